What follows belongs to an exercise in optimizing a design on an open flow for small area; a production flow would make more cautious choices. In this exercise RTL edits were held to simulation tests only and were not proved equivalent to the original. The runs stand in the order in which they began. Some may have run side by side, so a run need not build on the results above it, and the first need not be the original design. The series may have gaps, and a smaller design here may also do less where the tests do not look. No driver is modelled on the clock port, so clocking that relies on it looks cheaper here than on a real chip.

`design/flow/config.mk`:
```
export PLATFORM = sky130hd
export DESIGN_NAME = adc16_top
export DESIGN_NICKNAME = adc16_top
export VERILOG_FILES = /design/flow/design.v
export SDC_FILE = /design/flow/constraint.sdc
export NUM_CORES = 4
export LEC_CHECK = 0
export CAP_MARGIN = 20
export CORE_MARGIN = 2
export CORE_UTILIZATION = 40
export SLEW_MARGIN = 20
```
`design/flow/constraint.sdc`:
```
create_clock -name core_clock -period 20.0 [get_ports {CLK}]
set_input_delay 4.0000 -clock core_clock [delete_from_list [all_inputs] [get_ports {CLK}]]
set_output_delay 4.0000 -clock core_clock [all_outputs]
set_load 0.01 [all_outputs]
```
`design/flow/design.v`:
```
module UART_RX #(parameter BAUDRATE = 115200, parameter FREQ = 50_000_000)(
    input                 CLK,
    input                 RESET_n,
    input                 RX,
    output reg    [7:0]   DATA_OUT,
    output reg            VALID
    );
    localparam T = FREQ / BAUDRATE;
    reg                   BUSY;  
	reg    [7:0]          DATA_OUT_reg; 
    reg    [3:0]          cnt_bit;  
    reg    [31:0]         cnt_clk;
    wire                  end_cnt_clk;
    wire                  end_cnt_bit;
    assign                end_cnt_clk = cnt_clk == T - 1;
    assign                end_cnt_bit = end_cnt_clk && cnt_bit == 10 - 1;
    always @(posedge CLK or negedge RESET_n) begin
        if(RESET_n == 0)
            BUSY <= 0; 
        else if(BUSY == 0 && RX == 0)
            BUSY <= 1;
        else if(cnt_bit == 0 && cnt_clk == T / 2 - 1 && RX == 1)
            BUSY <= 0;
        else if(end_cnt_bit)
            BUSY <= 0;
    end
    always @(posedge CLK or negedge RESET_n) begin
        if(RESET_n == 0)
            cnt_clk <= 0;
        else if(BUSY) begin
            if(end_cnt_clk)
                cnt_clk <= 0;
            else
                cnt_clk <= cnt_clk + 1'b1;
        end else
            cnt_clk <= 0;
    end
    always @(posedge CLK or negedge RESET_n) begin
        if(RESET_n == 0)
            cnt_bit <= 0;
        else if(end_cnt_clk) begin
            if(end_cnt_bit)
                cnt_bit <= 0;
            else
                cnt_bit <= cnt_bit + 1'b1;
        end
    end    
    always @(posedge CLK or negedge RESET_n) begin
        if(RESET_n == 0)
            DATA_OUT_reg <= 0;
        else if(cnt_clk == T / 2 - 1 && cnt_bit != 1 - 1 && cnt_bit != 10 - 1)
            DATA_OUT_reg[cnt_bit - 1] <= RX;
    end
    always @(posedge CLK or negedge RESET_n) begin
        if(RESET_n == 0)
            VALID <= 0;
        else if(end_cnt_bit) begin
            VALID <= 1;
        end else
            VALID <= 0;
    end
    always @(posedge CLK) begin
        if(end_cnt_bit)
            DATA_OUT <= DATA_OUT_reg;
    end
endmodule
module uart_tx #(parameter BAUDRATE = 115200, parameter FREQ = 50_000_000)(
input               clk,
input               reset_n,
input               wrreq,
input       [7:0]   wdata,
input               RX,
output reg          TX,
output reg          IDLE
);
localparam T = FREQ / BAUDRATE;
reg         [7:0]   DATA;
reg         [3:0]   cnt_bit;
reg         [31:0]  cnt_clk;
wire                end_cnt_clk;
wire                end_cnt_bit;
assign end_cnt_clk = cnt_clk == T - 1;
assign end_cnt_bit = end_cnt_clk && cnt_bit == 10 - 1;
always @(posedge clk or negedge reset_n) begin
    if(!reset_n)
        IDLE <= 1;
    else if(wrreq) begin
	     DATA <= wdata;
        IDLE <= 0;
    end else if(end_cnt_bit)
        IDLE <= 1;
end
always @(posedge clk or negedge reset_n) begin
    if(!reset_n)
        cnt_clk <= 0;
    else if(IDLE == 0) begin
        if(end_cnt_clk)
            cnt_clk <= 0;
        else
            cnt_clk <= cnt_clk + 1;
    end
end
always @(posedge clk or negedge reset_n) begin
    if(!reset_n)
        cnt_bit <= 0;
    else if(end_cnt_clk) begin
        if(end_cnt_bit)
            cnt_bit <= 0;
        else
            cnt_bit <= cnt_bit + 1;
    end
end
always @(posedge clk or negedge reset_n) begin
    if(!reset_n)
        TX <= 1;
    else if(IDLE == 0 && cnt_clk == 0) begin
        if(cnt_bit == 0)
            TX <= 0;
        else if(cnt_bit == 9)
            TX <= 1;
        else
            TX <= DATA[cnt_bit - 1];
    end
end
endmodule
module LTC2203(
    input   wire           CLK,
    input   wire           RESET_n,
    input   wire           CLKOUT_U10_n,
    input   wire           CLKOUT_U11_n,
    input   wire           CLKOUT_U12_n,
    input   wire           CLKOUT_U13_n,
    input   wire           CLKOUT_U14_n,
    input   wire           CLKOUT_U15_n,
    input   wire           CLKOUT_U16_n,
    input   wire           CLKOUT_U17_n,
    input   wire           CLKOUT_U18_n,
    input   wire           CLKOUT_U19_n,
    input   wire           CLKOUT_U20_n,
    input   wire           CLKOUT_U21_n,
    input   wire           CLKOUT_U22_n,
    input   wire           CLKOUT_U23_n,
    input   wire           CLKOUT_U24_n,
    input   wire           CLKOUT_U25_n,
    input   wire           CLKOUT_U10_p,
    input   wire           CLKOUT_U11_p,
    input   wire           CLKOUT_U12_p,
    input   wire           CLKOUT_U13_p,
    input   wire           CLKOUT_U14_p,
    input   wire           CLKOUT_U15_p,
    input   wire           CLKOUT_U16_p,
    input   wire           CLKOUT_U17_p,
    input   wire           CLKOUT_U18_p,
    input   wire           CLKOUT_U19_p,
    input   wire           CLKOUT_U20_p,
    input   wire           CLKOUT_U21_p,
    input   wire           CLKOUT_U22_p,
    input   wire           CLKOUT_U23_p,
    input   wire           CLKOUT_U24_p,
    input   wire           CLKOUT_U25_p,
    input   wire  [15:0]   DATA_IN_U10,
    input   wire  [15:0]   DATA_IN_U11,
    input   wire  [15:0]   DATA_IN_U12,
    input   wire  [15:0]   DATA_IN_U13,
    input   wire  [15:0]   DATA_IN_U14,
    input   wire  [15:0]   DATA_IN_U15,
    input   wire  [15:0]   DATA_IN_U16,
    input   wire  [15:0]   DATA_IN_U17,
    input   wire  [15:0]   DATA_IN_U18,
    input   wire  [15:0]   DATA_IN_U19,
    input   wire  [15:0]   DATA_IN_U20,
    input   wire  [15:0]   DATA_IN_U21,
    input   wire  [15:0]   DATA_IN_U22,
    input   wire  [15:0]   DATA_IN_U23,
    input   wire  [15:0]   DATA_IN_U24,
    input   wire  [15:0]   DATA_IN_U25,
    output  wire  [15:0]   DATA_OUT_U10,
    output  wire  [15:0]   DATA_OUT_U11,
    output  wire  [15:0]   DATA_OUT_U12,
    output  wire  [15:0]   DATA_OUT_U13,
    output  wire  [15:0]   DATA_OUT_U14,
    output  wire  [15:0]   DATA_OUT_U15,
    output  wire  [15:0]   DATA_OUT_U16,
    output  wire  [15:0]   DATA_OUT_U17,
    output  wire  [15:0]   DATA_OUT_U18,
    output  wire  [15:0]   DATA_OUT_U19,
    output  wire  [15:0]   DATA_OUT_U20,
    output  wire  [15:0]   DATA_OUT_U21,
    output  wire  [15:0]   DATA_OUT_U22,
    output  wire  [15:0]   DATA_OUT_U23,
    output  wire  [15:0]   DATA_OUT_U24,
    output  wire  [15:0]   DATA_OUT_U25
    );
    wire       [15:0]      CLKOUT_n_bus = {CLKOUT_U25_n, CLKOUT_U24_n, CLKOUT_U23_n, CLKOUT_U22_n, CLKOUT_U21_n, CLKOUT_U20_n, CLKOUT_U19_n, CLKOUT_U18_n, CLKOUT_U17_n, CLKOUT_U16_n, CLKOUT_U15_n, CLKOUT_U14_n, CLKOUT_U13_n, CLKOUT_U12_n, CLKOUT_U11_n, CLKOUT_U10_n};
    wire       [255:0]     DATA_IN_bus  = {DATA_IN_U25, DATA_IN_U24, DATA_IN_U23, DATA_IN_U22, DATA_IN_U21, DATA_IN_U20, DATA_IN_U19, DATA_IN_U18, DATA_IN_U17, DATA_IN_U16, DATA_IN_U15, DATA_IN_U14, DATA_IN_U13, DATA_IN_U12, DATA_IN_U11, DATA_IN_U10};
    reg        [15:0]      CLKOUT_n_d;
    reg        [255:0]     DATA_IN_reg;
    always @(posedge CLK or negedge RESET_n) begin
        if (!RESET_n)
            CLKOUT_n_d <= 16'hFFFF;
        else
            CLKOUT_n_d <= CLKOUT_n_bus;
    end
    genvar k;
    generate
        for (k = 0; k < 16; k = k + 1) begin : g_ch
            always @(posedge CLK) begin
                if (CLKOUT_n_bus[k] && !CLKOUT_n_d[k])
                    DATA_IN_reg[16*k +: 16] <= DATA_IN_bus[16*k +: 16];
            end
        end
    endgenerate
    assign                 DATA_OUT_U10 = DATA_IN_reg[15:0];
    assign                 DATA_OUT_U11 = DATA_IN_reg[31:16];
    assign                 DATA_OUT_U12 = DATA_IN_reg[47:32];
    assign                 DATA_OUT_U13 = DATA_IN_reg[63:48];
    assign                 DATA_OUT_U14 = DATA_IN_reg[79:64];
    assign                 DATA_OUT_U15 = DATA_IN_reg[95:80];
    assign                 DATA_OUT_U16 = DATA_IN_reg[111:96];
    assign                 DATA_OUT_U17 = DATA_IN_reg[127:112];
    assign                 DATA_OUT_U18 = DATA_IN_reg[143:128];
    assign                 DATA_OUT_U19 = DATA_IN_reg[159:144];
    assign                 DATA_OUT_U20 = DATA_IN_reg[175:160];
    assign                 DATA_OUT_U21 = DATA_IN_reg[191:176];
    assign                 DATA_OUT_U22 = DATA_IN_reg[207:192];
    assign                 DATA_OUT_U23 = DATA_IN_reg[223:208];
    assign                 DATA_OUT_U24 = DATA_IN_reg[239:224];
    assign                 DATA_OUT_U25 = DATA_IN_reg[255:240];
endmodule
module DATA_TRANS(
    input   wire               CLK_50M,
    input   wire               RESET_n,
    input   wire   [15:0]      DATA_IN_U10,
    input   wire   [15:0]      DATA_IN_U11,
    input   wire   [15:0]      DATA_IN_U12,
    input   wire   [15:0]      DATA_IN_U13,
    input   wire   [15:0]      DATA_IN_U14,
    input   wire   [15:0]      DATA_IN_U15,
    input   wire   [15:0]      DATA_IN_U16,
    input   wire   [15:0]      DATA_IN_U17,
    input   wire   [15:0]      DATA_IN_U18,
    input   wire   [15:0]      DATA_IN_U19,
    input   wire   [15:0]      DATA_IN_U20,
    input   wire   [15:0]      DATA_IN_U21,
    input   wire   [15:0]      DATA_IN_U22,
    input   wire   [15:0]      DATA_IN_U23,
    input   wire   [15:0]      DATA_IN_U24,
    input   wire   [15:0]      DATA_IN_U25,
    input   wire               RX,
    output  wire               TX
    );
    reg             [ 7:0]     CHANNEL;
    reg             [15:0]     DATA[15:0];   
    reg             [ 7:0]     DATA_RX;
    wire            [ 7:0]     DATA_RX_reg;
    reg             [ 7:0]     STATE;
    reg                        SEND_REQ;
    reg             [ 7:0]     SEND_DATA;
    wire                       VALID;
    wire                       IDLE;
    always @(posedge CLK_50M) begin
        if (!RESET_n) begin
            STATE <= 0;
            SEND_REQ <= 0;
        end else begin
            case (STATE)
                0: begin
                    CHANNEL <= 0;
                    STATE <= 1;
                    SEND_REQ <= 0;
                end
                1: begin
                            if(DATA_RX == 8'hFF) begin
                              DATA[0] <= DATA_IN_U10; 
                              DATA[1] <= DATA_IN_U11;
                              DATA[2] <= DATA_IN_U12;
                              DATA[3] <= DATA_IN_U13;
                              DATA[4] <= DATA_IN_U14;
                              DATA[5] <= DATA_IN_U15;
                              DATA[6] <= DATA_IN_U16;
                              DATA[7] <= DATA_IN_U17;
                              DATA[8] <= DATA_IN_U18;
                              DATA[9] <= DATA_IN_U19;
                              DATA[10] <= DATA_IN_U20;
                              DATA[11] <= DATA_IN_U21;
                              DATA[12] <= DATA_IN_U22;
                              DATA[13] <= DATA_IN_U23;
                              DATA[14] <= DATA_IN_U24;
                              DATA[15] <= DATA_IN_U25;
                              STATE <= 2;
                          end
                end
                2: begin
                    if (CHANNEL <= 15) begin
                        SEND_DATA <= DATA[CHANNEL][7:0];
                        STATE <= 3;
                    end else begin
                        if(DATA_RX == 8'h00)
                                    STATE <= 0;
                    end
                end
                3: begin
                    SEND_REQ <= 1;
                    STATE <= 4;
                end
                4: begin
                    SEND_REQ <= 0;
                    STATE <= 5;
                end
                5: begin
                    if (IDLE) begin
                        SEND_DATA <= DATA[CHANNEL][15:8];
                        STATE <= 6;
                    end
                end
                6: begin
                    SEND_REQ <= 1;
                    STATE <= 7;
                end
                7: begin
                    SEND_REQ <= 0;
                    STATE <= 8;
                end
                8: begin
                    if (IDLE) begin
                        CHANNEL <= CHANNEL+1;
                        STATE <= 2;
                    end
                end
                default: 
                    STATE <= 0;
            endcase
        end
    end
     always @(posedge CLK_50M) begin
            if (!RESET_n)
                DATA_RX[7:0] <= 8'h00;
            else if(VALID)
                DATA_RX[7:0] <= DATA_RX_reg[7:0];
     end
    UART_RX i2(
         .CLK        (CLK_50M),
        .RESET_n    (RESET_n),
        .RX         (RX),
        .DATA_OUT   (DATA_RX_reg),
        .VALID      (VALID)
    ); 
    uart_tx i1 (
        .clk        (CLK_50M),
        .reset_n    (RESET_n),
        .wrreq      (SEND_REQ),
        .wdata      (SEND_DATA),
        .RX         (1'b1),
        .TX         (TX),
        .IDLE       (IDLE)
    );
endmodule  
module adc16_top(
 	input                  CLK,
    input                  RESET_n,
	input                  RX1,
	output                 TX1,
    input   wire           CLKOUT_U10_n,
    input   wire           CLKOUT_U11_n,
    input   wire           CLKOUT_U12_n,
    input   wire           CLKOUT_U13_n,
    input   wire           CLKOUT_U14_n,
    input   wire           CLKOUT_U15_n,
    input   wire           CLKOUT_U16_n,
    input   wire           CLKOUT_U17_n,
    input   wire           CLKOUT_U18_n,
    input   wire           CLKOUT_U19_n,
    input   wire           CLKOUT_U20_n,
    input   wire           CLKOUT_U21_n,
    input   wire           CLKOUT_U22_n,
    input   wire           CLKOUT_U23_n,
    input   wire           CLKOUT_U24_n,
    input   wire           CLKOUT_U25_n,
    input   wire           CLKOUT_U10_p,
    input   wire           CLKOUT_U11_p,
    input   wire           CLKOUT_U12_p,
    input   wire           CLKOUT_U13_p,
    input   wire           CLKOUT_U14_p,
    input   wire           CLKOUT_U15_p,
    input   wire           CLKOUT_U16_p,
    input   wire           CLKOUT_U17_p,
    input   wire           CLKOUT_U18_p,
    input   wire           CLKOUT_U19_p,
    input   wire           CLKOUT_U20_p,
    input   wire           CLKOUT_U21_p,
    input   wire           CLKOUT_U22_p,
    input   wire           CLKOUT_U23_p,
    input   wire           CLKOUT_U24_p,
    input   wire           CLKOUT_U25_p,
    input   wire  [15:0]   DATA_IN_U10,
    input   wire  [15:0]   DATA_IN_U11,
    input   wire  [15:0]   DATA_IN_U12,
    input   wire  [15:0]   DATA_IN_U13,
    input   wire  [15:0]   DATA_IN_U14,
    input   wire  [15:0]   DATA_IN_U15,
    input   wire  [15:0]   DATA_IN_U16,
    input   wire  [15:0]   DATA_IN_U17,
    input   wire  [15:0]   DATA_IN_U18,
    input   wire  [15:0]   DATA_IN_U19,
    input   wire  [15:0]   DATA_IN_U20,
    input   wire  [15:0]   DATA_IN_U21,
    input   wire  [15:0]   DATA_IN_U22,
    input   wire  [15:0]   DATA_IN_U23,
    input   wire  [15:0]   DATA_IN_U24,
    input   wire  [15:0]   DATA_IN_U25
	);
    wire          [15:0]   DATA_OUT_U10;
    wire          [15:0]   DATA_OUT_U11;
    wire          [15:0]   DATA_OUT_U12;
    wire          [15:0]   DATA_OUT_U13;
    wire          [15:0]   DATA_OUT_U14;
    wire          [15:0]   DATA_OUT_U15;
    wire          [15:0]   DATA_OUT_U16;
    wire          [15:0]   DATA_OUT_U17;
    wire          [15:0]   DATA_OUT_U18;
    wire          [15:0]   DATA_OUT_U19;
    wire          [15:0]   DATA_OUT_U20;
    wire          [15:0]   DATA_OUT_U21;
    wire          [15:0]   DATA_OUT_U22;
    wire          [15:0]   DATA_OUT_U23;
    wire          [15:0]   DATA_OUT_U24;
    wire          [15:0]   DATA_OUT_U25;
    DATA_TRANS ins2(
        .CLK_50M        (CLK),
        .RESET_n        (RESET_n),
        .DATA_IN_U10    (DATA_OUT_U10),
        .DATA_IN_U11    (DATA_OUT_U11),
        .DATA_IN_U12    (DATA_OUT_U12),
        .DATA_IN_U13    (DATA_OUT_U13),
        .DATA_IN_U14    (DATA_OUT_U14),
        .DATA_IN_U15    (DATA_OUT_U15),
        .DATA_IN_U16    (DATA_OUT_U16),
        .DATA_IN_U17    (DATA_OUT_U17),
        .DATA_IN_U18    (DATA_OUT_U18),
        .DATA_IN_U19    (DATA_OUT_U19),
        .DATA_IN_U20    (DATA_OUT_U20),
        .DATA_IN_U21    (DATA_OUT_U21),
        .DATA_IN_U22    (DATA_OUT_U22),
        .DATA_IN_U23    (DATA_OUT_U23),
        .DATA_IN_U24    (DATA_OUT_U24),
        .DATA_IN_U25    (DATA_OUT_U25),
        .RX             (RX1),
        .TX             (TX1)
    );
    LTC2203 ins3(
        .CLK            (CLK),
        .RESET_n        (RESET_n),
        .CLKOUT_U10_n   (CLKOUT_U10_n),
        .CLKOUT_U11_n   (CLKOUT_U11_n),
        .CLKOUT_U12_n   (CLKOUT_U12_n),
        .CLKOUT_U13_n   (CLKOUT_U13_n),
        .CLKOUT_U14_n   (CLKOUT_U14_n),
        .CLKOUT_U15_n   (CLKOUT_U15_n),
        .CLKOUT_U16_n   (CLKOUT_U16_n),
        .CLKOUT_U17_n   (CLKOUT_U17_n),
        .CLKOUT_U18_n   (CLKOUT_U18_n),
        .CLKOUT_U19_n   (CLKOUT_U19_n),
        .CLKOUT_U20_n   (CLKOUT_U20_n),
        .CLKOUT_U21_n   (CLKOUT_U21_n),
        .CLKOUT_U22_n   (CLKOUT_U22_n),
        .CLKOUT_U23_n   (CLKOUT_U23_n),
        .CLKOUT_U24_n   (CLKOUT_U24_n),
        .CLKOUT_U25_n   (CLKOUT_U25_n),
        .CLKOUT_U10_p   (CLKOUT_U10_p),
        .CLKOUT_U11_p   (CLKOUT_U11_p),
        .CLKOUT_U12_p   (CLKOUT_U12_p),
        .CLKOUT_U13_p   (CLKOUT_U13_p),
        .CLKOUT_U14_p   (CLKOUT_U14_p),
        .CLKOUT_U15_p   (CLKOUT_U15_p),
        .CLKOUT_U16_p   (CLKOUT_U16_p),
        .CLKOUT_U17_p   (CLKOUT_U17_p),
        .CLKOUT_U18_p   (CLKOUT_U18_p),
        .CLKOUT_U19_p   (CLKOUT_U19_p),
        .CLKOUT_U20_p   (CLKOUT_U20_p),
        .CLKOUT_U21_p   (CLKOUT_U21_p),
        .CLKOUT_U22_p   (CLKOUT_U22_p),
        .CLKOUT_U23_p   (CLKOUT_U23_p),
        .CLKOUT_U24_p   (CLKOUT_U24_p),
        .CLKOUT_U25_p   (CLKOUT_U25_p),
        .DATA_IN_U10    (DATA_IN_U10),
        .DATA_IN_U11    (DATA_IN_U11),
        .DATA_IN_U12    (DATA_IN_U12),
        .DATA_IN_U13    (DATA_IN_U13),
        .DATA_IN_U14    (DATA_IN_U14),
        .DATA_IN_U15    (DATA_IN_U15),
        .DATA_IN_U16    (DATA_IN_U16),
        .DATA_IN_U17    (DATA_IN_U17),
        .DATA_IN_U18    (DATA_IN_U18),
        .DATA_IN_U19    (DATA_IN_U19),
        .DATA_IN_U20    (DATA_IN_U20),
        .DATA_IN_U21    (DATA_IN_U21),
        .DATA_IN_U22    (DATA_IN_U22),
        .DATA_IN_U23    (DATA_IN_U23),
        .DATA_IN_U24    (DATA_IN_U24),
        .DATA_IN_U25    (DATA_IN_U25),
        .DATA_OUT_U10   (DATA_OUT_U10),
        .DATA_OUT_U11   (DATA_OUT_U11),
        .DATA_OUT_U12   (DATA_OUT_U12),
        .DATA_OUT_U13   (DATA_OUT_U13),
        .DATA_OUT_U14   (DATA_OUT_U14),
        .DATA_OUT_U15   (DATA_OUT_U15),
        .DATA_OUT_U16   (DATA_OUT_U16),
        .DATA_OUT_U17   (DATA_OUT_U17),
        .DATA_OUT_U18   (DATA_OUT_U18),
        .DATA_OUT_U19   (DATA_OUT_U19),
        .DATA_OUT_U20   (DATA_OUT_U20),
        .DATA_OUT_U21   (DATA_OUT_U21),
        .DATA_OUT_U22   (DATA_OUT_U22),
        .DATA_OUT_U23   (DATA_OUT_U23),
        .DATA_OUT_U24   (DATA_OUT_U24),
        .DATA_OUT_U25   (DATA_OUT_U25)
    );
endmodule
```
`design/flow/run.sh`:
```
#!/bin/bash
# synth_recipe.tcl (not shown) runs the flow's synth.tcl, then flattens the netlist and writes it again
# the make line also repeats each setting of config.mk as NAME=value (left out here)
make -C /OpenROAD-flow-scripts/flow DESIGN_CONFIG=/design/flow/config.mk WORK_HOME=/design/flow/orfs CLKGATE_MAP_FILE= SYNTH_SCRIPT=/design/flow/synth_recipe.tcl finish
```
==> run notes, run 1 <==
* **outcome** complete, no violations
* **commonest cells in the netlist** sky130_fd_sc_hd__edfxtp_1 (544), sky130_fd_sc_hd__dfrtp_1 (82), sky130_fd_sc_hd__nor2_1 (74)
* **achievable frequency** 159 MHz
* **maximum clock path buffer count** 3
* **via count** 13820
* **number of gates given a new drive strength after cts** 0
* **worst path cell trace** buf_4, nand3_1, nor3_4, buf_12, buf_6
* **Post CTS Setup Buffer Count** 0
* **CTS root buf** sky130_fd_sc_hd__clkbuf_16
* **Post-CTS Hold Fix Bufs** 0
* **latest clock arrival within the worst-skew pair** 620 ps
* **Tmin final** 6290 ps
* **clock tree from TritonCTS** built
* **share of the synthesized area in the top cell type** 66.5%
* **Critical Path Source Type** input port
* **RSZ-0062 raised after global routing** no
* **Core Box Area** 60600 um^2
* **average via count per standard cell** 5.30
* **total wire length** 60500 um
* **count of state elements after synthesis** 657
* **Worst Setup End Kind** flop
* **reg-to-reg critical path startpoint** ins2.CHANNEL[2]
* **Slowest-stage cell, CP** sky130_fd_sc_hd__buf_6
* **cell row count** 90
* **x dimension of the die** 252 um
* **leading cell type by number of instances after synthesis** sky130_fd_sc_hd__edfxtp_1
* **number of global-route vias before repair** 14416
* **Starting Density** 40.6%
* **Die Span Y** 252 um
* **growth of design area from synthesis to finish** 24.5%
* **total gr overflow** 0
* **drt pass-1 iters** 7
* **leading area contributor after synthesis** sky130_fd_sc_hd__edfxtp_1
* **Synth Cell Area** 24600 um^2
* **HPWL after detailed placement** 40200 um
* **path type of the worst setup path** in -> reg
* **Fin. Hold Viols** 0
* **# Max-Cap Violations** 0
* **area of the die** 63400 um^2
* **share of the yosys chip area belonging to registers** 77.8%
* **final weighted congestion in routability-driven placement** 0.770
* **dominant register cell in the synthesized netlist** sky130_fd_sc_hd__edfxtp_1
* **DRC violations left** 0
* **dominant delay contributor by cell family on the critical path** buffers and inverters
* **count of yosys warnings during synthesis** 5
* **clock edge transition at the registers on the reported setup and hold paths** 60 ps
* **total buffers and inverters traversed by the critical path** 3
* **distinct cell type count of the synthesized netlist** 75
* **H-tree level count** 3
* **global-route wire length before repair** 89100 um
* **Worst EP arrival** 6510 ps
* **worst r2r path cells** 6
* **period utilization** 31.4%
* **cell count along the critical path** 5
* **Post-synth EDFFs** 544
* **reg-to-reg slack, setup** 16020 ps
* **number of cells produced by synthesis** 1458
* **capture instance of the worst register-to-register path** ins2.SEND_DATA[5]
* **maximum fanout count along the critical path** 167
* **IO buf count** 275
* **transition at the pin with the smallest max-transition slack** 1050 ps
* **Total Nets Final** 2083
* **Slew HR** 29.8%
* **# clock sinks** 657
* **share of post-route cells with drive strength above 1** 10.9%
* **final routed wire length divided by cell count** 23.2 um
* **class of the tightest hold or removal check** reg -> reg
* **Total GRT Usage** 19.2%
* **Post-Syn Nets** 1776
* **largest clock skew in the final design** 29.3 ps
* **Worst setup startpoint** RESET_n
* **destination of the critical timing path** ins2.DATA[15][8]
* **largest cells by area after synthesis** sky130_fd_sc_hd__edfxtp_1 (66%), sky130_fd_sc_hd__dfrtp_1 (8.4%), sky130_fd_sc_hd__dfstp_2 (1.9%)
* **largest stage delay on the critical path** 700 ps
* **initial antenna violation count** 6
* **drt first-iter violations** 1278
* **Slew Limit Fails** 0
* **Async SR Flop Fraction** 15.2%
* **Final Setup Violations** 0
* **antenna violation net count after detailed routing** 0
* **maximum number of pins on one net before global-route repair** 168
* **syn_area_per_cell** 16.9 um^2
* **sum of negative setup slack** 0 ps
* **required time of the worst setup path** 20230 ps
* **Inserted Clock Buffers** 71
* **IO Pins** 292
layer usage:
metal / GRT usage, % / part of all wire, % / routed length (um)
met2: 32.6 / 51 / 30700
met3: 3.04 / 5.6 / 3370
met4: 7.19 / 2.4 / 1480
met1: 24.9 / 41 / 24900
met5: 0 / 0 / 0
worst min path at each step:
stage	from	to	slack [ps]	depth (start not counted)
after floorplan	ins2.SEND_REQ	ins2.i1.IDLE	360	1
after global placement	ins2.SEND_DATA[3]	ins2.i1.DATA[3]	400	0
after detailed placement	ins2.SEND_REQ	ins2.i1.IDLE	390	1
after CTS	ins2.SEND_REQ	ins2.i1.IDLE	400	1
after global routing	ins3.DATA_IN_reg[24]	ins2.DATA[1][8]	410	0
final	ins2.SEND_REQ	ins2.i1.IDLE	400	1
layout by cell type (no fill, tap or decap), types with 7 or more instances in the layout:
| cell type | count |
|---|---|
| sky130_fd_sc_hd__a221oi_1 | 19 |
| sky130_fd_sc_hd__clkinv_1 | 9 |
| sky130_fd_sc_hd__nand3_1 | 45 |
| sky130_fd_sc_hd__nand4_1 | 30 |
| sky130_fd_sc_hd__dfstp_2 | 18 |
| sky130_fd_sc_hd__dfxtp_1 | 13 |
| sky130_fd_sc_hd__buf_4 | 21 |
| sky130_fd_sc_hd__nor2b_1 | 19 |
| sky130_fd_sc_hd__and4_1 | 7 |
| sky130_fd_sc_hd__nor4_1 | 25 |
| sky130_fd_sc_hd__a222oi_1 | 16 |
| sky130_fd_sc_hd__clkdlybuf4s50_1 | 274 |
| sky130_fd_sc_hd__a211oi_1 | 9 |
| sky130_fd_sc_hd__o21ai_0 | 27 |
| sky130_fd_sc_hd__inv_1 | 22 |
| sky130_fd_sc_hd__o31ai_1 | 8 |
| sky130_fd_sc_hd__dfrtp_1 | 82 |
| sky130_fd_sc_hd__mux2i_1 | 28 |
| sky130_fd_sc_hd__clkbuf_16 | 72 |
| sky130_fd_sc_hd__xnor2_1 | 29 |
| sky130_fd_sc_hd__nor3_1 | 15 |
| sky130_fd_sc_hd__nor2_1 | 74 |
| sky130_fd_sc_hd__xor2_1 | 39 |
| sky130_fd_sc_hd__and3_1 | 24 |
| sky130_fd_sc_hd__clkbuf_1 | 20 |
| sky130_fd_sc_hd__a31oi_1 | 7 |
| sky130_fd_sc_hd__clkinv_2 | 12 |
| sky130_fd_sc_hd__nor2b_2 | 11 |
| sky130_fd_sc_hd__mux2_2 | 15 |
| sky130_fd_sc_hd__edfxtp_1 | 544 |
| sky130_fd_sc_hd__a22o_1 | 10 |
| sky130_fd_sc_hd__ha_1 | 23 |
| sky130_fd_sc_hd__mux4_2 | 8 |
| sky130_fd_sc_hd__a22oi_1 | 32 |
| sky130_fd_sc_hd__diode_2 | 7 |
| sky130_fd_sc_hd__nand2_1 | 59 |
| sky130_fd_sc_hd__a21oi_1 | 28 |
through the flow:
stage / utilization (%) / hold WS [ps] / std cells / cell area, um^2 / setup slack [ps]
CTS: 50.5 / 398 / 2600 / 30600 / 13380
floorplan: - / 361 / 1458 / 24600 / 5420
detailed placement: 46.7 / 387 / 2474 / 28300 / 12730
finish: 50.5 / 400 / 2607 / 30600 / 13710
global route: 50.5 / 411 / 2606 / 30600 / 13460
global placement: 46.7 / 401 / 2474 / 28300 / 12820
cells by family after synthesis:
family          Yosys count  synth area share [%]
simple gates            359                  7.92
compound gates          204                  6.24
flops                   657                  77.8
xor+xnor                 69                  2.49
mux                      55                  2.74
buf+inv                  87                  1.40
fa+ha+maj                27                  1.38
final cells by class:
class / count / area (um^2)
antenna: 7 / 17.5
sequential: 657 / 19100
clock inverter: 34 / 377
multi-input combinational: 714 / 5200
tap: 782 / 978
clock buffer: 92 / 1880
inverter: 23 / 86.3
fill: 5001 / 30000
timing repair buffer: 298 / 2940
Power of run 1 is not shown: the default activity estimate is doubtful for this run.
==> inputs of run 2 (changes only) <==
--- a/design/flow/design.v
+++ b/design/flow/design.v
@@ -4,22 +4,23 @@
     input                 RX,
-    output reg    [7:0]   DATA_OUT,
-    output reg            VALID
+    output reg            RX_FF,
+    output reg            RX_00
     );
     localparam T = FREQ / BAUDRATE;
-    reg                   BUSY;  
-	reg    [7:0]          DATA_OUT_reg; 
-    reg    [3:0]          cnt_bit;  
-    reg    [31:0]         cnt_clk;
-    wire                  end_cnt_clk;
-    wire                  end_cnt_bit;
-    assign                end_cnt_clk = cnt_clk == T - 1;
-    assign                end_cnt_bit = end_cnt_clk && cnt_bit == 10 - 1;
+    reg                   BUSY;
+    reg    [3:0]          cnt_bit;
+    reg    [8:0]          cnt_clk;
+    reg                   ones;
+    reg                   zeros;
+    reg                   VALID;
+    wire                  end_cnt_clk = cnt_clk == T - 1;
+    wire                  end_cnt_bit = end_cnt_clk && cnt_bit == 10 - 1;
+    wire                  mid         = cnt_clk == T / 2 - 1;
     always @(posedge CLK or negedge RESET_n) begin
-        if(RESET_n == 0)
-            BUSY <= 0; 
-        else if(BUSY == 0 && RX == 0)
+        if (RESET_n == 0)
+            BUSY <= 0;
+        else if (BUSY == 0 && RX == 0)
             BUSY <= 1;
-        else if(cnt_bit == 0 && cnt_clk == T / 2 - 1 && RX == 1)
+        else if (cnt_bit == 0 && mid && RX == 1)
             BUSY <= 0;
-        else if(end_cnt_bit)
+        else if (end_cnt_bit)
             BUSY <= 0;
@@ -27,10 +28,7 @@
     always @(posedge CLK or negedge RESET_n) begin
-        if(RESET_n == 0)
+        if (RESET_n == 0)
             cnt_clk <= 0;
-        else if(BUSY) begin
-            if(end_cnt_clk)
-                cnt_clk <= 0;
-            else
-                cnt_clk <= cnt_clk + 1'b1;
-        end else
+        else if (BUSY && !end_cnt_clk)
+            cnt_clk <= cnt_clk + 1'b1;
+        else
             cnt_clk <= 0;
@@ -38,6 +36,6 @@
     always @(posedge CLK or negedge RESET_n) begin
-        if(RESET_n == 0)
+        if (RESET_n == 0)
             cnt_bit <= 0;
-        else if(end_cnt_clk) begin
-            if(end_cnt_bit)
+        else if (end_cnt_clk) begin
+            if (end_cnt_bit)
                 cnt_bit <= 0;
@@ -46,20 +44,23 @@
         end
-    end    
-    always @(posedge CLK or negedge RESET_n) begin
-        if(RESET_n == 0)
-            DATA_OUT_reg <= 0;
-        else if(cnt_clk == T / 2 - 1 && cnt_bit != 1 - 1 && cnt_bit != 10 - 1)
-            DATA_OUT_reg[cnt_bit - 1] <= RX;
+    end
+    always @(posedge CLK) begin
+        if (mid && cnt_bit != 0 && cnt_bit != 10 - 1) begin
+            ones  <= RX & (ones | cnt_bit == 1);
+            zeros <= !RX & (zeros | cnt_bit == 1);
+        end
     end
     always @(posedge CLK or negedge RESET_n) begin
-        if(RESET_n == 0)
-            VALID <= 0;
-        else if(end_cnt_bit) begin
-            VALID <= 1;
-        end else
+        if (RESET_n == 0)
             VALID <= 0;
+        else
+            VALID <= end_cnt_bit;
     end
     always @(posedge CLK) begin
-        if(end_cnt_bit)
-            DATA_OUT <= DATA_OUT_reg;
+        if (!RESET_n) begin
+            RX_FF <= 1'b0;
+            RX_00 <= 1'b1;
+        end else if (VALID) begin
+            RX_FF <= ones;
+            RX_00 <= zeros;
+        end
     end
@@ -69,55 +70,38 @@
 input               reset_n,
-input               wrreq,
-input       [7:0]   wdata,
-input               RX,
-output reg          TX,
-output reg          IDLE
+input               busy,
+input               wbit,
+output      [2:0]   widx,
+output              done,
+output reg          TX
 );
 localparam T = FREQ / BAUDRATE;
-reg         [7:0]   DATA;
 reg         [3:0]   cnt_bit;
-reg         [31:0]  cnt_clk;
-wire                end_cnt_clk;
-wire                end_cnt_bit;
-assign end_cnt_clk = cnt_clk == T - 1;
-assign end_cnt_bit = end_cnt_clk && cnt_bit == 10 - 1;
+reg         [8:0]   cnt_clk;
+wire                end_cnt_clk = cnt_clk == T - 1;
+assign widx = cnt_bit[2:0];
+assign done = busy && end_cnt_clk && cnt_bit == 8;
 always @(posedge clk or negedge reset_n) begin
-    if(!reset_n)
-        IDLE <= 1;
-    else if(wrreq) begin
-	     DATA <= wdata;
-        IDLE <= 0;
-    end else if(end_cnt_bit)
-        IDLE <= 1;
-end
-always @(posedge clk or negedge reset_n) begin
-    if(!reset_n)
+    if (!reset_n)
+        cnt_clk <= 0;
+    else if (busy && !end_cnt_clk)
+        cnt_clk <= cnt_clk + 1'b1;
+    else
         cnt_clk <= 0;
-    else if(IDLE == 0) begin
-        if(end_cnt_clk)
-            cnt_clk <= 0;
-        else
-            cnt_clk <= cnt_clk + 1;
-    end
 end
 always @(posedge clk or negedge reset_n) begin
-    if(!reset_n)
-        cnt_bit <= 0;
-    else if(end_cnt_clk) begin
-        if(end_cnt_bit)
-            cnt_bit <= 0;
-        else
-            cnt_bit <= cnt_bit + 1;
-    end
+    if (!reset_n)
+        cnt_bit <= 4'hF;
+    else if (busy && end_cnt_clk)
+        cnt_bit <= (cnt_bit == 8) ? 4'hF : cnt_bit + 1'b1;
 end
 always @(posedge clk or negedge reset_n) begin
-    if(!reset_n)
+    if (!reset_n)
         TX <= 1;
-    else if(IDLE == 0 && cnt_clk == 0) begin
-        if(cnt_bit == 0)
+    else if (busy && cnt_clk == 0) begin
+        if (cnt_bit == 4'hF)
             TX <= 0;
-        else if(cnt_bit == 9)
+        else if (cnt_bit == 8)
             TX <= 1;
         else
-            TX <= DATA[cnt_bit - 1];
+            TX <= wbit;
     end
@@ -251,82 +235,46 @@
     );
-    reg             [ 7:0]     CHANNEL;
-    reg             [15:0]     DATA[15:0];   
-    reg             [ 7:0]     DATA_RX;
-    wire            [ 7:0]     DATA_RX_reg;
-    reg             [ 7:0]     STATE;
-    reg                        SEND_REQ;
-    reg             [ 7:0]     SEND_DATA;
-    wire                       VALID;
-    wire                       IDLE;
+    localparam S_START = 3'd0,   
+               S_WAIT  = 3'd1,   
+               S_NEXT  = 3'd2,   
+               S_SET   = 3'd3,
+               S_REQ   = 3'd4,
+               S_BUSY  = 3'd5,   
+               S_POST  = 3'd6;   
+    wire            [255:0]    DATA_IN = {DATA_IN_U25, DATA_IN_U24, DATA_IN_U23, DATA_IN_U22, DATA_IN_U21, DATA_IN_U20, DATA_IN_U19, DATA_IN_U18, DATA_IN_U17, DATA_IN_U16, DATA_IN_U15, DATA_IN_U14, DATA_IN_U13, DATA_IN_U12, DATA_IN_U11, DATA_IN_U10};
+    reg             [255:0]    DATA;
+    reg             [ 2:0]     STATE;
+    reg             [ 5:0]     BYTE;       
+    wire                       RX_FF;
+    wire                       RX_00;
+    wire            [ 2:0]     widx;
+    wire                       done;
+    always @(posedge CLK_50M) begin
+        if (STATE == S_WAIT && RX_FF)
+            DATA <= DATA_IN;
+    end
     always @(posedge CLK_50M) begin
         if (!RESET_n) begin
-            STATE <= 0;
-            SEND_REQ <= 0;
+            STATE <= S_START;
         end else begin
             case (STATE)
-                0: begin
-                    CHANNEL <= 0;
-                    STATE <= 1;
-                    SEND_REQ <= 0;
-                end
-                1: begin
-                            if(DATA_RX == 8'hFF) begin
-                              DATA[0] <= DATA_IN_U10; 
-                              DATA[1] <= DATA_IN_U11;
-                              DATA[2] <= DATA_IN_U12;
-                              DATA[3] <= DATA_IN_U13;
-                              DATA[4] <= DATA_IN_U14;
-                              DATA[5] <= DATA_IN_U15;
-                              DATA[6] <= DATA_IN_U16;
-                              DATA[7] <= DATA_IN_U17;
-                              DATA[8] <= DATA_IN_U18;
-                              DATA[9] <= DATA_IN_U19;
-                              DATA[10] <= DATA_IN_U20;
-                              DATA[11] <= DATA_IN_U21;
-                              DATA[12] <= DATA_IN_U22;
-                              DATA[13] <= DATA_IN_U23;
-                              DATA[14] <= DATA_IN_U24;
-                              DATA[15] <= DATA_IN_U25;
-                              STATE <= 2;
-                          end
+                S_START: STATE <= S_WAIT;
+                S_WAIT: begin
+                    BYTE <= 0;
+                    if (RX_FF)
+                        STATE <= S_NEXT;
                 end
-                2: begin
-                    if (CHANNEL <= 15) begin
-                        SEND_DATA <= DATA[CHANNEL][7:0];
-                        STATE <= 3;
-                    end else begin
-                        if(DATA_RX == 8'h00)
-                                    STATE <= 0;
-                    end
+                S_NEXT: begin
+                    if (!BYTE[5])
+                        STATE <= S_SET;
+                    else if (RX_00)
+                        STATE <= S_START;
                 end
-                3: begin
-                    SEND_REQ <= 1;
-                    STATE <= 4;
+                S_SET:  STATE <= S_REQ;
+                S_REQ:  STATE <= S_BUSY;
+                S_BUSY: if (done) STATE <= S_POST;
+                S_POST: begin
+                    BYTE <= BYTE + 1'b1;
+                    STATE <= BYTE[0] ? S_NEXT : S_SET;
                 end
-                4: begin
-                    SEND_REQ <= 0;
-                    STATE <= 5;
-                end
-                5: begin
-                    if (IDLE) begin
-                        SEND_DATA <= DATA[CHANNEL][15:8];
-                        STATE <= 6;
-                    end
-                end
-                6: begin
-                    SEND_REQ <= 1;
-                    STATE <= 7;
-                end
-                7: begin
-                    SEND_REQ <= 0;
-                    STATE <= 8;
-                end
-                8: begin
-                    if (IDLE) begin
-                        CHANNEL <= CHANNEL+1;
-                        STATE <= 2;
-                    end
-                end
-                default: 
-                    STATE <= 0;
+                default: STATE <= S_START;
             endcase
@@ -334,15 +282,9 @@
     end
-     always @(posedge CLK_50M) begin
-            if (!RESET_n)
-                DATA_RX[7:0] <= 8'h00;
-            else if(VALID)
-                DATA_RX[7:0] <= DATA_RX_reg[7:0];
-     end
     UART_RX i2(
-         .CLK        (CLK_50M),
+        .CLK        (CLK_50M),
         .RESET_n    (RESET_n),
         .RX         (RX),
-        .DATA_OUT   (DATA_RX_reg),
-        .VALID      (VALID)
-    ); 
+        .RX_FF      (RX_FF),
+        .RX_00      (RX_00)
+    );
     uart_tx i1 (
@@ -350,9 +292,9 @@
         .reset_n    (RESET_n),
-        .wrreq      (SEND_REQ),
-        .wdata      (SEND_DATA),
-        .RX         (1'b1),
-        .TX         (TX),
-        .IDLE       (IDLE)
+        .busy       (STATE == S_BUSY),
+        .wbit       (DATA[{BYTE[4:0], widx}]),
+        .widx       (widx),
+        .done       (done),
+        .TX         (TX)
     );
-endmodule  
+endmodule
 module adc16_top(
==> run 2 against run 1 <==
Net effect: sequential share of layout area grew 3.0 points; die area down 18%; global-route usage shrank 3.9 points.
==> run notes, run 2 <==
* **outcome** complete, no violations
* **leading area contributor after synthesis** sky130_fd_sc_hd__edfxtp_1
* **CTS root buf** sky130_fd_sc_hd__clkbuf_16
* **largest cells by area after synthesis** sky130_fd_sc_hd__edfxtp_1 (78%), sky130_fd_sc_hd__mux4_2 (6.9%), sky130_fd_sc_hd__dfrtp_1 (3.0%)
* **leading cell type by number of instances after synthesis** sky130_fd_sc_hd__edfxtp_1
* **total gr overflow** 0, unchanged
* **Slew Limit Fails** 0, unchanged
* **Inserted Clock Buffers** 57, -20%
* **Starting Density** 40.3%, -0.24 points
* **H-tree level count** 2, -1
* **commonest cells in the netlist** sky130_fd_sc_hd__edfxtp_1 (520), sky130_fd_sc_hd__mux4_2 (62), sky130_fd_sc_hd__nor2_1 (49)
* **via count** 9410, -32%
* **multi-input logic area** 3100 um^2, -40%
* **# Max-Cap Violations** 0, unchanged
* **drt pass-1 iters** 5, -2
* **reg-to-reg slack, setup** 15920 ps, -100 ps
* **Critical Path Source Type** flop
* **number of cells produced by synthesis** 926, -36%
* **antenna violation net count after detailed routing** 0, unchanged
* **IO Pins** 292, unchanged
* **period utilization** 28.5%, -2.9 points
* **growth of design area from synthesis to finish** 27.9%
* **IO buf count** 275, unchanged
* **Worst Setup End Kind** primary output
* **Slew HR** 29.2%, -0.58 points
* **number of global-route vias before repair** 9937, -31%
* **distinct cell type count of the synthesized netlist** 58, -23%
* **Post-CTS Hold Fix Bufs** 0, unchanged
* **global-route wire length before repair** 59000 um, -34%
* **Post CTS Setup Buffer Count** 0, unchanged
* **Async SR Flop Fraction** 7.89%, -7.3 points
* **clock edge transition at the registers on the reported setup and hold paths** 60 ps, about the same
* **clock tree from TritonCTS** built
* **average via count per standard cell** 4.74, -11%
* **capture instance of the worst register-to-register path** ins2.i1.TX
* **Total Nets Final** 1564, -25%
* **Worst EP arrival** 1710 ps, -4800 ps
* **total buffers and inverters traversed by the critical path** 1, -2
* **dominant register cell in the synthesized netlist** sky130_fd_sc_hd__edfxtp_1
* **share of the yosys chip area belonging to registers** 83.7%, +5.9 points
* **FILL cells** 3970, -21%
* **initial antenna violation count** 8, +2
* **Core Box Area** 50000 um^2, -18%
* **dominant delay contributor by cell family on the critical path** flip-flops
* **required time of the worst setup path** 16000 ps, -4230 ps
* **DRC violations left** 0, unchanged
* **Synth Cell Area** 20100 um^2, -18%
* **drt first-iter violations** 608, -52%
* **syn_area_per_cell** 21.8 um^2, +29%
* **destination of the critical timing path** TX1
* **final weighted congestion in routability-driven placement** 0.766, -0.52%
* **Slowest-stage cell, CP** sky130_fd_sc_hd__dfstp_2
* **total wire length** 39200 um, -35%
* **final cell area excluding filler cells** 25800 um^2, -16%
* **cell area after placement** 23800 um^2, -16%
* **maximum number of pins on one net before global-route repair** 85, -49%
* **Tmin final** 5710 ps, -580 ps
* **commonest cells after routing, fill and taps aside** sky130_fd_sc_hd__edfxtp_1 (520), sky130_fd_sc_hd__clkdlybuf4s50_1 (274), sky130_fd_sc_hd__mux4_2 (62)
* **maximum clock path buffer count** 3, unchanged
* **cell count along the critical path** 1, -4
* **largest clock skew in the final design** 16.2 ps, -13.2 ps
* **sum of negative setup slack** 0 ps, unchanged
* **HPWL after detailed placement** 26200 um, -35%
* **most common cell after layout, fill and taps aside** sky130_fd_sc_hd__edfxtp_1
* **Fin. Hold Viols** 0, unchanged
* **transition at the pin with the smallest max-transition slack** 1060 ps, +8.65 ps
* **Worst Hold Margin** 412 ps, +11.2 ps
* **reg-to-reg critical path startpoint** ins2.i1.cnt_bit[0]
* **number of gates given a new drive strength after cts** 0, unchanged
* **# clock sinks** 570, -13%
* **worst path cell trace** clkdlybuf4s50_1
* **worst r2r path cells** 8, +2
* **class of the tightest hold or removal check** reg -> reg
* **count of yosys warnings during synthesis** 4, -1
* **Die Span Y** 228 um, -9.3%
* **path type of the worst setup path** reg -> out
* **x dimension of the die** 228 um, -9.3%
* **share of the synthesized area in the top cell type** 77.5%, +11 points
* **largest stage delay on the critical path** 570 ps, -130 ps
* **share of post-route cells with drive strength above 1** 15.9%, +5.0 points
* **area of the die** 52200 um^2, -18%
* **Post-Syn Nets** 1229, -31%
* **maximum fanout count along the critical path** 2, -99%
* **cell row count** 82, -8.9%
* **count of state elements after synthesis** 570, -13%
* **latest clock arrival within the worst-skew pair** 600 ps, -20 ps
* **Total GRT Usage** 15.3%, -3.9 points
* **Worst setup startpoint** ins2.i1.TX
* **Post-synth EDFFs** 520, -4.4%
* **Final Setup Violations** 0, unchanged
* **final routed wire length divided by cell count** 19.8 um, -15%
* **achievable frequency** 175 MHz, +10%
* **RSZ-0062 raised after global routing** no
* **fin util** 51.5%, +1.0 points
* **total area of sequential cells** 16900 um^2, -12%
[run 2: changes by cell type in the layout (fill, tap and decap cells not counted), sizes merged, moves of 18 or more]
cell	change
nand4	-27
a22oi	-29
nand2	-36
xnor2	-21
a21oi	-19
dfrtp	-58
nor4	-27
and3	-18
nor2	-25
xor2	-30
edfxtp	-24
mux4	+55
nand3	-32
[run 2: cell families (layout without fill, tap and decap cells)]
logic type | Yosys count | after routing | synth area share [%]
AOI/OAI and AO/OA | 57 | 57 | 1.89
xor gates and xnor gates | 18 | 18 | 0.783
adders and majority gates | 12 | 12 | 0.745
buffers and inverters | 37 | 420 | 0.938
DFF | 570 | 570 | 83.7
muxes | 88 | 88 | 8.33
other | 0 | 5 | 0
and+or+nand+nor | 144 | 144 | 3.58
[run 2: stage by stage]
step,cells,setup slack [ps]
after floorplan,926,1040
after global placement,1873,14190
after detailed placement,1873,14380
after CTS,1980,14240
after global routing,1986,14250
final,1986,14290
[run 2: cell type report]
type / count / area share, %
clock inverter: 22 / 1.07
multi-input combinational: 319 / 12.0
antenna: 5 / 0.0486
inverter: 14 / 0.204
tap: 672 / 3.26
sequential: 570 / 65.5
timing repair buffer: 299 / 11.4
clock buffer: 85 / 6.41
[run 2: per-layer routing]
layer  global-route usage, %  wire, um  up-vias
met4                    6.52      1240        4
met1                    19.0     16000     4694
met2                    25.8     19800      241
met5                       0        24        -
li1                        -         -     4393
met3                    3.56      2240       78
[run 2: worst min path at each step]
stage	slack (ps)	startpoint	cells past startpoint	to
2_1_floorplan	400	ins3.DATA_IN_reg[0]	0	ins2.DATA[0]
3_3_place_gp	400	ins3.DATA_IN_reg[66]	0	ins2.DATA[66]
3_5_place_dp	400	ins3.DATA_IN_reg[105]	0	ins2.DATA[105]
4_1_cts	410	ins3.DATA_IN_reg[199]	0	ins2.DATA[199]
5_1_grt	420	ins3.DATA_IN_reg[218]	0	ins2.DATA[218]
6_report	410	ins3.DATA_IN_reg[202]	0	ins2.DATA[202]
Power of run 2 is not shown: the default activity estimate is doubtful for this run.
==> inputs of run 3 (changes only) <==
==> design/flow/flow/run.sh (new file) <==
#!/bin/bash
set -euo pipefail
bash standard.sh "BUFFER_PORTS_ARGS=-buffer_cell sky130_fd_sc_hd__buf_1" finish > standard.log 2>&1
==> design/flow/standard.sh (new file) <==
#!/bin/bash
# synth_recipe.tcl (not shown) runs the flow's synth.tcl, then flattens the netlist and writes it again
# the make line also repeats each setting of config.mk as NAME=value (left out here)
make -C /OpenROAD-flow-scripts/flow DESIGN_CONFIG=/design/flow/config.mk WORK_HOME=/design/flow/orfs CLKGATE_MAP_FILE= SYNTH_SCRIPT=/design/flow/synth_recipe.tcl "${@:-finish}"
removed: design/flow/run.sh
==> run 3 against run 2 <==
Net effect: still clean on timing, DRC and antenna; first-iteration DRC count is 9.7% higher; design area is 7.0% lower; die area stayed put; utilization is 3.6 points lower; synthesized area stayed put; routed wire length is 1.9% lower; worst hold slack worse by 3.2 ps; critical path type unchanged; critical endpoint unchanged; largest cell class unchanged.
==> run notes, run 3 <==
* **outcome** complete, no violations
* **count of state elements after synthesis** 570, unchanged
* **Critical Path Source Type** flop
* **reg-to-reg slack, setup** 15950 ps, +30 ps
* **largest stage delay on the critical path** 540 ps, -30 ps
* **# Max-Cap Violations** 0, unchanged
* **final routed wire length divided by cell count** 19.4 um, -1.7%
* **drt first-iter violations** 667, +9.7%
* **required time of the worst setup path** 16000 ps, about the same
* **maximum clock path buffer count** 3, unchanged
* **HPWL after detailed placement** 25500 um, -2.7%
* **class of the tightest hold or removal check** reg -> reg
* **global-route wire length before repair** 58700 um, -0.51%
* **CTS root buf** sky130_fd_sc_hd__clkbuf_16
* **worst hold path cell count** 0, unchanged
* **maximum fanout count along the critical path** 2, unchanged
* **leading cell type by number of instances after synthesis** sky130_fd_sc_hd__edfxtp_1
* **share of post-route cells with drive strength above 1** 16.0%, +0.11 points
* **worst r2r path cells** 8, unchanged
* **transition at the pin with the smallest max-transition slack** 1020 ps, -43.0 ps
* **largest clock skew in the final design** 21.7 ps, +5.51 ps
* **initial antenna violation count** 5, -3
* **drt pass-1 iters** 4, -1
* **Post-Syn Nets** 1229, unchanged
* **period utilization** 26.7%, -1.8 points
* **total wire length** 38500 um, -1.9%
* **Worst Setup End Kind** primary output
* **largest cells by area after synthesis** sky130_fd_sc_hd__edfxtp_1 (78%), sky130_fd_sc_hd__mux4_2 (6.9%), sky130_fd_sc_hd__dfrtp_1 (3.0%)
* **share of the yosys chip area belonging to registers** 83.7%, unchanged
* **Starting Density** 40.3%, unchanged
* **Total GRT Usage** 15.1%, -0.20 points
* **commonest cells in the netlist** sky130_fd_sc_hd__edfxtp_1 (520), sky130_fd_sc_hd__mux4_2 (62), sky130_fd_sc_hd__nor2_1 (49)
* **clock edge transition at the registers on the reported setup and hold paths** 60 ps, about the same
* **Worst setup startpoint** ins2.i1.TX
* **cell count along the critical path** 1, unchanged
* **Inserted Clock Buffers** 57, unchanged
* **path type of the worst setup path** reg -> out
* **Core Box Area** 50000 um^2, unchanged
* **Slowest-stage cell, CP** sky130_fd_sc_hd__dfstp_2
* **Die Span Y** 228 um, unchanged
* **antenna violation net count after detailed routing** 0, unchanged
* **number of gates given a new drive strength after cts** 0, unchanged
* **x dimension of the die** 228 um, unchanged
* **Slew HR** 32.1%, +2.9 points
* **total gr overflow** 0, unchanged
* **maximum number of pins on one net before global-route repair** 85, unchanged
* **average via count per standard cell** 4.74, about the same
* **latest clock arrival within the worst-skew pair** 600 ps, about the same
* **Async SR Flop Fraction** 7.89%, unchanged
* **most common cell after layout, fill and taps aside** sky130_fd_sc_hd__edfxtp_1
* **Final Setup Violations** 0, unchanged
* **clock tree from TritonCTS** built
* **worst path cell trace** buf_1
* **number of cells produced by synthesis** 926, unchanged
* **Fin. Hold Viols** 0, unchanged
* **syn_area_per_cell** 21.8 um^2, unchanged
* **Worst EP arrival** 1340 ps, -370 ps
* **Post CTS Setup Buffer Count** 0, unchanged
* **growth of design area from synthesis to finish** 19.0%
* **total buffers and inverters traversed by the critical path** 1, unchanged
* **distinct cell type count of the synthesized netlist** 58, unchanged
* **area of the die** 52200 um^2, unchanged
* **via count** 9399, -0.12%
* **reg-to-reg critical path startpoint** ins2.i1.cnt_bit[0]
* **DRC violations left** 0, unchanged
* **Post-CTS Hold Fix Bufs** 0, unchanged
* **Post-synth EDFFs** 520, unchanged
* **H-tree level count** 2, unchanged
* **Synth Cell Area** 20100 um^2, unchanged
* **dominant delay contributor by cell family on the critical path** flip-flops
* **dominant register cell in the synthesized netlist** sky130_fd_sc_hd__edfxtp_1
* **sum of negative setup slack** 0 ps, unchanged
* **RSZ-0062 raised after global routing** no
* **commonest cells after routing, fill and taps aside** sky130_fd_sc_hd__edfxtp_1 (520), sky130_fd_sc_hd__buf_1 (274), sky130_fd_sc_hd__mux4_2 (62)
* **achievable frequency** 187 MHz, +6.9%
* **destination of the critical timing path** TX1
* **number of global-route vias before repair** 10023, +0.87%
* **Slew Limit Fails** 0, unchanged
* **cell row count** 82, unchanged
* **Total Nets Final** 1562, -0.13%
* **IO Pins** 292, unchanged
* **leading area contributor after synthesis** sky130_fd_sc_hd__edfxtp_1
* **share of the synthesized area in the top cell type** 77.5%, unchanged
* **IO buf count** 275, unchanged
* **count of yosys warnings during synthesis** 4, unchanged
* **Tmin final** 5340 ps, -369 ps
* **# clock sinks** 570, unchanged
* **capture instance of the worst register-to-register path** ins2.i1.TX
* **final weighted congestion in routability-driven placement** 0.764, -0.22%
[run 3: how the worst min path moves through the flow]
stage,from,to,slack [ps]
6_report,ins3.DATA_IN_reg[201],ins2.DATA[201],410
2_1_floorplan,ins3.DATA_IN_reg[0],ins2.DATA[0],400
4_1_cts,ins3.DATA_IN_reg[201],ins2.DATA[201],400
3_5_place_dp,ins3.DATA_IN_reg[103],ins2.DATA[103],400
3_3_place_gp,ins3.DATA_IN_reg[179],ins2.DATA[179],400
5_1_grt,ins3.DATA_IN_reg[201],ins2.DATA[201],400
[run 3: kinds of logic (layout without fill, tap and decap cells)]
family          after synthesis  count (layout)  synth area share [%]
mux                          88              88                  8.33
flops                       570             570                  83.7
fa+ha+maj                    12              12                 0.745
simple gates                144             144                  3.58
compound gates               57              57                  1.89
buf+inv                      37             417                 0.938
other cells                   0               5                     0
xor+xnor                     18              18                 0.783
[run 3: area by class of cell]
cell class                      instances  area (um^2)
Antenna cell                            5         12.5
Clock buffer                           70         1490
Clock inverter                         36          378
Fill cell                            4198        26000
Inverter                               14         52.6
Multi-Input combinational cell        319         3100
Sequential cell                       570        16900
Tap cell                              672          841
Timing Repair Buffer                  297         1220
[run 3: per-stage QoR]
step                cells  worst slack, ps  hold WS, ps  cell area, um^2  util, %
floorplan             926             1040          400            20100        -
global placement     1871            14540          400            22100     44.1
detailed placement   1871            14660          405            22100     44.2
CTS                  1977            14600          398            23900     47.9
global route         1983            14600          402            24000     48.0
finish               1983            14660          409            24000     48.0
[run 3: per-layer routing]
layer	up-vias	share of wire, %	track usage, %
met1	4732	41	18.8
met3	57	5.3	3.59
li1	4376	-	-
met4	0	2.5	4.84
met5	-	0	0
met2	234	51	26.0
Power of run 3 is not shown: the default activity estimate is doubtful for this run.
==> inputs of run 4 (changes only) <==
==> design/flow/run.sh (new file) <==
#!/bin/bash
# synth_recipe.tcl (not shown) runs the flow's synth.tcl, then flattens the netlist and writes it again
# the make line also repeats each setting of config.mk as NAME=value (left out here)
make -C /OpenROAD-flow-scripts/flow DESIGN_CONFIG=/design/flow/config.mk WORK_HOME=/design/flow/orfs CLKGATE_MAP_FILE= SYNTH_SCRIPT=/design/flow/synth_recipe.tcl finish
--- a/design/flow/config.mk
+++ b/design/flow/config.mk
@@ -10,2 +10,3 @@
 export CORE_UTILIZATION = 40
+export CTS_BUF_LIST = sky130_fd_sc_hd__clkbuf_4 sky130_fd_sc_hd__clkbuf_8
 export SLEW_MARGIN = 20
removed: design/flow/flow/run.sh
removed: design/flow/standard.sh
==> run 4 against run 3 <==
Net effect: clock skew rose by 8.2 ps; non-clock buffer count rose by 2; register-to-register slack barely moved; largest cell class unchanged; synthesized cell count did not move; worst setup slack got worse by 440 ps; count of clock-buffer cells in the layout rose by 66.
==> run notes, run 4 <==
* **count of yosys warnings during synthesis** 4, unchanged
* **Die Span Y** 228 um, unchanged
* **Critical Path Source Type** flop
* **global-route wire length before repair** 60400 um, +2.9%
* **path type of the worst setup path** reg -> out
* **latest clock arrival within the worst-skew pair** 670 ps, +70 ps
* **commonest cells in the netlist** sky130_fd_sc_hd__edfxtp_1 (520), sky130_fd_sc_hd__mux4_2 (62), sky130_fd_sc_hd__nor2_1 (49)
* **reg-to-reg critical path startpoint** ins2.i1.cnt_bit[0]
* **number of global-route vias before repair** 10346, +3.2%
* **Total GRT Usage** 15.7%, +0.60 points
* **syn_area_per_cell** 21.8 um^2, unchanged
* **total gr overflow** 0, unchanged
* **Starting Density** 40.3%, unchanged
* **final routed wire length divided by cell count** 19.5 um, +0.33%
* **met2 Track Usage GR** 26.4%, +0.40 points
* **total buffers and inverters traversed by the critical path** 1, unchanged
* **clock tree from TritonCTS** built
* **number of gates given a new drive strength after cts** 0, unchanged
* **Synth Cell Area** 20100 um^2, unchanged
* **dominant register cell in the synthesized netlist** sky130_fd_sc_hd__edfxtp_1
* **period utilization** 28.9%, +2.2 points
* **Worst setup startpoint** ins2.i1.TX
* **capture instance of the worst register-to-register path** ins2.i1.TX
* **total wire length** 39900 um, +3.7%
* **area of the die** 52200 um^2, unchanged
* **sum of negative setup slack** 0 ps, unchanged
* **Slew Limit Fails** 0, unchanged
* **initial antenna violation count** 9, +4
* **commonest cells after routing, fill and taps aside** sky130_fd_sc_hd__edfxtp_1 (520), sky130_fd_sc_hd__clkdlybuf4s50_1 (274), sky130_fd_sc_hd__clkbuf_8 (100)
* **RSZ-0062 raised after global routing** no
* **maximum clock path buffer count** 3, unchanged
* **Core Box Area** 50000 um^2, unchanged
* **worst r2r path cells** 8, unchanged
* **largest clock skew in the final design** 29.9 ps, +8.18 ps
* **largest stage delay on the critical path** 570 ps, +30 ps
* **average via count per standard cell** 4.69, -1.1%
* **destination of the critical timing path** TX1
* **distinct cell type count of the synthesized netlist** 58, unchanged
* **cell count along the critical path** 1, unchanged
* **achievable frequency** 173 MHz, -7.7%
* **non-filler instance count after layout** 2049, +3.3%
* **via count** 9602, +2.2%
* **Worst EP arrival** 1780 ps, +440 ps
* **drt first-iter violations** 617, -7.5%
* **outcome** complete, no violations
* **fin util** 51.5%, +3.6 points
* **leading cell type by number of instances after synthesis** sky130_fd_sc_hd__edfxtp_1
* **transition at the pin with the smallest max-transition slack** 1050 ps, +34.0 ps
* **dominant delay contributor by cell family on the critical path** flip-flops
* **Worst Setup End Kind** primary output
* **final weighted congestion in routability-driven placement** 0.766, +0.22%
* **global-route layer with the greatest usage** met2
* **maximum number of pins on one net before global-route repair** 85, unchanged
* **reg-to-reg slack, setup** 15940 ps, about the same
* **antenna violation net count after detailed routing** 0, unchanged
* **CTS root buf** sky130_fd_sc_hd__clkbuf_8
* **worst path cell trace** clkdlybuf4s50_1
* **Global Route met1 Usage** 18.9%, +0.037 points
* **x dimension of the die** 228 um, unchanged
* **count of state elements after synthesis** 570, unchanged
* **Post-synth EDFFs** 520, unchanged
* **Slew HR** 29.9%, -2.3 points
* **most common cell after layout, fill and taps aside** sky130_fd_sc_hd__edfxtp_1
* **Fin. Hold Viols** 0, unchanged
* **Post-Syn Nets** 1229, unchanged
* **IO Pins** 292, unchanged
* **Tmin final** 5780 ps, +442 ps
* **class of the tightest hold or removal check** reg -> reg
* **# clock sinks** 570, unchanged
* **share of the yosys chip area belonging to registers** 83.7%, unchanged
* **maximum fanout count along the critical path** 2, unchanged
* **required time of the worst setup path** 16000 ps, about the same
* **share of post-route cells with drive strength above 1** 20.0%, +4.0 points
* **Post CTS Setup Buffer Count** 0, unchanged
* **Final Setup Violations** 0, unchanged
* **Inserted Clock Buffers** 94, +65%
* **leading area contributor after synthesis** sky130_fd_sc_hd__edfxtp_1
* **drt pass-1 iters** 5, +1
* **growth of design area from synthesis to finish** 27.9%
* **Async SR Flop Fraction** 7.89%, unchanged
* **# Max-Cap Violations** 0, unchanged
* **DRC violations left** 0, unchanged
* **cell row count** 82, unchanged
* **Total Nets Final** 1601, +2.5%
* **clock edge transition at the registers on the reported setup and hold paths** 60 ps, about the same
* **largest cells by area after synthesis** sky130_fd_sc_hd__edfxtp_1 (78%), sky130_fd_sc_hd__mux4_2 (6.9%), sky130_fd_sc_hd__dfrtp_1 (3.0%)
* **Post-CTS Hold Fix Bufs** 0, unchanged
* **IO buf count** 275, unchanged
* **share of the synthesized area in the top cell type** 77.5%, unchanged
* **met3 Use GR** 4.90%, +1.3 points
* **HPWL after detailed placement** 26200 um, +2.7%
* **H-tree level count** 3, +1
* **Slowest-stage cell, CP** sky130_fd_sc_hd__dfstp_2
* **dpl cells** 1873, +0.11%
* **number of cells produced by synthesis** 926, unchanged
* **Worst Hold Margin** 408 ps, -0.612 ps
[run 4: cell counts after synthesis]
No cell type changed its count.
[run 4: worst min-delay path by stage]
| stage | start | endpoint | slack (ps) | cells past startpoint |
|---|---|---|---|---|
| after detailed placement | ins3.DATA_IN_reg[105] | ins2.DATA[105] | 400 | 0 |
| after global routing | ins3.DATA_IN_reg[42] | ins2.DATA[42] | 420 | 0 |
| after floorplan | ins3.DATA_IN_reg[0] | ins2.DATA[0] | 400 | 0 |
| final | ins3.DATA_IN_reg[199] | ins2.DATA[199] | 410 | 0 |
| after CTS | ins3.DATA_IN_reg[5] | ins2.DATA[5] | 410 | 0 |
| after global placement | ins3.DATA_IN_reg[66] | ins2.DATA[66] | 400 | 0 |
[run 4: through the flow]
step                worst slack [ps]  instance area, um^2
floorplan                       1040                20100
global placement               14190                23800
detailed placement             14380                23800
CTS                            14150                25700
global route                   14150                25800
finish                         14220                25800
[run 4: cells by family (layout without fill, tap and decap cells)]
group / after synthesis / in the layout / synth area share (%)
fa+ha+maj: 12 / 12 / 0.745
compound gates: 57 / 57 / 1.89
other cells: 0 / 5 / 0
simple gates: 144 / 144 / 3.58
flops: 570 / 570 / 83.7
buf+inv: 37 / 483 / 0.938
xor+xnor: 18 / 18 / 0.783
mux: 88 / 88 / 8.33
[run 4: routing by layer]
metal,routed length [um],part of all wire (%)
met5,38,0.095
met2,20100,50
met1,16200,41
met3,2350,5.9
met4,1190,3.0
[run 4: area by class of cell]
| type | count | area [um^2] |
|---|---|---|
| fillers | 4027 | 24200 |
| multi-input cells | 319 | 3100 |
| flip-flops and latches | 570 | 16900 |
| inverters | 14 | 52.6 |
| well taps | 672 | 841 |
| repair buffers | 299 | 2950 |
| clock inverters | 34 | 283 |
| diodes | 5 | 12.5 |
| clock buffers | 136 | 1650 |
Power of run 4 is not shown: the default activity estimate is doubtful for this run.
==> inputs of run 5 (changes only) <==
==> design/flow/flow/run.sh (new file) <==
#!/bin/bash
set -euo pipefail
bash standard.sh \
  "BUFFER_PORTS_ARGS=-buffer_cell sky130_fd_sc_hd__buf_1" \
  "CTS_ARGS=-sink_clustering_enable -repair_clock_nets -sink_clustering_size 30 -sink_clustering_max_diameter 200 -dont_use_dummy_load" \
  finish > standard.log 2>&1
==> design/flow/standard.sh (new file) <==
#!/bin/bash
# synth_recipe.tcl (not shown) runs the flow's synth.tcl, then flattens the netlist and writes it again
# the make line also repeats each setting of config.mk as NAME=value (left out here)
make -C /OpenROAD-flow-scripts/flow DESIGN_CONFIG=/design/flow/config.mk WORK_HOME=/design/flow/orfs CLKGATE_MAP_FILE= SYNTH_SCRIPT=/design/flow/synth_recipe.tcl "${@:-finish}"
--- a/design/flow/config.mk
+++ b/design/flow/config.mk
@@ -10,3 +10,2 @@
 export CORE_UTILIZATION = 40
-export CTS_BUF_LIST = sky130_fd_sc_hd__clkbuf_4 sky130_fd_sc_hd__clkbuf_8
 export SLEW_MARGIN = 20
removed: design/flow/run.sh
==> run 5 against run 4 <==
Net effect: flip-flop and latch count is the same; non-clock buffer count fell by 3; sequential share of layout area rose by 9.1 points; design area shrank 12%; critical endpoint unchanged.
==> run notes, run 5 <==
* **maximum fanout count along the critical path** 2, unchanged
* **average via count per standard cell** 4.78, +2.0%
* **maximum clock path buffer count** 3, unchanged
* **Worst EP arrival** 1340 ps, -440 ps
* **Post CTS Setup Buffer Count** 0, unchanged
* **RSZ-0062 raised after global routing** no
* **share of the synthesized area in the top cell type** 77.5%, unchanged
* **clock edge transition at the registers on the reported setup and hold paths** 110 ps, +50 ps
* **Slew Limit Fails** 0, unchanged
* **initial antenna violation count** 6, -3
* **worst r2r path cells** 8, unchanged
* **sum of negative setup slack** 0 ps, unchanged
* **cell count along the critical path** 1, unchanged
* **commonest cells after routing, fill and taps aside** sky130_fd_sc_hd__edfxtp_1 (520), sky130_fd_sc_hd__buf_1 (274), sky130_fd_sc_hd__mux4_2 (62)
* **count of state elements after synthesis** 570, unchanged
* **total wire length** 37700 um, -5.6%
* **drt pass-1 iters** 5, unchanged
* **Die Span Y** 228 um, unchanged
* **required time of the worst setup path** 16000 ps, about the same
* **Post-Syn Nets** 1229, unchanged
* **share of post-route cells with drive strength above 1** 11.4%, -8.7 points
* **most common cell after layout, fill and taps aside** sky130_fd_sc_hd__edfxtp_1
* **distinct cell type count of the synthesized netlist** 58, unchanged
* **period utilization** 26.7%, -2.2 points
* **capture instance of the worst register-to-register path** ins2.i1.TX
* **number of cells produced by synthesis** 926, unchanged
* **final routed wire length divided by cell count** 19.8 um, +1.8%
* **Final Setup Violations** 0, unchanged
* **drt first-iter violations** 704, +14%
* **Fin. Hold Viols** 0, unchanged
* **# Max-Cap Violations** 0, unchanged
* **non-filler instance count after layout** 1899, -7.3%
* **x dimension of the die** 228 um, unchanged
* **clock tree from TritonCTS** built
* **class of the tightest hold or removal check** reg -> reg
* **CTS root buf** sky130_fd_sc_hd__clkbuf_16
* **antenna violation net count after detailed routing** 0, unchanged
* **latest clock arrival within the worst-skew pair** 570 ps, -100 ps
* **Total GRT Usage** 14.5%, -1.2 points
* **dpl cells** 1871, -0.11%
* **via count** 9076, -5.5%
* **IO Pins** 292, unchanged
* **Post-synth EDFFs** 520, unchanged
* **Total Nets Final** 1526, -4.7%
* **Slew HR** 29.2%, -0.62 points
* **number of global-route vias before repair** 9589, -7.3%
* **IO buf count** 275, unchanged
* **dominant register cell in the synthesized netlist** sky130_fd_sc_hd__edfxtp_1
* **share of the yosys chip area belonging to registers** 83.7%, unchanged
* **largest clock skew in the final design** 17.5 ps, -12.3 ps
* **dominant delay contributor by cell family on the critical path** flip-flops
* **reg-to-reg slack, setup** 15960 ps, +20 ps
* **Post-CTS Hold Fix Bufs** 0, unchanged
* **DRC violations left** 0, unchanged
* **path type of the worst setup path** reg -> out
* **count of yosys warnings during synthesis** 4, unchanged
* **commonest cells in the netlist** sky130_fd_sc_hd__edfxtp_1 (520), sky130_fd_sc_hd__mux4_2 (62), sky130_fd_sc_hd__nor2_1 (49)
* **Worst Setup End Kind** primary output
* **Inserted Clock Buffers** 22, -77%
* **growth of design area from synthesis to finish** 12.3%
* **destination of the critical timing path** TX1
* **HPWL after detailed placement** 25500 um, -2.7%
* **Async SR Flop Fraction** 7.89%, unchanged
* **worst path cell trace** buf_1
* **final weighted congestion in routability-driven placement** 0.764, -0.22%
* **largest cells by area after synthesis** sky130_fd_sc_hd__edfxtp_1 (78%), sky130_fd_sc_hd__mux4_2 (6.9%), sky130_fd_sc_hd__dfrtp_1 (3.0%)
* **leading cell type by number of instances after synthesis** sky130_fd_sc_hd__edfxtp_1
* **Tmin final** 5340 ps, -435 ps
* **area of the die** 52200 um^2, unchanged
* **syn_area_per_cell** 21.8 um^2, unchanged
* **global-route wire length before repair** 56700 um, -6.1%
* **reg-to-reg critical path startpoint** ins2.i1.cnt_bit[0]
* **total gr overflow** 0, unchanged
* **FILL cells** 4287, +6.5%
* **achievable frequency** 187 MHz, +8.1%
* **cell row count** 82, unchanged
* **Worst setup startpoint** ins2.i1.TX
* **maximum number of pins on one net before global-route repair** 85, unchanged
* **Synth Cell Area** 20100 um^2, unchanged
* **Starting Density** 40.3%, unchanged
* **Slowest-stage cell, CP** sky130_fd_sc_hd__dfstp_2
* **# clock sinks** 570, unchanged
* **number of gates given a new drive strength after cts** 0, unchanged
* **H-tree level count** 1, -2
* **leading area contributor after synthesis** sky130_fd_sc_hd__edfxtp_1
* **transition at the pin with the smallest max-transition slack** 1060 ps, +9.28 ps
* **total buffers and inverters traversed by the critical path** 1, unchanged
* **fin util** 45.3%, -6.3 points
* **Core Box Area** 50000 um^2, unchanged
* **largest stage delay on the critical path** 560 ps, about the same
* **outcome** complete, no violations
* **Critical Path Source Type** flop
==> run 5: cell counts after synthesis <==
No cell type changed its count.
==> run 5: how the worst min path moves through the flow <==
stage / startpoint / endpoint / cells past startpoint
after global routing: ins3.DATA_IN_reg[237] / ins2.DATA[237] / 0
after floorplan: ins3.DATA_IN_reg[0] / ins2.DATA[0] / 0
after global placement: ins3.DATA_IN_reg[179] / ins2.DATA[179] / 0
after CTS: ins3.DATA_IN_reg[157] / ins2.DATA[157] / 0
final: ins3.DATA_IN_reg[157] / ins2.DATA[157] / 0
after detailed placement: ins3.DATA_IN_reg[103] / ins2.DATA[103] / 0
==> run 5: cell type report <==
cell class	count	area, um^2	area share (%)
Antenna cell	6	15.0	0.0664
Clock buffer	22	551	2.43
Inverter	14	52.6	0.232
Multi-Input combinational cell	319	3100	13.7
Sequential cell	570	16900	74.6
Tap cell	672	841	3.72
Timing Repair Buffer	296	1190	5.26
==> run 5: per-layer routing <==
layer	vias to the layer above	global-route usage (%)	routed length [um]
li1	4241	-	-
met1	4622	18.6	15900
met2	182	25.6	19300
met3	31	2.66	1590
met4	0	3.43	802
met5	-	0	0
==> run 5: cells by family after synthesis <==
logic type                 synth area share [%]
AOI/OAI and AO/OA                          1.89
xor gates and xnor gates                  0.783
adders and majority gates                 0.745
buffers and inverters                     0.938
DFF                                        83.7
muxes                                      8.33
and+or+nand+nor                            3.58
==> run 5: per-stage QoR <==
stage               worst slack, ps  hold slack [ps]  instance area, um^2
CTS                           14600              421                22600
global placement              14540              400                22100
finish                        14660              416                22600
floorplan                      1040              400                20100
detailed placement            14660              405                22100
global route                  14580              426                22600
Power of run 5 is not shown: the default activity estimate is doubtful for this run.
==> inputs of run 6 (changes only) <==
--- a/design/flow/design.v
+++ b/design/flow/design.v
@@ -1,2 +1,2 @@
-module UART_RX #(parameter BAUDRATE = 115200, parameter FREQ = 50_000_000)(
+module UART_RX (
     input                 CLK,
@@ -7,3 +7,4 @@
     );
-    localparam T = FREQ / BAUDRATE;
+    localparam [8:0] L_MID = 9'h026;   
+    localparam [8:0] L_END = 9'h0b6;   
     reg                   BUSY;
@@ -14,7 +15,7 @@
     reg                   VALID;
-    wire                  end_cnt_clk = cnt_clk == T - 1;
+    wire                  end_cnt_clk = cnt_clk == L_END;
     wire                  end_cnt_bit = end_cnt_clk && cnt_bit == 10 - 1;
-    wire                  mid         = cnt_clk == T / 2 - 1;
-    always @(posedge CLK or negedge RESET_n) begin
-        if (RESET_n == 0)
+    wire                  mid         = cnt_clk == L_MID;
+    always @(posedge CLK) begin
+        if (!RESET_n)
             BUSY <= 0;
@@ -27,7 +28,5 @@
     end
-    always @(posedge CLK or negedge RESET_n) begin
-        if (RESET_n == 0)
-            cnt_clk <= 0;
-        else if (BUSY && !end_cnt_clk)
-            cnt_clk <= cnt_clk + 1'b1;
+    always @(posedge CLK) begin
+        if (RESET_n && BUSY && !end_cnt_clk)
+            cnt_clk <= {cnt_clk[7:0], ~(cnt_clk[8] ^ cnt_clk[4])};
         else
@@ -35,4 +34,4 @@
     end
-    always @(posedge CLK or negedge RESET_n) begin
-        if (RESET_n == 0)
+    always @(posedge CLK) begin
+        if (!RESET_n)
             cnt_bit <= 0;
@@ -51,7 +50,4 @@
     end
-    always @(posedge CLK or negedge RESET_n) begin
-        if (RESET_n == 0)
-            VALID <= 0;
-        else
-            VALID <= end_cnt_bit;
+    always @(posedge CLK) begin
+        VALID <= RESET_n && end_cnt_bit;
     end
@@ -67,3 +63,3 @@
 endmodule
-module uart_tx #(parameter BAUDRATE = 115200, parameter FREQ = 50_000_000)(
+module uart_tx (
 input               clk,
@@ -76,13 +72,11 @@
 );
-localparam T = FREQ / BAUDRATE;
+localparam [8:0] L_END = 9'h0b6;   
 reg         [3:0]   cnt_bit;
 reg         [8:0]   cnt_clk;
-wire                end_cnt_clk = cnt_clk == T - 1;
-assign widx = cnt_bit[2:0];
-assign done = busy && end_cnt_clk && cnt_bit == 8;
-always @(posedge clk or negedge reset_n) begin
-    if (!reset_n)
-        cnt_clk <= 0;
-    else if (busy && !end_cnt_clk)
-        cnt_clk <= cnt_clk + 1'b1;
+wire                end_cnt_clk = cnt_clk == L_END;
+assign widx = ~cnt_bit[2:0];
+assign done = busy && end_cnt_clk && cnt_bit == 7;
+always @(posedge clk) begin
+    if (reset_n && busy && !end_cnt_clk)
+        cnt_clk <= {cnt_clk[7:0], ~(cnt_clk[8] ^ cnt_clk[4])};
     else
@@ -90,7 +84,7 @@
 end
-always @(posedge clk or negedge reset_n) begin
-    if (!reset_n)
-        cnt_bit <= 4'hF;
+always @(posedge clk) begin
+    if (!reset_n || done)
+        cnt_bit <= 0;
     else if (busy && end_cnt_clk)
-        cnt_bit <= (cnt_bit == 8) ? 4'hF : cnt_bit + 1'b1;
+        cnt_bit <= cnt_bit - 1'b1;
 end
@@ -100,5 +94,5 @@
     else if (busy && cnt_clk == 0) begin
-        if (cnt_bit == 4'hF)
+        if (cnt_bit == 0)
             TX <= 0;
-        else if (cnt_bit == 8)
+        else if (cnt_bit == 7)
             TX <= 1;
==> run 6 against run 5 <==
Net effect: still clean on timing, DRC and antenna; count of clock-buffer cells in the layout unchanged; maximum frequency increased by 0.31%; final cell count decreased by 1.4%; critical path depth unchanged; largest cell class unchanged.
==> run notes, run 6 <==
* **final cell area excluding filler cells** 22400 um^2, -1.2%
* **largest cells by area after synthesis** sky130_fd_sc_hd__edfxtp_1 (78%), sky130_fd_sc_hd__mux4_2 (5.2%), sky130_fd_sc_hd__dfxtp_1 (3.3%)
* **maximum number of pins on one net before global-route repair** 85, unchanged
* **final weighted congestion in routability-driven placement** 0.741, -3.1%
* **commonest cells after routing, fill and taps aside** sky130_fd_sc_hd__edfxtp_1 (520), sky130_fd_sc_hd__buf_1 (274), sky130_fd_sc_hd__mux4_2 (46)
* **Die Span Y** 227 um, -0.48%
* **Core Box Area** 49100 um^2, -1.8%
* **Inserted Clock Buffers** 22, unchanged
* **dominant register cell in the synthesized netlist** sky130_fd_sc_hd__edfxtp_1
* **antenna violation net count after detailed routing** 0, unchanged
* **Critical Path Source Type** flop
* **commonest cells in the netlist** sky130_fd_sc_hd__edfxtp_1 (520), sky130_fd_sc_hd__mux4_2 (46), sky130_fd_sc_hd__dfxtp_1 (33)
* **cell row count** 81, -1.2%
* **via count** 8925, -1.7%
* **Starting Density** 40.7%, +0.35 points
* **Worst EP arrival** 1330 ps, about the same
* **Worst setup startpoint** ins2.i1.TX
* **count of yosys warnings during synthesis** 4, unchanged
* **number of cells produced by synthesis** 914, -1.3%
* **outcome** complete, no violations
* **cell area after placement** 21800 um^2, -1.2%
* **Fin. Hold Viols** 0, unchanged
* **total buffers and inverters traversed by the critical path** 1, unchanged
* **initial antenna violation count** 1, -5
* **Worst Setup End Kind** primary output
* **required time of the worst setup path** 16000 ps, about the same
* **final routed wire length divided by cell count** 19.7 um, -0.74%
* **maximum fanout count along the critical path** 2, unchanged
* **Final Setup Violations** 0, unchanged
* **share of the yosys chip area belonging to registers** 83.8%, +0.097 points
* **Slew Limit Fails** 0, unchanged
* **latest clock arrival within the worst-skew pair** 560 ps, about the same
* **total wire length** 36900 um, -2.2%
* **CTS root buf** sky130_fd_sc_hd__clkbuf_16
* **# clock sinks** 570, unchanged
* **HPWL after detailed placement** 25200 um, -1.2%
* **Total Nets Final** 1506, -1.3%
* **period utilization** 26.6%, -0.081 points
* **average via count per standard cell** 4.77, -0.25%
* **total gr overflow** 0, unchanged
* **share of post-route cells with drive strength above 1** 10.0%, -1.4 points
* **DRC violations left** 0, unchanged
* **Hold Path Origin** ins3.DATA_IN_reg[56]
* **transition at the pin with the smallest max-transition slack** 963 ps, -99.0 ps
* **count of state elements after synthesis** 570, unchanged
* **worst path cell trace** buf_1
* **drt first-iter violations** 703, -0.14%
* **Post-Syn Nets** 1211, -1.5%
* **number of global-route vias before repair** 9305, -3.0%
* **leading cell type by number of instances after synthesis** sky130_fd_sc_hd__edfxtp_1
* **area of the die** 51700 um^2, -0.96%
* **Slowest-stage cell, CP** sky130_fd_sc_hd__dfstp_2
* **syn_area_per_cell** 21.8 um^2, +0.32%
* **leading area contributor after synthesis** sky130_fd_sc_hd__edfxtp_1
* **class of the tightest hold or removal check** reg -> reg
* **global-route wire length before repair** 54400 um, -4.0%
* **drt pass-1 iters** 4, -1
* **# Max-Cap Violations** 0, unchanged
* **maximum clock path buffer count** 3, unchanged
* **clock tree from TritonCTS** built
* **dominant delay contributor by cell family on the critical path** flip-flops
* **Slew HR** 35.8%, +6.6 points
* **path type of the worst setup path** reg -> out
* **Total GRT Usage** 14.2%, -0.23 points
* **distinct cell type count of the synthesized netlist** 56, -3.4%
* **achievable frequency** 188 MHz, +0.31%
* **Post-synth EDFFs** 520, unchanged
* **Synth Cell Area** 19900 um^2, -0.98%
* **IO buf count** 275, unchanged
* **H-tree level count** 1, unchanged
* **Async SR Flop Fraction** 2.98%, -4.9 points
* **RSZ-0062 raised after global routing** no
* **FILL cells** 4229, -1.4%
* **sum of negative setup slack** 0 ps, unchanged
* **x dimension of the die** 227 um, -0.48%
* **fin util** 45.6%, +0.31 points
* **clock edge transition at the registers on the reported setup and hold paths** 120 ps, about the same
* **growth of design area from synthesis to finish** 12.1%
* **Post-CTS Hold Fix Bufs** 0, unchanged
* **number of gates given a new drive strength after cts** 0, unchanged
* **share of the synthesized area in the top cell type** 78.3%, +0.76 points
* **most common cell after layout, fill and taps aside** sky130_fd_sc_hd__edfxtp_1
* **largest clock skew in the final design** 11.3 ps, -6.25 ps
* **Post CTS Setup Buffer Count** 0, unchanged
* **Tmin final** 5330 ps, -16.3 ps
* **IO Pins** 292, unchanged
* **reg-to-reg critical path startpoint** ins2.i1.cnt_bit[0]
* **largest stage delay on the critical path** 550 ps, about the same
==> run 6: changes by cell type after synthesis, moves of 7 or more <==
cell,before,now
sky130_fd_sc_hd__nor2_1,49,29
sky130_fd_sc_hd__and2_1,5,23
sky130_fd_sc_hd__mux4_2,62,46
sky130_fd_sc_hd__mux2i_1,21,32
sky130_fd_sc_hd__a21oi_1,9,19
sky130_fd_sc_hd__nor2b_1,21,31
sky130_fd_sc_hd__dfrtp_1,24,0
sky130_fd_sc_hd__mux4_1,1,10
sky130_fd_sc_hd__dfxtp_1,5,33
sky130_fd_sc_hd__nor3_1,4,11
==> run 6: final timing paths <==
check,end,slack [ps],cells past startpoint
min in group asynchronous,ins3.CLKOUT_n_d[8],3880,2
max in group asynchronous,ins3.CLKOUT_n_d[12],16060,2
setup / recovery,TX1,14670,1
setup reg to reg,ins2.i1.TX,16640,8
hold / removal,ins2.DATA[56],420,0
hold reg to reg,ins2.DATA[56],420,0
==> run 6: layer usage <==
layer  global-route usage [%]  part of all wire (%)
met1                     19.7                    43
met2                     23.7                    49
met3                     2.25                   5.2
met4                     3.61                   2.0
met5                        0                     0
==> run 6: layout make-up <==
class | count | area, um^2 | area share (%)
inverters | 7 | 26.3 | 0.117
flip-flops and latches | 570 | 16700 | 74.8
diodes | 1 | 2.50 | 0.0112
well taps | 664 | 831 | 3.71
clock buffers | 22 | 551 | 2.46
repair buffers | 299 | 1230 | 5.52
multi-input cells | 309 | 2990 | 13.4
==> run 6: stage by stage <==
stage	hold slack, ps	cells	setup slack (ps)
CTS	420	1870	14620
floorplan	400	914	12880
global route	432	1872	14590
global placement	401	1848	14630
finish	422	1872	14670
detailed placement	405	1848	14630
==> run 6: kinds of logic after synthesis <==
logic type,synth area share [%]
mux,8.23
buf+inv,1.20
simple gates,3.91
compound gates,2.15
flops,83.8
xor+xnor,0.307
fa+ha+maj,0.376
Power of run 6 is not shown: the default activity estimate is doubtful for this run.
==> inputs of run 7 (changes only) <==
--- a/design/flow/config.mk
+++ b/design/flow/config.mk
@@ -7,5 +7,5 @@
 export LEC_CHECK = 0
-export CAP_MARGIN = 20
+export CAP_MARGIN = 0
 export CORE_MARGIN = 2
 export CORE_UTILIZATION = 40
-export SLEW_MARGIN = 20
+export SLEW_MARGIN = 0
==> run 7 against run 6 <==
Net effect: critical path depth unchanged; via count barely moved; synthesized cell count is the same; utilization shrank 0.056 points; final cell count hardly changed; die area unchanged; register-to-register slack got worse by 20 ps; non-clock buffer count is 1 lower; critical endpoint unchanged.
==> run notes, run 7 <==
* **outcome** complete, no violations
* **final weighted congestion in routability-driven placement** 0.741, unchanged
* **cell count along the critical path** 1, unchanged
* **dominant delay contributor by cell family on the critical path** flip-flops
* **latest clock arrival within the worst-skew pair** 560 ps, about the same
* **non-filler instance count after layout** 1871, -0.053%
* **fin util** 45.5%, -0.056 points
* **number of cells produced by synthesis** 914, unchanged
* **IO Pins** 292, unchanged
* **Core Box Area** 49100 um^2, unchanged
* **Post CTS Setup Buffer Count** 0, unchanged
* **Synth Cell Area** 19900 um^2, unchanged
* **dominant register cell in the synthesized netlist** sky130_fd_sc_hd__edfxtp_1
* **Slew HR** 27.1%, -8.7 points
* **worst hold path cell count** 0, unchanged
* **IO buf count** 275, unchanged
* **Critical Path Source Type** flop
* **growth of design area from synthesis to finish** 12.0%
* **count of yosys warnings during synthesis** 4, unchanged
* **largest clock skew in the final design** 14.7 ps, +3.46 ps
* **cell row count** 81, unchanged
* **average via count per standard cell** 4.77, about the same
* **total area of sequential cells** 16700 um^2, unchanged
* **RSZ-0062 raised after global routing** no
* **Slowest-stage cell, CP** sky130_fd_sc_hd__dfstp_2
* **path type of the worst setup path** reg -> out
* **Tmin final** 5330 ps, +3.60 ps
* **Worst EP arrival** 1330 ps, about the same
* **Die Span Y** 227 um, unchanged
* **Post-CTS Hold Fix Bufs** 0, unchanged
* **class of the tightest hold or removal check** reg -> reg
* **Slew Limit Fails** 0, unchanged
* **# clock sinks** 570, unchanged
* **final routed wire length divided by cell count** 19.7 um, about the same
* **largest stage delay on the critical path** 550 ps, about the same
* **share of the synthesized area in the top cell type** 78.3%, unchanged
* **count of state elements after synthesis** 570, unchanged
* **global-route wire length before repair** 54400 um, unchanged
* **x dimension of the die** 227 um, unchanged
* **largest cells by area after synthesis** sky130_fd_sc_hd__edfxtp_1 (78%), sky130_fd_sc_hd__mux4_2 (5.2%), sky130_fd_sc_hd__dfxtp_1 (3.3%)
* **# Max-Cap Violations** 0, unchanged
* **commonest cells in the netlist** sky130_fd_sc_hd__edfxtp_1 (520), sky130_fd_sc_hd__mux4_2 (46), sky130_fd_sc_hd__dfxtp_1 (33)
* **area of the die** 51700 um^2, unchanged
* **H-tree level count** 1, unchanged
* **most common cell after layout, fill and taps aside** sky130_fd_sc_hd__edfxtp_1
* **number of global-route vias before repair** 9305, unchanged
* **drt pass-1 iters** 4, unchanged
* **Worst Setup End Kind** primary output
* **Post-Syn Nets** 1211, unchanged
* **initial antenna violation count** 1, unchanged
* **Total GRT Usage** 14.2%, unchanged
* **required time of the worst setup path** 16000 ps, about the same
* **syn_area_per_cell** 21.8 um^2, unchanged
* **multi-input logic area** 2990 um^2, unchanged
* **Final Setup Violations** 0, unchanged
* **leading cell type by number of instances after synthesis** sky130_fd_sc_hd__edfxtp_1
* **Starting Density** 40.7%, unchanged
* **maximum clock path buffer count** 3, unchanged
* **commonest cells after routing, fill and taps aside** sky130_fd_sc_hd__edfxtp_1 (520), sky130_fd_sc_hd__buf_1 (274), sky130_fd_sc_hd__mux4_2 (46)
* **antenna violation net count after detailed routing** 0, unchanged
* **transition at the pin with the smallest max-transition slack** 1090 ps, +131 ps
* **share of post-route cells with drive strength above 1** 9.95%, -0.075 points
* **achievable frequency** 188 MHz, about the same
* **via count** 8919, -0.067%
* **Total Nets Final** 1505, -0.066%
* **Fin. Hold Viols** 0, unchanged
* **worst r2r path cells** 8, unchanged
* **Async SR Flop Fraction** 2.98%, unchanged
* **distinct cell type count of the synthesized netlist** 56, unchanged
* **Post-synth EDFFs** 520, unchanged
* **HPWL after detailed placement** 25200 um, unchanged
* **Inserted Clock Buffers** 22, unchanged
* **drt first-iter violations** 691, -1.7%
* **share of the yosys chip area belonging to registers** 83.8%, unchanged
* **leading area contributor after synthesis** sky130_fd_sc_hd__edfxtp_1
* **FILL cells** 4232, +0.071%
* **DRC violations left** 0, unchanged
* **total buffers and inverters traversed by the critical path** 1, unchanged
* **dpl cells** 1848, unchanged
* **number of gates given a new drive strength after cts** 0, unchanged
* **total wire length** 36900 um, about the same
* **total gr overflow** 0, unchanged
* **maximum fanout count along the critical path** 2, unchanged
* **maximum number of pins on one net before global-route repair** 85, unchanged
* **sum of negative setup slack** 0 ps, unchanged
* **worst path cell trace** buf_1
* **period utilization** 26.7%, about the same
* **CTS root buf** sky130_fd_sc_hd__clkbuf_16
* **clock edge transition at the registers on the reported setup and hold paths** 120 ps, about the same
* **clock tree from TritonCTS** built
## run 7: cell counts after synthesis
No cell type changed its count.
## run 7: final cells by class
class | instances | area share [%]
antenna | 1 | 0.0112
clock buffer | 22 | 2.46
tap | 664 | 3.72
sequential | 570 | 74.9
multi-input combinational | 309 | 13.4
timing repair buffer | 298 | 5.40
inverter | 7 | 0.118
## run 7: kinds of logic after synthesis
kind of cell / count (synthesis) / synth area share (%)
xor+xnor: 7 / 0.307
compound gates: 62 / 2.15
mux: 90 / 8.23
simple gates: 144 / 3.91
flops: 570 / 83.8
fa+ha+maj: 6 / 0.376
buf+inv: 35 / 1.20
## run 7: path summary, 6_finish.rpt
check                                      from                  end  slack (ps)
setup reg to reg             ins2.i1.cnt_bit[0]           ins2.i1.TX       16620
min in group asynchronous               RESET_n   ins3.CLKOUT_n_d[8]        3870
setup / recovery                     ins2.i1.TX                  TX1       14670
hold reg to reg            ins3.DATA_IN_reg[56]        ins2.DATA[56]         420
max in group asynchronous               RESET_n  ins3.CLKOUT_n_d[13]       16070
hold / removal             ins3.DATA_IN_reg[56]        ins2.DATA[56]         420
## run 7: stage by stage
stage          hold slack, ps  worst slack [ps]  area (um^2)
2_1_floorplan             400             12880        19900
6_report                  421             14670        22300
3_5_place_dp              405             14630        21800
3_3_place_gp              401             14630        21800
4_1_cts                   420             14620        22300
5_1_grt                   432             14590        22300
## run 7: layer usage
metal | global-route usage [%] | share of wire, % | vias up
li1 | - | - | 4206
met1 | 19.7 | 43 | 4463
met2 | 23.7 | 49 | 212
met3 | 2.25 | 5.3 | 38
met4 | 3.61 | 2.0 | 0
met5 | 0 | 0 | -
Power of run 7 is not shown: the default activity estimate is doubtful for this run.
==> inputs of run 8 (changes only) <==
--- a/design/flow/config.mk
+++ b/design/flow/config.mk
@@ -10,2 +10,3 @@
 export CORE_UTILIZATION = 40
+export GPL_TIMING_DRIVEN = 0
 export SLEW_MARGIN = 0
==> run 8 against run 7 <==
Net effect: worst hold slack worse by 27 ps; sequential share of layout area down 0.67 points; non-clock buffer count up 10; via count up 1.4%; register-to-register slack worse by 260 ps; synthesized cell count unchanged; utilization up 0.39 points; first-iteration DRC count down 2.3%; routed wire length up 6.4%; critical path depth unchanged; critical path type unchanged; largest cell class unchanged; highest routed layer is now met5.
==> run notes, run 8 <==
* **multi-input logic area** 3020 um^2, +0.92%
* **Starting Density** 40.7%, unchanged
* **H-tree level count** 1, unchanged
* **Die Span Y** 227 um, unchanged
* **path type of the worst setup path** reg -> out
* **initial antenna violation count** 3, +2
* **uppermost layer routed** met5
* **post-synthesis mux area share** 8.23%, unchanged
* **Post-synth EDFFs** 520, unchanged
* **met2 layer wire length in the routed design** 19500 um, +7.0%
* **share of the synthesized area in the top cell type** 78.3%, unchanged
* **average via count per standard cell** 4.81, +0.82%
* **syn_area_per_cell** 21.8 um^2, unchanged
* **Synth Area in Compound Gates** 2.15%, unchanged
* **cell row count** 81, unchanged
* **area share of xor/xnor cells in the synthesized design** 0.307%, unchanged
* **antenna violation net count after detailed routing** 0, unchanged
* **Critical Path Source Type** flop
* **transition at the pin with the smallest max-transition slack** 1340 ps, +242 ps
* **Post-Syn Nets** 1211, unchanged
* **final routed wire length divided by cell count** 20.9 um, +5.9%
* **drt pass-1 iters** 5, +1
* **final weighted congestion in routability-driven placement** 0.746, +0.70%
* **growth of design area from synthesis to finish** 12.9%
* **most common cell after layout, fill and taps aside** sky130_fd_sc_hd__edfxtp_1
* **global-route wire length before repair** 57500 um, +5.6%
* **leading cell type by number of instances after synthesis** sky130_fd_sc_hd__edfxtp_1
* **Worst EP arrival** 1410 ps, +80 ps
* **number of gates given a new drive strength after cts** 0, unchanged
* **dominant delay contributor by cell family on the critical path** flip-flops
* **Slowest-stage cell, CP** sky130_fd_sc_hd__dfstp_2
* **main combinational cell family by area after synthesis** multiplexers
* **via count** 9040, +1.4%
* **simple-gate area share of the yosys netlist** 3.91%, unchanged
* **total gr overflow** 0, unchanged
* **Post-CTS Hold Fix Bufs** 0, unchanged
* **commonest cells in the netlist** sky130_fd_sc_hd__edfxtp_1 (520), sky130_fd_sc_hd__mux4_2 (46), sky130_fd_sc_hd__dfxtp_1 (33)
* **Worst Setup End Kind** primary output
* **area of the die** 51700 um^2, unchanged
* **total area of sequential cells** 16700 um^2, about the same
* **FILL cells** 4206, -0.61%
* **Async SR Flop Fraction** 2.98%, unchanged
* **maximum fanout count along the critical path** 2, unchanged
* **total wire length** 39200 um, +6.4%
* **clock tree from TritonCTS** built
* **leading area contributor after synthesis** sky130_fd_sc_hd__edfxtp_1
* **synthesized-area fraction occupied by adder cells** 0.376%, unchanged
* **final cell area excluding filler cells** 22500 um^2, +0.85%
* **commonest cells after routing, fill and taps aside** sky130_fd_sc_hd__edfxtp_1 (520), sky130_fd_sc_hd__buf_1 (276), sky130_fd_sc_hd__mux4_2 (46)
* **CTS root buf** sky130_fd_sc_hd__clkbuf_16
* **Slew Limit Fails** 0, unchanged
* **maximum number of pins on one net before global-route repair** 67, -21%
* **Slew HR** 10.8%, -16 points
* **x dimension of the die** 227 um, unchanged
* **period utilization** 27.0%, +0.38 points
* **Total GRT Usage** 15.2%, +1.0 points
* **Total Nets Final** 1515, +0.66%
* **DRT met1 WL** 17100 um, +7.1%
* **latest clock arrival within the worst-skew pair** 600 ps, +40 ps
* **drt first-iter violations** 675, -2.3%
* **distinct cell type count of the synthesized netlist** 56, unchanged
* **largest clock skew in the final design** 70.3 ps, +55.6 ps
* **Final Setup Violations** 0, unchanged
* **number of global-route vias before repair** 9517, +2.3%
* **share of the yosys chip area belonging to registers** 83.8%, unchanged
* **count of yosys warnings during synthesis** 4, unchanged
* **RSZ-0062 raised after global routing** no
* **clock edge transition at the registers on the reported setup and hold paths** 120 ps, about the same
* **count of state elements after synthesis** 570, unchanged
* **outcome** complete, no violations
* **largest stage delay on the critical path** 550 ps, about the same
* **# clock sinks** 570, unchanged
* **share of post-route cells with drive strength above 1** 10.7%, +0.74 points
* **fin util** 45.9%, +0.39 points
* **Post CTS Setup Buffer Count** 0, unchanged
* **DRC violations left** 0, unchanged
* **Inserted Clock Buffers** 22, unchanged
* **largest cells by area after synthesis** sky130_fd_sc_hd__edfxtp_1 (78%), sky130_fd_sc_hd__mux4_2 (5.2%), sky130_fd_sc_hd__dfxtp_1 (3.3%)
* **number of cells produced by synthesis** 914, unchanged
* **required time of the worst setup path** 16000 ps, about the same
* **dominant register cell in the synthesized netlist** sky130_fd_sc_hd__edfxtp_1
* **sum of negative setup slack** 0 ps, unchanged
* **worst path cell trace** buf_1
* **maximum clock path buffer count** 3, unchanged
* **Fin. Hold Viols** 0, unchanged
* **total buffers and inverters traversed by the critical path** 1, unchanged
* **# Max-Cap Violations** 0, unchanged
* **cell area after placement** 21900 um^2, +0.76%
* **Core Box Area** 49100 um^2, unchanged
* **Synth Cell Area** 19900 um^2, unchanged
* **HPWL after detailed placement** 27900 um, +11%
* **class of the tightest hold or removal check** reg -> reg
* **IO buf count** 275, unchanged
* **total met3 wirelength after detailed routing** 2040 um, +3.6%
* **IO Pins** 292, unchanged
* **Tmin final** 5410 ps, +75.1 ps
* **achievable frequency** 185 MHz, -1.4%
[run 8: changes by cell type in the layout (fill, tap and decap cells not counted), moves of 5 or more]
cell,delta
sky130_fd_sc_hd__buf_4,-20
sky130_fd_sc_hd__buf_2,+10
sky130_fd_sc_hd__nor2b_1,-11
sky130_fd_sc_hd__buf_6,+5
sky130_fd_sc_hd__nor2b_2,+11
sky130_fd_sc_hd__clkbuf_1,+6
[run 8: per-stage QoR]
| step | hold slack (ps) | worst slack, ps | instances |
|---|---|---|---|
| floorplan | 400 | 12880 | 914 |
| global placement | 400 | 10330 | 1853 |
| detailed placement | 405 | 14240 | 1858 |
| CTS | 389 | 14550 | 1880 |
| global route | 406 | 14510 | 1881 |
| finish | 394 | 14590 | 1881 |
[run 8: area by class of cell]
type                    count  area share [%]
flip-flops and latches    570            74.2
multi-input cells         309            13.4
repair buffers            280            5.17
well taps                 664            3.69
clock buffers              22            2.44
plain buffers              28           0.950
inverters                   7           0.117
diodes                      1          0.0111
[run 8: cells by family after synthesis]
logic type,Yosys count
AO/OA/AOI/OAI,62
XOR/XNOR,7
adder cells (fa/ha/maj),6
buffers and inverters,35
flip-flops,570
multiplexers,90
AND/OR/NAND/NOR,144
[run 8: final timing paths]
path / cells past startpoint / start / slack, ps / endpoint
worst min-delay path: 0 / ins3.DATA_IN_reg[74] / 390 / ins2.DATA[74]
worst min register to register: 0 / ins3.DATA_IN_reg[74] / 390 / ins2.DATA[74]
worst max-delay path: 1 / ins2.i1.TX / 14590 / TX1
worst max register to register: 9 / ins2.i1.cnt_bit[1] / 16360 / ins2.i1.TX
min in group asynchronous: 1 / RESET_n / 3650 / ins3.CLKOUT_n_d[8]
max in group asynchronous: 2 / RESET_n / 16100 / ins3.CLKOUT_n_d[14]
[run 8: layer usage]
| layer | vias up | GRT usage (%) |
|---|---|---|
| met5 | - | 0 |
| met4 | 4 | 3.48 |
| met3 | 41 | 2.80 |
| met2 | 209 | 25.7 |
| met1 | 4562 | 20.7 |
| li1 | 4224 | - |
Power of run 8 is not shown: the default activity estimate is doubtful for this run.
==> inputs of run 9 (changes only) <==
--- a/design/flow/flow/run.sh
+++ b/design/flow/flow/run.sh
@@ -1,4 +1,12 @@
 #!/bin/bash
+# The standard layout (standard.sh) with three changes:
+#  - synthesis maps the combinational logic with an area-oriented ABC script;
+#  - port buffers are sky130_fd_sc_hd__buf_1 instead of the default cell;
+#  - clock-tree sinks are clustered into groups of up to 30, without dummy loads.
 set -euo pipefail
+W=$PWD
+export CUSTOM_ABC_SCRIPT=$W/flow/abc_area.script
+export FLOW_SYNTH_TCL=$W/synth_recipe.tcl
 bash standard.sh \
+  "SYNTH_SCRIPT=$W/flow/synth.tcl" \
   "BUFFER_PORTS_ARGS=-buffer_cell sky130_fd_sc_hd__buf_1" \
==> design/flow/flow/abc_area.script (new file) <==
strash
&get -n
&st
&syn2
&dch
&put
amap -m
==> design/flow/flow/synth.tcl (new file) <==
# The standard synthesis (synth_recipe.tcl), with Yosys's abc pass given
# an area-oriented ABC script (abc_area.script beside this file) in place of
# ORFS's speed script. Only the combinational mapping changes: the flip-flops
# are mapped by dfflibmap before abc runs, exactly as in the standard flow.
proc abc {args} {
  set i [lsearch -exact $args -script]
  if {$i >= 0} { lset args [expr {$i + 1}] $::env(CUSTOM_ABC_SCRIPT) }
  yosys abc {*}$args
}
source $::env(FLOW_SYNTH_TCL)
--- a/design/flow/config.mk
+++ b/design/flow/config.mk
@@ -10,3 +10,2 @@
 export CORE_UTILIZATION = 40
-export GPL_TIMING_DRIVEN = 0
 export SLEW_MARGIN = 0
==> run 9 against run 8 <==
Net effect: critical path depth is 3 higher; sequential share of layout area up 2.1 points; worst setup slack worse by 68 ps; die area fell by 3.0%; first-iteration DRC count rose by 3.3%; largest cell class unchanged; global-route usage up 0.62 points; flip-flop and latch count unchanged.
==> run notes, run 9 <==
* **share of the yosys chip area belonging to registers** 86.5%, +2.6 points
* **distinct cell type count of the synthesized netlist** 30, -46%
* **worst hold path cell count** 2, +2
* **Critical Path Source Type** input port
* **# clock sinks** 570, unchanged
* **largest cells by area after synthesis** sky130_fd_sc_hd__edfxtp_1 (81%), sky130_fd_sc_hd__o221ai_1 (5.8%), sky130_fd_sc_hd__dfxtp_1 (3.4%)
* **setup slack after placement** 13870 ps, -375 ps
* **H-tree level count** 1, unchanged
* **reg-to-reg slack, setup** 16360 ps, about the same
* **number of gates given a new drive strength after cts** 0, unchanged
* **Fin. Hold Viols** 0, unchanged
* **worst path cell trace** clkbuf_2, buf_4, clkinv_1, a21oi_1
* **worst r2r path cells** 12, +3
* **initial antenna violation count** 4, +1
* **outcome** complete, no violations
* **Worst Setup Slack, final** 14530 ps, -67.5 ps
* **Slew HR** 15.2%, +4.4 points
* **leading area contributor after synthesis** sky130_fd_sc_hd__edfxtp_1
* **Post CTS Setup Buffer Count** 0, unchanged
* **most common cell after layout, fill and taps aside** sky130_fd_sc_hd__edfxtp_1
* **Async SR Flop Fraction** 2.98%, unchanged
* **global-route wire length before repair** 59700 um, +3.9%
* **Global Route met1 Usage** 21.1%, +0.46 points
* **growth of design area from synthesis to finish** 13.3%
* **Slowest-stage cell, CP** sky130_fd_sc_hd__a21oi_1
* **average via count per standard cell** 5.28, +9.9%
* **DRC violations left** 0, unchanged
* **Post-synth EDFFs** 520, unchanged
* **cell row count** 80, -1.2%
* **sum of negative setup slack** 0 ps, unchanged
* **Die Span Y** 224 um, -1.5%
* **Worst EP arrival** 5690 ps, +4280 ps
* **maximum number of pins on one net before global-route repair** 81, +21%
* **met3 Use GR** 3.24%, +0.44 points
* **transition at the pin with the smallest max-transition slack** 1270 ps, -66.2 ps
* **leading cell type by number of instances after synthesis** sky130_fd_sc_hd__edfxtp_1
* **IO buf count** 275, unchanged
* **global-route layer with the greatest usage** met2
* **Slew Limit Fails** 0, unchanged
* **RSZ-0062 raised after global routing** no
* **Core Box Area** 47700 um^2, -2.7%
* **final routed wire length divided by cell count** 21.3 um, +2.1%
* **Total Nets Final** 1592, +5.1%
* **via count** 10085, +12%
* **total buffers and inverters traversed by the critical path** 3, +2
* **number of global-route vias before repair** 10212, +7.3%
* **final weighted congestion in routability-driven placement** 0.779, +4.4%
* **dominant register cell in the synthesized netlist** sky130_fd_sc_hd__edfxtp_1
* **met2 Track Usage GR** 26.8%, +1.1 points
* **count of state elements after synthesis** 570, unchanged
* **drt first-iter violations** 697, +3.3%
* **required time of the worst setup path** 20210 ps, +4210 ps
* **largest stage delay on the critical path** 610 ps, +60 ps
* **FILL cells** 4055, -3.6%
* **count of yosys warnings during synthesis** 4, unchanged
* **clock edge transition at the registers on the reported setup and hold paths** 120 ps, about the same
* **# Max-Cap Violations** 0, unchanged
* **area of the die** 50100 um^2, -3.0%
* **maximum fanout count along the critical path** 22, +20
* **Inserted Clock Buffers** 22, unchanged
* **commonest cells in the netlist** sky130_fd_sc_hd__edfxtp_1 (520), sky130_fd_sc_hd__o221ai_1 (129), sky130_fd_sc_hd__nand3_1 (56)
* **syn_area_per_cell** 20.0 um^2, -8.5%
* **total wire length** 40700 um, +3.7%
* **maximum clock path buffer count** 3, unchanged
* **dominant delay contributor by cell family on the critical path** buffers and inverters
* **class of the tightest hold or removal check** reg -> reg
* **cell count along the critical path** 4, +3
* **IO Pins** 292, unchanged
* **share of the synthesized area in the top cell type** 80.7%, +2.5 points
* **Starting Density** 40.5%, -0.16 points
* **Synth Cell Area** 19300 um^2, -3.0%
* **clock tree from TritonCTS** built
* **drt pass-1 iters** 4, -1
* **Total GRT Usage** 15.9%, +0.62 points
* **path type of the worst setup path** in -> reg
* **achievable frequency** 183 MHz, -1.2%
* **antenna violation net count after detailed routing** 0, unchanged
* **total gr overflow** 0, unchanged
* **Final Setup Violations** 0, unchanged
* **Post-Syn Nets** 1266, +4.5%
* **largest clock skew in the final design** 16.4 ps, -53.9 ps
* **Worst Setup End Kind** flop
* **latest clock arrival within the worst-skew pair** 560 ps, -40 ps
* **share of post-route cells with drive strength above 1** 5.72%, -5.0 points
* **period utilization** 27.4%, +0.34 points
* **HPWL after detailed placement** 26200 um, -6.3%
* **Post-CTS Hold Fix Bufs** 0, unchanged
* **CTS root buf** sky130_fd_sc_hd__clkbuf_16
* **x dimension of the die** 224 um, -1.5%
* **Tmin final** 5470 ps, +67.5 ps
* **commonest cells after routing, fill and taps aside** sky130_fd_sc_hd__edfxtp_1 (520), sky130_fd_sc_hd__buf_1 (274), sky130_fd_sc_hd__o221ai_1 (129)
* **number of cells produced by synthesis** 969, +6.0%
run 9: cell count changes in the layout (fill, tap and decap cells not counted), moves of 24 or more:
cell	before	now
sky130_fd_sc_hd__clkinv_1	0	34
sky130_fd_sc_hd__nand3_1	9	56
sky130_fd_sc_hd__mux4_2	46	0
sky130_fd_sc_hd__mux2i_1	32	0
sky130_fd_sc_hd__buf_4	3	27
sky130_fd_sc_hd__o221ai_1	0	129
run 9: area by class of cell:
type                            instances  area (um^2)  share of cell area [%]
Sequential cell                       570        16700                    76.3
Timing Repair Buffer                  302         1240                    5.64
Inverter                               38          145                   0.662
Antenna cell                            2         5.00                  0.0228
Multi-Input combinational cell        361         2480                    11.3
Tap cell                              615          769                    3.51
Clock buffer                           22          551                    2.51
run 9: worst paths after layout:
kind,from,end
max in group asynchronous,RESET_n,ins3.CLKOUT_n_d[14]
hold reg to reg,ins2.i2.cnt_clk[5],ins2.i2.cnt_clk[6]
min in group asynchronous,RESET_n,ins3.CLKOUT_n_d[12]
setup / recovery,RESET_n,ins2.BYTE[4]
setup reg to reg,ins2.i1.cnt_bit[1],ins2.i1.TX
hold / removal,ins2.i2.cnt_clk[5],ins2.i2.cnt_clk[6]
run 9: logic make-up (layout without fill, tap and decap cells):
family                     Yosys count  after routing  share of synthesized area, %
DFF                                570            570                          86.5
AOI/OAI and AO/OA                  204            204                          8.62
and+or+nand+nor                    151            151                          3.80
buffers and inverters               38            362                         0.737
adders and majority gates            6              6                         0.388
other                                0              2                             0
run 9: per-layer routing:
metal | routed length, um | part of all wire (%)
met4 | 794 | 2.0
met2 | 19900 | 49
met3 | 2420 | 5.9
met1 | 17500 | 43
met5 | 25 | 0.061
run 9: worst register-to-register path, cell delays in order, from the launching register on:
cell	delay, ps
sky130_fd_sc_hd__dfxtp_4	460
sky130_fd_sc_hd__inv_4	490
sky130_fd_sc_hd__buf_4	910
sky130_fd_sc_hd__o221ai_1	250
sky130_fd_sc_hd__a31oi_1	210
sky130_fd_sc_hd__a32oi_1	150
sky130_fd_sc_hd__o22ai_1	430
sky130_fd_sc_hd__o22ai_1	130
sky130_fd_sc_hd__o22ai_1	130
sky130_fd_sc_hd__o22a_1	180
sky130_fd_sc_hd__o22ai_1	90
sky130_fd_sc_hd__nor2_1	100
sky130_fd_sc_hd__a21o_1	90
run 9: per-stage QoR:
step                      area [um^2]  utilization, %  hold slack [ps]  std cells
after floorplan                 19300               -              400        969
after global placement          21400            44.7              401       1886
after detailed placement        21400            44.7              405       1886
after CTS                       21900            45.9              417       1908
after global routing            21900            45.9              427       1910
final                           21900            45.9              415       1910
Power of run 9 is not shown: the default activity estimate is doubtful for this run.
==> inputs of run 10 (changes only) <==
--- a/design/flow/flow/run.sh
+++ b/design/flow/flow/run.sh
@@ -12,3 +12,3 @@
   "BUFFER_PORTS_ARGS=-buffer_cell sky130_fd_sc_hd__buf_1" \
-  "CTS_ARGS=-sink_clustering_enable -repair_clock_nets -sink_clustering_size 30 -sink_clustering_max_diameter 200 -dont_use_dummy_load" \
+  "CTS_ARGS=-sink_clustering_enable -repair_clock_nets -sink_clustering_size 40 -sink_clustering_max_diameter 60 -dont_use_dummy_load" \
   finish > standard.log 2>&1
==> run 10 against run 9 <==
Net effect: still clean on timing, DRC and antenna; utilization increased by 0.79 points; final cell count is 0.79% higher; global-route usage rose by 0.32 points; synthesized cell count did not move; via count increased by 1.1%; count of clock-buffer cells in the layout rose by 15; clock skew increased by 35 ps; critical path type unchanged; critical endpoint unchanged; largest cell class unchanged; highest routed layer unchanged.
==> run notes, run 10 <==
* **outcome** complete, no violations
* **area of the die** 50100 um^2, unchanged
* **Critical Path Source Type** input port
* **via count** 10199, +1.1%
* **fin util** 46.7%, +0.79 points
* **class of the tightest hold or removal check** reg -> reg
* **Total Nets Final** 1607, +0.94%
* **count of state elements after synthesis** 570, unchanged
* **share of the synthesized area in the top cell type** 80.7%, unchanged
* **initial antenna violation count** 4, unchanged
* **# clock sinks** 570, unchanged
* **maximum number of pins on one net before global-route repair** 81, unchanged
* **average via count per standard cell** 5.30, +0.34%
* **growth of design area from synthesis to finish** 15.3%
* **endpoint of the worst hold-timing path** ins2.DATA[123]
* **commonest cells after routing, fill and taps aside** sky130_fd_sc_hd__edfxtp_1 (520), sky130_fd_sc_hd__buf_1 (274), sky130_fd_sc_hd__o221ai_1 (129)
* **dominant register cell in the synthesized netlist** sky130_fd_sc_hd__edfxtp_1
* **reg-to-reg slack, setup** 16350 ps, about the same
* **Post-Syn Nets** 1266, unchanged
* **required time of the worst setup path** 20150 ps, -60 ps
* **IO buf count** 275, unchanged
* **Post CTS Setup Buffer Count** 0, unchanged
* **distinct cell type count of the synthesized netlist** 30, unchanged
* **Fin. Hold Viols** 0, unchanged
* **global-route wire length before repair** 60200 um, +0.92%
* **final routed wire length divided by cell count** 21.3 um, +0.19%
* **number of global-route vias before repair** 10333, +1.2%
* **Async SR Flop Fraction** 2.98%, unchanged
* **setup slack after placement** 13870 ps, unchanged
* **Slew HR** 14.6%, -0.57 points
* **share of post-route cells with drive strength above 1** 6.80%, +1.1 points
* **achievable frequency** 181 MHz, -0.64%
* **capture instance of the worst register-to-register path** ins2.i1.TX
* **dpl cells** 1886, unchanged
* **clock edge transition at the registers on the reported setup and hold paths** 80 ps, -40 ps
* **Post-synth EDFFs** 520, unchanged
* **Die Span Y** 224 um, unchanged
* **RSZ-0062 raised after global routing** no
* **HPWL after detailed placement** 26200 um, unchanged
* **Final Setup Violations** 0, unchanged
* **Total GRT Usage** 16.2%, +0.32 points
* **path type of the worst setup path** in -> reg
* **latest clock arrival within the worst-skew pair** 570 ps, about the same
* **total met3 wirelength after detailed routing** 2360 um, -2.4%
* **cell row count** 80, unchanged
* **Starting Density** 40.5%, unchanged
* **Inserted Clock Buffers** 37, +68%
* **reg-to-reg critical path startpoint** ins2.i1.cnt_bit[1]
* **antenna violation net count after detailed routing** 0, unchanged
* **leading cell type by number of instances after synthesis** sky130_fd_sc_hd__edfxtp_1
* **maximum fanout count along the critical path** 22, unchanged
* **drt first-iter violations** 585, -16%
* **commonest cells in the netlist** sky130_fd_sc_hd__edfxtp_1 (520), sky130_fd_sc_hd__o221ai_1 (129), sky130_fd_sc_hd__nand3_1 (56)
* **largest cells by area after synthesis** sky130_fd_sc_hd__edfxtp_1 (81%), sky130_fd_sc_hd__o221ai_1 (5.8%), sky130_fd_sc_hd__dfxtp_1 (3.4%)
* **drt pass-1 iters** 5, +1
* **final weighted congestion in routability-driven placement** 0.779, unchanged
* **Synth Cell Area** 19300 um^2, unchanged
* **DRT met1 WL** 17600 um, +0.30%
* **FILL cells** 4006, -1.2%
* **share of the yosys chip area belonging to registers** 86.5%, unchanged
* **Worst Setup End Kind** flop
* **Tmin final** 5510 ps, +35.4 ps
* **Slew Limit Fails** 0, unchanged
* **number of gates given a new drive strength after cts** 0, unchanged
* **Post-CTS Hold Fix Bufs** 0, unchanged
* **clock tree from TritonCTS** built
* **# Max-Cap Violations** 0, unchanged
* **met2 layer wire length in the routed design** 20200 um, +1.1%
* **worst hold path cell count** 0, -2
* **H-tree level count** 2, +1
* **number of cells produced by synthesis** 969, unchanged
* **maximum clock path buffer count** 3, unchanged
* **period utilization** 27.5%, +0.18 points
* **DRC violations left** 0, unchanged
* **Core Box Area** 47700 um^2, unchanged
* **non-filler instance count after layout** 1925, +0.79%
* **worst r2r path cells** 12, unchanged
* **total wire length** 41100 um, +0.98%
* **leading area contributor after synthesis** sky130_fd_sc_hd__edfxtp_1
* **uppermost layer routed** met5
* **syn_area_per_cell** 20.0 um^2, unchanged
* **Worst Setup Slack, final** 14490 ps, -35.4 ps
* **total gr overflow** 0, unchanged
* **x dimension of the die** 224 um, unchanged
* **Worst EP arrival** 5660 ps, -30 ps
* **Hold Path Origin** ins3.DATA_IN_reg[123]
* **count of yosys warnings during synthesis** 4, unchanged
* **sum of negative setup slack** 0 ps, unchanged
* **largest clock skew in the final design** 51.1 ps, +34.6 ps
* **IO Pins** 292, unchanged
* **most common cell after layout, fill and taps aside** sky130_fd_sc_hd__edfxtp_1
* **transition at the pin with the smallest max-transition slack** 1280 ps, +8.58 ps
* **CTS root buf** sky130_fd_sc_hd__clkbuf_16
-- run 10: cell counts after synthesis --
Identical to the previous run, type by type.
-- run 10: cell type report --
| class | count | area [um^2] | area share [%] |
|---|---|---|---|
| well taps | 615 | 769 | 3.45 |
| repair buffers | 302 | 1240 | 5.54 |
| inverters | 38 | 145 | 0.651 |
| diodes | 2 | 5.00 | 0.0224 |
| flip-flops and latches | 570 | 16700 | 75.0 |
| multi-input cells | 361 | 2480 | 11.1 |
| clock buffers | 37 | 926 | 4.15 |
-- run 10: worst max-delay path, cell delays in order --
cell and delay, ps:
sky130_fd_sc_hd__clkbuf_2 80, sky130_fd_sc_hd__buf_4 460, sky130_fd_sc_hd__clkinv_1 500, sky130_fd_sc_hd__a21oi_1 610
-- run 10: kinds of logic after synthesis --
logic type / synth area share [%]
adders and majority gates: 0.388
and+or+nand+nor: 3.80
buffers and inverters: 0.737
AOI/OAI and AO/OA: 8.62
DFF: 86.5
-- run 10: worst max path at each step --
stage,slack (ps),cells past startpoint,from,endpoint
final,14490,4,RESET_n,ins2.BYTE[4]
after global placement,13930,4,RESET_n,ins2.BYTE[1]
after CTS,14440,4,RESET_n,ins2.BYTE[2]
after detailed placement,13870,4,RESET_n,ins2.BYTE[2]
after global routing,14270,4,RESET_n,ins2.BYTE[2]
after floorplan,7350,3,ins2.STATE[2],ins2.DATA[0]
-- run 10: per-layer routing --
layer | vias up | global-route usage [%]
met3 | 62 | 3.62
met1 | 5131 | 21.3
li1 | 4739 | -
met4 | 4 | 5.29
met5 | - | 0
met2 | 263 | 26.8
-- run 10: through the flow --
step / area, um^2 / hold slack, ps
6_report: 22300 / 400
5_1_grt: 22300 / 401
4_1_cts: 22300 / 404
3_5_place_dp: 21400 / 405
3_3_place_gp: 21400 / 401
2_1_floorplan: 19300 / 400
Power of run 10 is not shown: the default activity estimate is doubtful for this run.
==> inputs of run 11 (changes only) <==
--- a/design/flow/flow/run.sh
+++ b/design/flow/flow/run.sh
@@ -12,3 +12,3 @@
   "BUFFER_PORTS_ARGS=-buffer_cell sky130_fd_sc_hd__buf_1" \
-  "CTS_ARGS=-sink_clustering_enable -repair_clock_nets -sink_clustering_size 40 -sink_clustering_max_diameter 60 -dont_use_dummy_load" \
+  "CTS_ARGS=-sink_clustering_enable -repair_clock_nets -sink_clustering_size 30 -sink_clustering_max_diameter 200 -dont_use_dummy_load" \
   finish > standard.log 2>&1
--- a/design/flow/config.mk
+++ b/design/flow/config.mk
@@ -9,3 +9,4 @@
 export CORE_MARGIN = 2
-export CORE_UTILIZATION = 40
+export CORE_UTILIZATION = 65
+export PLACE_DENSITY = 0.75
 export SLEW_MARGIN = 0
==> run 11 against run 10 <==
Net effect: still clean; worst setup slack gained 110 ps; die area shrank 38%; clock skew shrank 18 ps; worst hold slack lost 2.7 ps; utilization grew 27 points; critical endpoint unchanged; largest cell class unchanged.
==> run notes, run 11 <==
* **maximum number of pins on one net before global-route repair** 76, -6.2%
* **cell row count** 63, -21%
* **Core Box Area** 29500 um^2, -38%
* **final routed wire length divided by cell count** 22.2 um, +3.8%
* **antenna violation net count after detailed routing** 0, unchanged
* **growth of design area from synthesis to finish** 11.7%
* **maximum clock path buffer count** 3, unchanged
* **Total Nets Final** 1587, -1.2%
* **most common cell after layout, fill and taps aside** sky130_fd_sc_hd__edfxtp_1
* **Final Setup Violations** 0, unchanged
* **Worst Hold Margin** 398 ps, -2.70 ps
* **period utilization** 27.0%, -0.55 points
* **drt pass-1 iters** 7, +2
* **Worst Setup End Kind** flop
* **largest cells by area after synthesis** sky130_fd_sc_hd__edfxtp_1 (81%), sky130_fd_sc_hd__o221ai_1 (5.8%), sky130_fd_sc_hd__dfxtp_1 (3.4%)
* **Post-CTS Hold Fix Bufs** 0, unchanged
* **largest clock skew in the final design** 32.8 ps, -18.3 ps
* **Total GRT Usage** 23.9%, +7.7 points
* **total wire length** 37300 um, -9.2%
* **Post-synth EDFFs** 520, unchanged
* **maximum fanout count along the critical path** 22, unchanged
* **Worst EP arrival** 5590 ps, -70 ps
* **IO buf count** 275, unchanged
* **Slew Limit Fails** 0, unchanged
* **RSZ-0062 raised after global routing** no
* **Slew HR** 15.8%, +1.2 points
* **number of global-route vias before repair** 10170, -1.6%
* **commonest cells in the netlist** sky130_fd_sc_hd__edfxtp_1 (520), sky130_fd_sc_hd__o221ai_1 (129), sky130_fd_sc_hd__nand3_1 (56)
* **achievable frequency** 185 MHz, +2.0%
* **number of gates given a new drive strength after cts** 0, unchanged
* **outcome** complete, no violations
* **Tmin final** 5400 ps, -110 ps
* **area of the die** 31200 um^2, -38%
* **# clock sinks** 570, unchanged
* **Post-Syn Nets** 1266, unchanged
* **class of the tightest hold or removal check** reg -> reg
* **via count** 10279, +0.78%
* **share of post-route cells with drive strength above 1** 5.36%, -1.4 points
* **global-route wire length before repair** 55800 um, -7.4%
* **commonest cells after routing, fill and taps aside** sky130_fd_sc_hd__edfxtp_1 (520), sky130_fd_sc_hd__buf_1 (274), sky130_fd_sc_hd__o221ai_1 (129)
* **CTS root buf** sky130_fd_sc_hd__clkbuf_16
* **clock tree from TritonCTS** built
* **number of cells produced by synthesis** 969, unchanged
* **Post CTS Setup Buffer Count** 0, unchanged
* **sum of negative setup slack** 0 ps, unchanged
* **Async SR Flop Fraction** 2.98%, unchanged
* **dominant register cell in the synthesized netlist** sky130_fd_sc_hd__edfxtp_1
* **clock edge transition at the registers on the reported setup and hold paths** 110 ps, +30 ps
* **path type of the worst setup path** in -> reg
* **share of the yosys chip area belonging to registers** 86.5%, unchanged
* **count of yosys warnings during synthesis** 4, unchanged
* **drt first-iter violations** 1092, +87%
* **leading area contributor after synthesis** sky130_fd_sc_hd__edfxtp_1
* **leading cell type by number of instances after synthesis** sky130_fd_sc_hd__edfxtp_1
* **initial antenna violation count** 8, +4
* **HPWL after detailed placement** 23100 um, -12%
* **Critical Path Source Type** input port
* **total gr overflow** 0, unchanged
* **Starting Density** 65.6%, +25 points
* **H-tree level count** 1, -1
* **syn_area_per_cell** 20.0 um^2, unchanged
* **# Max-Cap Violations** 0, unchanged
* **count of state elements after synthesis** 570, unchanged
* **distinct cell type count of the synthesized netlist** 30, unchanged
* **FILL cells** 1770, -56%
* **Synth Cell Area** 19300 um^2, unchanged
* **final weighted congestion in routability-driven placement** 0.851, +9.3%
* **IO Pins** 292, unchanged
* **latest clock arrival within the worst-skew pair** 560 ps, about the same
* **transition at the pin with the smallest max-transition slack** 1260 ps, -17.5 ps
* **Die Span Y** 176 um, -21%
* **Fin. Hold Viols** 0, unchanged
* **x dimension of the die** 176 um, -21%
* **average via count per standard cell** 6.10, +15%
* **DRC violations left** 0, unchanged
* **Inserted Clock Buffers** 22, -41%
* **required time of the worst setup path** 20190 ps, +40 ps
* **share of the synthesized area in the top cell type** 80.7%, unchanged
[run 11: changes by cell type in the layout (fill, tap and decap cells not counted)]
cell / previous run / this run
sky130_fd_sc_hd__buf_4: 27 / 22
sky130_fd_sc_hd__clkbuf_16: 37 / 22
sky130_fd_sc_hd__dfxtp_2: 0 / 1
sky130_fd_sc_hd__dfxtp_4: 2 / 1
sky130_fd_sc_hd__diode_2: 2 / 6
[run 11: kinds of logic after synthesis]
logic type	share of synthesized area, %
AOI/OAI and AO/OA	8.62
adders and majority gates	0.388
buffers and inverters	0.737
DFF	86.5
and+or+nand+nor	3.80
[run 11: cell type report]
class                      instances  area, um^2  share of cell area (%)
tap                              390         488                    2.26
clock buffer                      22         551                    2.55
inverter                          38         145                   0.672
sequential                       570       16700                    77.4
timing repair buffer             297        1200                    5.55
multi-input combinational        361        2480                    11.5
antenna                            6        15.0                  0.0695
[run 11: layer usage]
layer  up-vias  GRT usage, %  share of wire [%]
li1       4694             -                  -
met1      5046          32.7                 39
met2       467          39.4                 49
met3        64          5.51                9.0
met4         8          6.51                2.4
met5         -             0               0.13
[run 11: worst paths after layout]
kind	start	endpoint	slack [ps]	cells past startpoint
worst max register to register	ins2.i1.cnt_bit[1]	ins2.i1.TX	16040	12
worst min register to register	ins3.DATA_IN_reg[51]	ins2.DATA[51]	400	0
worst max-delay path	RESET_n	ins2.BYTE[4]	14600	4
min in group asynchronous	RESET_n	ins3.CLKOUT_n_d[2]	3790	2
max in group asynchronous	RESET_n	ins3.CLKOUT_n_d[6]	16160	2
worst min-delay path	ins3.DATA_IN_reg[51]	ins2.DATA[51]	400	0
[run 11: per-stage QoR]
stage,instance area [um^2],utilization (%),setup slack (ps),cells
6_report,21600,73.3,14600,1684
4_1_cts,21600,73.2,14590,1678
3_3_place_gp,21000,71.4,14050,1656
5_1_grt,21600,73.3,14430,1682
2_1_floorplan,19300,-,7350,969
3_5_place_dp,21000,71.4,14030,1656
[run 11: worst max-delay path, stage by stage]
cell and delay, ps:
sky130_fd_sc_hd__clkbuf_2 80, sky130_fd_sc_hd__buf_4 380, sky130_fd_sc_hd__clkinv_1 480, sky130_fd_sc_hd__a21oi_1 630
Power of run 11 is not shown: the default activity estimate is doubtful for this run.
==> inputs of run 12 (changes only) <==
--- a/design/flow/design.v
+++ b/design/flow/design.v
@@ -68,3 +68,3 @@
 input               wbit,
-output      [2:0]   widx,
+output      [3:0]   bitno,
 output              done,
@@ -76,4 +76,4 @@
 wire                end_cnt_clk = cnt_clk == L_END;
-assign widx = ~cnt_bit[2:0];
-assign done = busy && end_cnt_clk && cnt_bit == 7;
+assign bitno = cnt_bit;
+assign done = busy && end_cnt_clk && cnt_bit == 9;
 always @(posedge clk) begin
@@ -88,3 +88,3 @@
     else if (busy && end_cnt_clk)
-        cnt_bit <= cnt_bit - 1'b1;
+        cnt_bit <= cnt_bit + 1'b1;
 end
@@ -96,3 +96,3 @@
             TX <= 0;
-        else if (cnt_bit == 7)
+        else if (cnt_bit == 9)
             TX <= 1;
@@ -237,3 +237,5 @@
     wire            [255:0]    DATA_IN = {DATA_IN_U25, DATA_IN_U24, DATA_IN_U23, DATA_IN_U22, DATA_IN_U21, DATA_IN_U20, DATA_IN_U19, DATA_IN_U18, DATA_IN_U17, DATA_IN_U16, DATA_IN_U15, DATA_IN_U14, DATA_IN_U13, DATA_IN_U12, DATA_IN_U11, DATA_IN_U10};
-    reg             [255:0]    DATA;
+    reg             [255:0]    RING;
+    reg             [ 3:0]     PHASE;
+    reg                        NBIT;
     reg             [ 2:0]     STATE;
@@ -242,7 +244,27 @@
     wire                       RX_00;
-    wire            [ 2:0]     widx;
+    wire            [ 3:0]     bitno;
     wire                       done;
+    wire                       load = STATE == S_WAIT && RX_FF;
+    wire            [15:0]     head;
+    genvar c;
+    generate
+        for (c = 0; c < 16; c = c + 1) begin : g_ring
+            always @(posedge CLK_50M) begin
+                if (load)
+                    RING[16*c +: 16] <= DATA_IN[16*c +: 16];
+                else
+                    RING[16*c +: 16] <= {RING[16*c], RING[16*c+1 +: 15]};
+            end
+            assign head[c] = RING[16*c];
+        end
+    endgenerate
+    always @(posedge CLK_50M) begin
+        if (load)
+            PHASE <= 4'd0;
+        else
+            PHASE <= PHASE + 1'b1;
+    end
     always @(posedge CLK_50M) begin
-        if (STATE == S_WAIT && RX_FF)
-            DATA <= DATA_IN;
+        if (PHASE == {BYTE[0], bitno[2:0]})
+            NBIT <= head[BYTE[4:1]];
     end
@@ -287,4 +309,4 @@
         .busy       (STATE == S_BUSY),
-        .wbit       (DATA[{BYTE[4:0], widx}]),
-        .widx       (widx),
+        .wbit       (NBIT),
+        .bitno      (bitno),
         .done       (done),
==> run 12 against run 11 <==
Net effect: non-clock buffer count fell by 2; clock skew rose by 31 ps; design area down 8.3%; worst hold slack worse by 9.0 ps; first-iteration DRC count is 15% lower; maximum frequency grew 2.1%.
==> run notes, run 12 <==
* **maximum fanout count along the critical path** 23, +4.5%
* **worst hold path cell count** 1, +1
* **x dimension of the die** 169 um, -4.5%
* **worst path cell trace** clkbuf_2, buf_4, clkinv_1, a21oi_1
* **sum of negative setup slack** 0 ps, unchanged
* **clock tree from TritonCTS** built
* **drt pass-1 iters** 5, -2
* **drt first-iter violations** 928, -15%
* **syn_area_per_cell** 17.1 um^2, -15%
* **Tmin final** 5290 ps, -109 ps
* **leading cell type by number of instances after synthesis** sky130_fd_sc_hd__dfxtp_1
* **RSZ-0062 raised after global routing** no
* **antenna violation net count after detailed routing** 0, unchanged
* **total wire length** 30900 um, -17%
* **number of cells produced by synthesis** 1033, +6.6%
* **IO buf count** 275, unchanged
* **Slew HR** 29.4%, +14 points
* **Critical Path Source Type** input port
* **commonest cells in the netlist** sky130_fd_sc_hd__dfxtp_1 (293), sky130_fd_sc_hd__edfxtp_1 (265), sky130_fd_sc_hd__a22o_1 (256)
* **growth of design area from synthesis to finish** 12.5%
* **IO Pins** 292, unchanged
* **CTS root buf** sky130_fd_sc_hd__clkbuf_16
* **count of state elements after synthesis** 575, +0.88%
* **largest clock skew in the final design** 63.9 ps, +31.1 ps
* **Synth Cell Area** 17600 um^2, -8.9%
* **final routed wire length divided by cell count** 18.2 um, -18%
* **share of post-route cells with drive strength above 1** 4.66%, -0.69 points
* **number of gates given a new drive strength after cts** 0, unchanged
* **Core Box Area** 26800 um^2, -9.1%
* **cell row count** 60, -4.8%
* **period utilization** 26.5%, -0.55 points
* **HPWL after detailed placement** 19600 um, -15%
* **area of the die** 28400 um^2, -8.7%
* **clock edge transition at the registers on the reported setup and hold paths** 110 ps, about the same
* **endpoint of the worst hold-timing path** ins2.RING[5]
* **transition at the pin with the smallest max-transition slack** 1060 ps, -201 ps
* **Async SR Flop Fraction** 2.96%, -0.026 points
* **distinct cell type count of the synthesized netlist** 32, +6.7%
* **# clock sinks** 575, +0.88%
* **Worst EP arrival** 5470 ps, -120 ps
* **Post-synth EDFFs** 265, -49%
* **leading area contributor after synthesis** sky130_fd_sc_hd__edfxtp_1
* **maximum number of pins on one net before global-route repair** 166, +120%
* **commonest cells after routing, fill and taps aside** sky130_fd_sc_hd__dfxtp_1 (293), sky130_fd_sc_hd__buf_1 (274), sky130_fd_sc_hd__edfxtp_1 (265)
* **Post-Syn Nets** 1332, +5.2%
* **number of global-route vias before repair** 9252, -9.0%
* **final weighted congestion in routability-driven placement** 0.811, -4.7%
* **Total Nets Final** 1652, +4.1%
* **H-tree level count** 1, unchanged
* **multi-input logic area** 3190 um^2, +29%
* **# Max-Cap Violations** 0, unchanged
* **reg-to-reg critical path startpoint** ins2.STATE[1]
* **Total GRT Usage** 21.2%, -2.7 points
* **Fin. Hold Viols** 0, unchanged
* **Worst Setup End Kind** flop
* **capture instance of the worst register-to-register path** ins2.RING[144]
* **initial antenna violation count** 3, -5
* **global-route wire length before repair** 47600 um, -15%
* **Hold Path Origin** ins3.DATA_IN_reg[5]
* **FILL cells** 1712, -3.3%
* **Final Setup Violations** 0, unchanged
* **worst r2r path cells** 7, -5
* **required time of the worst setup path** 20180 ps, about the same
* **Starting Density** 65.7%, +0.12 points
* **via count** 9587, -6.7%
* **outcome** complete, no violations
* **Inserted Clock Buffers** 23, +4.5%
* **Post CTS Setup Buffer Count** 0, unchanged
* **path type of the worst setup path** in -> reg
* **latest clock arrival within the worst-skew pair** 550 ps, about the same
* **Die Span Y** 169 um, -4.5%
* **largest stage delay on the critical path** 580 ps, -50 ps
* **total area of sequential cells** 14300 um^2, -15%
* **Post-CTS Hold Fix Bufs** 0, unchanged
* **class of the tightest hold or removal check** reg -> reg
* **share of the yosys chip area belonging to registers** 81.0%, -5.5 points
* **most common cell after layout, fill and taps aside** sky130_fd_sc_hd__dfxtp_1
* **total gr overflow** 0, unchanged
* **maximum clock path buffer count** 3, unchanged
* **reg-to-reg slack, setup** 16700 ps, +660 ps
* **share of the synthesized area in the top cell type** 45.2%, -36 points
* **DRC violations left** 0, unchanged
* **Slew Limit Fails** 0, unchanged
* **Slowest-stage cell, CP** sky130_fd_sc_hd__a21oi_1
* **largest cells by area after synthesis** sky130_fd_sc_hd__edfxtp_1 (45%), sky130_fd_sc_hd__dfxtp_1 (33%), sky130_fd_sc_hd__a22o_1 (13%)
* **dominant register cell in the synthesized netlist** sky130_fd_sc_hd__dfxtp_1
* **count of yosys warnings during synthesis** 4, unchanged
* **achievable frequency** 189 MHz, +2.1%
* **average via count per standard cell** 5.66, -7.3%
## run 12: changes by cell type after synthesis, sizes merged, moves of 3 or more
cell,previous run,this run
a31oi,16,1
nor4,3,6
o22ai,16,12
a32oi,17,0
clkinv,38,43
nand2,9,12
a22o,0,256
o221ai,129,1
nand3,56,7
dfxtp,33,293
edfxtp,520,265
## run 12: cells by family (layout without fill, tap and decap cells)
group,after synthesis,in the layout,synth area share [%]
fa+ha+maj,8,8,0.568
buf+inv,43,361,0.916
flops,575,575,81.0
compound gates,304,304,14.7
other cells,0,3,0
simple gates,103,103,2.80
## run 12: worst max path at each step
stage | start | endpoint | depth (start not counted)
floorplan | ins2.STATE[1] | ins2.RING[0] | 6
global placement | RESET_n | ins2.BYTE[2] | 4
detailed placement | RESET_n | ins2.BYTE[3] | 4
CTS | RESET_n | ins2.BYTE[3] | 4
global route | RESET_n | ins2.BYTE[3] | 4
finish | RESET_n | ins2.BYTE[3] | 4
## run 12: per-stage QoR
stage	hold WS (ps)	util [%]	area, um^2	setup WS, ps	instances
after floorplan	403	-	17600	8510	1033
after global placement	415	71.8	19200	14130	1669
after detailed placement	423	71.8	19200	14080	1669
after CTS	391	73.9	19800	14680	1692
after global routing	390	74.0	19800	14560	1694
final	389	74.0	19800	14710	1695
## run 12: final cells by class
cell class,count,share of cell area [%]
Antenna cell,3,0.0379
Clock buffer,23,2.90
Inverter,43,0.852
Multi-Input combinational cell,415,16.1
Sequential cell,575,72.0
Tap cell,341,2.15
Timing Repair Buffer,295,5.97
## run 12: per-layer routing
| layer | wire, um | track usage (%) | part of all wire, % |
|---|---|---|---|
| met1 | 14200 | 31.5 | 46 |
| met2 | 14200 | 33.3 | 46 |
| met3 | 1810 | 3.62 | 5.8 |
| met4 | 658 | 5.28 | 2.1 |
| met5 | 0 | 0 | 0 |
## run 12: worst max-delay path, delay by kind of cell
kind                   cells  cell delay (ps)
AOI/OAI and AO/OA          1              580
buffers and inverters      3              870
Power of run 12 is not shown: the default activity estimate is doubtful for this run.
==> inputs of run 13 (changes only) <==
--- a/design/flow/design.v
+++ b/design/flow/design.v
@@ -248,10 +248,12 @@
     wire            [15:0]     head;
-    genvar c;
+    wire                       empty = STATE == S_WAIT || (BYTE[4:0] == 31 && bitno[3]);
+    genvar c, j;
     generate
         for (c = 0; c < 16; c = c + 1) begin : g_ring
-            always @(posedge CLK_50M) begin
-                if (load)
-                    RING[16*c +: 16] <= DATA_IN[16*c +: 16];
-                else
-                    RING[16*c +: 16] <= {RING[16*c], RING[16*c+1 +: 15]};
+            for (j = 0; j < 16; j = j + 2) begin : g_st
+                always @(posedge CLK_50M) begin
+                    RING[16*c+j]   <= ~((load & DATA_IN[16*c+j]) | RING[16*c+j+1]);
+                    RING[16*c+j+1] <= ~((!load | DATA_IN[16*c+j+1]) &
+                                        (j == 14 ? (RING[16*c] | empty) : RING[16*c+j+2]));
+                end
             end
@@ -268,3 +270,3 @@
         if (PHASE == {BYTE[0], bitno[2:0]})
-            NBIT <= head[BYTE[4:1]];
+            NBIT <= head[BYTE[4:1]] ^ !PHASE[0];
     end
==> run 13 against run 12 <==
Net effect: still clean; first-iteration DRC count is 20% lower; global-route usage grew 0.080 points; die area is 5.0% lower; flip-flop and latch count stayed put; sequential share of layout area is 3.6 points higher; synthesized area down 5.1%; maximum frequency is 4.9% lower; final cell count decreased by 0.41%; utilization up 0.83 points; critical endpoint is now ins2.BYTE[0].
==> run notes, run 13 <==
* **Synth Area in Compound Gates** 9.93%, -4.8 points
* **x dimension of the die** 164 um, -2.5%
* **number of cells produced by synthesis** 1041, +0.77%
* **Worst EP arrival** 5770 ps, +300 ps
* **total gr overflow** 0, unchanged
* **period utilization** 27.8%, +1.4 points
* **outcome** complete, no violations
* **path type of the worst setup path** in -> reg
* **drt first-iter violations** 747, -20%
* **Inserted Clock Buffers** 23, unchanged
* **Core Box Area** 25300 um^2, -5.8%
* **Tmin final** 5560 ps, +271 ps
* **area share of xor/xnor cells in the synthesized design** 0%, unchanged
* **most common cell after layout, fill and taps aside** sky130_fd_sc_hd__dfxtp_1
* **final cell area excluding filler cells** 18900 um^2, -4.7%
* **leading area contributor after synthesis** sky130_fd_sc_hd__edfxtp_1
* **synthesized-area fraction occupied by adder cells** 0.673%, +0.11 points
* **number of gates given a new drive strength after cts** 0, unchanged
* **final weighted congestion in routability-driven placement** 0.833, +2.8%
* **maximum fanout count along the critical path** 23, unchanged
* **Slew Limit Fails** 0, unchanged
* **dominant delay contributor by cell family on the critical path** buffers and inverters
* **Slew HR** 14.5%, -15 points
* **total wire length** 29300 um, -5.0%
* **count of state elements after synthesis** 575, unchanged
* **latest clock arrival within the worst-skew pair** 560 ps, about the same
* **largest cells by area after synthesis** sky130_fd_sc_hd__edfxtp_1 (48%), sky130_fd_sc_hd__dfxtp_1 (35%), sky130_fd_sc_hd__a21oi_1 (4.1%)
* **# clock sinks** 575, unchanged
* **number of global-route vias before repair** 8845, -4.4%
* **cell row count** 58, -3.3%
* **Post-Syn Nets** 1341, +0.68%
* **commonest cells in the netlist** sky130_fd_sc_hd__dfxtp_1 (293), sky130_fd_sc_hd__edfxtp_1 (265), sky130_fd_sc_hd__a21oi_1 (137)
* **# Max-Cap Violations** 0, unchanged
* **DRC violations left** 0, unchanged
* **transition at the pin with the smallest max-transition slack** 1280 ps, +221 ps
* **worst path cell trace** clkbuf_2, clkinv_1, a21oi_1
* **required time of the worst setup path** 20210 ps, +30 ps
* **FILL cells** 1635, -4.5%
* **cell area after placement** 18300 um^2, -4.9%
* **initial antenna violation count** 1, -2
* **share of the yosys chip area belonging to registers** 85.3%, +4.3 points
* **sum of negative setup slack** 0 ps, unchanged
* **Slowest-stage cell, CP** sky130_fd_sc_hd__clkbuf_2
* **dpl cells** 1662, -0.42%
* **post-synthesis mux area share** 0%, unchanged
* **final routed wire length divided by cell count** 17.4 um, -4.6%
* **CTS root buf** sky130_fd_sc_hd__clkbuf_16
* **H-tree level count** 1, unchanged
* **largest stage delay on the critical path** 630 ps, +50 ps
* **clock edge transition at the registers on the reported setup and hold paths** 110 ps, about the same
* **multi-input logic area** 2290 um^2, -28%
* **via count** 9041, -5.7%
* **area of the die** 27000 um^2, -5.0%
* **Fin. Hold Viols** 0, unchanged
* **clock tree from TritonCTS** built
* **maximum number of pins on one net before global-route repair** 91, -45%
* **main combinational cell family by area after synthesis** compound AO/OA/AOI/OAI gates
* **Synth Cell Area** 16700 um^2, -5.1%
* **dominant register cell in the synthesized netlist** sky130_fd_sc_hd__dfxtp_1
* **Post-CTS Hold Fix Bufs** 0, unchanged
* **drt pass-1 iters** 4, -1
* **distinct cell type count of the synthesized netlist** 30, -6.3%
* **Starting Density** 66.2%, +0.48 points
* **maximum clock path buffer count** 3, unchanged
* **IO buf count** 275, unchanged
* **commonest cells after routing, fill and taps aside** sky130_fd_sc_hd__dfxtp_1 (293), sky130_fd_sc_hd__buf_1 (274), sky130_fd_sc_hd__edfxtp_1 (265)
* **Post-synth EDFFs** 265, unchanged
* **Worst Setup End Kind** flop
* **share of post-route cells with drive strength above 1** 4.42%, -0.24 points
* **antenna violation net count after detailed routing** 0, unchanged
* **share of the synthesized area in the top cell type** 47.6%, +2.4 points
* **Total Nets Final** 1658, +0.36%
* **achievable frequency** 180 MHz, -4.9%
* **total area of sequential cells** 14300 um^2, unchanged
* **Die Span Y** 164 um, -2.5%
* **simple-gate area share of the yosys netlist** 3.02%, +0.22 points
* **largest clock skew in the final design** 62.3 ps, -1.70 ps
* **Final Setup Violations** 0, unchanged
* **Post CTS Setup Buffer Count** 0, unchanged
* **leading cell type by number of instances after synthesis** sky130_fd_sc_hd__dfxtp_1
* **syn_area_per_cell** 16.1 um^2, -5.8%
* **HPWL after detailed placement** 19200 um, -1.7%
* **Worst Hold Margin** 316 ps, -73.0 ps
* **Async SR Flop Fraction** 2.96%, unchanged
* **Total GRT Usage** 21.3%, +0.080 points
* **count of yosys warnings during synthesis** 4, unchanged
* **RSZ-0062 raised after global routing** no
* **non-filler instance count after layout** 1688, -0.41%
* **IO Pins** 292, unchanged
* **average via count per standard cell** 5.36, -5.3%
* **global-route wire length before repair** 44400 um, -6.5%
* **growth of design area from synthesis to finish** 13.0%
* **total buffers and inverters traversed by the critical path** 2, -1
* **Critical Path Source Type** input port
* **class of the tightest hold or removal check** reg -> reg
## run 13: area by class of cell
class                      count  share of cell area, %
sequential                   575                   75.5
antenna                        2                 0.0265
clock buffer                  23                   3.05
inverter                      46                  0.927
tap                          330                   2.19
timing repair buffer         292                   6.17
multi-input combinational    420                   12.1
## run 13: path summary, 6_finish.rpt
path                       cells past startpoint  slack, ps           from                   to
setup / recovery                               3      14440        RESET_n         ins2.BYTE[0]
hold reg to reg                                1        320  ins2.RING[21]        ins2.RING[20]
hold / removal                                 1        320  ins2.RING[21]        ins2.RING[20]
min in group asynchronous                      1       3940        RESET_n   ins3.CLKOUT_n_d[1]
setup reg to reg                               7      16970  ins2.STATE[1]       ins2.RING[192]
max in group asynchronous                      1      16000        RESET_n  ins3.CLKOUT_n_d[15]
## run 13: kinds of logic (layout without fill, tap and decap cells)
kind of cell               count (synthesis)  count (layout)
DFF                                      575             575
buffers and inverters                     46             361
and+or+nand+nor                          105             105
adders and majority gates                  9               9
other                                      0               2
AOI/OAI and AO/OA                        306             306
## run 13: per-stage QoR
| stage | setup WS, ps | utilization, % |
|---|---|---|
| 5_1_grt | 14200 | 74.8 |
| 3_3_place_gp | 13810 | 72.5 |
| 6_report | 14440 | 74.8 |
| 2_1_floorplan | 14510 | - |
| 4_1_cts | 14400 | 74.7 |
| 3_5_place_dp | 13780 | 72.5 |
## run 13: worst reg2reg max path: stages, from the launching register on
cell	delay (ps)
sky130_fd_sc_hd__dfxtp_1	350
sky130_fd_sc_hd__clkinv_1	70
sky130_fd_sc_hd__nand2_1	80
sky130_fd_sc_hd__nor2_1	220
sky130_fd_sc_hd__nand2_4	430
sky130_fd_sc_hd__inv_4	570
sky130_fd_sc_hd__buf_4	900
sky130_fd_sc_hd__a21oi_1	210
## run 13: routing by layer
metal	track usage [%]	share of wire, %
met1	28.7	43
met2	36.1	48
met3	4.07	6.6
met5	0	0
met4	5.22	2.1
Power of run 13 is not shown: the default activity estimate is doubtful for this run.
==> inputs of run 14 (changes only) <==
--- a/design/flow/flow/run.sh
+++ b/design/flow/flow/run.sh
@@ -12,3 +12,3 @@
   "BUFFER_PORTS_ARGS=-buffer_cell sky130_fd_sc_hd__buf_1" \
-  "CTS_ARGS=-sink_clustering_enable -repair_clock_nets -sink_clustering_size 30 -sink_clustering_max_diameter 200 -dont_use_dummy_load" \
+  "CTS_ARGS=-sink_clustering_enable -repair_clock_nets -sink_clustering_size 16 -sink_clustering_max_diameter 200 -buf_list sky130_fd_sc_hd__clkbuf_8 -dont_use_dummy_load" \
   finish > standard.log 2>&1
==> run 14 against run 13 <==
Net effect: register-to-register slack improved by 50 ps; final cell count increased by 1.0%; utilization is 0.089 points lower; global-route usage rose by 0.16 points; count of clock-buffer cells in the layout increased by 18; maximum frequency is essentially flat; sequential share of layout area is 0.090 points higher; via count is 0.50% higher; clock skew is 29 ps lower; worst hold slack better by 45 ps; highest routed layer is now met5.
==> run notes, run 14 <==
* **CTS root buf** sky130_fd_sc_hd__clkbuf_8
* **# clock sinks** 575, unchanged
* **maximum fanout count along the critical path** 23, unchanged
* **class of the tightest hold or removal check** reg -> reg
* **growth of design area from synthesis to finish** 12.8%
* **IO Pins** 292, unchanged
* **clock edge transition at the registers on the reported setup and hold paths** 90 ps, -20 ps
* **required time of the worst setup path** 20200 ps, about the same
* **Post-Syn Nets** 1341, unchanged
* **average via count per standard cell** 5.33, -0.50%
* **total gr overflow** 0, unchanged
* **Slowest-stage cell, CP** sky130_fd_sc_hd__clkbuf_2
* **share of post-route cells with drive strength above 1** 5.61%, +1.2 points
* **distinct cell type count of the synthesized netlist** 30, unchanged
* **initial antenna violation count** 1, unchanged
* **Total GRT Usage** 21.4%, +0.16 points
* **Final Setup Violations** 0, unchanged
* **Critical Path Source Type** input port
* **antenna violation net count after detailed routing** 0, unchanged
* **# Max-Cap Violations** 0, unchanged
* **maximum number of pins on one net before global-route repair** 91, unchanged
* **global-route wire length before repair** 44600 um, +0.29%
* **IO buf count** 275, unchanged
* **area of the die** 27000 um^2, unchanged
* **cell area after placement** 18300 um^2, unchanged
* **outcome** complete, no violations
* **number of gates given a new drive strength after cts** 0, unchanged
* **share of the synthesized area in the top cell type** 47.6%, unchanged
* **count of state elements after synthesis** 575, unchanged
* **syn_area_per_cell** 16.1 um^2, unchanged
* **leading area contributor after synthesis** sky130_fd_sc_hd__edfxtp_1
* **DRC violations left** 0, unchanged
* **x dimension of the die** 164 um, unchanged
* **count of yosys warnings during synthesis** 4, unchanged
* **final weighted congestion in routability-driven placement** 0.833, unchanged
* **worst path cell trace** clkbuf_2, clkinv_1, a21oi_1
* **achievable frequency** 180 MHz, about the same
* **cell row count** 58, unchanged
* **share of the yosys chip area belonging to registers** 85.3%, unchanged
* **number of global-route vias before repair** 8982, +1.5%
* **leading cell type by number of instances after synthesis** sky130_fd_sc_hd__dfxtp_1
* **via count** 9086, +0.50%
* **dominant register cell in the synthesized netlist** sky130_fd_sc_hd__dfxtp_1
* **Fin. Hold Viols** 0, unchanged
* **Post-synth EDFFs** 265, unchanged
* **Async SR Flop Fraction** 2.96%, unchanged
* **RSZ-0062 raised after global routing** no
* **maximum clock path buffer count** 3, unchanged
* **largest stage delay on the critical path** 630 ps, about the same
* **sum of negative setup slack** 0 ps, unchanged
* **number of cells produced by synthesis** 1041, unchanged
* **final cell area excluding filler cells** 18900 um^2, -0.12%
* **Total Nets Final** 1675, +1.0%
* **clock tree from TritonCTS** built
* **Slew Limit Fails** 0, unchanged
* **largest cells by area after synthesis** sky130_fd_sc_hd__edfxtp_1 (48%), sky130_fd_sc_hd__dfxtp_1 (35%), sky130_fd_sc_hd__a21oi_1 (4.1%)
* **cell count along the critical path** 3, unchanged
* **commonest cells in the netlist** sky130_fd_sc_hd__dfxtp_1 (293), sky130_fd_sc_hd__edfxtp_1 (265), sky130_fd_sc_hd__a21oi_1 (137)
* **Inserted Clock Buffers** 41, +78%
* **Worst Setup End Kind** flop
* **Post CTS Setup Buffer Count** 0, unchanged
* **total buffers and inverters traversed by the critical path** 2, unchanged
* **Die Span Y** 164 um, unchanged
* **Post-CTS Hold Fix Bufs** 0, unchanged
* **total wire length** 29200 um, -0.62%
* **Synth Cell Area** 16700 um^2, unchanged
* **largest clock skew in the final design** 32.9 ps, -29.4 ps
* **worst hold path cell count** 1, unchanged
* **transition at the pin with the smallest max-transition slack** 1270 ps, -8.46 ps
* **FILL cells** 1632, -0.18%
* **path type of the worst setup path** in -> reg
* **HPWL after detailed placement** 19200 um, unchanged
* **Worst Hold Margin** 361 ps, +45.4 ps
* **H-tree level count** 2, +1
* **most common cell after layout, fill and taps aside** sky130_fd_sc_hd__dfxtp_1
* **Slew HR** 15.1%, +0.57 points
* **Core Box Area** 25300 um^2, unchanged
* **drt first-iter violations** 688, -7.9%
* **Tmin final** 5560 ps, +2.90 ps
* **latest clock arrival within the worst-skew pair** 570 ps, about the same
* **period utilization** 27.8%, about the same
* **Worst EP arrival** 5770 ps, about the same
* **drt pass-1 iters** 5, +1
* **final routed wire length divided by cell count** 17.1 um, -1.6%
* **Starting Density** 66.2%, unchanged
* **worst r2r path cells** 7, unchanged
* **commonest cells after routing, fill and taps aside** sky130_fd_sc_hd__dfxtp_1 (293), sky130_fd_sc_hd__buf_1 (274), sky130_fd_sc_hd__edfxtp_1 (265)
* **dominant delay contributor by cell family on the critical path** buffers and inverters
[run 14: cell counts after synthesis]
No cell type changed its count.
[run 14: through the flow]
| step | util [%] | std cells | setup slack, ps |
|---|---|---|---|
| 2_1_floorplan | - | 1041 | 14510 |
| 3_3_place_gp | 72.5 | 1662 | 13810 |
| 3_5_place_dp | 72.5 | 1662 | 13780 |
| 4_1_cts | 74.7 | 1703 | 14400 |
| 5_1_grt | 74.7 | 1703 | 14190 |
| 6_report | 74.7 | 1705 | 14440 |
[run 14: routing by layer]
metal  share of wire (%)  vias to the layer above  global-route usage (%)
met1                  43                     4311                    28.7
li1                    -                     4463                       -
met3                 7.0                       55                    4.62
met4                 1.9                        2                    6.52
met2                  48                      255                    35.7
met5               0.045                        -                       0
[run 14: cells by family (layout without fill, tap and decap cells)]
logic type,count (synthesis),count (layout),share of synthesized area (%)
adders and majority gates,9,9,0.673
DFF,575,575,85.3
AOI/OAI and AO/OA,306,306,9.93
and+or+nand+nor,105,105,3.02
buffers and inverters,46,378,1.03
other,0,2,0
[run 14: worst paths after layout]
path | from | slack [ps] | endpoint
max in group asynchronous | RESET_n | 16000 | ins3.CLKOUT_n_d[14]
min in group asynchronous | RESET_n | 3940 | ins3.CLKOUT_n_d[3]
setup / recovery | RESET_n | 14440 | ins2.BYTE[1]
hold reg to reg | ins2.RING[99] | 360 | ins2.RING[98]
setup reg to reg | ins2.STATE[1] | 17020 | ins2.RING[206]
hold / removal | ins2.RING[99] | 360 | ins2.RING[98]
[run 14: worst reg2reg max path, cell delays in order (launching register included)]
cell	delay, ps
sky130_fd_sc_hd__dfxtp_1	340
sky130_fd_sc_hd__clkinv_1	80
sky130_fd_sc_hd__nand2_1	80
sky130_fd_sc_hd__nor2_1	220
sky130_fd_sc_hd__nand2_4	430
sky130_fd_sc_hd__inv_4	570
sky130_fd_sc_hd__buf_4	890
sky130_fd_sc_hd__a21oi_1	230
[run 14: final cells by class]
type / instances / area [um^2] / area share [%]
Multi-Input combinational cell: 420 / 2290 / 12.1
Timing Repair Buffer: 291 / 1150 / 6.11
Sequential cell: 575 / 14300 / 75.6
Clock buffer: 41 / 564 / 2.99
Antenna cell: 2 / 5.00 / 0.0265
Tap cell: 330 / 413 / 2.19
Inverter: 46 / 175 / 0.928
Power of run 14 is not shown: the default activity estimate is doubtful for this run.
==> inputs of run 15 (changes only) <==
--- a/design/flow/flow/run.sh
+++ b/design/flow/flow/run.sh
@@ -12,3 +12,3 @@
   "BUFFER_PORTS_ARGS=-buffer_cell sky130_fd_sc_hd__buf_1" \
-  "CTS_ARGS=-sink_clustering_enable -repair_clock_nets -sink_clustering_size 16 -sink_clustering_max_diameter 200 -buf_list sky130_fd_sc_hd__clkbuf_8 -dont_use_dummy_load" \
+  "CTS_ARGS=-sink_clustering_enable -repair_clock_nets -sink_clustering_size 34 -sink_clustering_max_diameter 200 -dont_use_dummy_load" \
   finish > standard.log 2>&1
==> run 15 against run 14 <==
Net effect: still clean; utilization fell by 0.24 points; sequential share of layout area rose by 0.25 points; routed wire length fell by 0.12%; final cell count fell by 1.2%; flip-flop and latch count did not move; non-clock buffer count did not move; critical path type unchanged; largest cell class unchanged.
==> run notes, run 15 <==
* **outcome** complete, no violations
* **Critical Path Source Type** input port
* **syn_area_per_cell** 16.1 um^2, unchanged
* **# Max-Cap Violations** 0, unchanged
* **largest clock skew in the final design** 22.2 ps, -10.7 ps
* **number of cells produced by synthesis** 1041, unchanged
* **dpl cells** 1662, unchanged
* **antenna violation net count after detailed routing** 0, unchanged
* **Total GRT Usage** 21.2%, -0.18 points
* **final routed wire length divided by cell count** 17.3 um, +1.1%
* **commonest cells in the netlist** sky130_fd_sc_hd__dfxtp_1 (293), sky130_fd_sc_hd__edfxtp_1 (265), sky130_fd_sc_hd__a21oi_1 (137)
* **latest clock arrival within the worst-skew pair** 540 ps, -30 ps
* **final weighted congestion in routability-driven placement** 0.833, unchanged
* **count of yosys warnings during synthesis** 4, unchanged
* **area of the die** 27000 um^2, unchanged
* **required time of the worst setup path** 20180 ps, -20 ps
* **Total Nets Final** 1654, -1.3%
* **Slowest-stage cell, CP** sky130_fd_sc_hd__clkbuf_2
* **total wire length** 29100 um, -0.12%
* **drt pass-1 iters** 5, unchanged
* **commonest cells after routing, fill and taps aside** sky130_fd_sc_hd__dfxtp_1 (293), sky130_fd_sc_hd__buf_1 (274), sky130_fd_sc_hd__edfxtp_1 (265)
* **clock edge transition at the registers on the reported setup and hold paths** 120 ps, +30 ps
* **largest stage delay on the critical path** 620 ps, about the same
* **IO Pins** 292, unchanged
* **growth of design area from synthesis to finish** 12.5%
* **leading cell type by number of instances after synthesis** sky130_fd_sc_hd__dfxtp_1
* **destination of the critical timing path** ins2.BYTE[0]
* **IO buf count** 275, unchanged
* **Synth Cell Area** 16700 um^2, unchanged
* **Tmin final** 5570 ps, +2.70 ps
* **Final Setup Violations** 0, unchanged
* **path type of the worst setup path** in -> reg
* **Post-synth EDFFs** 265, unchanged
* **share of the yosys chip area belonging to registers** 85.3%, unchanged
* **worst path cell trace** clkbuf_2, clkinv_1, a21oi_1
* **reg-to-reg critical path startpoint** ins2.STATE[1]
* **distinct cell type count of the synthesized netlist** 30, unchanged
* **drt first-iter violations** 713, +3.6%
* **FILL cells** 1633, +0.061%
* **largest cells by area after synthesis** sky130_fd_sc_hd__edfxtp_1 (48%), sky130_fd_sc_hd__dfxtp_1 (35%), sky130_fd_sc_hd__a21oi_1 (4.1%)
* **maximum clock path buffer count** 3, unchanged
* **most common cell after layout, fill and taps aside** sky130_fd_sc_hd__dfxtp_1
* **Post-Syn Nets** 1341, unchanged
* **total gr overflow** 0, unchanged
* **worst r2r path cells** 7, unchanged
* **cell row count** 58, unchanged
* **global-route wire length before repair** 44300 um, -0.70%
* **Post CTS Setup Buffer Count** 0, unchanged
* **sum of negative setup slack** 0 ps, unchanged
* **Die Span Y** 164 um, unchanged
* **reg-to-reg slack, setup** 17020 ps, about the same
* **dominant register cell in the synthesized netlist** sky130_fd_sc_hd__dfxtp_1
* **period utilization** 27.8%, about the same
* **Fin. Hold Viols** 0, unchanged
* **Inserted Clock Buffers** 20, -51%
* **x dimension of the die** 164 um, unchanged
* **capture instance of the worst register-to-register path** ins2.RING[90]
* **Async SR Flop Fraction** 2.96%, unchanged
* **transition at the pin with the smallest max-transition slack** 1260 ps, -8.94 ps
* **HPWL after detailed placement** 19200 um, unchanged
* **clock tree from TritonCTS** built
* **via count** 8986, -1.1%
* **count of state elements after synthesis** 575, unchanged
* **share of post-route cells with drive strength above 1** 4.14%, -1.5 points
* **CTS root buf** sky130_fd_sc_hd__clkbuf_16
* **number of gates given a new drive strength after cts** 0, unchanged
* **maximum fanout count along the critical path** 23, unchanged
* **Starting Density** 66.2%, unchanged
* **Worst Hold Margin** 373 ps, +12.5 ps
* **non-filler instance count after layout** 1685, -1.2%
* **average via count per standard cell** 5.33, about the same
* **leading area contributor after synthesis** sky130_fd_sc_hd__edfxtp_1
* **worst hold path cell count** 1, unchanged
* **Core Box Area** 25300 um^2, unchanged
* **initial antenna violation count** 3, +2
* **fin util** 74.5%, -0.24 points
* **Worst EP arrival** 5750 ps, -20 ps
* **Slew Limit Fails** 0, unchanged
* **maximum number of pins on one net before global-route repair** 91, unchanged
* **Worst Setup End Kind** flop
* **achievable frequency** 180 MHz, about the same
* **class of the tightest hold or removal check** reg -> reg
* **share of the synthesized area in the top cell type** 47.6%, unchanged
* **number of global-route vias before repair** 8747, -2.6%
* **Worst setup startpoint** RESET_n
* **# clock sinks** 575, unchanged
* **DRC violations left** 0, unchanged
* **Slew HR** 15.7%, +0.60 points
* **RSZ-0062 raised after global routing** no
* **H-tree level count** 1, -1
* **Post-CTS Hold Fix Bufs** 0, unchanged
[run 15: changes by cell type in the layout (fill, tap and decap cells not counted), sizes merged]
cell / previous run / this run
clkbuf: 42 / 21
diode: 2 / 3
[run 15: per-layer routing]
| metal | routed length (um) | GRT usage, % |
|---|---|---|
| met5 | 13 | 0 |
| met4 | 808 | 6.01 |
| met3 | 2010 | 3.97 |
| met2 | 13900 | 35.2 |
| met1 | 12400 | 29.3 |
[run 15: final cells by class]
class                   count  area, um^2  area share, %
diodes                      3        7.51         0.0399
well taps                 330         413           2.20
clock buffers              20         500           2.66
inverters                  46         175          0.931
flip-flops and latches    575       14300           75.9
repair buffers            291        1150           6.13
multi-input cells         420        2290           12.2
[run 15: critical path: cells and delay by family]
family | cells | cell delay, ps
compound gates | 1 | 600
buf+inv | 2 | 1140
[run 15: logic make-up (layout without fill, tap and decap cells)]
logic type               count (synthesis)  in the layout  synth area share, %
adder cells (fa/ha/maj)                  9              9                0.673
AO/OA/AOI/OAI                          306            306                 9.93
AND/OR/NAND/NOR                        105            105                 3.02
buffers and inverters                   46            357                 1.03
flip-flops                             575            575                 85.3
other                                    0              3                    0
[run 15: per-stage QoR]
stage / setup WS, ps / instance area, um^2
3_5_place_dp: 13780 / 18300
2_1_floorplan: 14510 / 16700
3_3_place_gp: 13810 / 18300
4_1_cts: 14370 / 18800
6_report: 14430 / 18800
5_1_grt: 14190 / 18800
[run 15: how the worst min path moves through the flow]
stage	slack (ps)	startpoint	endpoint
3_3_place_gp	360	ins2.RING[56]	ins2.RING[55]
4_1_cts	380	ins2.RING[209]	ins2.RING[208]
6_report	370	ins2.RING[209]	ins2.RING[208]
5_1_grt	380	ins2.RING[49]	ins2.RING[48]
2_1_floorplan	350	ins2.RING[102]	ins2.RING[101]
3_5_place_dp	360	ins2.RING[72]	ins2.RING[71]
Power of run 15 is not shown: the default activity estimate is doubtful for this run.
==> inputs of run 16 (changes only) <==
--- a/design/flow/design.v
+++ b/design/flow/design.v
@@ -9,3 +9,2 @@
     localparam [8:0] L_END = 9'h0b6;   
-    reg                   BUSY;
     reg    [3:0]          cnt_bit;
@@ -14,5 +13,5 @@
     reg                   zeros;
-    reg                   VALID;
+    wire                  busy        = !(cnt_bit[3] && cnt_bit[1]);
+    wire                  valid       = !busy && !cnt_bit[0];
     wire                  end_cnt_clk = cnt_clk == L_END;
-    wire                  end_cnt_bit = end_cnt_clk && cnt_bit == 10 - 1;
     wire                  mid         = cnt_clk == L_MID;
@@ -20,12 +19,12 @@
         if (!RESET_n)
-            BUSY <= 0;
-        else if (BUSY == 0 && RX == 0)
-            BUSY <= 1;
-        else if (cnt_bit == 0 && mid && RX == 1)
-            BUSY <= 0;
-        else if (end_cnt_bit)
-            BUSY <= 0;
+            cnt_bit <= 4'd15;
+        else if (!busy)
+            cnt_bit <= RX ? 4'd15 : 4'd0;
+        else if (cnt_bit == 0 && mid && RX)
+            cnt_bit <= 4'd15;
+        else if (end_cnt_clk)
+            cnt_bit <= cnt_bit + 1'b1;
     end
     always @(posedge CLK) begin
-        if (RESET_n && BUSY && !end_cnt_clk)
+        if (RESET_n && busy && !end_cnt_clk)
             cnt_clk <= {cnt_clk[7:0], ~(cnt_clk[8] ^ cnt_clk[4])};
@@ -35,13 +34,3 @@
     always @(posedge CLK) begin
-        if (!RESET_n)
-            cnt_bit <= 0;
-        else if (end_cnt_clk) begin
-            if (end_cnt_bit)
-                cnt_bit <= 0;
-            else
-                cnt_bit <= cnt_bit + 1'b1;
-        end
-    end
-    always @(posedge CLK) begin
-        if (mid && cnt_bit != 0 && cnt_bit != 10 - 1) begin
+        if (mid && busy && cnt_bit != 0 && cnt_bit != 10 - 1) begin
             ones  <= RX & (ones | cnt_bit == 1);
@@ -51,5 +40,2 @@
     always @(posedge CLK) begin
-        VALID <= RESET_n && end_cnt_bit;
-    end
-    always @(posedge CLK) begin
         if (!RESET_n) begin
@@ -57,3 +43,3 @@
             RX_00 <= 1'b1;
-        end else if (VALID) begin
+        end else if (valid) begin
             RX_FF <= ones;
@@ -66,6 +52,9 @@
 input               reset_n,
-input               busy,
-input               wbit,
-output      [3:0]   bitno,
-output              done,
+input               rx_ff,
+input               rx_00,
+input               nbit,
+output              load,       
+output reg  [5:0]   BYTE,       
+output      [2:0]   bitno,      
+output              empty,      
 output reg          TX
@@ -73,7 +62,41 @@
 localparam [8:0] L_END = 9'h0b6;   
-reg         [3:0]   cnt_bit;
+localparam [3:0] T_POST = 4'd10, T_NEXT = 4'd12, T_SET = 4'd13, T_REQ = 4'd14,
+                 T_START = 4'd15;
+reg                 WAIT;
+reg         [3:0]   step;
 reg         [8:0]   cnt_clk;
+wire                busy = step <= 9;          
 wire                end_cnt_clk = cnt_clk == L_END;
-assign bitno = cnt_bit;
-assign done = busy && end_cnt_clk && cnt_bit == 9;
+assign load  = WAIT && rx_ff;
+assign bitno = step[2:0];
+assign empty = WAIT || (BYTE[4:0] == 31 && step == 9);
+always @(posedge clk) begin
+    if (!reset_n) begin
+        WAIT <= 1'b0;
+        step <= T_START;
+    end else if (WAIT) begin
+        if (rx_ff) begin
+            WAIT <= 1'b0;
+            step <= T_NEXT;
+            BYTE <= 0;
+        end
+    end else begin
+        case (step)
+            T_START: WAIT <= 1'b1;
+            T_NEXT: begin
+                if (!BYTE[5])
+                    step <= T_SET;
+                else if (rx_00)
+                    step <= T_START;
+            end
+            T_SET:  step <= T_REQ;
+            T_REQ:  step <= 4'd0;
+            T_POST: begin
+                BYTE <= BYTE + 1'b1;
+                step <= BYTE[0] ? T_NEXT : T_SET;
+            end
+            default: if (end_cnt_clk) step <= step + 1'b1;    
+        endcase
+    end
+end
 always @(posedge clk) begin
@@ -84,8 +107,2 @@
 end
-always @(posedge clk) begin
-    if (!reset_n || done)
-        cnt_bit <= 0;
-    else if (busy && end_cnt_clk)
-        cnt_bit <= cnt_bit + 1'b1;
-end
 always @(posedge clk or negedge reset_n) begin
@@ -94,8 +111,8 @@
     else if (busy && cnt_clk == 0) begin
-        if (cnt_bit == 0)
+        if (step == 0)
             TX <= 0;
-        else if (cnt_bit == 9)
+        else if (step == 9)
             TX <= 1;
         else
-            TX <= wbit;
+            TX <= nbit;
     end
@@ -229,9 +246,2 @@
     );
-    localparam S_START = 3'd0,   
-               S_WAIT  = 3'd1,   
-               S_NEXT  = 3'd2,   
-               S_SET   = 3'd3,
-               S_REQ   = 3'd4,
-               S_BUSY  = 3'd5,   
-               S_POST  = 3'd6;   
     wire            [255:0]    DATA_IN = {DATA_IN_U25, DATA_IN_U24, DATA_IN_U23, DATA_IN_U22, DATA_IN_U21, DATA_IN_U20, DATA_IN_U19, DATA_IN_U18, DATA_IN_U17, DATA_IN_U16, DATA_IN_U15, DATA_IN_U14, DATA_IN_U13, DATA_IN_U12, DATA_IN_U11, DATA_IN_U10};
@@ -240,11 +250,9 @@
     reg                        NBIT;
-    reg             [ 2:0]     STATE;
-    reg             [ 5:0]     BYTE;       
     wire                       RX_FF;
     wire                       RX_00;
-    wire            [ 3:0]     bitno;
-    wire                       done;
-    wire                       load = STATE == S_WAIT && RX_FF;
+    wire                       load;
+    wire            [ 5:0]     BYTE;
+    wire            [ 2:0]     bitno;
+    wire                       empty;
     wire            [15:0]     head;
-    wire                       empty = STATE == S_WAIT || (BYTE[4:0] == 31 && bitno[3]);
     genvar c, j;
@@ -272,30 +280,2 @@
     end
-    always @(posedge CLK_50M) begin
-        if (!RESET_n) begin
-            STATE <= S_START;
-        end else begin
-            case (STATE)
-                S_START: STATE <= S_WAIT;
-                S_WAIT: begin
-                    BYTE <= 0;
-                    if (RX_FF)
-                        STATE <= S_NEXT;
-                end
-                S_NEXT: begin
-                    if (!BYTE[5])
-                        STATE <= S_SET;
-                    else if (RX_00)
-                        STATE <= S_START;
-                end
-                S_SET:  STATE <= S_REQ;
-                S_REQ:  STATE <= S_BUSY;
-                S_BUSY: if (done) STATE <= S_POST;
-                S_POST: begin
-                    BYTE <= BYTE + 1'b1;
-                    STATE <= BYTE[0] ? S_NEXT : S_SET;
-                end
-                default: STATE <= S_START;
-            endcase
-        end
-    end
     UART_RX i2(
@@ -310,6 +290,9 @@
         .reset_n    (RESET_n),
-        .busy       (STATE == S_BUSY),
-        .wbit       (NBIT),
+        .rx_ff      (RX_FF),
+        .rx_00      (RX_00),
+        .nbit       (NBIT),
+        .load       (load),
+        .BYTE       (BYTE),
         .bitno      (bitno),
-        .done       (done),
+        .empty      (empty),
         .TX         (TX)
==> run 16 against run 15 <==
Net effect: synthesized cell count increased by 0.38%; worst setup slack better by 16 ps; register-to-register slack lost 260 ps; utilization rose by 0.18 points; flip-flop and latch count is 4 lower; critical path type unchanged; highest routed layer is now met4; critical path depth increased by 1; synthesized area down 0.21%; count of clock-buffer cells in the layout unchanged.
==> run notes, run 16 <==
* **outcome** complete, no violations
* **largest cells by area after synthesis** sky130_fd_sc_hd__edfxtp_1 (48%), sky130_fd_sc_hd__dfxtp_1 (35%), sky130_fd_sc_hd__a21oi_1 (4.0%)
* **H-tree level count** 1, unchanged
* **maximum fanout count along the critical path** 25, +8.7%
* **Post-Syn Nets** 1347, +0.45%
* **clock edge transition at the registers on the reported setup and hold paths** 120 ps, about the same
* **HPWL after detailed placement** 19800 um, +2.9%
* **DRC violations left** 0, unchanged
* **class of the tightest hold or removal check** reg -> reg
* **distinct cell type count of the synthesized netlist** 29, -3.3%
* **total wire length** 29700 um, +1.8%
* **syn_area_per_cell** 16.0 um^2, -0.59%
* **IO buf count** 275, unchanged
* **count of state elements after synthesis** 571, -0.70%
* **Slew HR** 23.6%, +7.9 points
* **share of post-route cells with drive strength above 1** 4.49%, +0.35 points
* **share of the yosys chip area belonging to registers** 85.0%, -0.30 points
* **commonest cells after routing, fill and taps aside** sky130_fd_sc_hd__dfxtp_1 (289), sky130_fd_sc_hd__buf_1 (274), sky130_fd_sc_hd__edfxtp_1 (265)
* **share of the synthesized area in the top cell type** 47.7%, +0.10 points
* **# clock sinks** 571, -0.70%
* **Inserted Clock Buffers** 20, unchanged
* **commonest cells in the netlist** sky130_fd_sc_hd__dfxtp_1 (289), sky130_fd_sc_hd__edfxtp_1 (265), sky130_fd_sc_hd__a21oi_1 (134)
* **sum of negative setup slack** 0 ps, unchanged
* **Die Span Y** 164 um, -0.10%
* **leading cell type by number of instances after synthesis** sky130_fd_sc_hd__dfxtp_1
* **Tmin final** 5550 ps, -15.7 ps
* **global-route wire length before repair** 45100 um, +2.0%
* **Post-CTS Hold Fix Bufs** 0, unchanged
* **average via count per standard cell** 5.37, +0.71%
* **number of gates given a new drive strength after cts** 0, unchanged
* **most common cell after layout, fill and taps aside** sky130_fd_sc_hd__dfxtp_1
* **Core Box Area** 25200 um^2, -0.29%
* **x dimension of the die** 164 um, -0.10%
* **FILL cells** 1596, -2.3%
* **transition at the pin with the smallest max-transition slack** 1130 ps, -131 ps
* **latest clock arrival within the worst-skew pair** 530 ps, about the same
* **via count** 9082, +1.1%
* **cell area after placement** 18300 um^2, about the same
* **required time of the worst setup path** 20170 ps, about the same
* **total gr overflow** 0, unchanged
* **dominant register cell in the synthesized netlist** sky130_fd_sc_hd__dfxtp_1
* **number of global-route vias before repair** 8917, +1.9%
* **count of yosys warnings during synthesis** 4, unchanged
* **area of the die** 27000 um^2, -0.21%
* **final cell area excluding filler cells** 18800 um^2, about the same
* **Worst Hold Margin** 356 ps, -17.1 ps
* **Worst EP arrival** 5720 ps, -30 ps
* **Total GRT Usage** 21.6%, +0.35 points
* **CTS root buf** sky130_fd_sc_hd__clkbuf_16
* **fin util** 74.6%, +0.18 points
* **Final Setup Violations** 0, unchanged
* **antenna violation net count after detailed routing** 0, unchanged
* **leading area contributor after synthesis** sky130_fd_sc_hd__edfxtp_1
* **largest clock skew in the final design** 23.0 ps, +0.790 ps
* **RSZ-0062 raised after global routing** no
* **final weighted congestion in routability-driven placement** 0.840, +0.79%
* **Starting Density** 66.3%, about the same
* **growth of design area from synthesis to finish** 12.7%
* **Critical Path Source Type** input port
* **cell row count** 58, unchanged
* **Post CTS Setup Buffer Count** 0, unchanged
* **drt first-iter violations** 806, +13%
* **Async SR Flop Fraction** 2.98%, +0.021 points
* **reg-to-reg slack, setup** 16760 ps, -260 ps
* **number of cells produced by synthesis** 1045, +0.38%
* **path type of the worst setup path** in -> reg
* **final routed wire length divided by cell count** 17.5 um, +1.5%
* **IO Pins** 292, unchanged
* **maximum clock path buffer count** 3, unchanged
* **initial antenna violation count** 1, -2
* **Fin. Hold Viols** 0, unchanged
* **Total Nets Final** 1663, +0.54%
* **period utilization** 27.8%, -0.079 points
* **Worst Setup End Kind** flop
* **clock tree from TritonCTS** built
* **Slew Limit Fails** 0, unchanged
* **drt pass-1 iters** 5, unchanged
* **maximum number of pins on one net before global-route repair** 76, -16%
* **# Max-Cap Violations** 0, unchanged
* **Synth Cell Area** 16700 um^2, -0.21%
* **achievable frequency** 180 MHz, +0.28%
* **Post-synth EDFFs** 265, unchanged
[run 16: worst max-delay path: stages]
cell and delay [ps]:
sky130_fd_sc_hd__clkbuf_2 80, sky130_fd_sc_hd__buf_4 420, sky130_fd_sc_hd__clkinv_1 320, sky130_fd_sc_hd__a211oi_1 880
[run 16: worst paths after layout]
| kind | to | from | cells past startpoint |
|---|---|---|---|
| worst min-delay path | ins2.RING[172] | ins2.RING[173] | 1 |
| worst max register to register | ins2.i1.step[0] | ins2.i1.step[0] | 12 |
| worst min register to register | ins2.RING[172] | ins2.RING[173] | 1 |
| worst max-delay path | ins2.i1.BYTE[4] | RESET_n | 4 |
| min in group asynchronous | ins3.CLKOUT_n_d[14] | RESET_n | 2 |
| max in group asynchronous | ins3.CLKOUT_n_d[4] | RESET_n | 2 |
[run 16: cell families (layout without fill, tap and decap cells)]
kind of cell	Yosys count	in the layout	synth area share, %
AO/OA/AOI/OAI	310	310	10.0
adder cells (fa/ha/maj)	11	11	0.825
buffers and inverters	38	352	0.855
flip-flops	571	571	85.0
other	0	2	0
AND/OR/NAND/NOR	115	115	3.25
[run 16: stage by stage]
step                instances  setup WS (ps)
floorplan                1045          14720
global placement         1669          13870
detailed placement       1669          13860
CTS                      1689          14430
global route             1690          14320
finish                   1691          14450
[run 16: area by class of cell]
| cell class | instances | area, um^2 | share of cell area (%) |
|---|---|---|---|
| Timing Repair Buffer | 294 | 1180 | 6.26 |
| Multi-Input combinational cell | 436 | 2370 | 12.6 |
| Clock buffer | 20 | 500 | 2.66 |
| Antenna cell | 2 | 5.00 | 0.0266 |
| Sequential cell | 571 | 14200 | 75.5 |
| Tap cell | 330 | 413 | 2.20 |
| Inverter | 38 | 145 | 0.772 |
[run 16: routing by layer]
layer  track usage, %  vias to the layer above  wire length (um)
met4             5.62                        0               623
met1             30.2                     4333             12900
met3             4.17                       32              2160
met2             35.3                      282             14000
met5                0                        -                 0
li1                 -                     4435                 -
Power of run 16 is not shown: the default activity estimate is doubtful for this run.
==> inputs of run 17 (changes only) <==
--- a/design/flow/config.mk
+++ b/design/flow/config.mk
@@ -9,4 +9,4 @@
 export CORE_MARGIN = 2
-export CORE_UTILIZATION = 65
-export PLACE_DENSITY = 0.75
+export CORE_UTILIZATION = 75
+export PLACE_DENSITY = 0.85
 export SLEW_MARGIN = 0
==> run 17 against run 16 <==
Net effect: sequential share of layout area is 0.26 points higher; still clean on timing, DRC and antenna; non-clock buffer count unchanged; critical path depth decreased by 1; worst setup slack worse by 320 ps; die area shrank 13%; clock skew is 1.1 ps higher; design area down 0.35%; final cell count shrank 3.0%.
==> run notes, run 17 <==
* **antenna violation net count after detailed routing** 0, unchanged
* **final weighted congestion in routability-driven placement** 0.827, -1.5%
* **DRC violations left** 0, unchanged
* **# clock sinks** 571, unchanged
* **Slew HR** 23.3%, -0.32 points
* **Slew Limit Fails** 0, unchanged
* **Total GRT Usage** 27.5%, +5.9 points
* **RSZ-0062 raised after global routing** no
* **Final Setup Violations** 0, unchanged
* **via count** 9373, +3.2%
* **Critical Path Source Type** input port
* **Worst setup startpoint** RESET_n
* **drt pass-1 iters** 5, unchanged
* **FILL cells** 1027, -36%
* **total gr overflow** 0, unchanged
* **post-synthesis mux area share** 0%, unchanged
* **most common cell after layout, fill and taps aside** sky130_fd_sc_hd__dfxtp_1
* **area of the die** 23500 um^2, -13%
* **total area of sequential cells** 14200 um^2, unchanged
* **CTS root buf** sky130_fd_sc_hd__clkbuf_16
* **count of state elements after synthesis** 571, unchanged
* **main combinational cell family by area after synthesis** compound AO/OA/AOI/OAI gates
* **Worst EP arrival** 6040 ps, +320 ps
* **Core Box Area** 21800 um^2, -13%
* **number of global-route vias before repair** 9520, +6.8%
* **area share of xor/xnor cells in the synthesized design** 0%, unchanged
* **multi-input logic area** 2360 um^2, -0.11%
* **transition at the pin with the smallest max-transition slack** 1140 ps, +4.73 ps
* **Total Nets Final** 1663, unchanged
* **number of cells produced by synthesis** 1045, unchanged
* **clock edge transition at the registers on the reported setup and hold paths** 110 ps, about the same
* **maximum clock path buffer count** 3, unchanged
* **x dimension of the die** 153 um, -6.7%
* **Post-Syn Nets** 1347, unchanged
* **commonest cells in the netlist** sky130_fd_sc_hd__dfxtp_1 (289), sky130_fd_sc_hd__edfxtp_1 (265), sky130_fd_sc_hd__a21oi_1 (134)
* **outcome** complete, no violations
* **cell row count** 54, -6.9%
* **Fin. Hold Viols** 0, unchanged
* **global-route wire length before repair** 49500 um, +9.6%
* **leading cell type by number of instances after synthesis** sky130_fd_sc_hd__dfxtp_1
* **IO Pins** 292, unchanged
* **worst hold path cell count** 1, unchanged
* **commonest cells after routing, fill and taps aside** sky130_fd_sc_hd__dfxtp_1 (289), sky130_fd_sc_hd__buf_1 (274), sky130_fd_sc_hd__edfxtp_1 (265)
* **Tmin final** 5870 ps, +322 ps
* **Post-synth EDFFs** 265, unchanged
* **maximum fanout count along the critical path** 25, unchanged
* **Inserted Clock Buffers** 20, unchanged
* **latest clock arrival within the worst-skew pair** 530 ps, about the same
* **final routed wire length divided by cell count** 20.0 um, +14%
* **share of the synthesized area in the top cell type** 47.7%, unchanged
* **drt first-iter violations** 808, +0.25%
* **share of the yosys chip area belonging to registers** 85.0%, unchanged
* **capture instance of the worst register-to-register path** ins2.i1.step[0]
* **Starting Density** 76.5%, +10 points
* **achievable frequency** 170 MHz, -5.5%
* **syn_area_per_cell** 16.0 um^2, unchanged
* **Post CTS Setup Buffer Count** 0, unchanged
* **path type of the worst setup path** in -> reg
* **number of gates given a new drive strength after cts** 0, unchanged
* **largest cells by area after synthesis** sky130_fd_sc_hd__edfxtp_1 (48%), sky130_fd_sc_hd__dfxtp_1 (35%), sky130_fd_sc_hd__a21oi_1 (4.0%)
* **count of yosys warnings during synthesis** 4, unchanged
* **destination of the critical timing path** ins2.i1.BYTE[4]
* **largest clock skew in the final design** 24.1 ps, +1.10 ps
* **growth of design area from synthesis to finish** 12.3%
* **worst r2r path cells** 12, unchanged
* **average via count per standard cell** 5.71, +6.3%
* **reg-to-reg critical path startpoint** ins2.i1.step[0]
* **simple-gate area share of the yosys netlist** 3.25%, unchanged
* **synthesized-area fraction occupied by adder cells** 0.825%, unchanged
* **maximum number of pins on one net before global-route repair** 73, -3.9%
* **H-tree level count** 1, unchanged
* **required time of the worst setup path** 20170 ps, about the same
* **sum of negative setup slack** 0 ps, unchanged
* **leading area contributor after synthesis** sky130_fd_sc_hd__edfxtp_1
* **Post-CTS Hold Fix Bufs** 0, unchanged
* **total wire length** 32900 um, +11%
* **HPWL after detailed placement** 21700 um, +9.5%
* **reg-to-reg slack, setup** 16800 ps, +40 ps
* **# Max-Cap Violations** 0, unchanged
* **Synth Area in Compound Gates** 10.0%, unchanged
* **Worst Setup End Kind** flop
* **Die Span Y** 153 um, -6.7%
* **IO buf count** 275, unchanged
* **Async SR Flop Fraction** 2.98%, unchanged
* **share of post-route cells with drive strength above 1** 4.42%, -0.074 points
* **initial antenna violation count** 2, +1
* **Worst Hold Margin** 378 ps, +21.8 ps
* **Synth Cell Area** 16700 um^2, unchanged
* **period utilization** 29.4%, +1.6 points
* **distinct cell type count of the synthesized netlist** 29, unchanged
* **clock tree from TritonCTS** built
* **class of the tightest hold or removal check** reg -> reg
* **dominant register cell in the synthesized netlist** sky130_fd_sc_hd__dfxtp_1
-- run 17: cell counts after synthesis --
No cell type changed its count.
-- run 17: area by class of cell --
class | instances | share of cell area [%]
antenna | 2 | 0.0267
clock buffer | 20 | 2.67
inverter | 38 | 0.775
multi-input combinational | 436 | 12.6
sequential | 571 | 75.8
tap | 280 | 1.87
timing repair buffer | 294 | 6.28
-- run 17: routing by layer --
metal  wire length (um)  GRT usage [%]  part of all wire (%)  up-vias
met5                 12              0                 0.037        -
met4                695           6.31                   2.1        2
met3               2200           5.10                   6.7       50
met2              17100           49.6                    52      386
met1              12800           35.2                    39     4503
li1                   -              -                     -     4432
-- run 17: worst max-delay path, stage by stage --
cell and delay [ps]:
sky130_fd_sc_hd__clkbuf_2 700, sky130_fd_sc_hd__clkinv_1 440, sky130_fd_sc_hd__a211oi_1 880
-- run 17: how the worst min path moves through the flow --
stage	slack [ps]	end	start
final	380	ins2.RING[161]	ins2.RING[162]
after detailed placement	360	ins2.RING[43]	ins2.RING[44]
after CTS	380	ins2.RING[161]	ins2.RING[162]
after global routing	390	ins2.RING[82]	ins2.RING[83]
after floorplan	350	ins2.RING[101]	ins2.RING[102]
after global placement	350	ins2.RING[245]	ins2.RING[246]
-- run 17: logic make-up (layout without fill, tap and decap cells) --
group	count (synthesis)	count (layout)
flip-flops	571	571
AO/OA/AOI/OAI	310	310
AND/OR/NAND/NOR	115	115
buffers and inverters	38	352
adder cells (fa/ha/maj)	11	11
other	0	2
-- run 17: stage by stage --
step,instances,utilization [%],cell area (um^2),worst slack (ps)
2_1_floorplan,1045,-,16700,14720
3_3_place_gp,1619,83.5,18200,13610
3_5_place_dp,1619,83.5,18200,13450
4_1_cts,1639,85.8,18700,14040
5_1_grt,1640,85.8,18700,13900
6_report,1641,85.8,18700,14130
Power of run 17 is not shown: the default activity estimate is doubtful for this run.
==> inputs of run 18 (changes only) <==
--- a/design/flow/design.v
+++ b/design/flow/design.v
@@ -56,3 +56,3 @@
 output              load,       
-output reg  [5:0]   BYTE,       
+output reg  [4:0]   BYTE,       
 output      [2:0]   bitno,      
@@ -62,4 +62,4 @@
 localparam [8:0] L_END = 9'h0b6;   
-localparam [3:0] T_POST = 4'd10, T_NEXT = 4'd12, T_SET = 4'd13, T_REQ = 4'd14,
-                 T_START = 4'd15;
+localparam [3:0] T_POST = 4'd10, T_DONE = 4'd11, T_NEXT = 4'd12, T_SET = 4'd13,
+                 T_REQ = 4'd14, T_START = 4'd15;
 reg                 WAIT;
@@ -71,3 +71,3 @@
 assign bitno = step[2:0];
-assign empty = WAIT || (BYTE[4:0] == 31 && step == 9);
+assign empty = WAIT || (BYTE == 31 && step == 9);
 always @(posedge clk) begin
@@ -85,8 +85,4 @@
             T_START: WAIT <= 1'b1;
-            T_NEXT: begin
-                if (!BYTE[5])
-                    step <= T_SET;
-                else if (rx_00)
-                    step <= T_START;
-            end
+            T_NEXT: step <= T_SET;
+            T_DONE: if (rx_00) step <= T_START;
             T_SET:  step <= T_REQ;
@@ -95,3 +91,3 @@
                 BYTE <= BYTE + 1'b1;
-                step <= BYTE[0] ? T_NEXT : T_SET;
+                step <= BYTE == 31 ? T_DONE : BYTE[0] ? T_NEXT : T_SET;
             end
@@ -253,3 +249,3 @@
     wire                       load;
-    wire            [ 5:0]     BYTE;
+    wire            [ 4:0]     BYTE;
     wire            [ 2:0]     bitno;
--- a/design/flow/flow/run.sh
+++ b/design/flow/flow/run.sh
@@ -4,3 +4,3 @@
 #  - port buffers are sky130_fd_sc_hd__buf_1 instead of the default cell;
-#  - clock-tree sinks are clustered into groups of up to 30, without dummy loads.
+#  - clock-tree sinks are clustered into groups of up to 34, without dummy loads.
 set -euo pipefail
--- a/design/flow/config.mk
+++ b/design/flow/config.mk
@@ -9,4 +9,4 @@
 export CORE_MARGIN = 2
-export CORE_UTILIZATION = 75
-export PLACE_DENSITY = 0.85
+export CORE_UTILIZATION = 65
+export PLACE_DENSITY = 0.75
 export SLEW_MARGIN = 0
==> run 18 against run 17 <==
Net effect: still clean on timing, DRC and antenna; critical path depth is 1 higher; final cell count up 2.6%; first-iteration DRC count grew 6.9%; synthesized cell count shrank 0.48%; non-clock buffer count fell by 2; routed wire length down 9.7%; via count is 3.3% lower.
==> run notes, run 18 <==
* **area of the die** 26900 um^2, +15%
* **IO Pins** 292, unchanged
* **Die Span Y** 164 um, +7.1%
* **total area of sequential cells** 14200 um^2, -0.21%
* **Slowest-stage cell, CP** sky130_fd_sc_hd__clkbuf_2
* **Starting Density** 66.2%, -10 points
* **clock tree from TritonCTS** built
* **total buffers and inverters traversed by the critical path** 2, unchanged
* **Post-synth EDFFs** 264, -0.38%
* **dominant register cell in the synthesized netlist** sky130_fd_sc_hd__dfxtp_1
* **leading area contributor after synthesis** sky130_fd_sc_hd__edfxtp_1
* **Synth Cell Area** 16700 um^2, -0.15%
* **final weighted congestion in routability-driven placement** 0.794, -4.1%
* **reg-to-reg slack, setup** 16300 ps, -500 ps
* **x dimension of the die** 164 um, +7.1%
* **Hold Path Origin** ins2.RING[91]
* **Worst Setup End Kind** flop
* **worst r2r path cells** 5, -7
* **Post-CTS Hold Fix Bufs** 0, unchanged
* **final routed wire length divided by cell count** 17.6 um, -12%
* **H-tree level count** 1, unchanged
* **largest cells by area after synthesis** sky130_fd_sc_hd__edfxtp_1 (48%), sky130_fd_sc_hd__dfxtp_1 (35%), sky130_fd_sc_hd__a21oi_1 (4.0%)
* **Final Setup Violations** 0, unchanged
* **# clock sinks** 570, -0.18%
* **required time of the worst setup path** 20450 ps, +280 ps
* **FILL cells** 1631, +59%
* **worst path cell trace** clkbuf_2, clkinv_1, or3_1, a221oi_1
* **number of cells produced by synthesis** 1040, -0.48%
* **Slew Limit Fails** 0, unchanged
* **most common cell after layout, fill and taps aside** sky130_fd_sc_hd__dfxtp_1
* **total wire length** 29700 um, -9.7%
* **class of the tightest hold or removal check** reg -> reg
* **count of state elements after synthesis** 570, -0.18%
* **outcome** complete, no violations
* **sum of negative setup slack** 0 ps, unchanged
* **global-route wire length before repair** 45500 um, -8.1%
* **share of post-route cells with drive strength above 1** 4.22%, -0.20 points
* **share of the synthesized area in the top cell type** 47.6%, -0.11 points
* **distinct cell type count of the synthesized netlist** 29, unchanged
* **initial antenna violation count** 1, -1
* **Fin. Hold Viols** 0, unchanged
* **Slew HR** 17.9%, -5.3 points
* **growth of design area from synthesis to finish** 12.5%
* **maximum number of pins on one net before global-route repair** 69, -5.5%
* **transition at the pin with the smallest max-transition slack** 1230 ps, +91.9 ps
* **reg-to-reg critical path startpoint** ins2.i1.WAIT
* **share of the yosys chip area belonging to registers** 85.0%, about the same
* **largest stage delay on the critical path** 680 ps, -200 ps
* **Core Box Area** 25200 um^2, +15%
* **maximum fanout count along the critical path** 26, +4.0%
* **number of gates given a new drive strength after cts** 0, unchanged
* **Post-Syn Nets** 1342, -0.37%
* **Total GRT Usage** 21.8%, -5.7 points
* **Tmin final** 5510 ps, -367 ps
* **DRC violations left** 0, unchanged
* **cell row count** 58, +7.4%
* **number of global-route vias before repair** 8947, -6.0%
* **leading cell type by number of instances after synthesis** sky130_fd_sc_hd__dfxtp_1
* **clock edge transition at the registers on the reported setup and hold paths** 120 ps, about the same
* **commonest cells after routing, fill and taps aside** sky130_fd_sc_hd__dfxtp_1 (289), sky130_fd_sc_hd__buf_1 (274), sky130_fd_sc_hd__edfxtp_1 (264)
* **path type of the worst setup path** in -> reg
* **total gr overflow** 0, unchanged
* **HPWL after detailed placement** 19800 um, -8.8%
* **maximum clock path buffer count** 3, unchanged
* **syn_area_per_cell** 16.0 um^2, +0.33%
* **largest clock skew in the final design** 25.9 ps, +1.88 ps
* **Async SR Flop Fraction** 2.98%, +0.0052 points
* **Worst EP arrival** 5960 ps, -80 ps
* **Post CTS Setup Buffer Count** 0, unchanged
* **Inserted Clock Buffers** 20, unchanged
* **count of yosys warnings during synthesis** 4, unchanged
* **endpoint of the worst hold-timing path** ins2.RING[90]
* **# Max-Cap Violations** 0, unchanged
* **commonest cells in the netlist** sky130_fd_sc_hd__dfxtp_1 (289), sky130_fd_sc_hd__edfxtp_1 (264), sky130_fd_sc_hd__a21oi_1 (133)
* **drt pass-1 iters** 5, unchanged
* **antenna violation net count after detailed routing** 0, unchanged
* **worst hold path cell count** 1, unchanged
* **average via count per standard cell** 5.38, -5.8%
* **IO buf count** 275, unchanged
* **drt first-iter violations** 864, +6.9%
* **latest clock arrival within the worst-skew pair** 550 ps, +20 ps
* **achievable frequency** 182 MHz, +6.7%
* **Critical Path Source Type** input port
* **period utilization** 27.5%, -1.8 points
* **capture instance of the worst register-to-register path** ins2.i1.BYTE[1]
* **via count** 9061, -3.3%
* **dominant delay contributor by cell family on the critical path** buffers and inverters
* **multi-input logic area** 2370 um^2, +0.37%
* **CTS root buf** sky130_fd_sc_hd__clkbuf_16
* **Total Nets Final** 1656, -0.42%
* **RSZ-0062 raised after global routing** no
-- run 18: changes by cell type after synthesis, sizes merged, moves of 2 or more --
cell    before  now
a211oi       6    8
a221o        3    1
a221oi       5    9
clkinv      38   36
nand2       11    8
nand3b       2    0
o22ai       29   19
o32ai        1    3
-- run 18: worst register-to-register path, stage by stage (launching register included) --
cell and delay [ps]:
sky130_fd_sc_hd__dfxtp_1 710, sky130_fd_sc_hd__nand2_4 500, sky130_fd_sc_hd__inv_4 780, sky130_fd_sc_hd__buf_4 810, sky130_fd_sc_hd__nor2_1 170, sky130_fd_sc_hd__nor2_1 390
-- run 18: cell type report --
| cell class | instances | area share [%] |
|---|---|---|
| sequential | 570 | 75.5 |
| inverter | 36 | 0.734 |
| clock buffer | 20 | 2.67 |
| multi-input combinational | 434 | 12.7 |
| timing repair buffer | 292 | 6.19 |
| antenna | 2 | 0.0267 |
| tap | 330 | 2.20 |
-- run 18: through the flow --
stage	area [um^2]	setup slack [ps]	hold slack [ps]	cells	util (%)
3_3_place_gp	18200	13870	355	1662	72.5
4_1_cts	18700	14410	373	1682	74.4
2_1_floorplan	16700	14550	354	1040	-
3_5_place_dp	18200	13830	361	1662	72.5
6_report	18800	14490	370	1684	74.5
5_1_grt	18700	14320	388	1683	74.5
-- run 18: worst max-delay path by stage --
stage / startpoint / end / cells past startpoint
after floorplan: ins2.i1.WAIT / ins2.i1.BYTE[0] / 4
after global placement: RESET_n / ins2.i1.cnt_clk[0] / 4
after detailed placement: RESET_n / ins2.i1.cnt_clk[0] / 4
after CTS: RESET_n / ins2.i1.cnt_clk[0] / 4
after global routing: RESET_n / ins2.i1.cnt_clk[0] / 4
final: RESET_n / ins2.i1.cnt_clk[0] / 4
-- run 18: metal layers --
layer	wire length, um	GRT usage, %	vias to the layer above
met2	14400	35.9	281
li1	-	-	4421
met3	2240	4.37	33
met1	12600	30.6	4326
met5	0	0	-
met4	420	5.02	0
-- run 18: cells by family (layout without fill, tap and decap cells) --
kind of cell    after synthesis  count (layout)  synth area share (%)
flops                       570             570                  85.0
other cells                   0               2                     0
buf+inv                      36             348                 0.811
fa+ha+maj                    11              11                 0.826
compound gates              309             309                  10.1
simple gates                114             114                  3.27
Power of run 18 is not shown: the default activity estimate is doubtful for this run.
==> inputs of run 19 (changes only) <==
--- a/design/flow/design.v
+++ b/design/flow/design.v
@@ -187,8 +187,8 @@
     reg        [15:0]      CLKOUT_n_d;
+    reg                    RESET_d;       
     reg        [255:0]     DATA_IN_reg;
-    always @(posedge CLK or negedge RESET_n) begin
-        if (!RESET_n)
-            CLKOUT_n_d <= 16'hFFFF;
-        else
-            CLKOUT_n_d <= CLKOUT_n_bus;
+    wire                   armed = RESET_n && !RESET_d;
+    always @(posedge CLK) begin
+        RESET_d    <= !RESET_n;
+        CLKOUT_n_d <= CLKOUT_n_bus;
     end
@@ -198,3 +198,3 @@
             always @(posedge CLK) begin
-                if (CLKOUT_n_bus[k] && !CLKOUT_n_d[k])
+                if (armed && CLKOUT_n_bus[k] && !CLKOUT_n_d[k])
                     DATA_IN_reg[16*k +: 16] <= DATA_IN_bus[16*k +: 16];
==> run 19 against run 18 <==
Net effect: still clean on timing, DRC and antenna; clock skew fell by 2.9 ps; flip-flop and latch count rose by 1; worst setup slack got worse by 870 ps; synthesized cell count rose by 0.38%; register-to-register slack improved by 650 ps; worst hold slack improved by 2.5 ps; critical endpoint is now ins3.DATA_IN_reg[63].
==> run notes, run 19 <==
* **outcome** complete, no violations
* **# Max-Cap Violations** 0, unchanged
* **Post-Syn Nets** 1346, +0.30%
* **Post CTS Setup Buffer Count** 0, unchanged
* **Core Box Area** 25100 um^2, -0.29%
* **maximum number of pins on one net before global-route repair** 85, +23%
* **Slew HR** 18.3%, +0.34 points
* **Async SR Flop Fraction** 0.175%, -2.8 points
* **share of the synthesized area in the top cell type** 47.7%, +0.13 points
* **Fin. Hold Viols** 0, unchanged
* **fin util** 74.4%, about the same
* **commonest cells after routing, fill and taps aside** sky130_fd_sc_hd__dfxtp_1 (306), sky130_fd_sc_hd__buf_1 (275), sky130_fd_sc_hd__edfxtp_1 (264)
* **number of cells produced by synthesis** 1044, +0.38%
* **period utilization** 31.9%, +4.3 points
* **maximum fanout count along the critical path** 16, -38%
* **path type of the worst setup path** in -> reg
* **growth of design area from synthesis to finish** 12.4%, about the same
* **Worst Setup End Kind** flop
* **IO buf count** 275, unchanged
* **Post-synth EDFFs** 264, unchanged
* **H-tree level count** 1, unchanged
* **RSZ-0062 raised after global routing** no
* **Total GRT Usage** 22.2%, +0.34 points
* **dominant register cell in the synthesized netlist** sky130_fd_sc_hd__dfxtp_1
* **clock tree from TritonCTS** built
* **IO Pins** 292, unchanged
* **leading area contributor after synthesis** sky130_fd_sc_hd__edfxtp_1
* **average via count per standard cell** 5.36, -0.29%
* **total wire length** 30200 um, +1.6%
* **# clock sinks** 571, +0.18%
* **antenna violation net count after detailed routing** 0, unchanged
* **maximum clock path buffer count** 3, unchanged
* **count of yosys warnings during synthesis** 4, unchanged
* **Synth Cell Area** 16600 um^2, -0.26%
* **final weighted congestion in routability-driven placement** 0.768, -3.3%
* **clock edge transition at the registers on the reported setup and hold paths** 120 ps, about the same
* **latest clock arrival within the worst-skew pair** 540 ps, about the same
* **Post-CTS Hold Fix Bufs** 0, unchanged
* **share of post-route cells with drive strength above 1** 3.13%, -1.1 points
* **global-route wire length before repair** 45900 um, +0.86%
* **syn_area_per_cell** 15.9 um^2, -0.64%
* **x dimension of the die** 164 um, -0.13%
* **commonest cells in the netlist** sky130_fd_sc_hd__dfxtp_1 (306), sky130_fd_sc_hd__edfxtp_1 (264), sky130_fd_sc_hd__a21oi_1 (135)
* **number of gates given a new drive strength after cts** 0, unchanged
* **drt pass-1 iters** 5, unchanged
* **Critical Path Source Type** input port
* **area of the die** 26900 um^2, -0.26%
* **largest cells by area after synthesis** sky130_fd_sc_hd__edfxtp_1 (48%), sky130_fd_sc_hd__dfxtp_1 (37%), sky130_fd_sc_hd__a21oi_1 (4.1%)
* **leading cell type by number of instances after synthesis** sky130_fd_sc_hd__dfxtp_1
* **drt first-iter violations** 749, -13%
* **count of state elements after synthesis** 571, +0.18%
* **share of the yosys chip area belonging to registers** 84.7%, -0.26 points
* **required time of the worst setup path** 20170 ps, -280 ps
* **Slew Limit Fails** 0, unchanged
* **total gr overflow** 0, unchanged
* **Final Setup Violations** 0, unchanged
* **class of the tightest hold or removal check** reg -> reg
* **largest clock skew in the final design** 23.1 ps, -2.88 ps
* **initial antenna violation count** 3, +2
* **HPWL after detailed placement** 20300 um, +2.9%
* **Total Nets Final** 1646, -0.60%
* **distinct cell type count of the synthesized netlist** 29, unchanged
* **CTS root buf** sky130_fd_sc_hd__clkbuf_16
* **number of global-route vias before repair** 8924, -0.26%
* **non-filler instance count after layout** 1675, -0.53%
* **Starting Density** 66.2%, about the same
* **most common cell after layout, fill and taps aside** sky130_fd_sc_hd__dfxtp_1
* **Inserted Clock Buffers** 20, unchanged
* **Worst EP arrival** 6540 ps, +580 ps
* **DRC violations left** 0, unchanged
* **cell row count** 58, unchanged
* **dpl cells** 1652, -0.60%
* **via count** 8986, -0.83%
* **Tmin final** 6370 ps, +868 ps
* **Die Span Y** 164 um, -0.13%
* **achievable frequency** 157 MHz, -14%
* **transition at the pin with the smallest max-transition slack** 1220 ps, -7.90 ps
* **sum of negative setup slack** 0 ps, unchanged
* **final routed wire length divided by cell count** 18.0 um, +2.2%
run 19: logic make-up after synthesis:
group,share of synthesized area (%)
compound gates,10.1
flops,84.7
simple gates,3.52
fa+ha+maj,0.828
buf+inv,0.813
run 19: layout make-up:
class                   count  area, um^2
diodes                      3        7.51
clock buffers              20         500
fillers                  1586        6430
inverters                  36         138
multi-input cells         437        2490
flip-flops and latches    571       14100
well taps                 330         413
repair buffers            278        1050
run 19: final timing paths:
kind | startpoint | endpoint | slack [ps] | cells after the start
max in group asynchronous | RESET_n | ins2.i1.TX | 16290 | 1
max | RESET_n | ins3.DATA_IN_reg[63] | 13630 | 5
min reg2reg | ins2.RING[168] | ins2.RING[167] | 370 | 1
min | ins2.RING[168] | ins2.RING[167] | 370 | 1
max reg2reg | ins2.i1.WAIT | ins2.RING[114] | 16950 | 4
min in group asynchronous | RESET_n | ins2.i1.TX | 3690 | 1
run 19: critical path: stages:
cell and delay (ps):
sky130_fd_sc_hd__buf_1 360, sky130_fd_sc_hd__clkinv_1 360, sky130_fd_sc_hd__or2_1 500, sky130_fd_sc_hd__buf_4 310, sky130_fd_sc_hd__nor3b_2 990
run 19: metrics by stage:
| stage | hold WS (ps) | worst slack (ps) | cell area, um^2 |
|---|---|---|---|
| after floorplan | 354 | 13690 | 16600 |
| after global placement | 356 | 13030 | 18200 |
| after detailed placement | 361 | 12970 | 18200 |
| after CTS | 374 | 13540 | 18700 |
| after global routing | 389 | 13390 | 18700 |
| final | 372 | 13630 | 18700 |
run 19: routing by layer:
layer	wire length, um	vias to the layer above	GRT usage [%]	part of all wire [%]
li1	-	4421	-	-
met3	2400	45	6.04	8.0
met5	0	-	0	0
met4	695	0	5.46	2.3
met2	14300	250	36.7	47
met1	12800	4270	29.6	42
Power of run 19 is not shown: the default activity estimate is doubtful for this run.
==> inputs of run 20 (changes only) <==
--- a/design/flow/flow/run.sh
+++ b/design/flow/flow/run.sh
@@ -12,3 +12,3 @@
   "BUFFER_PORTS_ARGS=-buffer_cell sky130_fd_sc_hd__buf_1" \
-  "CTS_ARGS=-sink_clustering_enable -repair_clock_nets -sink_clustering_size 34 -sink_clustering_max_diameter 200 -dont_use_dummy_load" \
+  "CTS_ARGS=-sink_clustering_enable -repair_clock_nets -sink_clustering_size 36 -sink_clustering_max_diameter 200 -dont_use_dummy_load" \
   finish > standard.log 2>&1
==> run 20 against run 19 <==
Net effect: clock skew up 13 ps; via count down 0.20%; flip-flop and latch count unchanged; register-to-register slack better by 60 ps; design area down 0.13%; synthesized cell count unchanged; worst hold slack worse by 3.0 ps; sequential share of layout area up 0.10 points; worst setup slack worse by 24 ps; routed wire length down 0.28%; critical path depth unchanged; synthesized area unchanged.
==> run notes, run 20 <==
* **FILL cells** 1605, +1.2%
* **drt first-iter violations** 879, +17%
* **Critical Path Source Type** input port
* **most common cell after layout, fill and taps aside** sky130_fd_sc_hd__dfxtp_1
* **latest clock arrival within the worst-skew pair** 550 ps, about the same
* **leading area contributor after synthesis** sky130_fd_sc_hd__edfxtp_1
* **total wire length** 30100 um, -0.28%
* **Synth Cell Area** 16600 um^2, unchanged
* **largest clock skew in the final design** 36.2 ps, +13.2 ps
* **Core Box Area** 25100 um^2, unchanged
* **global-route wire length before repair** 46000 um, +0.20%
* **number of global-route vias before repair** 8926, +0.022%
* **maximum fanout count along the critical path** 16, unchanged
* **outcome** complete, no violations
* **commonest cells after routing, fill and taps aside** sky130_fd_sc_hd__dfxtp_1 (306), sky130_fd_sc_hd__buf_1 (275), sky130_fd_sc_hd__edfxtp_1 (264)
* **growth of design area from synthesis to finish** 12.3%
* **dominant register cell in the synthesized netlist** sky130_fd_sc_hd__dfxtp_1
* **dpl cells** 1652, unchanged
* **initial antenna violation count** 4, +1
* **class of the tightest hold or removal check** reg -> reg
* **syn_area_per_cell** 15.9 um^2, unchanged
* **share of the yosys chip area belonging to registers** 84.7%, unchanged
* **count of state elements after synthesis** 571, unchanged
* **largest cells by area after synthesis** sky130_fd_sc_hd__edfxtp_1 (48%), sky130_fd_sc_hd__dfxtp_1 (37%), sky130_fd_sc_hd__a21oi_1 (4.1%)
* **HPWL after detailed placement** 20300 um, unchanged
* **CTS root buf** sky130_fd_sc_hd__clkbuf_16
* **Slew Limit Fails** 0, unchanged
* **Starting Density** 66.2%, unchanged
* **total gr overflow** 0, unchanged
* **area of the die** 26900 um^2, unchanged
* **number of gates given a new drive strength after cts** 0, unchanged
* **Async SR Flop Fraction** 0.175%, unchanged
* **number of cells produced by synthesis** 1044, unchanged
* **via count** 8968, -0.20%
* **area share of xor/xnor cells in the synthesized design** 0%, unchanged
* **share of post-route cells with drive strength above 1** 3.06%, -0.072 points
* **IO buf count** 275, unchanged
* **achievable frequency** 156 MHz, -0.38%
* **maximum clock path buffer count** 3, unchanged
* **Inserted Clock Buffers** 19, -5.0%
* **non-filler instance count after layout** 1674, -0.060%
* **IO Pins** 292, unchanged
* **Die Span Y** 164 um, unchanged
* **clock tree from TritonCTS** built
* **synthesized-area fraction occupied by adder cells** 0.828%, unchanged
* **Post-synth EDFFs** 264, unchanged
* **main combinational cell family by area after synthesis** compound AO/OA/AOI/OAI gates
* **Post-Syn Nets** 1346, unchanged
* **H-tree level count** 1, unchanged
* **post-synthesis mux area share** 0%, unchanged
* **drt pass-1 iters** 5, unchanged
* **path type of the worst setup path** in -> reg
* **fin util** 74.3%, -0.10 points
* **Worst Setup End Kind** flop
* **share of the synthesized area in the top cell type** 47.7%, unchanged
* **x dimension of the die** 164 um, unchanged
* **Final Setup Violations** 0, unchanged
* **Total Nets Final** 1645, -0.061%
* **transition at the pin with the smallest max-transition slack** 1200 ps, -22.6 ps
* **Post-CTS Hold Fix Bufs** 0, unchanged
* **final routed wire length divided by cell count** 18.0 um, -0.22%
* **Total GRT Usage** 22.2%, +0.067 points
* **leading cell type by number of instances after synthesis** sky130_fd_sc_hd__dfxtp_1
* **Worst EP arrival** 6540 ps, about the same
* **DRC violations left** 0, unchanged
* **clock edge transition at the registers on the reported setup and hold paths** 120 ps, about the same
* **sum of negative setup slack** 0 ps, unchanged
* **count of yosys warnings during synthesis** 4, unchanged
* **# Max-Cap Violations** 0, unchanged
* **Slew HR** 19.8%, +1.5 points
* **period utilization** 32.0%, +0.12 points
* **cell row count** 58, unchanged
* **average via count per standard cell** 5.36, -0.14%
* **RSZ-0062 raised after global routing** no
* **final weighted congestion in routability-driven placement** 0.768, unchanged
* **Fin. Hold Viols** 0, unchanged
* **required time of the worst setup path** 20140 ps, -30 ps
* **# clock sinks** 571, unchanged
* **commonest cells in the netlist** sky130_fd_sc_hd__dfxtp_1 (306), sky130_fd_sc_hd__edfxtp_1 (264), sky130_fd_sc_hd__a21oi_1 (135)
* **Post CTS Setup Buffer Count** 0, unchanged
* **distinct cell type count of the synthesized netlist** 29, unchanged
* **simple-gate area share of the yosys netlist** 3.52%, unchanged
* **maximum number of pins on one net before global-route repair** 85, unchanged
* **Tmin final** 6400 ps, +24.4 ps
* **antenna violation net count after detailed routing** 0, unchanged
* **Synth Area in Compound Gates** 10.1%, unchanged
## run 20: cell types whose count changed in the layout (fill, tap and decap cells not counted)
cell                        before  now
sky130_fd_sc_hd__clkbuf_16      20   19
## run 20: final timing paths
| kind | startpoint | to | slack (ps) | cells past startpoint |
|---|---|---|---|---|
| max in group asynchronous | RESET_n | ins2.i1.TX | 16270 | 1 |
| max | RESET_n | ins3.DATA_IN_reg[55] | 13600 | 5 |
| max reg2reg | ins2.i1.WAIT | ins2.RING[66] | 17010 | 4 |
| min in group asynchronous | RESET_n | ins2.i1.TX | 3700 | 1 |
| min | ins2.RING[21] | ins2.RING[20] | 370 | 1 |
| min reg2reg | ins2.RING[21] | ins2.RING[20] | 370 | 1 |
## run 20: logic make-up after synthesis
logic type / after synthesis
buffers and inverters: 36
AOI/OAI and AO/OA: 308
and+or+nand+nor: 118
DFF: 571
adders and majority gates: 11
## run 20: cell type report
cell class	instances	area [um^2]	share of cell area (%)
antenna	3	7.51	0.0402
clock buffer	19	475	2.55
inverter	36	138	0.738
multi-input combinational	437	2490	13.3
sequential	571	14100	75.5
tap	330	413	2.21
timing repair buffer	278	1050	5.65
## run 20: metrics by stage
step,hold WS [ps],area (um^2),worst slack (ps)
floorplan,354,16600,13690
global placement,356,18200,13030
detailed placement,361,18200,12970
CTS,374,18700,13550
global route,387,18700,13380
finish,369,18700,13600
## run 20: critical path, cell delays in order
cell and delay, ps:
sky130_fd_sc_hd__buf_1 360, sky130_fd_sc_hd__clkinv_1 370, sky130_fd_sc_hd__or2_1 510, sky130_fd_sc_hd__buf_4 310, sky130_fd_sc_hd__nor3b_2 970
## run 20: layer usage
| layer | up-vias | part of all wire [%] | GRT usage [%] |
|---|---|---|---|
| met2 | 263 | 48 | 37.0 |
| met4 | 0 | 2.9 | 5.78 |
| met5 | - | 0 | 0 |
| met3 | 46 | 7.8 | 5.83 |
| li1 | 4425 | - | - |
| met1 | 4234 | 42 | 29.5 |
Power of run 20 is not shown: the default activity estimate is doubtful for this run.
==> inputs of run 21 (changes only) <==
--- a/design/flow/flow/run.sh
+++ b/design/flow/flow/run.sh
@@ -12,3 +12,3 @@
   "BUFFER_PORTS_ARGS=-buffer_cell sky130_fd_sc_hd__buf_1" \
-  "CTS_ARGS=-sink_clustering_enable -repair_clock_nets -sink_clustering_size 36 -sink_clustering_max_diameter 200 -dont_use_dummy_load" \
+  "CTS_ARGS=-sink_clustering_enable -repair_clock_nets -sink_clustering_size 34 -sink_clustering_max_diameter 200 -root_buf sky130_fd_sc_hd__clkbuf_8 -tree_buf sky130_fd_sc_hd__clkbuf_8 -sink_clustering_buffer sky130_fd_sc_hd__clkbuf_16 -dont_use_dummy_load" \
   finish > standard.log 2>&1
==> run 21 against run 20 <==
Net effect: routed wire length is 0.18% higher; worst setup slack improved by 76 ps; clock skew shrank 9.5 ps; critical endpoint unchanged; highest routed layer unchanged.
==> run notes, run 21 <==
* **outcome** complete, no violations
* **fin util** 74.3%, about the same
* **number of cells produced by synthesis** 1044, unchanged
* **global-route wire length before repair** 45900 um, -0.24%
* **clock edge transition at the registers on the reported setup and hold paths** 110 ps, about the same
* **cell row count** 58, unchanged
* **drt pass-1 iters** 5, unchanged
* **Worst EP arrival** 6560 ps, +20 ps
* **path type of the worst setup path** in -> reg
* **antenna violation net count after detailed routing** 0, unchanged
* **HPWL after detailed placement** 20300 um, unchanged
* **number of gates given a new drive strength after cts** 0, unchanged
* **via count** 8972, +0.045%
* **Critical Path Source Type** input port
* **share of post-route cells with drive strength above 1** 3.13%, +0.072 points
* **worst path cell trace** buf_1, clkinv_1, or2_1, buf_4, nor3b_2
* **count of state elements after synthesis** 571, unchanged
* **maximum fanout count along the critical path** 16, unchanged
* **total area of sequential cells** 14100 um^2, unchanged
* **transition at the pin with the smallest max-transition slack** 1230 ps, +29.4 ps
* **number of global-route vias before repair** 8928, +0.022%
* **period utilization** 31.6%, -0.38 points
* **count of yosys warnings during synthesis** 4, unchanged
* **post-synthesis mux area share** 0%, unchanged
* **Worst Setup End Kind** flop
* **Core Box Area** 25100 um^2, unchanged
* **share of the yosys chip area belonging to registers** 84.7%, unchanged
* **CTS root buf** sky130_fd_sc_hd__clkbuf_8
* **Total GRT Usage** 22.2%, -0.039 points
* **area share of xor/xnor cells in the synthesized design** 0%, unchanged
* **dominant register cell in the synthesized netlist** sky130_fd_sc_hd__dfxtp_1
* **clock tree from TritonCTS** built
* **Starting Density** 66.2%, unchanged
* **commonest cells in the netlist** sky130_fd_sc_hd__dfxtp_1 (306), sky130_fd_sc_hd__edfxtp_1 (264), sky130_fd_sc_hd__a21oi_1 (135)
* **FILL cells** 1589, -1.0%
* **Slew Limit Fails** 0, unchanged
* **syn_area_per_cell** 15.9 um^2, unchanged
* **total gr overflow** 0, unchanged
* **maximum number of pins on one net before global-route repair** 85, unchanged
* **required time of the worst setup path** 20240 ps, +100 ps
* **main combinational cell family by area after synthesis** compound AO/OA/AOI/OAI gates
* **most common cell after layout, fill and taps aside** sky130_fd_sc_hd__dfxtp_1
* **Tmin final** 6320 ps, -76.3 ps
* **latest clock arrival within the worst-skew pair** 610 ps, +60 ps
* **leading area contributor after synthesis** sky130_fd_sc_hd__edfxtp_1
* **DRC violations left** 0, unchanged
* **final cell area excluding filler cells** 18600 um^2, about the same
* **average via count per standard cell** 5.36, about the same
* **H-tree level count** 1, unchanged
* **distinct cell type count of the synthesized netlist** 29, unchanged
* **maximum clock path buffer count** 3, unchanged
* **Total Nets Final** 1646, +0.061%
* **Slew HR** 17.8%, -2.0 points
* **setup slack after placement** 12970 ps, unchanged
* **Worst Setup Slack, final** 13680 ps, +76.3 ps
* **final weighted congestion in routability-driven placement** 0.768, unchanged
* **class of the tightest hold or removal check** reg -> reg
* **simple-gate area share of the yosys netlist** 3.52%, unchanged
* **drt first-iter violations** 732, -17%
* **multi-input logic area** 2490 um^2, unchanged
* **Post-CTS Hold Fix Bufs** 0, unchanged
* **area of the die** 26900 um^2, unchanged
* **cell area after placement** 18200 um^2, unchanged
* **Post-Syn Nets** 1346, unchanged
* **Slowest-stage cell, CP** sky130_fd_sc_hd__nor3b_2
* **growth of design area from synthesis to finish** 12.2%, about the same
* **Synth Cell Area** 16600 um^2, unchanged
* **Final Setup Violations** 0, unchanged
* **leading cell type by number of instances after synthesis** sky130_fd_sc_hd__dfxtp_1
* **total wire length** 30100 um, +0.18%
* **final routed wire length divided by cell count** 18.0 um, +0.12%
* **achievable frequency** 158 MHz, +1.2%
* **share of the synthesized area in the top cell type** 47.7%, unchanged
* **commonest cells after routing, fill and taps aside** sky130_fd_sc_hd__dfxtp_1 (306), sky130_fd_sc_hd__buf_1 (275), sky130_fd_sc_hd__edfxtp_1 (264)
* **# clock sinks** 571, unchanged
* **initial antenna violation count** 3, -1
* **# Max-Cap Violations** 0, unchanged
* **Post-synth EDFFs** 264, unchanged
* **largest stage delay on the critical path** 990 ps, +20 ps
* **RSZ-0062 raised after global routing** no
* **IO Pins** 292, unchanged
* **sum of negative setup slack** 0 ps, unchanged
* **Synth Area in Compound Gates** 10.1%, unchanged
* **largest cells by area after synthesis** sky130_fd_sc_hd__edfxtp_1 (48%), sky130_fd_sc_hd__dfxtp_1 (37%), sky130_fd_sc_hd__a21oi_1 (4.1%)
* **x dimension of the die** 164 um, unchanged
* **Post CTS Setup Buffer Count** 0, unchanged
* **Die Span Y** 164 um, unchanged
* **Fin. Hold Viols** 0, unchanged
* **IO buf count** 275, unchanged
* **Inserted Clock Buffers** 20, +1
* **synthesized-area fraction occupied by adder cells** 0.828%, unchanged
* **largest clock skew in the final design** 26.7 ps, -9.47 ps
* **Async SR Flop Fraction** 0.175%, unchanged
[run 21: cell counts after synthesis]
No cell type changed its count.
[run 21: cell type report]
cell class,instances,share of cell area [%]
multi-input cells,437,13.4
clock buffers,20,2.50
repair buffers,278,5.66
inverters,36,0.738
flip-flops and latches,571,75.5
well taps,330,2.21
diodes,3,0.0403
[run 21: worst max-delay path: cells and delay by family]
kind	cells	cell delay [ps]
and+or+nand+nor	2	1490
buffers and inverters	3	1040
[run 21: final timing paths]
kind | startpoint | to | slack, ps | cells after the start
worst max-delay path | RESET_n | ins3.DATA_IN_reg[55] | 13680 | 5
worst min-delay path | ins2.RING[168] | ins2.RING[167] | 370 | 1
worst max register to register | ins2.i1.WAIT | ins2.RING[202] | 16970 | 4
worst min register to register | ins2.RING[168] | ins2.RING[167] | 370 | 1
max in group asynchronous | RESET_n | ins2.i1.TX | 16350 | 1
min in group asynchronous | RESET_n | ins2.i1.TX | 3620 | 1
[run 21: cells by family after synthesis]
logic type / Yosys count
buffers and inverters: 36
DFF: 571
adders and majority gates: 11
AOI/OAI and AO/OA: 308
and+or+nand+nor: 118
[run 21: through the flow]
stage | hold WS [ps] | std cells
2_1_floorplan | 354 | 1044
3_3_place_gp | 356 | 1652
3_5_place_dp | 361 | 1652
4_1_cts | 374 | 1672
5_1_grt | 389 | 1673
6_report | 373 | 1675
[run 21: routing by layer]
| layer | part of all wire, % | track usage [%] | vias to the layer above |
|---|---|---|---|
| met1 | 43 | 29.6 | 4266 |
| met3 | 7.7 | 6.04 | 46 |
| met2 | 47 | 36.7 | 239 |
| met5 | 0 | 0 | - |
| met4 | 2.4 | 5.62 | 0 |
| li1 | - | - | 4421 |
Power of run 21 is not shown: the default activity estimate is doubtful for this run.
==> inputs of run 22 (changes only) <==
--- a/design/flow/flow/run.sh
+++ b/design/flow/flow/run.sh
@@ -12,3 +12,3 @@
   "BUFFER_PORTS_ARGS=-buffer_cell sky130_fd_sc_hd__buf_1" \
-  "CTS_ARGS=-sink_clustering_enable -repair_clock_nets -sink_clustering_size 34 -sink_clustering_max_diameter 200 -root_buf sky130_fd_sc_hd__clkbuf_8 -tree_buf sky130_fd_sc_hd__clkbuf_8 -sink_clustering_buffer sky130_fd_sc_hd__clkbuf_16 -dont_use_dummy_load" \
+  "CTS_ARGS=-sink_clustering_enable -repair_clock_nets -sink_clustering_size 34 -sink_clustering_max_diameter 200 -root_buf sky130_fd_sc_hd__clkbuf_4 -tree_buf sky130_fd_sc_hd__clkbuf_4 -sink_clustering_buffer sky130_fd_sc_hd__clkbuf_16 -dont_use_dummy_load" \
   finish > standard.log 2>&1
==> run 22 against run 21 <==
Net effect: worst setup slack gained 160 ps; utilization shrank 0.065 points; via count grew 0.25%; synthesized cell count is the same; maximum frequency grew 2.6%; still clean; global-route usage is essentially flat; first-iteration DRC count shrank 1.4%; count of clock-buffer cells in the layout is the same; non-clock buffer count is the same; register-to-register slack lost 20 ps.
==> run notes, run 22 <==
* **outcome** complete, no violations
* **commonest cells in the netlist** sky130_fd_sc_hd__dfxtp_1 (306), sky130_fd_sc_hd__edfxtp_1 (264), sky130_fd_sc_hd__a21oi_1 (135)
* **maximum number of pins on one net before global-route repair** 85, unchanged
* **share of the synthesized area in the top cell type** 47.7%, unchanged
* **number of cells produced by synthesis** 1044, unchanged
* **count of yosys warnings during synthesis** 4, unchanged
* **total gr overflow** 0, unchanged
* **area of the die** 26900 um^2, unchanged
* **achievable frequency** 162 MHz, +2.6%
* **largest cells by area after synthesis** sky130_fd_sc_hd__edfxtp_1 (48%), sky130_fd_sc_hd__dfxtp_1 (37%), sky130_fd_sc_hd__a21oi_1 (4.1%)
* **Total Nets Final** 1646, unchanged
* **total met3 wirelength after detailed routing** 2310 um, -0.17%
* **growth of design area from synthesis to finish** 12.1%, about the same
* **Post-Syn Nets** 1346, unchanged
* **total buffers and inverters traversed by the critical path** 3, unchanged
* **worst hold path cell count** 1, unchanged
* **Post CTS Setup Buffer Count** 0, unchanged
* **initial antenna violation count** 4, +1
* **Inserted Clock Buffers** 20, unchanged
* **Final Setup Violations** 0, unchanged
* **drt pass-1 iters** 5, unchanged
* **number of global-route vias before repair** 8921, -0.078%
* **reg-to-reg critical path startpoint** ins2.i1.WAIT
* **latest clock arrival within the worst-skew pair** 770 ps, +160 ps
* **dominant register cell in the synthesized netlist** sky130_fd_sc_hd__dfxtp_1
* **largest stage delay on the critical path** 990 ps, about the same
* **class of the tightest hold or removal check** reg -> reg
* **transition at the pin with the smallest max-transition slack** 1210 ps, -13.1 ps
* **reg-to-reg slack, setup** 16950 ps, -20 ps
* **# Max-Cap Violations** 0, unchanged
* **non-filler instance count after layout** 1676, +0.060%
* **average via count per standard cell** 5.37, +0.19%
* **Tmin final** 6160 ps, -163 ps
* **required time of the worst setup path** 20390 ps, +150 ps
* **met2 layer wire length in the routed design** 14200 um, about the same
* **Hold Path Origin** ins2.RING[168]
* **DRC violations left** 0, unchanged
* **final weighted congestion in routability-driven placement** 0.768, unchanged
* **largest clock skew in the final design** 26.1 ps, -0.629 ps
* **maximum fanout count along the critical path** 16, unchanged
* **antenna violation net count after detailed routing** 0, unchanged
* **via count** 8994, +0.25%
* **worst path cell trace** buf_1, clkinv_1, or2_1, buf_4, nor3b_2
* **endpoint of the worst hold-timing path** ins2.RING[167]
* **Slew HR** 18.7%, +0.88 points
* **Fin. Hold Viols** 0, unchanged
* **number of gates given a new drive strength after cts** 0, unchanged
* **count of state elements after synthesis** 571, unchanged
* **period utilization** 30.8%, -0.81 points
* **dominant delay contributor by cell family on the critical path** simple AND/OR/NAND/NOR gates
* **share of post-route cells with drive strength above 1** 3.13%, unchanged
* **capture instance of the worst register-to-register path** ins2.RING[202]
* **clock edge transition at the registers on the reported setup and hold paths** 110 ps, about the same
* **FILL cells** 1595, +0.38%
* **Die Span Y** 164 um, unchanged
* **Core Box Area** 25100 um^2, unchanged
* **total wire length** 30200 um, +0.16%
* **# clock sinks** 571, unchanged
* **commonest cells after routing, fill and taps aside** sky130_fd_sc_hd__dfxtp_1 (306), sky130_fd_sc_hd__buf_1 (275), sky130_fd_sc_hd__edfxtp_1 (264)
* **RSZ-0062 raised after global routing** no
* **path type of the worst setup path** in -> reg
* **Synth Cell Area** 16600 um^2, unchanged
* **global-route wire length before repair** 45900 um, unchanged
* **distinct cell type count of the synthesized netlist** 29, unchanged
* **H-tree level count** 1, unchanged
* **Post-synth EDFFs** 264, unchanged
* **sum of negative setup slack** 0 ps, unchanged
* **drt first-iter violations** 722, -1.4%
* **final routed wire length divided by cell count** 18.0 um, about the same
* **CTS root buf** sky130_fd_sc_hd__clkbuf_4
* **HPWL after detailed placement** 20300 um, unchanged
* **Total GRT Usage** 22.2%, about the same
* **share of the yosys chip area belonging to registers** 84.7%, unchanged
* **Post-CTS Hold Fix Bufs** 0, unchanged
* **x dimension of the die** 164 um, unchanged
* **syn_area_per_cell** 15.9 um^2, unchanged
* **Starting Density** 66.2%, unchanged
* **uppermost layer routed** met4
* **most common cell after layout, fill and taps aside** sky130_fd_sc_hd__dfxtp_1
* **IO Pins** 292, unchanged
* **Worst EP arrival** 6550 ps, about the same
* **Slowest-stage cell, CP** sky130_fd_sc_hd__nor3b_2
* **Async SR Flop Fraction** 0.175%, unchanged
* **IO buf count** 275, unchanged
* **cell row count** 58, unchanged
* **leading area contributor after synthesis** sky130_fd_sc_hd__edfxtp_1
* **Slew Limit Fails** 0, unchanged
* **Worst Setup End Kind** flop
* **DRT met1 WL** 12900 um, +0.25%
* **maximum clock path buffer count** 3, unchanged
* **clock tree from TritonCTS** built
* **Critical Path Source Type** input port
* **worst r2r path cells** 4, unchanged
* **leading cell type by number of instances after synthesis** sky130_fd_sc_hd__dfxtp_1
* **dpl cells** 1652, unchanged
## run 22: cell families after synthesis
| family | after synthesis | share of synthesized area [%] |
|---|---|---|
| fa+ha+maj | 11 | 0.828 |
| buf+inv | 36 | 0.813 |
| simple gates | 118 | 3.52 |
| compound gates | 308 | 10.1 |
| flops | 571 | 84.7 |
## run 22: worst max path at each step
| stage | end | start | slack, ps | cells past startpoint |
|---|---|---|---|---|
| 3_3_place_gp | ins3.DATA_IN_reg[131] | RESET_n | 13030 | 5 |
| 6_report | ins3.DATA_IN_reg[55] | RESET_n | 13840 | 5 |
| 4_1_cts | ins3.DATA_IN_reg[52] | RESET_n | 13810 | 5 |
| 2_1_floorplan | ins3.DATA_IN_reg[0] | RESET_n | 13690 | 3 |
| 3_5_place_dp | ins3.DATA_IN_reg[50] | RESET_n | 12970 | 5 |
| 5_1_grt | ins3.DATA_IN_reg[55] | RESET_n | 13640 | 5 |
## run 22: metrics by stage
step	worst slack [ps]	hold WS, ps	utilization [%]	instance area [um^2]
6_report	13840	372	74.2	18600
5_1_grt	13640	390	74.2	18600
4_1_cts	13810	375	74.2	18600
3_5_place_dp	12970	361	72.4	18200
3_3_place_gp	13030	356	72.4	18200
2_1_floorplan	13690	354	-	16600
## run 22: cell type report
| cell class | count | area [um^2] | share of cell area [%] |
|---|---|---|---|
| sequential | 571 | 14100 | 75.6 |
| multi-input combinational | 437 | 2490 | 13.4 |
| timing repair buffer | 278 | 1050 | 5.66 |
| clock buffer | 20 | 448 | 2.40 |
| tap | 330 | 413 | 2.22 |
| inverter | 36 | 138 | 0.739 |
| antenna | 4 | 10.0 | 0.0537 |
## run 22: routing by layer
layer / up-vias / track usage, %
li1: 4421 / -
met1: 4280 / 29.6
met2: 249 / 36.7
met3: 44 / 5.96
met4: 0 / 5.70
met5: - / 0
Power of run 22 is not shown: the default activity estimate is doubtful for this run.
==> inputs of run 23 (changes only) <==
--- a/design/flow/flow/run.sh
+++ b/design/flow/flow/run.sh
@@ -4,3 +4,4 @@
 #  - port buffers are sky130_fd_sc_hd__buf_1 instead of the default cell;
-#  - clock-tree sinks are clustered into groups of up to 34, without dummy loads.
+#  - clock-tree sinks are clustered into groups of up to 34, each driven by a
+#    clkbuf_16, with clkbuf_4 above them, and without dummy loads.
 set -euo pipefail
==> run 23 against run 22 <==
Net effect: still clean on timing, DRC and antenna; final cell count unchanged; worst setup slack unchanged; count of clock-buffer cells in the layout unchanged; clock skew unchanged; worst hold slack unchanged; sequential share of layout area unchanged; synthesized area unchanged; maximum frequency unchanged; global-route usage unchanged; non-clock buffer count unchanged; design area unchanged.
==> run notes, run 23 <==
* **maximum clock path buffer count** 3, unchanged
* **destination of the critical timing path** ins3.DATA_IN_reg[55]
* **dominant register cell in the synthesized netlist** sky130_fd_sc_hd__dfxtp_1
* **achievable frequency** 162 MHz, unchanged
* **latest clock arrival within the worst-skew pair** 770 ps, about the same
* **Starting Density** 66.2%, unchanged
* **clock tree from TritonCTS** built
* **Final Setup Violations** 0, unchanged
* **outcome** complete, no violations
* **leading cell type by number of instances after synthesis** sky130_fd_sc_hd__dfxtp_1
* **commonest cells in the netlist** sky130_fd_sc_hd__dfxtp_1 (306), sky130_fd_sc_hd__edfxtp_1 (264), sky130_fd_sc_hd__a21oi_1 (135)
* **total wire length** 30200 um, unchanged
* **period utilization** 30.8%, unchanged
* **Slew Limit Fails** 0, unchanged
* **distinct cell type count of the synthesized netlist** 29, unchanged
* **IO Pins** 292, unchanged
* **number of global-route vias before repair** 8921, unchanged
* **# clock sinks** 571, unchanged
* **final routed wire length divided by cell count** 18.0 um, unchanged
* **Post-Syn Nets** 1346, unchanged
* **maximum number of pins on one net before global-route repair** 85, unchanged
* **area of the die** 26900 um^2, unchanged
* **required time of the worst setup path** 20390 ps, about the same
* **largest clock skew in the final design** 26.1 ps, unchanged
* **share of the synthesized area in the top cell type** 47.7%, unchanged
* **path type of the worst setup path** in -> reg
* **commonest cells after routing, fill and taps aside** sky130_fd_sc_hd__dfxtp_1 (306), sky130_fd_sc_hd__buf_1 (275), sky130_fd_sc_hd__edfxtp_1 (264)
* **x dimension of the die** 164 um, unchanged
* **sum of negative setup slack** 0 ps, unchanged
* **Critical Path Source Type** input port
* **count of yosys warnings during synthesis** 4, unchanged
* **transition at the pin with the smallest max-transition slack** 1210 ps, unchanged
* **drt pass-1 iters** 5, unchanged
* **growth of design area from synthesis to finish** 12.1%, unchanged
* **number of cells produced by synthesis** 1044, unchanged
* **RSZ-0062 raised after global routing** no
* **Inserted Clock Buffers** 20, unchanged
* **drt first-iter violations** 722, unchanged
* **Worst EP arrival** 6550 ps, about the same
* **reg-to-reg slack, setup** 16950 ps, about the same
* **# Max-Cap Violations** 0, unchanged
* **DRC violations left** 0, unchanged
* **initial antenna violation count** 4, unchanged
* **global-route wire length before repair** 45900 um, unchanged
* **largest cells by area after synthesis** sky130_fd_sc_hd__edfxtp_1 (48%), sky130_fd_sc_hd__dfxtp_1 (37%), sky130_fd_sc_hd__a21oi_1 (4.1%)
* **Async SR Flop Fraction** 0.175%, unchanged
* **Worst Setup End Kind** flop
* **clock edge transition at the registers on the reported setup and hold paths** 110 ps, about the same
* **IO buf count** 275, unchanged
* **Die Span Y** 164 um, unchanged
* **cell row count** 58, unchanged
* **FILL cells** 1595, unchanged
* **leading area contributor after synthesis** sky130_fd_sc_hd__edfxtp_1
* **Worst setup startpoint** RESET_n
* **Core Box Area** 25100 um^2, unchanged
* **most common cell after layout, fill and taps aside** sky130_fd_sc_hd__dfxtp_1
* **number of gates given a new drive strength after cts** 0, unchanged
* **Post-synth EDFFs** 264, unchanged
* **Slew HR** 18.7%, unchanged
* **H-tree level count** 1, unchanged
* **via count** 8994, unchanged
* **Post CTS Setup Buffer Count** 0, unchanged
* **Total Nets Final** 1646, unchanged
* **reg-to-reg critical path startpoint** ins2.i1.WAIT
* **count of state elements after synthesis** 571, unchanged
* **Hold Path Origin** ins2.RING[168]
* **maximum fanout count along the critical path** 16, unchanged
* **total gr overflow** 0, unchanged
* **class of the tightest hold or removal check** reg -> reg
* **syn_area_per_cell** 15.9 um^2, unchanged
* **HPWL after detailed placement** 20300 um, unchanged
* **antenna violation net count after detailed routing** 0, unchanged
* **CTS root buf** sky130_fd_sc_hd__clkbuf_4
* **average via count per standard cell** 5.37, unchanged
* **Post-CTS Hold Fix Bufs** 0, unchanged
* **Fin. Hold Viols** 0, unchanged
* **capture instance of the worst register-to-register path** ins2.RING[202]
* **final weighted congestion in routability-driven placement** 0.768, unchanged
* **share of the yosys chip area belonging to registers** 84.7%, unchanged
* **share of post-route cells with drive strength above 1** 3.13%, unchanged
* **Synth Cell Area** 16600 um^2, unchanged
* **Total GRT Usage** 22.2%, unchanged
* **Tmin final** 6160 ps, unchanged
* **worst r2r path cells** 4, unchanged
-- run 23: worst max-delay path, cell delays in order --
cell,delay [ps]
sky130_fd_sc_hd__buf_1,360
sky130_fd_sc_hd__clkinv_1,370
sky130_fd_sc_hd__or2_1,500
sky130_fd_sc_hd__buf_4,310
sky130_fd_sc_hd__nor3b_2,990
-- run 23: layout make-up --
type,instances,area (um^2),share of cell area [%]
clock buffer,20,448,2.40
tap,330,413,2.22
antenna,4,10.0,0.0537
multi-input combinational,437,2490,13.4
inverter,36,138,0.739
timing repair buffer,278,1050,5.66
sequential,571,14100,75.6
-- run 23: worst min path at each step --
stage	to	slack [ps]	cells after the start
floorplan	ins2.RING[101]	350	1
global placement	ins2.RING[59]	360	1
detailed placement	ins2.RING[229]	360	1
CTS	ins2.RING[167]	370	1
global route	ins2.RING[167]	390	1
finish	ins2.RING[167]	370	1
-- run 23: cell families (layout without fill, tap and decap cells) --
group,Yosys count,in the layout,synth area share (%)
AND/OR/NAND/NOR,118,118,3.52
flip-flops,571,571,84.7
adder cells (fa/ha/maj),11,11,0.828
AO/OA/AOI/OAI,308,308,10.1
buffers and inverters,36,334,0.813
other,0,4,0
-- run 23: routing by layer --
metal	wire, um	vias to the layer above	track usage [%]
met1	12900	4280	29.6
met2	14200	249	36.7
met3	2310	44	5.96
met4	741	0	5.70
li1	-	4421	-
met5	0	-	0
-- run 23: metrics by stage --
| step | setup slack, ps | cell area, um^2 | utilization (%) | hold WS (ps) | std cells |
|---|---|---|---|---|---|
| 6_report | 13840 | 18600 | 74.2 | 372 | 1676 |
| 5_1_grt | 13640 | 18600 | 74.2 | 390 | 1674 |
| 4_1_cts | 13810 | 18600 | 74.2 | 375 | 1672 |
| 3_5_place_dp | 12970 | 18200 | 72.4 | 361 | 1652 |
| 3_3_place_gp | 13030 | 18200 | 72.4 | 356 | 1652 |
| 2_1_floorplan | 13690 | 16600 | - | 354 | 1044 |
Power of run 23 is not shown: the default activity estimate is doubtful for this run.
==> inputs of run 24 (changes only) <==
--- a/design/flow/flow/run.sh
+++ b/design/flow/flow/run.sh
@@ -10,2 +10,3 @@
 export FLOW_SYNTH_TCL=$W/synth_recipe.tcl
+for step in GLOBAL_PLACE RESIZE CTS GLOBAL_ROUTE; do export PRE_${step}_TCL=$W/flow/small_buffers.tcl; done
 bash standard.sh \
==> design/flow/flow/small_buffers.tcl (new file) <==
# Keep the resizer's repair buffers small: bar the larger plain buffers.
set_dont_use [get_lib_cells {sky130_fd_sc_hd__buf_4 sky130_fd_sc_hd__buf_6 sky130_fd_sc_hd__buf_8 sky130_fd_sc_hd__buf_12 sky130_fd_sc_hd__buf_16 sky130_fd_sc_hd__bufbuf_8 sky130_fd_sc_hd__bufbuf_16}]
==> run 24 against run 23 <==
Net effect: still clean on timing, DRC and antenna; die area unchanged; sequential share of layout area about the same; maximum frequency decreased by 5.7%; non-clock buffer count increased by 5; final cell count increased by 0.24%; via count increased by 1.4%; critical endpoint is now ins3.DATA_IN_reg[69].
==> run notes, run 24 <==
* **number of cells produced by synthesis** 1044, unchanged
* **largest clock skew in the final design** 129 ps, +103 ps
* **transition at the pin with the smallest max-transition slack** 1230 ps, +13.7 ps
* **multi-input logic area** 2490 um^2, unchanged
* **Post CTS Setup Buffer Count** 0, unchanged
* **DRC violations left** 0, unchanged
* **worst hold path cell count** 1, unchanged
* **syn_area_per_cell** 15.9 um^2, unchanged
* **count of state elements after synthesis** 571, unchanged
* **number of global-route vias before repair** 9091, +1.9%
* **required time of the worst setup path** 20340 ps, -50 ps
* **Slew Limit Fails** 0, unchanged
* **leading cell type by number of instances after synthesis** sky130_fd_sc_hd__dfxtp_1
* **HPWL after detailed placement** 20700 um, +1.6%
* **class of the tightest hold or removal check** reg -> reg
* **largest cells by area after synthesis** sky130_fd_sc_hd__edfxtp_1 (48%), sky130_fd_sc_hd__dfxtp_1 (37%), sky130_fd_sc_hd__a21oi_1 (4.1%)
* **Post-synth EDFFs** 264, unchanged
* **maximum fanout count along the critical path** 16, unchanged
* **count of yosys warnings during synthesis** 4, unchanged
* **RSZ-0062 raised after global routing** no
* **Post-CTS Hold Fix Bufs** 0, unchanged
* **worst r2r path cells** 4, unchanged
* **Inserted Clock Buffers** 20, unchanged
* **final routed wire length divided by cell count** 18.2 um, +0.91%
* **Starting Density** 66.2%, unchanged
* **Worst EP arrival** 6870 ps, +320 ps
* **Hold Path Origin** ins2.RING[189]
* **period utilization** 32.7%, +1.9 points
* **dominant register cell in the synthesized netlist** sky130_fd_sc_hd__dfxtp_1
* **Slowest-stage cell, CP** sky130_fd_sc_hd__nor3b_2
* **number of gates given a new drive strength after cts** 0, unchanged
* **sum of negative setup slack** 0 ps, unchanged
* **capture instance of the worst register-to-register path** ins2.RING[184]
* **commonest cells after routing, fill and taps aside** sky130_fd_sc_hd__dfxtp_1 (306), sky130_fd_sc_hd__buf_1 (280), sky130_fd_sc_hd__edfxtp_1 (264)
* **total wire length** 30500 um, +1.2%
* **non-filler instance count after layout** 1680, +0.24%
* **Final Setup Violations** 0, unchanged
* **largest stage delay on the critical path** 1080 ps, +90 ps
* **outcome** complete, no violations
* **Critical Path Source Type** input port
* **x dimension of the die** 164 um, unchanged
* **Fin. Hold Viols** 0, unchanged
* **worst path cell trace** buf_1, clkinv_1, or2_1, buf_1, nor3b_2
* **total gr overflow** 0, unchanged
* **clock tree from TritonCTS** built
* **total area of sequential cells** 14100 um^2, unchanged
* **via count** 9119, +1.4%
* **latest clock arrival within the worst-skew pair** 820 ps, +50 ps
* **achievable frequency** 153 MHz, -5.7%
* **share of post-route cells with drive strength above 1** 3.12%, -0.012 points
* **Total Nets Final** 1651, +0.30%
* **Post-Syn Nets** 1346, unchanged
* **Tmin final** 6530 ps, +375 ps
* **growth of design area from synthesis to finish** 12.2%, about the same
* **IO buf count** 275, unchanged
* **antenna violation net count after detailed routing** 0, unchanged
* **# Max-Cap Violations** 0, unchanged
* **share of the yosys chip area belonging to registers** 84.7%, unchanged
* **dpl cells** 1657, +0.30%
* **clock edge transition at the registers on the reported setup and hold paths** 120 ps, about the same
* **endpoint of the worst hold-timing path** ins2.RING[188]
* **commonest cells in the netlist** sky130_fd_sc_hd__dfxtp_1 (306), sky130_fd_sc_hd__edfxtp_1 (264), sky130_fd_sc_hd__a21oi_1 (135)
* **path type of the worst setup path** in -> reg
* **drt first-iter violations** 761, +5.4%
* **maximum number of pins on one net before global-route repair** 67, -21%
* **Slew HR** 17.8%, -0.91 points
* **average via count per standard cell** 5.43, +1.1%
* **maximum clock path buffer count** 3, unchanged
* **Die Span Y** 164 um, unchanged
* **most common cell after layout, fill and taps aside** sky130_fd_sc_hd__dfxtp_1
* **# clock sinks** 571, unchanged
* **cell row count** 58, unchanged
* **global-route wire length before repair** 46600 um, +1.5%
* **final weighted congestion in routability-driven placement** 0.792, +3.1%
* **Total GRT Usage** 22.5%, +0.31 points
* **H-tree level count** 1, unchanged
* **CTS root buf** sky130_fd_sc_hd__clkbuf_4
* **leading area contributor after synthesis** sky130_fd_sc_hd__edfxtp_1
* **initial antenna violation count** 4, unchanged
* **Core Box Area** 25100 um^2, unchanged
* **Async SR Flop Fraction** 0.175%, unchanged
* **IO Pins** 292, unchanged
* **critical path's most frequent cell** sky130_fd_sc_hd__buf_1
* **reg-to-reg slack, setup** 17140 ps, +190 ps
* **share of the synthesized area in the top cell type** 47.7%, unchanged
* **Synth Cell Area** 16600 um^2, unchanged
* **FILL cells** 1619, +1.5%
* **Worst Setup End Kind** flop
* **area of the die** 26900 um^2, unchanged
* **drt pass-1 iters** 5, unchanged
* **reg-to-reg critical path startpoint** ins2.i1.WAIT
* **distinct cell type count of the synthesized netlist** 29, unchanged
[run 24: stage by stage]
step | worst slack [ps] | util [%] | hold slack, ps | area, um^2
after floorplan | 13690 | - | 354 | 16600
after global placement | 12670 | 72.4 | 355 | 18200
after detailed placement | 12640 | 72.4 | 361 | 18200
after CTS | 13450 | 74.2 | 260 | 18600
after global routing | 13290 | 74.2 | 289 | 18600
final | 13470 | 74.2 | 273 | 18600
[run 24: how the worst max path moves through the flow]
stage	start	endpoint	slack [ps]	cells past startpoint
floorplan	RESET_n	ins3.DATA_IN_reg[0]	13690	3
global placement	RESET_n	ins3.DATA_IN_reg[118]	12670	5
detailed placement	RESET_n	ins3.DATA_IN_reg[29]	12640	5
CTS	RESET_n	ins3.DATA_IN_reg[69]	13450	5
global route	RESET_n	ins3.DATA_IN_reg[71]	13290	5
finish	RESET_n	ins3.DATA_IN_reg[69]	13470	5
[run 24: per-layer routing]
layer	up-vias	wire length [um]	global-route usage (%)
met4	2	821	6.22
li1	4443	-	-
met5	-	13	0
met2	278	14600	37.3
met1	4351	12800	30.2
met3	45	2360	5.43
[run 24: worst max-delay path: cells and delay by family]
family,cells,cell delay [ps]
AND/OR/NAND/NOR,2,1610
buffers and inverters,3,1240
[run 24: cell families (layout without fill, tap and decap cells)]
kind of cell               after synthesis  in the layout  synth area share, %
adders and majority gates               11             11                0.828
other                                    0              3                    0
AOI/OAI and AO/OA                      308            308                 10.1
buffers and inverters                   36            339                0.813
DFF                                    571            571                 84.7
and+or+nand+nor                        118            118                 3.52
[run 24: area by class of cell]
type / instances / share of cell area, %
Inverter: 36 / 0.738
Multi-Input combinational cell: 437 / 13.4
Sequential cell: 571 / 75.5
Antenna cell: 3 / 0.0403
Clock buffer: 20 / 2.40
Timing Repair Buffer: 283 / 5.72
Tap cell: 330 / 2.21
Power of run 24 is not shown: the default activity estimate is doubtful for this run.
==> inputs of run 25 (changes only) <==
--- a/design/flow/design.v
+++ b/design/flow/design.v
@@ -33,7 +33,6 @@
     end
+    wire                  sample = mid && busy && cnt_bit != 0 && cnt_bit != 10 - 1;
     always @(posedge CLK) begin
-        if (mid && busy && cnt_bit != 0 && cnt_bit != 10 - 1) begin
-            ones  <= RX & (ones | cnt_bit == 1);
-            zeros <= !RX & (zeros | cnt_bit == 1);
-        end
+        ones  <= cnt_bit == 0 || (ones  && !(sample && !RX));
+        zeros <= cnt_bit == 0 || (zeros && !(sample &&  RX));
     end
--- a/design/flow/flow/run.sh
+++ b/design/flow/flow/run.sh
@@ -10,3 +10,2 @@
 export FLOW_SYNTH_TCL=$W/synth_recipe.tcl
-for step in GLOBAL_PLACE RESIZE CTS GLOBAL_ROUTE; do export PRE_${step}_TCL=$W/flow/small_buffers.tcl; done
 bash standard.sh \
removed: design/flow/flow/small_buffers.tcl
==> run 25 against run 24 <==
Net effect: register-to-register slack got worse by 180 ps; critical path depth did not move; via count fell by 0.76%; worst hold slack improved by 26 ps; maximum frequency rose by 5.9%; first-iteration DRC count fell by 21%; critical endpoint is now ins3.DATA_IN_reg[140]; count of clock-buffer cells in the layout did not move.
==> run notes, run 25 <==
* **commonest cells in the netlist** sky130_fd_sc_hd__dfxtp_1 (308), sky130_fd_sc_hd__edfxtp_1 (262), sky130_fd_sc_hd__a21oi_1 (133)
* **class of the tightest hold or removal check** reg -> reg
* **Post-Syn Nets** 1343, -0.22%
* **CTS root buf** sky130_fd_sc_hd__clkbuf_4
* **final routed wire length divided by cell count** 17.5 um, -3.4%
* **leading cell type by number of instances after synthesis** sky130_fd_sc_hd__dfxtp_1
* **global-route wire length before repair** 45400 um, -2.5%
* **Starting Density** 66.1%, -0.10 points
* **syn_area_per_cell** 15.9 um^2, +0.13%
* **share of the synthesized area in the top cell type** 47.4%, -0.29 points
* **Worst EP arrival** 6520 ps, -350 ps
* **x dimension of the die** 164 um, about the same
* **largest stage delay on the critical path** 940 ps, -140 ps
* **via count** 9050, -0.76%
* **Die Span Y** 164 um, about the same
* **maximum fanout count along the critical path** 16, unchanged
* **clock edge transition at the registers on the reported setup and hold paths** 120 ps, about the same
* **share of the yosys chip area belonging to registers** 84.7%, about the same
* **growth of design area from synthesis to finish** 12.2%, about the same
* **Worst Setup End Kind** flop
* **latest clock arrival within the worst-skew pair** 830 ps, about the same
* **Post-CTS Hold Fix Bufs** 0, unchanged
* **Tmin final** 6170 ps, -362 ps
* **area of the die** 26800 um^2, -0.15%
* **multi-input logic area** 2480 um^2, -0.55%
* **leading area contributor after synthesis** sky130_fd_sc_hd__edfxtp_1
* **IO Pins** 292, unchanged
* **period utilization** 30.9%, -1.8 points
* **Worst Setup Slack, final** 13830 ps, +362 ps
* **worst path cell trace** buf_1, clkinv_1, or2_1, buf_4, nor3b_2
* **Total GRT Usage** 21.9%, -0.56 points
* **number of global-route vias before repair** 8911, -2.0%
* **outcome** complete, no violations
* **Async SR Flop Fraction** 0.175%, unchanged
* **sum of negative setup slack** 0 ps, unchanged
* **required time of the worst setup path** 20350 ps, about the same
* **transition at the pin with the smallest max-transition slack** 1250 ps, +18.1 ps
* **most common cell after layout, fill and taps aside** sky130_fd_sc_hd__dfxtp_1
* **clock tree from TritonCTS** built
* **maximum clock path buffer count** 3, unchanged
* **DRC violations left** 0, unchanged
* **commonest cells after routing, fill and taps aside** sky130_fd_sc_hd__dfxtp_1 (308), sky130_fd_sc_hd__buf_1 (275), sky130_fd_sc_hd__edfxtp_1 (262)
* **Slew Limit Fails** 0, unchanged
* **HPWL after detailed placement** 19500 um, -5.7%
* **setup slack after placement** 13050 ps, +405 ps
* **initial antenna violation count** 4, unchanged
* **Slowest-stage cell, CP** sky130_fd_sc_hd__nor3b_2
* **path type of the worst setup path** in -> reg
* **distinct cell type count of the synthesized netlist** 29, unchanged
* **Post-synth EDFFs** 262, -0.76%
* **Post CTS Setup Buffer Count** 0, unchanged
* **drt pass-1 iters** 5, unchanged
* **reg-to-reg slack, setup** 16960 ps, -180 ps
* **final weighted congestion in routability-driven placement** 0.856, +8.1%
* **total area of sequential cells** 14100 um^2, -0.14%
* **Slew HR** 16.6%, -1.2 points
* **count of state elements after synthesis** 571, unchanged
* **total wire length** 29300 um, -3.9%
* **Inserted Clock Buffers** 20, unchanged
* **largest clock skew in the final design** 116 ps, -13.3 ps
* **FILL cells** 1644, +1.5%
* **H-tree level count** 1, unchanged
* **share of post-route cells with drive strength above 1** 3.21%, +0.091 points
* **Synth Cell Area** 16600 um^2, -0.16%
* **dominant delay contributor by cell family on the critical path** simple AND/OR/NAND/NOR gates
* **Total Nets Final** 1644, -0.42%
* **achievable frequency** 162 MHz, +5.9%
* **drt first-iter violations** 604, -21%
* **total buffers and inverters traversed by the critical path** 3, unchanged
* **dominant register cell in the synthesized netlist** sky130_fd_sc_hd__dfxtp_1
* **cell row count** 58, unchanged
* **largest cells by area after synthesis** sky130_fd_sc_hd__edfxtp_1 (47%), sky130_fd_sc_hd__dfxtp_1 (37%), sky130_fd_sc_hd__a21oi_1 (4.0%)
* **RSZ-0062 raised after global routing** no
* **Critical Path Source Type** input port
* **total gr overflow** 0, unchanged
* **Core Box Area** 25100 um^2, unchanged
* **number of gates given a new drive strength after cts** 0, unchanged
* **average via count per standard cell** 5.41, -0.28%
* **number of cells produced by synthesis** 1041, -0.29%
* **# Max-Cap Violations** 0, unchanged
* **Final Setup Violations** 0, unchanged
* **maximum number of pins on one net before global-route repair** 78, +16%
* **antenna violation net count after detailed routing** 0, unchanged
* **# clock sinks** 571, unchanged
* **count of yosys warnings during synthesis** 4, unchanged
* **IO buf count** 275, unchanged
* **Fin. Hold Viols** 0, unchanged
run 25: cell types whose count changed in the layout (fill, tap and decap cells not counted), sizes merged, moves of 2 or more:
cell | before | now
a21oi | 135 | 133
buf | 283 | 279
edfxtp | 264 | 262
dfxtp | 306 | 308
nor2 | 56 | 49
nor3 | 12 | 14
clkinv | 35 | 37
run 25: final timing paths:
kind,depth (start not counted),start,endpoint
worst max-delay path,5,RESET_n,ins3.DATA_IN_reg[140]
worst min-delay path,1,ins2.RING[47],ins2.RING[46]
worst max register to register,4,ins2.i1.WAIT,ins2.RING[38]
worst min register to register,1,ins2.RING[47],ins2.RING[46]
max in group asynchronous,1,RESET_n,ins2.i1.TX
min in group asynchronous,1,RESET_n,ins2.i1.TX
run 25: per-stage QoR:
step / area (um^2) / hold WS [ps] / utilization (%) / cells
final: 18600 / 298 / 74.1 / 1672
after detailed placement: 18200 / 361 / 72.3 / 1650
after global placement: 18200 / 355 / 72.3 / 1650
after global routing: 18600 / 308 / 74.1 / 1672
after CTS: 18600 / 284 / 74.1 / 1670
after floorplan: 16600 / 354 / - / 1041
run 25: kinds of logic (layout without fill, tap and decap cells):
group	Yosys count	in the layout	synth area share, %
DFF	571	571	84.7
and+or+nand+nor	112	112	3.39
adders and majority gates	11	11	0.830
buffers and inverters	38	337	0.860
AOI/OAI and AO/OA	309	309	10.2
other	0	2	0
run 25: area by class of cell:
class,count,area share (%)
flip-flops and latches,571,75.6
clock buffers,20,2.41
well taps,330,2.22
multi-input cells,432,13.3
inverters,38,0.780
repair buffers,279,5.71
diodes,2,0.0269
run 25: layer usage:
metal,vias to the layer above,track usage [%],share of wire [%]
met5,-,0,0.092
met4,4,6.94,3.3
met3,61,4.60,6.3
met2,274,36.6,49
met1,4291,29.4,42
li1,4420,-,-
run 25: worst reg2reg max path: stages (launching register included):
cell                      delay, ps
sky130_fd_sc_hd__dfxtp_1        720
sky130_fd_sc_hd__nand2_4        460
sky130_fd_sc_hd__inv_4          680
sky130_fd_sc_hd__buf_4          770
sky130_fd_sc_hd__a21oi_1        260
Power of run 25 is not shown: the default activity estimate is doubtful for this run.

## port drivers added, routing unchanged
Ports are ideal in the flow. The routed layouts listed here were re-timed in OpenROAD. Step 1: set_driving_cell puts a clkbuf_16 on CLK and a buf_2 on each other input, an assumption about the parent block. Step 2 also shifts input and output timing later by t, the mid clock arrival at the registers, as if the neighbouring blocks saw the same clock. a / b / c = ideal ports / drivers / drivers and shift; a / b = the first two.
run	shift t [ns]	setup slack, ns	latest minus earliest clock arrival (ns)
run 1	0.663	13.714 / 13.741 / 13.078	0.033 / 0.033
run 2	0.651	14.294 / 14.237 / 14.413	0.017 / 0.016
run 3	0.643	14.662 / 14.607 / 14.735	0.023 / 0.023
run 4	0.710	14.220 / 14.167 / 14.391	0.030 / 0.030
run 5	0.617	14.655 / 14.596 / 14.755	0.019 / 0.018
run 6	0.609	14.672 / 14.619 / 14.634	0.021 / 0.021
run 7	0.607	14.668 / 14.616 / 14.658	0.024 / 0.024
run 8	0.625	14.593 / 14.535 / 14.283	0.071 / 0.071
run 9	0.607	14.525 / 14.554 / 13.947	0.023 / 0.023
run 10	0.591	14.490 / 14.520 / 13.929	0.055 / 0.056
run 11	0.595	14.600 / 14.628 / 14.034	0.033 / 0.033
run 12	0.570	14.710 / 14.669 / 14.163	0.064 / 0.064
run 13	0.578	14.439 / 14.467 / 13.889	0.063 / 0.064
run 14	0.592	14.436 / 14.458 / 13.866	0.038 / 0.038
run 15	0.582	14.433 / 14.460 / 13.878	0.025 / 0.026
run 16	0.577	14.449 / 14.474 / 13.897	0.036 / 0.036
run 17	0.571	14.127 / 14.157 / 13.586	0.030 / 0.030
run 18	0.577	14.494 / 14.523 / 13.946	0.043 / 0.042
run 19	0.578	13.626 / 13.653 / 13.075	0.028 / 0.028
run 20	0.579	13.602 / 13.628 / 13.050	0.041 / 0.041
run 21	0.648	13.678 / 13.701 / 13.053	0.031 / 0.032
run 22	0.807	13.841 / 13.863 / 13.056	0.029 / 0.028
run 23	0.807	13.841 / 13.863 / 13.056	0.029 / 0.028
run 24	0.803	13.466 / 13.484 / 12.681	0.134 / 0.134
run 25	0.815	13.828 / 13.847 / 13.032	0.119 / 0.119
After both steps setup and hold are still met in every run listed. For run 25, which loses most, drivers alone change the setup slack by +0.019 ns; drivers and shift together by -0.796 ns.
